Background: an optimization exercise with open tools, aiming at small area. Do not read the settings as production practice. Only simulation tests tie the RTL to the original design; equivalence was not proved. Order is by start time. A run may have started before the one above it ended, and the first run may already hold edits. The series may have gaps, and a smaller design here may also do less where the tests do not look. The clock cells of run 12 come from the design's own scripts or RTL, not from TritonCTS. The clock input has no modelled driver; a real chip could not lean on it and would need a root buffer or a full tree.

<file path="config.mk">
export PLATFORM = sky130hd
export DESIGN_NAME = FanTimerTop
export DESIGN_NICKNAME = FanTimerTop
export VERILOG_FILES = /design/flow/design.v
export SDC_FILE = /design/flow/constraint.sdc
export NUM_CORES = 4
export LEC_CHECK = 0
export CAP_MARGIN = 20
export CORE_MARGIN = 2
export CORE_UTILIZATION = 40
export SLEW_MARGIN = 20
</file>
<file path="constraint.sdc">
create_clock -name core_clock -period 30.0 [get_ports {i_clk}]
set_input_delay 6.0000 -clock core_clock [delete_from_list [all_inputs] [get_ports {i_clk}]]
set_output_delay 6.0000 -clock core_clock [all_outputs]
set_load 0.01 [all_outputs]
</file>
<file path="design.v">
`timescale 1ns / 1ps
module ButtonController(
    input i_clk,
    input i_reset,
    input i_button,
    output o_button
    );
    parameter   PUSHED = 1'b1,
                RELEASED = 1'b0,
                TRUE = 1'b1,
                FALSE = 1'b0;
    parameter   DEBOUNCE = 100;
    reg r_prevState;
    reg [31:0] r_counter;
    reg r_button;
    assign o_button = r_button;
    always @(posedge i_clk or posedge i_reset) begin
        if (i_reset) begin
            r_prevState <= RELEASED;
            r_counter <= 0;
            r_button <= FALSE;
        end
        else begin
            if (i_button == PUSHED && r_prevState == RELEASED && r_counter < DEBOUNCE) begin
                r_counter <= r_counter + 1;
                r_button <= FALSE;
            end
            else if (i_button == PUSHED && r_prevState == RELEASED && r_counter == DEBOUNCE) begin
                r_prevState <= PUSHED;
                r_counter <= 0;
                r_button <= FALSE;
            end
            else if (i_button == RELEASED && r_prevState == PUSHED && r_counter < DEBOUNCE) begin
                r_counter <= r_counter + 1;
                r_button <= FALSE;
            end
            else if (i_button == RELEASED && r_prevState == PUSHED && r_counter == DEBOUNCE) begin
                r_prevState <= RELEASED;
                r_counter <= 0;
                r_button <= TRUE;
            end
            else begin
                r_button <= FALSE;
            end
        end
    end
endmodule
`timescale 1ns / 1ps
module ClockDivider_1Hz(
    input i_clk,
    input i_reset,
    output o_tick
    );
    reg r_clk;
    reg [31:0] r_counter;
    assign o_tick = (r_counter == 2_500 - 1) && !r_clk;
    always @(posedge i_clk or posedge i_reset) begin
        if (i_reset) begin
            r_clk <= 1'b0;
            r_counter <= 0;
        end
        else begin
            if (r_counter == 2_500 - 1) begin
                r_clk <= ~r_clk;
                r_counter <= 0;
            end
            else begin
                r_counter <= r_counter + 1;
            end
        end
    end
endmodule
`timescale 1ns / 1ps
module ClockDivider_1KHz(
    input i_clk,
    input i_reset,
    output o_tick
    );
    reg r_clk;
    reg [31:0] r_counter;
    assign o_tick = (r_counter == 50 - 1) && !r_clk;
    always @(posedge i_clk or posedge i_reset) begin
        if (i_reset) begin
            r_clk <= 1'b0;
            r_counter <= 0;
        end
        else begin
            if (r_counter == 50 - 1) begin
                r_clk <= ~r_clk;
                r_counter <= 0;
            end
            else begin
                r_counter <= r_counter + 1;
            end
        end
    end
endmodule
`timescale 1ns / 1ps
module ClockDivider_1MHz(
    input i_clk,
    input i_reset,
    output o_tick
    );
    reg r_clk;
    reg [5:0] r_counter;
    assign o_tick = (r_counter == 49) && !r_clk;
    always @(posedge i_clk or posedge i_reset) begin
        if(i_reset) begin
            r_clk <= 1'b0;
            r_counter <= 0;
        end
        else begin
            if(r_counter == 49) begin
                r_clk <= ~r_clk;
                r_counter <= 0;
            end
            else begin
                r_counter <= r_counter + 1;
            end
        end
    end
endmodule
`timescale 1ns / 1ps
module Counter_1s(
    input i_clk,
    input i_reset,
    input i_tick,
    input i_button_C,
    output [31:0] o_downCount
    );
    reg [31:0] r_downCount;
    assign o_downCount = r_downCount;
    always @(posedge i_clk or posedge i_reset) begin
        if(i_reset) r_downCount <= 0;
        else if (i_button_C)    r_downCount <= 0;
        else if (i_tick) r_downCount <= r_downCount + 1;
    end
endmodule
`timescale 1ns / 1ps
module Counter_FND(
    input i_clk,
    input i_reset,
    input i_tick,
    output [1:0] o_counter
    );
    reg [1:0] r_counter;
    assign o_counter = r_counter;
    always @(posedge i_clk or posedge i_reset) begin
        if (i_reset) begin
            r_counter <= 0;
        end
        else begin
            if (i_tick) r_counter <= r_counter + 1;
        end
    end
endmodule
`timescale 1ns / 1ps
module Counter_Fan(
    input i_clk,
    input i_reset,
    input i_tick,
    output [9:0] o_counter
    );
    reg [9:0] r_counter;
    assign o_counter = r_counter;
    always @(posedge i_clk or posedge i_reset) begin
        if(i_reset) begin
            r_counter <= 0;
        end
        else if (i_tick) begin
            if(r_counter == 999) begin
                r_counter <= 0;
            end
            else begin
                r_counter <= r_counter + 1;
            end
        end
    end
endmodule
`timescale 1ns / 1ps
module Decoder_2x4(
    input [1:0] i_digitPosition,
    output [3:0] o_Digit
    );
    reg [3:0] r_Digit;
    assign o_Digit = r_Digit;
    always @(*) begin
        case (i_digitPosition)
            2'b00 : r_Digit = 4'b1110;
            2'b01 : r_Digit = 4'b1101;
            2'b10 : r_Digit = 4'b1111;
            2'b11 : r_Digit = 4'b0111;
        endcase
    end
endmodule
`timescale 1ns / 1ps
module FSM_FAN(
    input i_clk,
    input i_reset,
    input i_button_R,
    input i_button_L,
    input i_button_D,
    output [1:0] o_fanState
    );
    parameter   S_FAN_0 = 2'b00,
                S_FAN_1 = 2'b01,
                S_FAN_2 = 2'b10,
                S_FAN_3 = 2'b11;
    reg [1:0] curState;
    reg [1:0] nextState;
    reg [1:0] r_fanState;
    assign o_fanState = r_fanState;
    always @(posedge i_clk or posedge i_reset) begin
        if(i_reset) curState <= S_FAN_0;
        else        curState <= nextState;
    end
    always @(i_button_D or i_button_R or i_button_L or curState) begin
        case (curState)
            S_FAN_0 : begin
                if(i_button_R)      nextState <= S_FAN_1;
                else                nextState <= S_FAN_0;
            end
            S_FAN_1 : begin
                if(i_button_D)      nextState <= S_FAN_0;
                else if(i_button_R) nextState <= S_FAN_2;
                else if(i_button_L) nextState <= S_FAN_0;
                else                nextState <= S_FAN_1;
            end
            S_FAN_2 : begin
                if(i_button_D)      nextState <= S_FAN_0;
                else if(i_button_R) nextState <= S_FAN_3;
                else if(i_button_L) nextState <= S_FAN_1;
                else                nextState <= S_FAN_2;
            end
            S_FAN_3 : begin
                if(i_button_D)      nextState <= S_FAN_0;
                else if(i_button_L) nextState <= S_FAN_2;
                else                nextState <= S_FAN_3;
            end
        endcase
    end
    always @(curState) begin
        case(curState)
            S_FAN_0 : r_fanState <= S_FAN_0;
            S_FAN_1 : r_fanState <= S_FAN_1;
            S_FAN_2 : r_fanState <= S_FAN_2;
            S_FAN_3 : r_fanState <= S_FAN_3;
        endcase 
    end
endmodule
`timescale 1ns / 1ps
module FSM_TIMER(
    input i_clk,
    input i_reset,
    input i_button_U,
    input i_button_C,
    input i_button_D,
    input [31:0] i_downCount,
    output [2:0] o_timerState
    );
    parameter   S_TIMER_INACTIVE    = 3'd0,    
                S_TIMER_5           = 3'd1,    
                S_TIMER_10          = 3'd2,    
                S_TIMER_15          = 3'd3,    
                S_TIMER_5_ACTIVE    = 3'd4,    
                S_TIMER_10_ACTIVE   = 3'd5,    
                S_TIMER_15_ACTIVE   = 3'd6,    
                S_TIMER_COMPLETE    = 3'd7;    
    reg [2:0] curState;
    reg [2:0] nextState;
    reg [2:0] r_timerState;
    assign o_timerState = r_timerState;
    always @(posedge i_clk or posedge i_reset) begin
        if(i_reset) curState <= S_TIMER_INACTIVE;
        else        curState <= nextState;
    end
    always @(*) begin
        case (curState)
            S_TIMER_INACTIVE : begin
                if(i_button_U)      nextState <= S_TIMER_5;
                else                nextState <= S_TIMER_INACTIVE;
            end
            S_TIMER_5 : begin
                if(i_button_U)          nextState <= S_TIMER_10;
                else if(i_button_C)     nextState <= S_TIMER_5_ACTIVE;
                else                    nextState <= S_TIMER_5;
            end
            S_TIMER_10 : begin
                if(i_button_U)          nextState <= S_TIMER_15;
                else if(i_button_C)     nextState <= S_TIMER_10_ACTIVE;
                else                    nextState <= S_TIMER_10;
            end
            S_TIMER_15 : begin
                if(i_button_U)          nextState <= S_TIMER_INACTIVE;
                else if(i_button_C)     nextState <= S_TIMER_15_ACTIVE;
                else                    nextState <= S_TIMER_15;
            end
            S_TIMER_5_ACTIVE : begin
                if(i_downCount > 4)     nextState <= S_TIMER_COMPLETE;
                else                    nextState <= S_TIMER_5_ACTIVE;
            end
            S_TIMER_10_ACTIVE : begin
                if(i_downCount > 9)    nextState <= S_TIMER_COMPLETE;
                else                    nextState <= S_TIMER_10_ACTIVE;
            end
            S_TIMER_15_ACTIVE : begin
                if(i_downCount > 14)    nextState <= S_TIMER_COMPLETE;
                else                    nextState <= S_TIMER_15_ACTIVE;
            end
            S_TIMER_COMPLETE : begin
                if(i_button_D)          nextState <= S_TIMER_INACTIVE;
                else                    nextState <= S_TIMER_COMPLETE;
            end
        endcase
    end
    always @(curState) begin
        case(curState)
            S_TIMER_INACTIVE  : r_timerState <= S_TIMER_INACTIVE;
            S_TIMER_5         : r_timerState <= S_TIMER_5;
            S_TIMER_10        : r_timerState <= S_TIMER_10;
            S_TIMER_15        : r_timerState <= S_TIMER_15;
            S_TIMER_5_ACTIVE  : r_timerState <= S_TIMER_5_ACTIVE;
            S_TIMER_10_ACTIVE : r_timerState <= S_TIMER_10_ACTIVE;
            S_TIMER_15_ACTIVE : r_timerState <= S_TIMER_15_ACTIVE;
            S_TIMER_COMPLETE  : r_timerState <= S_TIMER_COMPLETE;
        endcase
    end
endmodule
`timescale 1ns / 1ps
module ValueController(
    input [1:0] i_fanState,
    input [2:0] i_timerState,
    input [31:0] i_downCount,
    output [3:0] o_1000_value, o_100_value, o_10_value, o_1_value,
    output o_FANOnOff, o_TIMEROnOff
    );
    parameter   S_FAN_0 = 2'b00,
                S_FAN_1 = 2'b01,
                S_FAN_2 = 2'b10,
                S_FAN_3 = 2'b11;
    parameter   S_TIMER_INACTIVE    = 3'd0,    
                S_TIMER_5           = 3'd1,    
                S_TIMER_10          = 3'd2,    
                S_TIMER_15          = 3'd3,    
                S_TIMER_5_ACTIVE    = 3'd4,    
                S_TIMER_10_ACTIVE   = 3'd5,    
                S_TIMER_15_ACTIVE   = 3'd6,    
                S_TIMER_COMPLETE    = 3'd7;    
    parameter   S_FAN_OFF = 1'b0,
                S_FAN_ON  = 1'b1;
    parameter   S_TIMER_OFF = 1'b0,
                S_TIMER_ON  = 1'b1;
    reg [3:0] r_1000_value, r_100_value, r_10_value, r_1_value;
    assign o_1000_value = r_1000_value;
    assign o_100_value  = r_100_value;
    assign o_10_value   = r_10_value;
    assign o_1_value    = r_1_value;
    reg r_FANOnOff;
    assign o_FANOnOff = r_FANOnOff;
    reg r_TIMEROnOff;
    assign o_TIMEROnOff = r_TIMEROnOff;
    always @(*) begin
        r_100_value = 0;
        case(i_fanState)
            S_FAN_0 : begin
                r_1000_value = 0;
                r_FANOnOff = S_FAN_OFF;
            end
            S_FAN_1 : begin
                r_1000_value = 1;
                r_FANOnOff = S_FAN_ON;
            end
            S_FAN_2 : begin
                r_1000_value = 2;
                r_FANOnOff = S_FAN_ON;
            end
            S_FAN_3 : begin
                r_1000_value = 3;
                r_FANOnOff = S_FAN_ON;
            end
        endcase
        case(i_timerState)
            S_TIMER_INACTIVE : begin
                r_TIMEROnOff = S_TIMER_OFF;
                r_10_value = 0 / 10 % 10;
                r_1_value = 0 % 10;
            end
            S_TIMER_5 : begin
                r_TIMEROnOff = S_TIMER_OFF;
                r_10_value = 5 / 10 % 10;
                r_1_value = 5 % 10;
            end
            S_TIMER_10 : begin
                r_TIMEROnOff = S_TIMER_OFF;
                r_10_value = 10 / 10 % 10;
                r_1_value = 10 % 10;
            end
            S_TIMER_15 : begin
                r_TIMEROnOff = S_TIMER_OFF;
                r_10_value = 15 / 10 % 10;
                r_1_value = 15 % 10;
            end
            S_TIMER_5_ACTIVE : begin
                r_TIMEROnOff = S_TIMER_ON;
                r_10_value = (5 - i_downCount) / 10 % 10;
                r_1_value = (5 - i_downCount) % 10;
            end
            S_TIMER_10_ACTIVE : begin
                r_TIMEROnOff = S_TIMER_ON;
                r_10_value = (10 - i_downCount) / 10 % 10;
                r_1_value = (10 - i_downCount) % 10;
            end
            S_TIMER_15_ACTIVE : begin
                r_TIMEROnOff = S_TIMER_ON;
                r_10_value = (15 - i_downCount) / 10 % 10;
                r_1_value = (15 - i_downCount) % 10;
            end
            S_TIMER_COMPLETE : begin
                r_10_value = 0;
                r_1_value = 0;
                r_FANOnOff = S_FAN_OFF;
                r_TIMEROnOff = S_TIMER_OFF;
            end
        endcase
    end
endmodule
`timescale 1ns / 1ps
module MUX_FNDValueSel(
    input [3:0] i_1000_value, i_100_value, i_10_value, i_1_value,
    input [1:0] i_digitPosition,
    output [3:0] o_value
    );
    reg [3:0] r_value;
    assign o_value = r_value;
    always @(*) begin
        case (i_digitPosition)
            2'b00 : r_value = i_1_value;
            2'b01 : r_value = i_10_value;
            2'b10 : r_value = i_100_value;
            2'b11 : r_value = i_1000_value;
        endcase
    end
endmodule
`timescale 1ns / 1ps
module BCDToFND_Decoder(
    input [3:0] i_value,
    output [7:0] o_font
    );
    reg [7:0] r_font;
    assign o_font = r_font;
    always @(*) begin
        r_font = 8'hff;
        case (i_value)
            4'h0 : r_font = 8'hc0;
            4'h1 : r_font = 8'hf9;
            4'h2 : r_font = 8'ha4;
            4'h3 : r_font = 8'hb0;
            4'h4 : r_font = 8'h99;
            4'h5 : r_font = 8'h92;
            4'h6 : r_font = 8'h82;
            4'h7 : r_font = 8'hf8;
            4'h8 : r_font = 8'h80;
            4'h9 : r_font = 8'h98;
        endcase
    end
endmodule
`timescale 1ns / 1ps
module LightController(
    input i_FANOnOff, i_TIMEROnOff,
    input [3:0] i_1000_value,
    output [2:0] o_fanlight,
    output o_timerlight
    );
    parameter   S_FAN_OFF = 1'b0,
                S_FAN_ON  = 1'b1;
    parameter   S_TIMER_OFF = 1'b0,
                S_TIMER_ON  = 1'b1;
    reg [2:0] r_fanlight;
    assign o_fanlight = r_fanlight;
    reg r_timerlight;
    assign o_timerlight = r_timerlight;
    always @(*) begin
        case (i_FANOnOff)
            S_FAN_OFF : begin
                r_fanlight = 3'b000;
            end
            S_FAN_ON : begin
                r_fanlight = 3'b000;
                case (i_1000_value)
                    1 : r_fanlight = 3'b001;
                    2 : r_fanlight = 3'b011;
                    3 : r_fanlight = 3'b111;
                endcase
            end
        endcase
        case (i_TIMEROnOff)
            S_TIMER_OFF : begin
                r_timerlight = 1'b0;
            end
            S_TIMER_ON : begin
                r_timerlight = 1'b1;
            end
        endcase
    end
endmodule
`timescale 1ns / 1ps
module Comparator(
    input [9:0] i_counter,
    output o_fan_0, o_fan_1, o_fan_2, o_fan_3
    );
    assign o_fan_0 = (i_counter < 0)   ? 1'b1 : 1'b0;
    assign o_fan_1 = (i_counter < 222) ? 1'b1 : 1'b0;
    assign o_fan_2 = (i_counter < 444) ? 1'b1 : 1'b0;
    assign o_fan_3 = (i_counter < 666) ? 1'b1 : 1'b0;
endmodule
`timescale 1ns / 1ps
module MUX_4x1(
    input i_fan_0, i_fan_1, i_fan_2, i_fan_3,
    input i_FANOnOff,
    input [3:0] i_1000_value,
    output o_fan
    );
    parameter   S_FAN_OFF = 1'b0,
                S_FAN_ON  = 1'b1;
    reg r_fan;
    assign o_fan = r_fan;
    always @(*) begin
        r_fan = i_fan_0;
        case (i_FANOnOff)
            S_FAN_OFF : begin
                r_fan = i_fan_0;
            end
            S_FAN_ON : begin
                case(i_1000_value)
                    1 : r_fan = i_fan_1;
                    2 : r_fan = i_fan_2;
                    3 : r_fan = i_fan_3;
                endcase
            end
        endcase
    end
endmodule
`timescale 1ns / 1ps
module FanTimerTop(
    input i_clk,
    input i_reset,
    input i_button_R,
    input i_button_L,
    input i_button_D,
    input i_button_U,
    input i_button_C,
    output [3:0] o_FND_Digit,
    output [7:0] o_FND_Font,
    output [2:0] o_fanlight,
    output o_timerlight,
    output o_fan
    );
    wire w_1KHz_tick;
    ClockDivider_1KHz ClockDivider_1KHz(
        .i_clk(i_clk),
        .i_reset(i_reset),
        .o_tick(w_1KHz_tick)
    );
    wire [1:0] w_digitPosition;
    Counter_FND Counter_FND(
        .i_clk(i_clk),
        .i_reset(i_reset),
        .i_tick(w_1KHz_tick),
        .o_counter(w_digitPosition)
    );
    Decoder_2x4 Decoder_2x4(
        .i_digitPosition(w_digitPosition),
        .o_Digit(o_FND_Digit)
    );
    wire w_button_R;
    ButtonController Button_R(
        .i_clk(i_clk),
        .i_reset(i_reset),
        .i_button(i_button_R),
        .o_button(w_button_R)
    );
    wire w_button_L;
    ButtonController Button_L(
        .i_clk(i_clk),
        .i_reset(i_reset),
        .i_button(i_button_L),
        .o_button(w_button_L)
    );
    wire w_button_D;
    ButtonController Button_D(
        .i_clk(i_clk),
        .i_reset(i_reset),
        .i_button(i_button_D),
        .o_button(w_button_D)
    );
    wire w_button_U;
    ButtonController Button_U(
        .i_clk(i_clk),
        .i_reset(i_reset),
        .i_button(i_button_U),
        .o_button(w_button_U)
    );
    wire w_button_C;
    ButtonController Button_C(
        .i_clk(i_clk),
        .i_reset(i_reset),
        .i_button(i_button_C),
        .o_button(w_button_C)
    );
    wire [1:0] w_fanState;
    FSM_FAN FSM_FAN(
        .i_clk(i_clk),
        .i_reset(i_reset),
        .i_button_R(w_button_R),
        .i_button_L(w_button_L),
        .i_button_D(w_button_D),
        .o_fanState(w_fanState)
    );
    wire [31:0] w_downCount;
    wire [2:0] w_timerState;
    FSM_TIMER FSM_TIMER(
        .i_clk(i_clk),
        .i_reset(i_reset),
        .i_button_U(w_button_U),
        .i_button_C(w_button_C),
        .i_button_D(w_button_D),
        .i_downCount(w_downCount),
        .o_timerState(w_timerState)
    );
    wire w_1Hz_tick;
    ClockDivider_1Hz ClockDivider_1Hz(
        .i_clk(i_clk),
        .i_reset(i_reset),
        .o_tick(w_1Hz_tick)
    );
    Counter_1s Counter_1s(
        .i_clk(i_clk),
        .i_reset(i_reset),
        .i_tick(w_1Hz_tick),
        .i_button_C(w_button_C),
        .o_downCount(w_downCount)
    );
    wire [3:0] w_1000_value, w_100_value, w_10_value, w_1_value;
    wire w_FANOnOff, w_TIMEROnOff;
    ValueController ValueController(
        .i_fanState(w_fanState),
        .i_timerState(w_timerState),
        .i_downCount(w_downCount),
        .o_1000_value(w_1000_value), 
        .o_100_value(w_100_value), 
        .o_10_value(w_10_value), 
        .o_1_value(w_1_value),
        .o_FANOnOff(w_FANOnOff),
        .o_TIMEROnOff(w_TIMEROnOff)
    );
    wire [3:0] w_value;
    MUX_FNDValueSel MUX_FNDValueSel(
        .i_1000_value(w_1000_value), 
        .i_100_value(w_100_value), 
        .i_10_value(w_10_value), 
        .i_1_value(w_1_value),
        .i_digitPosition(w_digitPosition),
        .o_value(w_value)
    );
    BCDToFND_Decoder BCDToFND_Decoder(
        .i_value(w_value),
        .o_font(o_FND_Font)
    );
    LightController LightController(
        .i_FANOnOff(w_FANOnOff),
        .i_TIMEROnOff(w_TIMEROnOff),
        .i_1000_value(w_1000_value),
        .o_fanlight(o_fanlight),
        .o_timerlight(o_timerlight)
    );
    wire w_1MHz_tick;
    ClockDivider_1MHz ClockDivider_1MHz(
        .i_clk(i_clk),
        .i_reset(i_reset),
        .o_tick(w_1MHz_tick)
    );
    wire [9:0] w_counter;
    Counter_Fan Counter_Fan(
        .i_clk(i_clk),
        .i_reset(i_reset),
        .i_tick(w_1MHz_tick),
        .o_counter(w_counter)
    );
    wire w_fan_0, w_fan_1, w_fan_2, w_fan_3;
    Comparator Comparator(
        .i_counter(w_counter),
        .o_fan_0(w_fan_0), 
        .o_fan_1(w_fan_1), 
        .o_fan_2(w_fan_2), 
        .o_fan_3(w_fan_3)
    );
    MUX_4x1 MUX_4x1(
        .i_fan_0(w_fan_0), 
        .i_fan_1(w_fan_1), 
        .i_fan_2(w_fan_2), 
        .i_fan_3(w_fan_3),
        .i_FANOnOff(w_FANOnOff),
        .i_1000_value(w_1000_value),
        .o_fan(o_fan)
    );
endmodule
</file>
<file path="run.sh">
#!/bin/bash
# synth_recipe.tcl (not shown) runs the flow's synth.tcl, then flattens the netlist and writes it again
# the make line also repeats each setting of config.mk as NAME=value (left out here)
make -C /OpenROAD-flow-scripts/flow DESIGN_CONFIG=/design/flow/config.mk WORK_HOME=/design/flow/orfs CLKGATE_MAP_FILE= SYNTH_SCRIPT=/design/flow/synth_recipe.tcl finish
</file>
==> load_flow_metrics.sql, run 1 <==
INSERT INTO impl_metrics (metric_group, metric, value, unit) VALUES
('outcome', 'outcome', 'finished clean', ''),
('critical_path', 'crit_path_start_kind', 'flop', ''),
('layout', 'fillerInstances', '5568', ''),
('critical_path', 'reg2reg_depth', '15', ''),
('route', 'drt_pass1_iterations', '5', ''),
('placement', 'globalplace.congestion', '0.892', ''),
('critical_path', 'regToRegSetupSlack', '26.50', 'ns'),
('route', 'route.final.wire_length', '56600', 'um'),
('logic_synthesis', 'synth_area', '0.0231', 'mm2'),
('clock_tree', 'holdBufCountCts', '0', ''),
('placement', 'detailed_place_hpwl', '40400', 'um'),
('clock_tree', 'cts_root_buf', 'sky130_fd_sc_hd__clkbuf_16', ''),
('die', 'initial_util', '40.2', '%'),
('sta', 'grt_setup_unrepaired', 'false', ''),
('clock_tree', 'post_cts.resized_instances', '0', ''),
('global_routing', 'antenna_violations_before_repair', '0', ''),
('die', 'core', '0.0574', 'mm2'),
('global_routing', 'gr-total-overflow', '0', ''),
('clock_tree', 'clock_tree.buffer_depth', '3', ''),
('route', 'detail-route-antenna-nets', '0', ''),
('sta', 'tightest_pin_transition', '1.05', 'ns'),
('clock_tree', 'tritoncts', 'yes', ''),
('logic_synthesis', 'synth_sequential_area_ratio', '31.7', '%'),
('global_routing', 'global_route_wire_length_before_repair', '95600', 'um'),
('sta', 'setup_violations', '0', ''),
('sta', 'setup_total_negative_slack', '0', 'ns'),
('logic_synthesis', 'synth_edf_count', '0', ''),
('logic_synthesis', 'yosysWarningCount', '15', ''),
('clock_tree', 'cts.repair_timing.setup_buffer_count', '0', ''),
('route', 'vias_per_cell', '6.07', ''),
('die', 'floorplan.io_pins', '24', ''),
('clock_tree', 'cts.sinks', '292', ''),
('min_path', 'worst_hold_path.num_cells', '0', ''),
('sta', 'post-route-period-util', '84.7', '%'),
('clock_tree', 'clock_tree.htree_level_count', '1', ''),
('sta', 'timing.slew.headroom', '29.8', '%'),
('layout', 'layout-drive-gt1-share', '8.38', '%'),
('route', 'drtIter0Drc', '2068', ''),
('logic_synthesis', 'synthFlopType', 'sky130_fd_sc_hd__dfrtp_1', ''),
('critical_path', 'crit_path_top_delay_cell', 'sky130_fd_sc_hd__and2_1', ''),
('layout', 'final_nets', '2612', ''),
('sta', 'finClkSkew', '0.0243', 'ns'),
('logic_synthesis', 'synth_cell_types', '139', ''),
('job', 'max_cap_viol_count', '0', ''),
('layout', 'total_area_of_multi_input_combinational_cells', '0.0142', 'mm2'),
('die', 'fp-row-count', '88', ''),
('sta', 'final_max_slew_viol_count', '0', ''),
('layout', 'area_delta_synth_final', '4.75', '%'),
('critical_path', 'worst_path_largest_cell_delay', '0.88', 'ns'),
('critical_path', 'cp_data_arrival_time', '19.40', 'ns'),
('placement', 'count_of_buffers_inserted_at_the_top_level_ports', '21', ''),
('die', 'die-area', '0.0596', 'mm2'),
('clock_tree', 'clkTransAtPathRegs', '0.06', 'ns'),
('sta', 'tmin_final', '25.40', 'ns'),
('critical_path', 'required', '24.00', 'ns'),
('logic_synthesis', 'synth.ff_latch_count', '292', ''),
('route', 'route.vias.total', '20400', ''),
('route', 'post-route-drc-count', '0', ''),
('route', 'route.detailed.wl_per_inst', '16.9', 'um'),
('logic_synthesis', 'synth_cells', '2764', ''),
('logic_synthesis', 'synthesis.area_per_instance', '8.35', 'um2'),
('critical_path', 'critical_path.max_fanout', '29', ''),
('global_routing', 'grt.total_usage', '18.4', '%'),
('min_path', 'hp-class', 'reg2reg', ''),
('logic_synthesis', 'async_reset_ff_share', '100', '%'),
('sta', 'fmaxAchievable', '39.4', 'MHz'),
('layout', 'ff_latch_area', '0.00731', 'mm2'),
('global_routing', 'number_of_global_route_vias_before_repair', '19200', ''),
('global_routing', 'largest_net_degree_at_the_start_of_global_routing', '136', ''),
('die', 'die_y', '244', 'um'),
('critical_path', 'worst_setup_path_end_kind', 'output port', ''),
('clock_tree', 'worst_skew_pair_later_pin_latency', '0.57', 'ns'),
('die', 'fp.dieW', '244', 'um'),
('clock_tree', 'cts-buffers-inserted', '30', ''),
('critical_path', 'timing.setup.critical_path_class', 'reg2out', ''),
('layout', 'diodes', '0', ''),
('sta', 'finalHoldViolCount', '0', '');
==> routing by layer <==
layer  track usage (%)  share of wire (%)
met1              27.2                 49
met2              29.0                 45
met3              1.87                4.9
met4              3.96                1.6
met5                 0                  0
==> synth_stat cells, drive strengths merged (45+ instances only) <==
cell type    n  area [um2]
a21oi      127         658
a31oi       45         303
and3        45         282
buf         86         612
clkbuf     187         706
dfrtp      292        7310
inv         51         191
nand2      235         890
nand3      114         571
nand4       63         409
nor2       256         993
nor3       131         708
nor4        80         628
o211ai      46         369
o21ai      136         692
xnor2      128        1130
xor2        75         679
==> metrics by stage <==
stage / instance area, um2 / util, % / setup slack (ns) / hold slack, ns / instances
detailed placement: 23100 / 40.3 / 5.47 / 0.366 / 3301
global placement: 23100 / 40.3 / 6.26 / 0.365 / 3301
CTS: 24100 / 42.1 / 4.82 / 0.380 / 3354
finish: 24200 / 42.1 / 4.60 / 0.376 / 3354
floorplan: 23100 / - / 9.96 / 0.429 / 2765
global route: 24200 / 42.1 / 2.73 / 0.387 / 3354
==> kinds of logic (layout without fill, tap and decap cells) <==
logic type      Yosys count  in the layout  synth area share, %
xor+xnor                203            203                 7.84
fa+ha+maj                45             45                 2.36
other cells               1              2               0.0163
compound gates          764            764                 24.8
mux                      48             48                 2.22
simple gates           1081           1081                 24.4
buf+inv                 330            154                 6.75
flops                   292            292                 31.7
==> sequential cells by signal, indices dropped and copies added, names as in the netlist, 2 cells and up <==
signal	count
Button_D.r_counter	32
Counter_Fan.r_counter	10
Counter_FND.r_counter	2
ClockDivider_1KHz.r_counter	32
Counter_1s.r_downCount	32
Button_R.r_counter	32
ClockDivider_1MHz.r_counter	6
Button_L.r_counter	32
ClockDivider_1Hz.r_counter	32
FSM_FAN.curState	2
Button_C.r_counter	32
FSM_TIMER.curState	3
Button_U.r_counter	32
==> cell usage in the layout (no fill, tap or decap), types with 30 or more instances in the layout <==
| cell type | instances |
|---|---|
| sky130_fd_sc_hd__nand4_1 | 62 |
| sky130_fd_sc_hd__a31oi_1 | 43 |
| sky130_fd_sc_hd__a21oi_1 | 123 |
| sky130_fd_sc_hd__ha_1 | 37 |
| sky130_fd_sc_hd__inv_1 | 49 |
| sky130_fd_sc_hd__xor2_1 | 72 |
| sky130_fd_sc_hd__nor4_1 | 67 |
| sky130_fd_sc_hd__o211ai_1 | 43 |
| sky130_fd_sc_hd__dfrtp_1 | 292 |
| sky130_fd_sc_hd__clkbuf_16 | 30 |
| sky130_fd_sc_hd__nand3_1 | 114 |
| sky130_fd_sc_hd__o21ai_0 | 107 |
| sky130_fd_sc_hd__and3_1 | 45 |
| sky130_fd_sc_hd__nand2_1 | 232 |
| sky130_fd_sc_hd__xnor2_1 | 126 |
| sky130_fd_sc_hd__nor2_1 | 247 |
| sky130_fd_sc_hd__nor3_1 | 123 |
| sky130_fd_sc_hd__a211oi_1 | 34 |
==> final timing paths <==
kind | end | from
setup reg to reg | Counter_1s.r_downCount[29]$_DFFE_PP0P_ | ClockDivider_1Hz.r_counter[0]$_DFF_PP0_
max in group asynchronous | ClockDivider_1Hz.r_counter[4]$_DFF_PP0_ | i_reset
setup / recovery | o_FND_Font[3] | Counter_1s.r_downCount[1]$_DFFE_PP0P_
hold reg to reg | Button_U.r_counter[11]$_DFFE_PP0P_ | Button_U.r_counter[11]$_DFFE_PP0P_
min in group asynchronous | ClockDivider_1MHz.r_counter[3]$_DFF_PP0_ | i_reset
hold / removal | Button_U.r_counter[11]$_DFFE_PP0P_ | Button_U.r_counter[11]$_DFFE_PP0P_
==> critical path, delay by kind of cell, from the launching register on <==
kind	cells	cell delay, ns
adder cells (fa/ha/maj)	3	0.61
AO/OA/AOI/OAI	22	7.51
XOR/XNOR	3	0.53
AND/OR/NAND/NOR	23	7.97
multiplexers	2	0.70
flip-flops	1	0.57
buffers and inverters	3	0.86
==> area by class of cell <==
cell class              count  area share, %
repair buffers             49           1.76
clock buffers              40           3.51
flip-flops and latches    292           30.2
inverters                  52          0.839
clock inverters            13          0.761
well taps                 765           3.96
multi-input cells        2143           58.9
Power of run 1 is not shown: the default activity estimate is doubtful for this run.
==> run 2: changes to the inputs <==
==> design.v (replaced) <==
`timescale 1ns / 1ps
module ButtonController(
    input i_clk,
    input i_reset,
    input i_button,
    output o_button
    );
    reg       r_state;
    reg [6:0] r_counter;
    reg       r_button;
    assign o_button = r_button;
    wire w_active = i_button ^ r_state;
    wire w_full = r_counter[6] & r_counter[5] & r_counter[2];
    always @(posedge i_clk or posedge i_reset) begin
        if (i_reset) begin
            r_state   <= 1'b0;
            r_counter <= 7'd0;
            r_button  <= 1'b0;
        end
        else begin
            r_button <= w_active & w_full & r_state;
            if (w_active) begin
                if (w_full) begin
                    r_state   <= ~r_state;
                    r_counter <= 7'd0;
                end
                else begin
                    r_counter <= r_counter + 7'd1;
                end
            end
        end
    end
endmodule
`timescale 1ns / 1ps
module FanTimerTop(
    input i_clk,
    input i_reset,
    input i_button_R,
    input i_button_L,
    input i_button_D,
    input i_button_U,
    input i_button_C,
    output [3:0] o_FND_Digit,
    output [7:0] o_FND_Font,
    output [2:0] o_fanlight,
    output o_timerlight,
    output o_fan
    );
    wire w_R, w_L, w_D, w_U, w_C;
    ButtonController Button_R(.i_clk(i_clk), .i_reset(i_reset), .i_button(i_button_R), .o_button(w_R));
    ButtonController Button_L(.i_clk(i_clk), .i_reset(i_reset), .i_button(i_button_L), .o_button(w_L));
    ButtonController Button_D(.i_clk(i_clk), .i_reset(i_reset), .i_button(i_button_D), .o_button(w_D));
    ButtonController Button_U(.i_clk(i_clk), .i_reset(i_reset), .i_button(i_button_U), .o_button(w_U));
    ButtonController Button_C(.i_clk(i_clk), .i_reset(i_reset), .i_button(i_button_C), .o_button(w_C));
    reg [5:0] r_half;
    reg       r_phase;
    reg [5:0] r_lo;
    reg [4:0] r_hi;
    wire w_half_end = r_half[5] & r_half[4] & r_half[0];        
    wire w_tick100  = w_half_end & ~r_phase;
    wire w_lo_end   = r_lo[5] & r_lo[4] & r_lo[0];              
    wire w_hi_end   = r_hi[4] & r_hi[1] & r_hi[0];              
    wire w_lo_25    = r_lo[4] & r_lo[3] & ~r_lo[2] & ~r_lo[1] & r_lo[0];
    wire w_tick1s   = w_half_end & r_phase & w_lo_25;
    always @(posedge i_clk or posedge i_reset) begin
        if (i_reset) begin
            r_half  <= 6'd0;
            r_phase <= 1'b0;
            r_lo    <= 6'd0;
            r_hi    <= 5'd0;
        end
        else begin
            if (w_half_end) begin
                r_half  <= 6'd0;
                r_phase <= ~r_phase;
            end
            else begin
                r_half <= r_half + 6'd1;
            end
            if (w_tick100) begin
                if (w_lo_end) begin
                    r_lo <= 6'd0;
                    r_hi <= w_hi_end ? 5'd0 : r_hi + 5'd1;
                end
                else begin
                    r_lo <= r_lo + 6'd1;
                end
            end
        end
    end
    wire [1:0] w_pos = {r_lo[1] ^ r_hi[0], r_lo[0]};
    reg [1:0] r_fan;
    always @(posedge i_clk or posedge i_reset) begin
        if (i_reset) r_fan <= 2'd0;
        else if (w_D && r_fan != 2'd0) r_fan <= 2'd0;
        else if (w_R && r_fan != 2'd3) r_fan <= r_fan + 2'd1;
        else if (w_L && r_fan != 2'd0) r_fan <= r_fan - 2'd1;
    end
    reg [1:0] r_set;
    reg       r_run;
    reg [3:0] r_rem;
    wire w_active   = r_run & (r_set != 2'd0);
    wire w_complete = r_run & (r_set == 2'd0);
    wire w_zero     = (r_rem == 4'd0);
    wire [1:0] w_set_up = r_set + 2'd1;
    always @(posedge i_clk or posedge i_reset) begin
        if (i_reset) begin
            r_set <= 2'd0;
            r_run <= 1'b0;
            r_rem <= 4'd0;
        end
        else if (!r_run) begin
            if (w_U) begin
                r_set <= w_set_up;
                r_rem <= {w_set_up, w_set_up};
            end
            else if (w_C && r_set != 2'd0) begin
                r_run <= 1'b1;
            end
        end
        else if (r_set != 2'd0) begin
            if (w_zero) r_set <= 2'd0;
            else if (w_C) r_rem <= {r_set, r_set};
            else if (w_tick1s) r_rem <= r_rem - 4'd1;
        end
        else begin
            if (w_D) r_run <= 1'b0;
        end
    end
    wire w_tens = r_rem[3] & (r_rem[2] | r_rem[1]);
    wire [3:0] w_ones = w_tens ? r_rem - 4'd10 : r_rem;
    reg [3:0] w_value;
    always @(*) begin
        case (w_pos)
            2'd0: w_value = w_ones;
            2'd1: w_value = {3'd0, w_tens};
            default: w_value = {2'd0, r_fan};
        endcase
    end
    reg [7:0] r_font;
    always @(*) begin
        case (w_value)
            4'h0 : r_font = 8'hc0;
            4'h1 : r_font = 8'hf9;
            4'h2 : r_font = 8'ha4;
            4'h3 : r_font = 8'hb0;
            4'h4 : r_font = 8'h99;
            4'h5 : r_font = 8'h92;
            4'h6 : r_font = 8'h82;
            4'h7 : r_font = 8'hf8;
            4'h8 : r_font = 8'h80;
            4'h9 : r_font = 8'h98;
            default: r_font = 8'hff;
        endcase
    end
    assign o_FND_Font = r_font;
    assign o_FND_Digit = {~(w_pos == 2'd3), 1'b1, ~(w_pos == 2'd1), ~(w_pos == 2'd0)};
    wire w_fan_on = ~w_complete;
    assign o_fanlight   = w_fan_on ? {r_fan[1] & r_fan[0], r_fan[1], r_fan[1] | r_fan[0]} : 3'b000;
    assign o_timerlight = w_active;
    wire w_lt222 = (r_hi < 5'd4)  | ((r_hi == 5'd4)  & (r_lo < 6'd22));
    wire w_lt444 = (r_hi < 5'd8)  | ((r_hi == 5'd8)  & (r_lo < 6'd44));
    wire w_lt666 = (r_hi < 5'd13) | ((r_hi == 5'd13) & (r_lo < 6'd16));
    reg w_pwm;
    always @(*) begin
        case (r_fan)
            2'd0: w_pwm = 1'b0;
            2'd1: w_pwm = w_lt222;
            2'd2: w_pwm = w_lt444;
            default: w_pwm = w_lt666;
        endcase
    end
    assign o_fan = w_fan_on & w_pwm;
endmodule
--- a/config.mk
+++ b/config.mk
@@ -5,6 +5,7 @@
 export SDC_FILE = /design/flow/constraint.sdc
 export NUM_CORES = 4
 export LEC_CHECK = 0
+export ABC_AREA = 1
 export CAP_MARGIN = 20
 export CORE_MARGIN = 2
 export CORE_UTILIZATION = 40
==> run 2 against run 1 <==
Effect of this change: still clean on timing, DRC and antenna; cell area shrank 81%; area after synthesis fell by 82%; register-to-register slack better by 1.8 ns; die area down 82%; maximum frequency rose to 2.9 times the previous value; via count is 84% lower; final cell count shrank 79%; flip-flop and latch count shrank 220; routed wire length fell by 87%; core utilization grew 5.4 points; largest cell class unchanged.
==> load_flow_metrics.sql, run 2 <==
INSERT INTO impl_metrics (metric_group, metric, value, unit) VALUES
('outcome', 'outcome', 'finished clean', ''),
('clock_tree', 'worst_skew_pair_later_pin_latency', '0.34', 'ns'),
('placement', 'globalplace.congestion', '0.876', ''),
('layout', 'area_delta_synth_final', '14.5', '%'),
('logic_synthesis', 'post_synth_main_area_contributors', 'sky130_fd_sc_hd__dfrtp_1 (44%), sky130_fd_sc_hd__nand2_1 (11%), sky130_fd_sc_hd__inv_1 (8.3%)', ''),
('critical_path', 'startpoint_of_the_most_critical_register_to_register_path', 'r_set[0]$_DFFE_PP0P_', ''),
('die', 'core', '0.00982', 'mm2'),
('route', 'route.vias.total', '3240', ''),
('critical_path', 'worst_setup_path_end_kind', 'output port', ''),
('sta', 'post-route-period-util', '29.0', '%'),
('logic_synthesis', 'yosysWarningCount', '2', ''),
('logic_synthesis', 'yosys.area.top_type', 'sky130_fd_sc_hd__dfrtp_1', ''),
('critical_path', 'critical_path.max_fanout', '6', ''),
('die', 'die_y', '105', 'um'),
('logic_synthesis', 'async_reset_ff_share', '100', '%'),
('layout', 'most-common-layout-cells', 'sky130_fd_sc_hd__nand2_1 (116), sky130_fd_sc_hd__inv_1 (89), sky130_fd_sc_hd__dfrtp_1 (72)', ''),
('min_path', 'worst_hold_startpoint', 'r_lo[5]$_DFFE_PP0P_', ''),
('sta', 'grt_setup_unrepaired', 'false', ''),
('clock_tree', 'clock_tree.buffer_depth', '2', ''),
('placement', 'detailed_place_hpwl', '5480', 'um'),
('min_path', 'hold-path-endpoint', 'r_lo[5]$_DFFE_PP0P_', ''),
('logic_synthesis', 'synth_fa_ha_area_share', '6.76', '%'),
('sta', 'finalHoldViolCount', '0', ''),
('sta', 'setup_violations', '0', ''),
('die', 'die-area', '0.0110', 'mm2'),
('die', 'initial_util', '41.5', '%'),
('clock_tree', 'cts.repair_timing.setup_buffer_count', '0', ''),
('critical_path', 'regToRegSetupSlack', '28.33', 'ns'),
('sta', 'tmin_final', '8.71', 'ns'),
('sta', 'final_max_slew_viol_count', '0', ''),
('clock_tree', 'cts_root_buf', 'sky130_fd_sc_hd__clkbuf_8', ''),
('sta', 'timing.slew.headroom', '40.3', '%'),
('logic_synthesis', 'muxShareOfSynthArea', '0', '%'),
('critical_path', 'cp_data_arrival_time', '2.71', 'ns'),
('critical_path', 'reg2reg_depth', '8', ''),
('sta', 'setup_total_negative_slack', '0', 'ns'),
('die', 'fp-row-count', '36', ''),
('logic_synthesis', 'synth-simple-area-share', '27.6', '%'),
('logic_synthesis', 'area_share_of_the_leading_cell_type_in_the_synthesized_netlist', '44.2', '%'),
('clock_tree', 'holdBufCountCts', '0', ''),
('clock_tree', 'clock_tree.htree_level_count', '3', ''),
('logic_synthesis', 'yosys-top-cells-count', 'sky130_fd_sc_hd__nand2_1 (116), sky130_fd_sc_hd__inv_1 (90), sky130_fd_sc_hd__dfrtp_1 (72)', ''),
('critical_path', 'crit_path_start_kind', 'flop', ''),
('route', 'drtIter0Drc', '95', ''),
('job', 'max_cap_viol_count', '0', ''),
('critical_path', 'timing.setup.critical_path_class', 'reg2out', ''),
('die', 'fp.dieW', '105', 'um'),
('layout', 'layout-drive-gt1-share', '7.13', '%'),
('min_path', 'worst_hold_path.num_cells', '1', ''),
('logic_synthesis', 'synth_edf_count', '0', ''),
('global_routing', 'antenna_violations_before_repair', '0', ''),
('sta', 'finClkSkew', '0.0162', 'ns'),
('logic_synthesis', 'synthFlopType', 'sky130_fd_sc_hd__dfrtp_1', ''),
('die', 'floorplan.io_pins', '24', ''),
('logic_synthesis', 'synth_sequential_area_ratio', '44.2', '%'),
('route', 'drt_pass1_iterations', '4', ''),
('logic_synthesis', 'xor_xnor_cell_area_share_of_the_yosys_netlist', '2.92', '%'),
('global_routing', 'largest_net_degree_at_the_start_of_global_routing', '73', ''),
('logic_synthesis', 'synth_cell_types', '33', ''),
('logic_synthesis', 'synth_top_family_by_area', 'simple AND/OR/NAND/NOR gates', ''),
('layout', 'diodes', '0', ''),
('global_routing', 'gr-total-overflow', '0', ''),
('critical_path', 'r2r_end', 'r_set[0]$_DFFE_PP0P_', ''),
('logic_synthesis', 'synthesis.area_per_instance', '7.76', 'um2'),
('clock_tree', 'post_cts.resized_instances', '0', ''),
('sta', 'fmaxAchievable', '115', 'MHz'),
('sta', 'tightest_pin_transition', '0.895', 'ns'),
('logic_synthesis', 'synth.ff_latch_count', '72', ''),
('logic_synthesis', 'yosysMostFrequentCell', 'sky130_fd_sc_hd__nand2_1', ''),
('critical_path', 'required', '24.00', 'ns'),
('logic_synthesis', 'synth_cells', '525', ''),
('route', 'detail-route-antenna-nets', '0', ''),
('logic_synthesis', 'synth_area', '0.00407', 'mm2'),
('route', 'vias_per_cell', '4.67', ''),
('placement', 'count_of_buffers_inserted_at_the_top_level_ports', '21', ''),
('clock_tree', 'tritoncts', 'yes', ''),
('global_routing', 'number_of_global_route_vias_before_repair', '3079', ''),
('global_routing', 'grt.total_usage', '14.3', '%'),
('logic_synthesis', 'synth_compound_area_share', '9.37', '%'),
('clock_tree', 'cts-buffers-inserted', '9', ''),
('layout', 'final_nets', '585', ''),
('global_routing', 'global_route_wire_length_before_repair', '13100', 'um'),
('route', 'route.detailed.wl_per_inst', '10.4', 'um'),
('clock_tree', 'clkTransAtPathRegs', '0.09', 'ns'),
('layout', 'most_common_cell_after_layout_fill_and_taps_aside', 'sky130_fd_sc_hd__nand2_1', ''),
('route', 'post-route-drc-count', '0', ''),
('min_path', 'hp-class', 'reg2reg', ''),
('clock_tree', 'cts.sinks', '72', ''),
('route', 'route.final.wire_length', '7250', 'um');
-- run 2: changes by cell type after synthesis, sizes merged, moves of 60 or more --
| cell | before | now |
|---|---|---|
| a21oi | 127 | 29 |
| buf | 86 | 3 |
| dfrtp | 292 | 72 |
| nand4 | 63 | 3 |
| xor2 | 75 | 8 |
| nand3 | 114 | 48 |
| nor2 | 256 | 57 |
| clkbuf | 187 | 0 |
| o21ai | 136 | 37 |
| xnor2 | 128 | 3 |
| nand2 | 235 | 120 |
| nor3 | 131 | 18 |
| nor4 | 80 | 0 |
-- run 2: layer usage --
| metal | GRT usage (%) | routed length, um | vias to the layer above |
|---|---|---|---|
| met3 | 3.12 | 218 | 8 |
| met5 | 0 | 0 | - |
| li1 | - | - | 1720 |
| met4 | 4.76 | 117 | 0 |
| met2 | 24.0 | 3340 | 33 |
| met1 | 18.3 | 3570 | 1479 |
-- run 2: final cells by class --
| type | instances | area (um2) |
|---|---|---|
| multi-input cells | 358 | 1910 |
| flip-flops and latches | 72 | 1800 |
| well taps | 133 | 166 |
| clock inverters | 5 | 80.1 |
| clock buffers | 11 | 141 |
| repair buffers | 22 | 218 |
| fillers | 993 | 5160 |
| inverters | 93 | 349 |
-- run 2: through the flow --
step                      hold slack, ns  util [%]  instance area, um2  std cells  setup WS (ns)
final                              0.507      47.5                4660        694          21.29
after global routing               0.540      47.5                4660        694          21.00
after CTS                          0.509      47.5                4660        694          21.24
after detailed placement           0.488      45.2                4440        678          21.63
after global placement             0.484      45.2                4440        678          21.73
after floorplan                    0.433         -                4080        526          22.18
-- run 2: worst max path at each step --
stage / start / endpoint / slack (ns) / cells after the start
floorplan: i_reset / Button_C.r_button$_DFF_PP0_ / 22.18 / 1
global placement: r_rem[1]$_DFFE_PP0P_ / o_FND_Font[5] / 21.73 / 15
detailed placement: r_rem[1]$_DFFE_PP0P_ / o_FND_Font[6] / 21.63 / 15
CTS: r_rem[1]$_DFFE_PP0P_ / o_FND_Font[6] / 21.24 / 15
global route: r_rem[1]$_DFFE_PP0P_ / o_FND_Font[6] / 21.00 / 15
finish: r_rem[1]$_DFFE_PP0P_ / o_FND_Font[6] / 21.29 / 15
-- run 2: cell families (layout without fill, tap and decap cells) --
family,Yosys count,after routing
adder cells (fa/ha/maj),22,22
XOR/XNOR,11,11
other,1,2
buffers and inverters,96,131
AND/OR/NAND/NOR,252,252
flip-flops,72,72
AO/OA/AOI/OAI,71,71
-- run 2: worst max-delay path, cell delays in order, from the launching register on --
cell	delay (ns)
sky130_fd_sc_hd__dfrtp_1	0.40
sky130_fd_sc_hd__inv_1	0.12
sky130_fd_sc_hd__ha_1	0.24
sky130_fd_sc_hd__inv_1	0.06
sky130_fd_sc_hd__ha_1	0.20
sky130_fd_sc_hd__inv_1	0.09
sky130_fd_sc_hd__nand2_1	0.05
sky130_fd_sc_hd__nand2_1	0.06
sky130_fd_sc_hd__nand3_1	0.08
sky130_fd_sc_hd__nand2_2	0.13
sky130_fd_sc_hd__ha_1	0.16
sky130_fd_sc_hd__nor2_1	0.04
sky130_fd_sc_hd__nor2_1	0.11
sky130_fd_sc_hd__nand2_1	0.06
sky130_fd_sc_hd__nand2_1	0.05
sky130_fd_sc_hd__clkdlybuf4s50_1	0.53
Power of run 2 is not shown: the default activity estimate is doubtful for this run.
==> run 3: changes to the inputs <==
==> design.v (replaced) <==
module ButtonController(input i_clk, input i_reset, input i_button, output o_button);
    reg r_state; reg [6:0] c; reg r_button;
    assign o_button = r_button;
    wire a = i_button ^ r_state;
    wire term = ~c[0] & ~c[1] & ~c[2] & ~c[3] & c[6];
    wire fb = ~(c[6] ^ c[3]);
    wire [6:0] nx = {c[5], c[4] ^ term, c[3:0], fb};
    always @(posedge i_clk or posedge i_reset)
        if (i_reset) begin r_state <= 0; c <= 0; r_button <= 0; end
        else begin
            r_button <= a & term & r_state;
            r_state <= r_state ^ (a & term);
            if (a) c <= nx;
        end
endmodule
`timescale 1ns / 1ps
module FanTimerTop(
    input i_clk,
    input i_reset,
    input i_button_R,
    input i_button_L,
    input i_button_D,
    input i_button_U,
    input i_button_C,
    output [3:0] o_FND_Digit,
    output [7:0] o_FND_Font,
    output [2:0] o_fanlight,
    output o_timerlight,
    output o_fan
    );
    wire w_R, w_L, w_D, w_U, w_C;
    ButtonController Button_R(.i_clk(i_clk), .i_reset(i_reset), .i_button(i_button_R), .o_button(w_R));
    ButtonController Button_L(.i_clk(i_clk), .i_reset(i_reset), .i_button(i_button_L), .o_button(w_L));
    ButtonController Button_D(.i_clk(i_clk), .i_reset(i_reset), .i_button(i_button_D), .o_button(w_D));
    ButtonController Button_U(.i_clk(i_clk), .i_reset(i_reset), .i_button(i_button_U), .o_button(w_U));
    ButtonController Button_C(.i_clk(i_clk), .i_reset(i_reset), .i_button(i_button_C), .o_button(w_C));
    wire [1:0] w_pos;
    wire w_tick1s, w_lt222, w_lt444, w_lt666;
    TimeBase TimeBase(.i_clk(i_clk), .i_reset(i_reset), .o_pos(w_pos), .o_tick1s(w_tick1s),
                      .o_lt222(w_lt222), .o_lt444(w_lt444), .o_lt666(w_lt666));
    wire [1:0] w_fan;
    FanLevel FanLevel(.i_clk(i_clk), .i_reset(i_reset), .i_R(w_R), .i_L(w_L), .i_D(w_D), .o_fan(w_fan));
    wire w_active, w_complete;
    wire [3:0] w_rem;
    Timer Timer(.i_clk(i_clk), .i_reset(i_reset), .i_U(w_U), .i_C(w_C), .i_D(w_D), .i_tick(w_tick1s),
                .o_active(w_active), .o_complete(w_complete), .o_rem(w_rem));
    Display Display(.i_pos(w_pos), .i_rem(w_rem), .i_fan(w_fan), .o_digit(o_FND_Digit), .o_font(o_FND_Font));
    wire w_fan_on = ~w_complete;
    assign o_fanlight   = w_fan_on ? {w_fan[1] & w_fan[0], w_fan[1], w_fan[1] | w_fan[0]} : 3'b000;
    assign o_timerlight = w_active;
    reg w_pwm;
    always @(*) begin
        case (w_fan)
            2'd0: w_pwm = 1'b0;
            2'd1: w_pwm = w_lt222;
            2'd2: w_pwm = w_lt444;
            default: w_pwm = w_lt666;
        endcase
    end
    assign o_fan = w_fan_on & w_pwm;
endmodule
module TimeBase(
    input i_clk,
    input i_reset,
    output [1:0] o_pos,
    output o_tick1s,
    output o_lt222, o_lt444, o_lt666
    );
    reg [5:0] r_half;
    reg       r_phase;
    reg [5:0] r_lo;
    reg [4:0] r_hi;
    wire w_half_end = ~r_half[0] & r_half[2] & ~r_half[3] & r_half[5];
    wire w_half_fb  = r_half[0] ^ r_half[5];
    wire w_tick100  = w_half_end & ~r_phase;
    wire w_lo_end   = r_lo[5] & r_lo[4] & r_lo[0];              
    wire w_hi_end   = r_hi[4] & r_hi[1] & r_hi[0];              
    wire w_lo_25    = r_lo[4] & r_lo[3] & ~r_lo[2] & ~r_lo[1] & r_lo[0];
    assign o_tick1s = w_half_end & r_phase & w_lo_25;
    always @(posedge i_clk or posedge i_reset) begin
        if (i_reset) begin
            r_half  <= 6'd9;
            r_phase <= 1'b0;
            r_lo    <= 6'd0;
            r_hi    <= 5'd0;
        end
        else begin
            r_half <= {r_half[4:2], r_half[1] ^ w_half_end, r_half[0], w_half_fb};
            if (w_half_end) r_phase <= ~r_phase;
            if (w_tick100) begin
                if (w_lo_end) begin
                    r_lo <= 6'd0;
                    r_hi <= w_hi_end ? 5'd0 : r_hi + 5'd1;
                end
                else begin
                    r_lo <= r_lo + 6'd1;
                end
            end
        end
    end
    assign o_pos   = {r_lo[1] ^ r_hi[0], r_lo[0]};
    assign o_lt222 = (r_hi < 5'd4)  | ((r_hi == 5'd4)  & (r_lo < 6'd22));
    assign o_lt444 = (r_hi < 5'd8)  | ((r_hi == 5'd8)  & (r_lo < 6'd44));
    assign o_lt666 = (r_hi < 5'd13) | ((r_hi == 5'd13) & (r_lo < 6'd16));
endmodule
module FanLevel(
    input i_clk,
    input i_reset,
    input i_R, i_L, i_D,
    output [1:0] o_fan
    );
    reg [1:0] r_fan;
    assign o_fan = r_fan;
    always @(posedge i_clk or posedge i_reset) begin
        if (i_reset) r_fan <= 2'd0;
        else if (i_D && r_fan != 2'd0) r_fan <= 2'd0;
        else if (i_R && r_fan != 2'd3) r_fan <= r_fan + 2'd1;
        else if (i_L && r_fan != 2'd0) r_fan <= r_fan - 2'd1;
    end
endmodule
module Timer(
    input i_clk,
    input i_reset,
    input i_U, i_C, i_D, i_tick,
    output o_active, o_complete,
    output [3:0] o_rem
    );
    reg [1:0] r_set;
    reg       r_run;
    reg [3:0] r_rem;
    wire w_set   = r_set[1] | r_set[0];
    wire w_zero  = ~(r_rem[3] | r_rem[2] | r_rem[1] | r_rem[0]);
    wire [1:0] w_set_up = r_set + 2'd1;
    assign o_active   = r_run & w_set;
    assign o_complete = r_run & ~w_set;
    assign o_rem      = r_rem;
    always @(posedge i_clk or posedge i_reset) begin
        if (i_reset) begin
            r_set <= 2'd0;
            r_run <= 1'b0;
            r_rem <= 4'd0;
        end
        else if (!r_run) begin
            if (i_U) begin
                r_set <= w_set_up;
                r_rem <= {w_set_up, w_set_up};
            end
            else if (i_C && w_set) begin
                r_run <= 1'b1;
            end
        end
        else if (w_set) begin
            if (w_zero) r_set <= 2'd0;
            else if (i_C) r_rem <= {r_set, r_set};
            else if (i_tick) r_rem <= r_rem - 4'd1;
        end
        else begin
            if (i_D) r_run <= 1'b0;
        end
    end
endmodule
module Display(
    input [1:0] i_pos,
    input [3:0] i_rem,
    input [1:0] i_fan,
    output [3:0] o_digit,
    output [7:0] o_font
    );
    wire w_tens = i_rem[3] & (i_rem[2] | i_rem[1]);
    wire [3:0] w_ones = {i_rem[3] & ~w_tens, i_rem[2] & (i_rem[1] | ~w_tens), i_rem[1] ^ w_tens, i_rem[0]};
    wire [3:0] w_value = i_pos[1] ? {2'd0, i_fan} : (i_pos[0] ? {3'd0, w_tens} : w_ones);
    reg [7:0] r_font;
    always @(*) begin
        case (w_value)
            4'h0 : r_font = 8'hc0;
            4'h1 : r_font = 8'hf9;
            4'h2 : r_font = 8'ha4;
            4'h3 : r_font = 8'hb0;
            4'h4 : r_font = 8'h99;
            4'h5 : r_font = 8'h92;
            4'h6 : r_font = 8'h82;
            4'h7 : r_font = 8'hf8;
            4'h8 : r_font = 8'h80;
            4'h9 : r_font = 8'h98;
            default: r_font = 8'hff;
        endcase
    end
    assign o_font  = r_font;
    assign o_digit = {~(i_pos[1] & i_pos[0]), 1'b1, i_pos[1] | ~i_pos[0], i_pos[1] | i_pos[0]};
endmodule
==> run 3 against run 2 <==
Effect of this change: clock-buffer cell count unchanged; register-to-register slack improved by 0.20 ns; area after synthesis decreased by 8.6%; critical path type unchanged; routed wire length down 11%; die area decreased by 8.3%; synthesized cell count fell by 16%; highest routed layer unchanged.
==> load_flow_metrics.sql, run 3 <==
INSERT INTO impl_metrics (metric_group, metric, value, unit) VALUES
('outcome', 'outcome', 'finished clean', ''),
('route', 'route.final.wire_length', '6480', 'um'),
('logic_synthesis', 'area_share_of_the_leading_cell_type_in_the_synthesized_netlist', '47.1', '%'),
('sta', 'final_max_slew_viol_count', '0', ''),
('critical_path', 'worst_setup_path_end_kind', 'output port', ''),
('layout', 'most_common_cell_after_layout_fill_and_taps_aside', 'sky130_fd_sc_hd__nand2_1', ''),
('route', 'drt_pass1_iterations', '4', ''),
('critical_path', 'required', '24.00', 'ns'),
('global_routing', 'grt.total_usage', '14.4', '%'),
('sta', 'finClkSkew', '0.0148', 'ns'),
('logic_synthesis', 'synth_area', '0.00372', 'mm2'),
('clock_tree', 'holdBufCountCts', '0', ''),
('clock_tree', 'cts.sinks', '72', ''),
('sta', 'grt_setup_unrepaired', 'false', ''),
('sta', 'timing.slew.headroom', '41.5', '%'),
('critical_path', 'critical_path.max_fanout', '6', ''),
('placement', 'detailed_place_hpwl', '4770', 'um'),
('min_path', 'hp-class', 'reg2reg', ''),
('critical_path', 'timing.critical_path.from', 'Timer.r_rem[2]$_DFFE_PP0P_', ''),
('die', 'floorplan.io_pins', '24', ''),
('sta', 'finalHoldViolCount', '0', ''),
('die', 'initial_util', '40.7', '%'),
('logic_synthesis', 'synth_cell_types', '34', ''),
('clock_tree', 'cts-buffers-inserted', '9', ''),
('clock_tree', 'worst_skew_pair_later_pin_latency', '0.35', 'ns'),
('logic_synthesis', 'synth_sequential_area_ratio', '48.5', '%'),
('clock_tree', 'tritoncts', 'yes', ''),
('placement', 'count_of_buffers_inserted_at_the_top_level_ports', '21', ''),
('job', 'max_cap_viol_count', '0', ''),
('logic_synthesis', 'yosysMostFrequentCell', 'sky130_fd_sc_hd__nand2_1', ''),
('logic_synthesis', 'async_reset_ff_share', '100', '%'),
('sta', 'fmaxAchievable', '112', 'MHz'),
('logic_synthesis', 'synthesis.area_per_instance', '8.44', 'um2'),
('critical_path', 'r2r_end', 'Timer.r_rem[1]$_DFFE_PP0P_', ''),
('die', 'fp.dieW', '100', 'um'),
('layout', 'fillerInstances', '879', ''),
('route', 'detail-route-antenna-nets', '0', ''),
('die', 'die_y', '100', 'um'),
('die', 'core', '0.00915', 'mm2'),
('sta', 'tightest_pin_transition', '0.878', 'ns'),
('placement', 'globalplace.congestion', '0.804', ''),
('sta', 'setup_violations', '0', ''),
('critical_path', 'startpoint_of_the_most_critical_register_to_register_path', 'Timer.r_set[0]$_DFFE_PP0P_', ''),
('die', 'fp-row-count', '35', ''),
('route', 'route.detailed.wl_per_inst', '11.1', 'um'),
('logic_synthesis', 'synth_cells', '441', ''),
('die', 'die-area', '0.0101', 'mm2'),
('critical_path', 'reg2reg_depth', '8', ''),
('clock_tree', 'cts_root_buf', 'sky130_fd_sc_hd__clkbuf_8', ''),
('logic_synthesis', 'yosys-top-cells-count', 'sky130_fd_sc_hd__nand2_1 (89), sky130_fd_sc_hd__dfrtp_1 (70), sky130_fd_sc_hd__inv_1 (61)', ''),
('critical_path', 'worst_setup_path_endpoint', 'o_FND_Font[3]', ''),
('layout', 'most-common-layout-cells', 'sky130_fd_sc_hd__nand2_1 (89), sky130_fd_sc_hd__dfrtp_1 (70), sky130_fd_sc_hd__inv_1 (60)', ''),
('global_routing', 'gr-total-overflow', '0', ''),
('sta', 'post-route-period-util', '29.7', '%'),
('route', 'route.vias.total', '2757', ''),
('logic_synthesis', 'synth.ff_latch_count', '72', ''),
('route', 'vias_per_cell', '4.72', ''),
('critical_path', 'timing.setup.critical_path_class', 'reg2out', ''),
('logic_synthesis', 'post_synth_main_area_contributors', 'sky130_fd_sc_hd__dfrtp_1 (47%), sky130_fd_sc_hd__nand2_1 (9.0%), sky130_fd_sc_hd__inv_1 (6.2%)', ''),
('critical_path', 'crit_path_start_kind', 'flop', ''),
('logic_synthesis', 'synthFlopType', 'sky130_fd_sc_hd__dfrtp_1', ''),
('clock_tree', 'clock_tree.buffer_depth', '2', ''),
('global_routing', 'largest_net_degree_at_the_start_of_global_routing', '73', ''),
('route', 'post-route-drc-count', '0', ''),
('layout', 'layout-drive-gt1-share', '8.25', '%'),
('sta', 'tmin_final', '8.90', 'ns'),
('sta', 'setup_total_negative_slack', '0', 'ns'),
('logic_synthesis', 'synth_edf_count', '0', ''),
('layout', 'area_delta_synth_final', '14.7', '%'),
('layout', 'diodes', '0', ''),
('clock_tree', 'clkTransAtPathRegs', '0.08', 'ns'),
('clock_tree', 'post_cts.resized_instances', '0', ''),
('layout', 'final_nets', '491', ''),
('logic_synthesis', 'yosys.area.top_type', 'sky130_fd_sc_hd__dfrtp_1', ''),
('critical_path', 'cp_data_arrival_time', '2.90', 'ns'),
('critical_path', 'regToRegSetupSlack', '28.53', 'ns'),
('global_routing', 'antenna_violations_before_repair', '0', ''),
('global_routing', 'global_route_wire_length_before_repair', '11500', 'um'),
('logic_synthesis', 'yosysWarningCount', '6', ''),
('route', 'drtIter0Drc', '99', ''),
('clock_tree', 'clock_tree.htree_level_count', '3', ''),
('clock_tree', 'cts.repair_timing.setup_buffer_count', '0', ''),
('min_path', 'worst_hold_path.num_cells', '0', ''),
('global_routing', 'number_of_global_route_vias_before_repair', '2652', '');
run 3: cell count changes after synthesis, moves of 6 or more:
cell and change:
sky130_fd_sc_hd__nor3_1 -13, sky130_fd_sc_hd__nand3_1 -19, sky130_fd_sc_hd__nand2_1 -27, sky130_fd_sc_hd__inv_1 -29
sky130_fd_sc_hd__xor2_1 +13, sky130_fd_sc_hd__o21ai_0 +9, sky130_fd_sc_hd__nor2_1 -10, sky130_fd_sc_hd__ha_1 -6
run 3: critical path, cell delays in order, from the launching register on:
cell	delay (ns)
sky130_fd_sc_hd__dfrtp_1	0.42
sky130_fd_sc_hd__nor2_1	0.25
sky130_fd_sc_hd__nor2_1	0.11
sky130_fd_sc_hd__ha_1	0.29
sky130_fd_sc_hd__inv_1	0.06
sky130_fd_sc_hd__a22oi_4	0.22
sky130_fd_sc_hd__inv_1	0.09
sky130_fd_sc_hd__ha_1	0.28
sky130_fd_sc_hd__or2_1	0.24
sky130_fd_sc_hd__nand3_1	0.07
sky130_fd_sc_hd__nand2_1	0.05
sky130_fd_sc_hd__clkdlybuf4s50_1	0.47
run 3: worst min-delay path by stage:
stage                                       startpoint                           end  slack (ns)
after floorplan           TimeBase.r_half[4]$_DFF_PP0_  TimeBase.r_half[5]$_DFF_PP0_        0.33
after global placement    TimeBase.r_half[4]$_DFF_PP0_  TimeBase.r_half[5]$_DFF_PP0_        0.35
after detailed placement  TimeBase.r_half[4]$_DFF_PP0_  TimeBase.r_half[5]$_DFF_PP0_        0.34
after CTS                 TimeBase.r_half[4]$_DFF_PP0_  TimeBase.r_half[5]$_DFF_PP0_        0.36
after global routing      TimeBase.r_half[4]$_DFF_PP0_  TimeBase.r_half[5]$_DFF_PP0_        0.37
final                     TimeBase.r_half[4]$_DFF_PP0_  TimeBase.r_half[5]$_DFF_PP0_        0.35
run 3: final cells by class:
type / instances / area, um2 / share of cell area, %
clock inverter: 5 / 78.8 / 1.85
multi-input combinational: 298 / 1640 / 38.5
clock buffer: 11 / 141 / 3.31
sequential: 72 / 1800 / 42.3
tap: 111 / 139 / 3.25
inverter: 65 / 244 / 5.72
timing repair buffer: 22 / 218 / 5.10
run 3: per-stage QoR:
step / cells / cell area (um2) / hold slack (ns) / util (%) / setup slack (ns)
detailed placement: 568 / 4050 / 0.342 / 44.2 / 21.48
global placement: 568 / 4050 / 0.348 / 44.2 / 21.55
floorplan: 442 / 3730 / 0.331 / - / 22.08
CTS: 584 / 4270 / 0.359 / 46.6 / 21.09
finish: 584 / 4270 / 0.354 / 46.6 / 21.10
global route: 584 / 4270 / 0.368 / 46.6 / 20.90
run 3: per-layer routing:
| layer | global-route usage [%] | part of all wire (%) | vias up |
|---|---|---|---|
| met5 | 0 | 0 | - |
| met4 | 6.74 | 1.7 | 0 |
| met3 | 3.12 | 3.0 | 7 |
| met2 | 23.4 | 46 | 34 |
| met1 | 18.4 | 49 | 1261 |
| li1 | - | - | 1455 |
run 3: kinds of logic (layout without fill, tap and decap cells):
kind of cell | count (synthesis) | after routing | share of synthesized area (%)
AO/OA/AOI/OAI | 79 | 79 | 11.3
XOR/XNOR | 19 | 19 | 4.47
buffers and inverters | 72 | 103 | 7.50
other | 1 | 2 | 0.101
adder cells (fa/ha/maj) | 16 | 16 | 5.38
flip-flops | 72 | 72 | 48.5
AND/OR/NAND/NOR | 180 | 180 | 22.2
multiplexers | 2 | 2 | 0.605
Power of run 3 is not shown: the default activity estimate is doubtful for this run.
==> run 4: changes to the inputs <==
==> flow/run.sh (new file) <==
#!/bin/bash
# Own layout flow: the standard ORFS flow (standard.sh) with three changes:
#  - synthesis: the ABC area script is flow/abc_area.script (deeper area
#    optimisation) and adders are left to ABC instead of half/full-adder cells;
#    everything before ABC, and so every register, is the standard synthesis's;
#  - ports are buffered with sky130_fd_sc_hd__buf_1;
#  - clock tree synthesis inserts no dummy loads.
# Each make run's full output goes to a log file here; ORFS's own per-step logs
# are under orfs/logs.
set -euo pipefail
W=$(pwd)
OVL="$W/scripts_ovl"
mkdir -p "$OVL"
for f in "$FLOW_HOME"/scripts/*; do ln -sfn "$f" "$OVL/"; done
rm -f "$OVL/abc_area.script"
cp "$W/flow/abc_area.script" "$OVL/abc_area.script"

bash standard.sh SCRIPTS_DIR="$OVL" ABC_AREA=1 ADDER_MAP_FILE= synth > "$W/make_synth.log" 2>&1

bash standard.sh \
  BUFFER_PORTS_ARGS="-buffer_cell sky130_fd_sc_hd__buf_1" \
  CTS_ARGS="-sink_clustering_enable -repair_clock_nets -dont_use_dummy_load" \
  finish > "$W/make_layout.log" 2>&1
==> flow/abc_area.script (new file) <==
strash
&get -n
&deepsyn -T 30 -S 2
&put
dch -f
amap
topo
==> standard.sh (new file) <==
#!/bin/bash
# synth_recipe.tcl (not shown) runs the flow's synth.tcl, then flattens the netlist and writes it again
# the make line also repeats each setting of config.mk as NAME=value (left out here)
make -C /OpenROAD-flow-scripts/flow DESIGN_CONFIG=/design/flow/config.mk WORK_HOME=/design/flow/orfs CLKGATE_MAP_FILE= SYNTH_SCRIPT=/design/flow/synth_recipe.tcl "${@:-finish}"
removed: run.sh
==> run 4 against run 3 <==
Effect of this change: critical endpoint is now o_FND_Font[5]; synthesized cell count shrank 22%; clock skew grew 0.0089 ns; final cell count shrank 18%; global-route usage shrank 0.13 points; worst setup slack gained 0.18 ns; still clean; routed wire length shrank 15%; maximum frequency grew 2.1%; register-to-register slack lost 0.95 ns; area after synthesis shrank 16%; non-clock buffer count is the same.
==> load_flow_metrics.sql, run 4 <==
INSERT INTO impl_metrics (metric_group, metric, value, unit) VALUES
('global_routing', 'number_of_global_route_vias_before_repair', '2151', ''),
('die', 'fp.dieW', '92.6', 'um'),
('layout', 'most-common-layout-cells', 'sky130_fd_sc_hd__dfrtp_1 (70), sky130_fd_sc_hd__clkinv_1 (67), sky130_fd_sc_hd__nor2_1 (49)', ''),
('placement', 'count_of_buffers_inserted_at_the_top_level_ports', '21', ''),
('critical_path', 'critical_path.max_fanout', '5', ''),
('die', 'die-area', '0.00858', 'mm2'),
('critical_path', 'crit_path_top_delay_cell', 'sky130_fd_sc_hd__o22ai_1', ''),
('global_routing', 'gr-total-overflow', '0', ''),
('logic_synthesis', 'yosys-top-cells-count', 'sky130_fd_sc_hd__dfrtp_1 (70), sky130_fd_sc_hd__clkinv_1 (68), sky130_fd_sc_hd__nor2_1 (49)', ''),
('sta', 'final_max_slew_viol_count', '0', ''),
('critical_path', 'worst_path_largest_cell_delay', '0.37', 'ns'),
('clock_tree', 'holdBufCountCts', '0', ''),
('clock_tree', 'clock_tree.buffer_depth', '2', ''),
('die', 'die_y', '92.6', 'um'),
('clock_tree', 'post_cts.resized_instances', '0', ''),
('sta', 'fin_hold_ws', '0.336', 'ns'),
('die', 'initial_util', '41.1', '%'),
('global_routing', 'global_route_wire_length_before_repair', '9580', 'um'),
('placement', 'detailed_place_hpwl', '3960', 'um'),
('placement', 'place_inst', '468', ''),
('sta', 'finClkSkew', '0.0237', 'ns'),
('route', 'route.vias.total', '2380', ''),
('global_routing', 'largest_net_degree_at_the_start_of_global_routing', '73', ''),
('route', 'drtIter0Drc', '68', ''),
('logic_synthesis', 'area_share_of_the_leading_cell_type_in_the_synthesized_netlist', '55.8', '%'),
('job', 'max_cap_viol_count', '0', ''),
('logic_synthesis', 'synthFlopType', 'sky130_fd_sc_hd__dfrtp_1', ''),
('layout', 'final_area', '0.00347', 'mm2'),
('placement', 'globalplace.congestion', '0.753', ''),
('layout', 'layout-drive-gt1-share', '3.47', '%'),
('critical_path', 'timing.setup.critical_path_class', 'reg2out', ''),
('clock_tree', 'clkTransAtPathRegs', '0.06', 'ns'),
('route', 'drt_pass1_iterations', '4', ''),
('route', 'route.detailed.wl_per_inst', '11.5', 'um'),
('clock_tree', 'cts.repair_timing.setup_buffer_count', '0', ''),
('logic_synthesis', 'async_reset_ff_share', '100', '%'),
('clock_tree', 'cts.sinks', '72', ''),
('sta', 'setup_total_negative_slack', '0', 'ns'),
('sta', 'grt_setup_unrepaired', 'false', ''),
('critical_path', 'timing.critical_path.cells', 'clkinv_1 > o22ai_1 > or2_0 > a21oi_1 > a221oi_1 > clkinv_1 > nor2_1 > and2_0 > a21oi_1 > o21ai_0 > buf_1', ''),
('logic_synthesis', 'synth_sequential_area_ratio', '57.5', '%'),
('global_routing', 'antenna_violations_before_repair', '0', ''),
('critical_path', 'required', '24.00', 'ns'),
('logic_synthesis', 'post_synth_main_area_contributors', 'sky130_fd_sc_hd__dfrtp_1 (56%), sky130_fd_sc_hd__clkinv_1 (8.1%), sky130_fd_sc_hd__nor2_1 (5.9%)', ''),
('critical_path', 'crit_path_start_kind', 'flop', ''),
('outcome', 'outcome', 'finished clean', ''),
('clock_tree', 'tritoncts', 'yes', ''),
('clock_tree', 'worst_skew_pair_later_pin_latency', '0.33', 'ns'),
('logic_synthesis', 'synth_cells', '345', ''),
('logic_synthesis', 'synth_area', '0.00314', 'mm2'),
('sta', 'finalHoldViolCount', '0', ''),
('sta', 'post-route-period-util', '29.0', '%'),
('layout', 'area_delta_synth_final', '10.4', '%'),
('route', 'post-route-drc-count', '0', ''),
('critical_path', 'cp_data_arrival_time', '2.71', 'ns'),
('die', 'fp-row-count', '32', ''),
('logic_synthesis', 'synth.ff_latch_count', '72', ''),
('global_routing', 'grt.total_usage', '14.3', '%'),
('clock_tree', 'cts-buffers-inserted', '9', ''),
('logic_synthesis', 'yosysWarningCount', '6', ''),
('layout', 'diodes', '0', ''),
('layout', 'most_common_cell_after_layout_fill_and_taps_aside', 'sky130_fd_sc_hd__dfrtp_1', ''),
('route', 'vias_per_cell', '4.99', ''),
('clock_tree', 'cts_root_buf', 'sky130_fd_sc_hd__clkbuf_8', ''),
('logic_synthesis', 'yosys.area.top_type', 'sky130_fd_sc_hd__dfrtp_1', ''),
('placement', 'place_area', '0.00334', 'mm2'),
('clock_tree', 'clock_tree.htree_level_count', '3', ''),
('sta', 'timing.slew.headroom', '42.3', '%'),
('logic_synthesis', 'synthesis.area_per_instance', '9.10', 'um2'),
('sta', 'setup_violations', '0', ''),
('logic_synthesis', 'synth_cell_types', '28', ''),
('layout', 'final_nets', '384', ''),
('sta', 'tmin_final', '8.71', 'ns'),
('die', 'core', '0.00765', 'mm2'),
('logic_synthesis', 'yosysMostFrequentCell', 'sky130_fd_sc_hd__dfrtp_1', ''),
('layout', 'final_cell_count_no_fill', '477', ''),
('route', 'route.final.wire_length', '5480', 'um'),
('die', 'floorplan.io_pins', '24', ''),
('route', 'detail-route-antenna-nets', '0', ''),
('min_path', 'hp-class', 'reg2reg', ''),
('critical_path', 'worst_setup_path_end_kind', 'output port', ''),
('sta', 'fmaxAchievable', '115', 'MHz'),
('logic_synthesis', 'synth_edf_count', '0', ''),
('sta', 'tightest_pin_transition', '0.866', 'ns');
-- run 4: cell count changes after synthesis, moves of 16 or more --
cell                       previous run  this run
sky130_fd_sc_hd__nand3_1             23         3
sky130_fd_sc_hd__inv_1               61         0
sky130_fd_sc_hd__clkinv_1             0        68
sky130_fd_sc_hd__o22ai_1              0        29
sky130_fd_sc_hd__nand2_1             89        27
sky130_fd_sc_hd__xor2_1              18         0
sky130_fd_sc_hd__o21ai_0             43        19
sky130_fd_sc_hd__ha_1                16         0
-- run 4: path summary, 6_finish.rpt --
check                                        startpoint                             to  slack, ns  depth (start not counted)
min in group asynchronous                       i_reset                      async pin       5.90                          3
min reg2reg                TimeBase.r_half[4]$_DFF_PP0_   TimeBase.r_half[5]$_DFF_PP0_       0.34                          0
max                        TimeBase.r_lo[1]$_DFFE_PP0P_                  o_FND_Font[5]      21.29                         11
min                        TimeBase.r_half[4]$_DFF_PP0_   TimeBase.r_half[5]$_DFF_PP0_       0.34                          0
max in group asynchronous                       i_reset  FanLevel.r_fan[0]$_DFFE_PP0P_      23.52                          3
max reg2reg                TimeBase.r_half[0]$_DFF_PP1_   TimeBase.r_hi[3]$_DFFE_PP0P_      27.58                         11
-- run 4: area by class of cell --
class	count	area, um2
flip-flops and latches	72	1800
repair buffers	22	86.3
fillers	743	4180
inverters	68	255
multi-input cells	204	1070
clock buffers	9	124
well taps	102	128
-- run 4: routing by layer --
metal / vias up / wire (um) / global-route usage (%)
met5: - / 0 / 0
met3: 6 / 239 / 3.82
met4: 0 / 83 / 5.97
met1: 1085 / 2690 / 19.7
li1: 1243 / - / -
met2: 46 / 2460 / 21.3
-- run 4: per-stage QoR --
step	setup slack, ns	util [%]
after CTS	21.27	45.3
final	21.29	45.3
after floorplan	21.87	-
after detailed placement	21.64	43.7
after global routing	20.97	45.3
after global placement	21.81	43.7
-- run 4: logic make-up (layout without fill, tap and decap cells) --
| group | Yosys count | in the layout | synth area share, % |
|---|---|---|---|
| AND/OR/NAND/NOR | 107 | 107 | 14.8 |
| AO/OA/AOI/OAI | 95 | 95 | 19.0 |
| flip-flops | 72 | 72 | 57.5 |
| buffers and inverters | 70 | 99 | 8.61 |
| other | 1 | 2 | 0.119 |
-- run 4: worst max-delay path: cells and delay by family (launching register included) --
kind	cells	cell delay [ns]
simple gates	3	0.53
compound gates	5	1.01
buf+inv	3	0.52
flops	1	0.35
Power of run 4 is not shown: the default activity estimate is doubtful for this run.
==> run 5: changes to the inputs <==
--- a/flow/run.sh
+++ b/flow/run.sh
@@ -19,5 +19,5 @@
 
 bash standard.sh \
   BUFFER_PORTS_ARGS="-buffer_cell sky130_fd_sc_hd__buf_1" \
-  CTS_ARGS="-sink_clustering_enable -repair_clock_nets -dont_use_dummy_load" \
+  CTS_ARGS="-sink_clustering_enable -repair_clock_nets -dont_use_dummy_load -buf_list {sky130_fd_sc_hd__clkbuf_2 sky130_fd_sc_hd__clkbuf_4 sky130_fd_sc_hd__clkbuf_8} -sink_clustering_size 24" \
   finish > "$W/make_layout.log" 2>&1
==> run 5 against run 4 <==
Effect of this change: core utilization unchanged; clock skew unchanged; clock-buffer cell count unchanged; critical endpoint unchanged.
==> load_flow_metrics.sql, run 5 <==
INSERT INTO impl_metrics (metric_group, metric, value, unit) VALUES
('sta', 'tightest_pin_transition', '0.866', 'ns'),
('logic_synthesis', 'synth_fa_ha_area_share', '0', '%'),
('logic_synthesis', 'synth_top_family_by_area', 'compound AO/OA/AOI/OAI gates', ''),
('route', 'route.final.wire_length', '5480', 'um'),
('critical_path', 'required', '24.00', 'ns'),
('die', 'die_y', '92.6', 'um'),
('layout', 'diodes', '0', ''),
('logic_synthesis', 'xor_xnor_cell_area_share_of_the_yosys_netlist', '0', '%'),
('sta', 'final_max_slew_viol_count', '0', ''),
('global_routing', 'antenna_violations_before_repair', '0', ''),
('clock_tree', 'post_cts.resized_instances', '0', ''),
('route', 'drtIter0Drc', '68', ''),
('die', 'fp.dieW', '92.6', 'um'),
('logic_synthesis', 'synth_compound_area_share', '19.0', '%'),
('global_routing', 'grt.total_usage', '14.3', '%'),
('clock_tree', 'holdBufCountCts', '0', ''),
('logic_synthesis', 'synthesis.area_per_instance', '9.10', 'um2'),
('route', 'drt_pass1_iterations', '4', ''),
('critical_path', 'cp_data_arrival_time', '2.71', 'ns'),
('min_path', 'worst_hold_path.num_cells', '0', ''),
('critical_path', 'worst_path_largest_cell_delay', '0.37', 'ns'),
('sta', 'finClkSkew', '0.0237', 'ns'),
('clock_tree', 'cts.sinks', '72', ''),
('logic_synthesis', 'synth-simple-area-share', '14.8', '%'),
('logic_synthesis', 'synthFlopType', 'sky130_fd_sc_hd__dfrtp_1', ''),
('global_routing', 'largest_net_degree_at_the_start_of_global_routing', '73', ''),
('logic_synthesis', 'synth_cell_types', '28', ''),
('logic_synthesis', 'synth.ff_latch_count', '72', ''),
('critical_path', 'timing.setup.critical_path_class', 'reg2out', ''),
('critical_path', 'critical_path.max_fanout', '5', ''),
('sta', 'setup_violations', '0', ''),
('clock_tree', 'clock_tree.buffer_depth', '2', ''),
('critical_path', 'timing.critical_path.cells', 'clkinv_1 > o22ai_1 > or2_0 > a21oi_1 > a221oi_1 > clkinv_1 > nor2_1 > and2_0 > a21oi_1 > o21ai_0 > buf_1', ''),
('route', 'detail-route-antenna-nets', '0', ''),
('clock_tree', 'worst_skew_pair_later_pin_latency', '0.33', 'ns'),
('clock_tree', 'clock_tree.htree_level_count', '3', ''),
('global_routing', 'global_route_wire_length_before_repair', '9580', 'um'),
('min_path', 'hp-class', 'reg2reg', ''),
('die', 'fp-row-count', '32', ''),
('clock_tree', 'cts_root_buf', 'sky130_fd_sc_hd__clkbuf_8', ''),
('critical_path', 'reg2reg_depth', '11', ''),
('sta', 'setup_total_negative_slack', '0', 'ns'),
('route', 'route.detailed.wl_per_inst', '11.5', 'um'),
('logic_synthesis', 'synth_edf_count', '0', ''),
('placement', 'count_of_buffers_inserted_at_the_top_level_ports', '21', ''),
('route', 'route.vias.total', '2380', ''),
('logic_synthesis', 'yosys-top-cells-count', 'sky130_fd_sc_hd__dfrtp_1 (70), sky130_fd_sc_hd__clkinv_1 (68), sky130_fd_sc_hd__nor2_1 (49)', ''),
('route', 'vias_per_cell', '4.99', ''),
('layout', 'layout-drive-gt1-share', '3.47', '%'),
('sta', 'timing.slew.headroom', '42.3', '%'),
('die', 'core', '0.00765', 'mm2'),
('clock_tree', 'cts-buffers-inserted', '9', ''),
('die', 'initial_util', '41.1', '%'),
('logic_synthesis', 'synth_sequential_area_ratio', '57.5', '%'),
('sta', 'finalHoldViolCount', '0', ''),
('sta', 'grt_setup_unrepaired', 'false', ''),
('critical_path', 'crit_path_start_kind', 'flop', ''),
('logic_synthesis', 'area_share_of_the_leading_cell_type_in_the_synthesized_netlist', '55.8', '%'),
('layout', 'most_common_cell_after_layout_fill_and_taps_aside', 'sky130_fd_sc_hd__dfrtp_1', ''),
('die', 'die-area', '0.00858', 'mm2'),
('global_routing', 'gr-total-overflow', '0', ''),
('logic_synthesis', 'yosys.area.top_type', 'sky130_fd_sc_hd__dfrtp_1', ''),
('route', 'post-route-drc-count', '0', ''),
('logic_synthesis', 'muxShareOfSynthArea', '0', '%'),
('logic_synthesis', 'yosysMostFrequentCell', 'sky130_fd_sc_hd__dfrtp_1', ''),
('layout', 'final_nets', '384', ''),
('die', 'floorplan.io_pins', '24', ''),
('sta', 'fmaxAchievable', '115', 'MHz'),
('outcome', 'outcome', 'finished clean', ''),
('logic_synthesis', 'synth_cells', '345', ''),
('placement', 'globalplace.congestion', '0.753', ''),
('sta', 'tmin_final', '8.71', 'ns'),
('logic_synthesis', 'async_reset_ff_share', '100', '%'),
('critical_path', 'crit_path_top_delay_cell', 'sky130_fd_sc_hd__o22ai_1', ''),
('critical_path', 'worst_setup_path_end_kind', 'output port', ''),
('global_routing', 'number_of_global_route_vias_before_repair', '2151', ''),
('layout', 'area_delta_synth_final', '10.4', '%'),
('clock_tree', 'tritoncts', 'yes', ''),
('layout', 'most-common-layout-cells', 'sky130_fd_sc_hd__dfrtp_1 (70), sky130_fd_sc_hd__clkinv_1 (67), sky130_fd_sc_hd__nor2_1 (49)', ''),
('sta', 'post-route-period-util', '29.0', '%'),
('logic_synthesis', 'yosysWarningCount', '6', ''),
('clock_tree', 'clkTransAtPathRegs', '0.06', 'ns'),
('logic_synthesis', 'synth_area', '0.00314', 'mm2'),
('clock_tree', 'cts.repair_timing.setup_buffer_count', '0', ''),
('job', 'max_cap_viol_count', '0', ''),
('logic_synthesis', 'post_synth_main_area_contributors', 'sky130_fd_sc_hd__dfrtp_1 (56%), sky130_fd_sc_hd__clkinv_1 (8.1%), sky130_fd_sc_hd__nor2_1 (5.9%)', ''),
('placement', 'detailed_place_hpwl', '3960', 'um');
## run 5: logic make-up (layout without fill, tap and decap cells)
kind of cell	Yosys count	count (layout)
AND/OR/NAND/NOR	107	107
AO/OA/AOI/OAI	95	95
flip-flops	72	72
buffers and inverters	70	99
other	1	2
## run 5: worst paths after layout
| check | from | to | slack (ns) |
|---|---|---|---|
| worst max-delay path | TimeBase.r_lo[1]$_DFFE_PP0P_ | o_FND_Font[5] | 21.29 |
| worst min-delay path | TimeBase.r_half[4]$_DFF_PP0_ | TimeBase.r_half[5]$_DFF_PP0_ | 0.34 |
| worst max register to register | TimeBase.r_half[0]$_DFF_PP1_ | TimeBase.r_hi[3]$_DFFE_PP0P_ | 27.58 |
| worst min register to register | TimeBase.r_half[4]$_DFF_PP0_ | TimeBase.r_half[5]$_DFF_PP0_ | 0.34 |
| max in group asynchronous | i_reset | FanLevel.r_fan[0]$_DFFE_PP0P_ | 23.52 |
| min in group asynchronous | i_reset | async pin | 5.90 |
## run 5: area by class of cell
class                   instances  area, um2
clock buffers                   9        124
fillers                       743       4180
inverters                      68        255
multi-input cells             204       1070
flip-flops and latches         72       1800
well taps                     102        128
repair buffers                 22       86.3
## run 5: critical path: cells and delay by family (launching register included)
kind                   cells  cell delay [ns]
and+or+nand+nor            3             0.53
buffers and inverters      3             0.52
DFF                        1             0.35
AOI/OAI and AO/OA          5             1.01
## run 5: metrics by stage
stage	hold slack (ns)	area, um2	instances	setup slack, ns	util [%]
after global placement	0.336	3340	468	21.81	43.7
after detailed placement	0.346	3340	468	21.64	43.7
final	0.336	3470	477	21.29	45.3
after CTS	0.337	3470	477	21.27	45.3
after floorplan	0.331	3140	346	21.87	-
after global routing	0.363	3470	477	20.97	45.3
## run 5: per-layer routing
layer / global-route usage [%] / up-vias / wire length (um)
met5: 0 / - / 0
met4: 5.97 / 0 / 83
met3: 3.82 / 6 / 239
met2: 21.3 / 46 / 2460
met1: 19.7 / 1085 / 2690
li1: - / 1243 / -
Power of run 5 is not shown: the default activity estimate is doubtful for this run.
==> run 6: changes to the inputs <==
--- a/flow/run.sh
+++ b/flow/run.sh
@@ -19,5 +19,5 @@
 
 bash standard.sh \
   BUFFER_PORTS_ARGS="-buffer_cell sky130_fd_sc_hd__buf_1" \
-  CTS_ARGS="-sink_clustering_enable -repair_clock_nets -dont_use_dummy_load -buf_list {sky130_fd_sc_hd__clkbuf_2 sky130_fd_sc_hd__clkbuf_4 sky130_fd_sc_hd__clkbuf_8} -sink_clustering_size 24" \
+  CTS_ARGS="-sink_clustering_enable -repair_clock_nets -dont_use_dummy_load -buf_list sky130_fd_sc_hd__clkbuf_4 -sink_clustering_size 18" \
   finish > "$W/make_layout.log" 2>&1
==> run 6 against run 5 <==
Effect of this change: routed wire length about the same; worst setup slack worse by 0.080 ns; synthesized cell count unchanged; final cell count unchanged; core utilization down 0.74 points; area after synthesis unchanged; largest cell class unchanged.
==> load_flow_metrics.sql, run 6 <==
INSERT INTO impl_metrics (metric_group, metric, value, unit) VALUES
('outcome', 'outcome', 'finished clean', ''),
('placement', 'globalplace.congestion', '0.753', ''),
('sta', 'post-route-period-util', '29.3', '%'),
('route', 'routedLengthMet1', '2690', 'um'),
('die', 'die_y', '92.6', 'um'),
('logic_synthesis', 'synthFlopType', 'sky130_fd_sc_hd__dfrtp_1', ''),
('sta', 'tmin_final', '8.79', 'ns'),
('logic_synthesis', 'post_synth_main_area_contributors', 'sky130_fd_sc_hd__dfrtp_1 (56%), sky130_fd_sc_hd__clkinv_1 (8.1%), sky130_fd_sc_hd__nor2_1 (5.9%)', ''),
('logic_synthesis', 'synth_sequential_area_ratio', '57.5', '%'),
('layout', 'diodes', '0', ''),
('critical_path', 'critical_path.max_fanout', '5', ''),
('global_routing', 'grt.total_usage', '14.4', '%'),
('sta', 'setup_violations', '0', ''),
('critical_path', 'regToRegSetupSlack', '27.60', 'ns'),
('clock_tree', 'cts.repair_timing.setup_buffer_count', '0', ''),
('global_routing', 'largest_net_degree_at_the_start_of_global_routing', '73', ''),
('route', 'post-route-drc-count', '0', ''),
('critical_path', 'cp_num_buf_inv', '3', ''),
('logic_synthesis', 'yosys-top-cells-count', 'sky130_fd_sc_hd__dfrtp_1 (70), sky130_fd_sc_hd__clkinv_1 (68), sky130_fd_sc_hd__nor2_1 (49)', ''),
('layout', 'final_nets', '384', ''),
('clock_tree', 'cts-buffers-inserted', '9', ''),
('clock_tree', 'holdBufCountCts', '0', ''),
('route', 'route.final.wire_length', '5480', 'um'),
('clock_tree', 'post_cts.resized_instances', '0', ''),
('route', 'topRoutingLayerUsed', 'met4', ''),
('die', 'die-area', '0.00858', 'mm2'),
('sta', 'timing.slew.headroom', '42.1', '%'),
('layout', 'postLayoutCoreUtil', '44.6', '%'),
('route', 'wl_met2', '2460', 'um'),
('logic_synthesis', 'yosys.area.top_type', 'sky130_fd_sc_hd__dfrtp_1', ''),
('logic_synthesis', 'yosysWarningCount', '6', ''),
('global_routing', 'number_of_global_route_vias_before_repair', '2168', ''),
('sta', 'fmaxAchievable', '114', 'MHz'),
('clock_tree', 'clock_tree.htree_level_count', '3', ''),
('critical_path', 'required', '24.00', 'ns'),
('logic_synthesis', 'area_share_of_the_leading_cell_type_in_the_synthesized_netlist', '55.8', '%'),
('clock_tree', 'tritoncts', 'yes', ''),
('min_path', 'hold-path-endpoint', 'TimeBase.r_half[5]$_DFF_PP0_', ''),
('clock_tree', 'worst_skew_pair_later_pin_latency', '0.40', 'ns'),
('die', 'fp-row-count', '32', ''),
('layout', 'area_delta_synth_final', '8.61', '%'),
('global_routing', 'antenna_violations_before_repair', '0', ''),
('critical_path', 'timing.critical_path.max_delay_family', 'compound AO/OA/AOI/OAI gates', ''),
('placement', 'count_of_buffers_inserted_at_the_top_level_ports', '21', ''),
('route', 'route.vias.total', '2389', ''),
('sta', 'finalHoldViolCount', '0', ''),
('global_routing', 'gr-total-overflow', '0', ''),
('clock_tree', 'cts.sinks', '72', ''),
('critical_path', 'startpoint_of_the_most_critical_register_to_register_path', 'TimeBase.r_half[0]$_DFF_PP1_', ''),
('logic_synthesis', 'synth.ff_latch_count', '72', ''),
('min_path', 'worst_hold_path.num_cells', '0', ''),
('clock_tree', 'clkTransAtPathRegs', '0.10', 'ns'),
('sta', 'finClkSkew', '0.0383', 'ns'),
('logic_synthesis', 'synth_area', '0.00314', 'mm2'),
('critical_path', 'r2r_end', 'TimeBase.r_hi[3]$_DFFE_PP0P_', ''),
('critical_path', 'crit_path_top_delay_cell', 'sky130_fd_sc_hd__o22ai_1', ''),
('logic_synthesis', 'yosysMostFrequentCell', 'sky130_fd_sc_hd__dfrtp_1', ''),
('sta', 'tightest_pin_transition', '0.869', 'ns'),
('min_path', 'hp-class', 'reg2reg', ''),
('route', 'detail-route-antenna-nets', '0', ''),
('logic_synthesis', 'synth_cell_types', '28', ''),
('min_path', 'worst_hold_startpoint', 'TimeBase.r_half[4]$_DFF_PP0_', ''),
('die', 'fp.dieW', '92.6', 'um'),
('logic_synthesis', 'synth_cells', '345', ''),
('sta', 'setup_total_negative_slack', '0', 'ns'),
('die', 'initial_util', '41.1', '%'),
('layout', 'final_cell_count_no_fill', '477', ''),
('critical_path', 'timing.critical_path.cells', 'clkinv_1 > o22ai_1 > or2_0 > a21oi_1 > a221oi_1 > clkinv_1 > nor2_1 > and2_0 > a21oi_1 > o21ai_0 > buf_1', ''),
('job', 'max_cap_viol_count', '0', ''),
('placement', 'place_inst', '468', ''),
('route', 'drtIter0Drc', '64', ''),
('die', 'core', '0.00765', 'mm2'),
('layout', 'most-common-layout-cells', 'sky130_fd_sc_hd__dfrtp_1 (70), sky130_fd_sc_hd__clkinv_1 (67), sky130_fd_sc_hd__nor2_1 (49)', ''),
('logic_synthesis', 'synthesis.area_per_instance', '9.10', 'um2'),
('layout', 'layout-drive-gt1-share', '3.47', '%'),
('critical_path', 'worst_path_largest_cell_delay', '0.37', 'ns'),
('sta', 'grt_setup_unrepaired', 'false', ''),
('logic_synthesis', 'async_reset_ff_share', '100', '%'),
('critical_path', 'reg2reg_depth', '11', ''),
('global_routing', 'global_route_wire_length_before_repair', '9620', 'um'),
('route', 'met3_wirelength', '218', 'um'),
('layout', 'most_common_cell_after_layout_fill_and_taps_aside', 'sky130_fd_sc_hd__dfrtp_1', ''),
('die', 'floorplan.io_pins', '24', ''),
('placement', 'detailed_place_hpwl', '3960', 'um'),
('critical_path', 'crit_path_start_kind', 'flop', ''),
('critical_path', 'worst_setup_path_end_kind', 'output port', ''),
('route', 'drt_pass1_iterations', '4', ''),
('logic_synthesis', 'synth_edf_count', '0', ''),
('critical_path', 'cp_data_arrival_time', '2.79', 'ns'),
('sta', 'final_max_slew_viol_count', '0', ''),
('route', 'route.detailed.wl_per_inst', '11.5', 'um'),
('route', 'vias_per_cell', '5.01', ''),
('clock_tree', 'clock_tree.buffer_depth', '2', ''),
('clock_tree', 'cts_root_buf', 'sky130_fd_sc_hd__clkbuf_4', ''),
('critical_path', 'timing.setup.critical_path_class', 'reg2out', '');
## run 6: cell counts after synthesis
No cell type changed its count.
## run 6: per-layer routing
metal  up-vias  track usage [%]
met5         -                0
met2        43             21.4
met1      1086             19.7
met4         0             7.46
met3         8             3.58
li1       1252                -
## run 6: worst reg2reg max path: stages (launching register included)
cell,delay [ns]
sky130_fd_sc_hd__dfstp_2,0.37
sky130_fd_sc_hd__clkinv_1,0.05
sky130_fd_sc_hd__nand2_1,0.05
sky130_fd_sc_hd__nor3b_1,0.28
sky130_fd_sc_hd__clkinv_1,0.18
sky130_fd_sc_hd__or2_0,0.28
sky130_fd_sc_hd__nor2_1,0.23
sky130_fd_sc_hd__nand3_1,0.23
sky130_fd_sc_hd__clkinv_1,0.14
sky130_fd_sc_hd__and3_1,0.26
sky130_fd_sc_hd__o21a_1,0.17
sky130_fd_sc_hd__o22ai_1,0.09
## run 6: worst max path at each step
| stage | to | cells past startpoint | slack (ns) | startpoint |
|---|---|---|---|---|
| after floorplan | o_FND_Font[5] | 10 | 21.87 | TimeBase.r_lo[1]$_DFFE_PP0P_ |
| after global placement | o_FND_Font[5] | 11 | 21.81 | TimeBase.r_lo[1]$_DFFE_PP0P_ |
| after detailed placement | o_FND_Font[5] | 11 | 21.64 | TimeBase.r_lo[1]$_DFFE_PP0P_ |
| after CTS | o_FND_Font[5] | 11 | 21.18 | TimeBase.r_lo[1]$_DFFE_PP0P_ |
| after global routing | o_FND_Font[5] | 11 | 20.87 | TimeBase.r_lo[1]$_DFFE_PP0P_ |
| final | o_FND_Font[5] | 11 | 21.21 | TimeBase.r_lo[1]$_DFFE_PP0P_ |
## run 6: layout make-up
class	instances	area, um2
Fill cell	746	4240
Sequential cell	72	1800
Multi-Input combinational cell	204	1070
Inverter	68	255
Tap cell	102	128
Timing Repair Buffer	22	86.3
Clock buffer	9	67.6
## run 6: cell families (layout without fill, tap and decap cells)
family	Yosys count	in the layout	share of synthesized area (%)
AOI/OAI and AO/OA	95	95	19.0
buffers and inverters	70	99	8.61
other	1	2	0.119
and+or+nand+nor	107	107	14.8
DFF	72	72	57.5
## run 6: per-stage QoR
| stage | worst slack, ns | area [um2] | hold slack, ns |
|---|---|---|---|
| 2_1_floorplan | 21.87 | 3140 | 0.331 |
| 3_3_place_gp | 21.81 | 3340 | 0.336 |
| 3_5_place_dp | 21.64 | 3340 | 0.346 |
| 4_1_cts | 21.18 | 3410 | 0.336 |
| 5_1_grt | 20.87 | 3410 | 0.365 |
| 6_report | 21.21 | 3410 | 0.339 |
Power of run 6 is not shown: the default activity estimate is doubtful for this run.
==> run 7: changes to the inputs <==
--- a/flow/run.sh
+++ b/flow/run.sh
@@ -19,5 +19,5 @@
 
 bash standard.sh \
   BUFFER_PORTS_ARGS="-buffer_cell sky130_fd_sc_hd__buf_1" \
-  CTS_ARGS="-sink_clustering_enable -repair_clock_nets -dont_use_dummy_load -buf_list sky130_fd_sc_hd__clkbuf_4 -sink_clustering_size 18" \
+  CTS_ARGS="-sink_clustering_enable -repair_clock_nets -dont_use_dummy_load -buf_list sky130_fd_sc_hd__clkbuf_8 -sink_clustering_size 36" \
   finish > "$W/make_layout.log" 2>&1
==> run 7 against run 6 <==
Effect of this change: clock-buffer cell count did not move; cell area rose by 1.7%; critical endpoint unchanged; non-clock buffer count did not move; still clean; worst setup slack improved by 0.080 ns; global-route usage fell by 0.18 points.
==> load_flow_metrics.sql, run 7 <==
INSERT INTO impl_metrics (metric_group, metric, value, unit) VALUES
('sta', 'finClkSkew', '0.0237', 'ns'),
('critical_path', 'required', '24.00', 'ns'),
('critical_path', 'regToRegSetupSlack', '27.58', 'ns'),
('route', 'drt_pass1_iterations', '4', ''),
('global_routing', 'number_of_global_route_vias_before_repair', '2151', ''),
('clock_tree', 'cts_root_buf', 'sky130_fd_sc_hd__clkbuf_8', ''),
('route', 'route.final.wire_length', '5480', 'um'),
('layout', 'fillerInstances', '743', ''),
('layout', 'area_delta_synth_final', '10.4', '%'),
('clock_tree', 'worst_skew_pair_later_pin_latency', '0.33', 'ns'),
('layout', 'most-common-layout-cells', 'sky130_fd_sc_hd__dfrtp_1 (70), sky130_fd_sc_hd__clkinv_1 (67), sky130_fd_sc_hd__nor2_1 (49)', ''),
('global_routing', 'grt.busiest_layer', 'met2', ''),
('logic_synthesis', 'synth.ff_latch_count', '72', ''),
('die', 'fp-row-count', '32', ''),
('logic_synthesis', 'yosysMostFrequentCell', 'sky130_fd_sc_hd__dfrtp_1', ''),
('logic_synthesis', 'yosysWarningCount', '6', ''),
('clock_tree', 'cts.repair_timing.setup_buffer_count', '0', ''),
('sta', 'tmin_final', '8.71', 'ns'),
('die', 'die_y', '92.6', 'um'),
('logic_synthesis', 'synth_edf_count', '0', ''),
('layout', 'final_nets', '384', ''),
('layout', 'final_area', '0.00347', 'mm2'),
('clock_tree', 'cts-buffers-inserted', '9', ''),
('route', 'route.detailed.wl_per_inst', '11.5', 'um'),
('global_routing', 'antenna_violations_before_repair', '0', ''),
('min_path', 'worst_hold_path.num_cells', '0', ''),
('logic_synthesis', 'async_reset_ff_share', '100', '%'),
('clock_tree', 'clock_tree.htree_level_count', '3', ''),
('job', 'max_cap_viol_count', '0', ''),
('route', 'drtIter0Drc', '68', ''),
('clock_tree', 'post_cts.resized_instances', '0', ''),
('critical_path', 'cp_data_arrival_time', '2.71', 'ns'),
('critical_path', 'worst_path_largest_cell_delay', '0.37', 'ns'),
('clock_tree', 'holdBufCountCts', '0', ''),
('global_routing', 'largest_net_degree_at_the_start_of_global_routing', '73', ''),
('min_path', 'worst_hold_startpoint', 'TimeBase.r_half[4]$_DFF_PP0_', ''),
('logic_synthesis', 'synthFlopType', 'sky130_fd_sc_hd__dfrtp_1', ''),
('die', 'core', '0.00765', 'mm2'),
('critical_path', 'timing.critical_path.cells', 'clkinv_1 > o22ai_1 > or2_0 > a21oi_1 > a221oi_1 > clkinv_1 > nor2_1 > and2_0 > a21oi_1 > o21ai_0 > buf_1', ''),
('logic_synthesis', 'yosys-top-cells-count', 'sky130_fd_sc_hd__dfrtp_1 (70), sky130_fd_sc_hd__clkinv_1 (68), sky130_fd_sc_hd__nor2_1 (49)', ''),
('global_routing', 'gr-total-overflow', '0', ''),
('clock_tree', 'clkTransAtPathRegs', '0.06', 'ns'),
('critical_path', 'cp_num_buf_inv', '3', ''),
('critical_path', 'crit_path_top_delay_cell', 'sky130_fd_sc_hd__o22ai_1', ''),
('placement', 'count_of_buffers_inserted_at_the_top_level_ports', '21', ''),
('global_routing', 'global_route_wire_length_before_repair', '9580', 'um'),
('sta', 'fin_hold_ws', '0.336', 'ns'),
('sta', 'finalHoldViolCount', '0', ''),
('outcome', 'outcome', 'finished clean', ''),
('die', 'floorplan.io_pins', '24', ''),
('logic_synthesis', 'synth_sequential_area_ratio', '57.5', '%'),
('critical_path', 'timing.critical_path.max_delay_family', 'compound AO/OA/AOI/OAI gates', ''),
('sta', 'grt_setup_unrepaired', 'false', ''),
('clock_tree', 'clock_tree.buffer_depth', '2', ''),
('sta', 'post-route-period-util', '29.0', '%'),
('route', 'post-route-drc-count', '0', ''),
('placement', 'detailed_place_hpwl', '3960', 'um'),
('logic_synthesis', 'area_share_of_the_leading_cell_type_in_the_synthesized_netlist', '55.8', '%'),
('critical_path', 'timing.setup.critical_path_class', 'reg2out', ''),
('sta', 'timing.slew.headroom', '42.3', '%'),
('clock_tree', 'cts.sinks', '72', ''),
('global_routing', 'fraction_of_met2_tracks_used_by_global_routing', '21.3', '%'),
('critical_path', 'reg2reg_depth', '11', ''),
('die', 'die-area', '0.00858', 'mm2'),
('placement', 'place_area', '0.00334', 'mm2'),
('placement', 'globalplace.congestion', '0.753', ''),
('min_path', 'hold-path-endpoint', 'TimeBase.r_half[5]$_DFF_PP0_', ''),
('logic_synthesis', 'post_synth_main_area_contributors', 'sky130_fd_sc_hd__dfrtp_1 (56%), sky130_fd_sc_hd__clkinv_1 (8.1%), sky130_fd_sc_hd__nor2_1 (5.9%)', ''),
('global_routing', 'gr-usage-met1', '19.7', '%'),
('critical_path', 'critical_path.max_fanout', '5', ''),
('route', 'detail-route-antenna-nets', '0', ''),
('global_routing', 'grt.total_usage', '14.3', '%'),
('layout', 'most_common_cell_after_layout_fill_and_taps_aside', 'sky130_fd_sc_hd__dfrtp_1', ''),
('sta', 'tightest_pin_transition', '0.866', 'ns'),
('clock_tree', 'tritoncts', 'yes', ''),
('logic_synthesis', 'synth_cells', '345', ''),
('sta', 'setup_total_negative_slack', '0', 'ns'),
('critical_path', 'r2r_end', 'TimeBase.r_hi[3]$_DFFE_PP0P_', ''),
('critical_path', 'startpoint_of_the_most_critical_register_to_register_path', 'TimeBase.r_half[0]$_DFF_PP1_', ''),
('global_routing', 'groute.layer.met3.usage', '3.82', '%'),
('logic_synthesis', 'synthesis.area_per_instance', '9.10', 'um2'),
('sta', 'final_max_slew_viol_count', '0', ''),
('min_path', 'hp-class', 'reg2reg', ''),
('critical_path', 'worst_setup_path_end_kind', 'output port', ''),
('critical_path', 'timing.critical_path.from', 'TimeBase.r_lo[1]$_DFFE_PP0P_', ''),
('route', 'vias_per_cell', '4.99', ''),
('logic_synthesis', 'yosys.area.top_type', 'sky130_fd_sc_hd__dfrtp_1', ''),
('die', 'fp.dieW', '92.6', 'um'),
('sta', 'fmaxAchievable', '115', 'MHz'),
('die', 'initial_util', '41.1', '%'),
('layout', 'diodes', '0', ''),
('sta', 'setup_violations', '0', ''),
('logic_synthesis', 'synth_area', '0.00314', 'mm2'),
('logic_synthesis', 'synth_cell_types', '28', ''),
('route', 'route.vias.total', '2380', ''),
('layout', 'layout-drive-gt1-share', '3.47', '%'),
('critical_path', 'crit_path_start_kind', 'flop', '');
## run 7: per-layer routing
metal / share of wire, % / up-vias
met2: 45 / 46
met5: 0 / -
met1: 49 / 1085
met4: 1.5 / 0
met3: 4.4 / 6
li1: - / 1243
## run 7: kinds of logic after synthesis
logic type,synth area share (%)
flip-flops,57.5
AO/OA/AOI/OAI,19.0
AND/OR/NAND/NOR,14.8
other,0.119
buffers and inverters,8.61
## run 7: cell type report
| cell class | instances | area (um2) | area share, % |
|---|---|---|---|
| Timing Repair Buffer | 22 | 86.3 | 2.49 |
| Sequential cell | 72 | 1800 | 52.0 |
| Inverter | 68 | 255 | 7.36 |
| Clock buffer | 9 | 124 | 3.57 |
| Multi-Input combinational cell | 204 | 1070 | 30.9 |
| Tap cell | 102 | 128 | 3.68 |
## run 7: worst max path at each step
stage                    endpoint  slack [ns]  depth (start not counted)
floorplan           o_FND_Font[5]       21.87                         10
global placement    o_FND_Font[5]       21.81                         11
detailed placement  o_FND_Font[5]       21.64                         11
CTS                 o_FND_Font[5]       21.27                         11
global route        o_FND_Font[5]       20.97                         11
finish              o_FND_Font[5]       21.29                         11
## run 7: stage by stage
stage                     util [%]  std cells  worst slack [ns]
after floorplan                  -        346             21.87
after global routing          45.3        477             20.97
after global placement        43.7        468             21.81
after CTS                     45.3        477             21.27
after detailed placement      43.7        468             21.64
final                         45.3        477             21.29
Power of run 7 is not shown: the default activity estimate is doubtful for this run.
==> run 8: changes to the inputs <==
--- a/design.v
+++ b/design.v
@@ -9,7 +9,7 @@
         if (i_reset) begin r_state <= 0; c <= 0; r_button <= 0; end
         else begin
             r_button <= a & term & r_state;
-            r_state <= r_state ^ (a & term);
+            if (a & term) r_state <= ~r_state;
             if (a) c <= nx;
         end
 endmodule
--- a/flow/run.sh
+++ b/flow/run.sh
@@ -4,7 +4,7 @@
 #    optimisation) and adders are left to ABC instead of half/full-adder cells;
 #    everything before ABC, and so every register, is the standard synthesis's;
 #  - ports are buffered with sky130_fd_sc_hd__buf_1;
-#  - clock tree synthesis inserts no dummy loads.
+#  - clock tree synthesis uses clkbuf_4 buffers and inserts no dummy loads.
 # Each make run's full output goes to a log file here; ORFS's own per-step logs
 # are under orfs/logs.
 set -euo pipefail
@@ -19,5 +19,5 @@
 
 bash standard.sh \
   BUFFER_PORTS_ARGS="-buffer_cell sky130_fd_sc_hd__buf_1" \
-  CTS_ARGS="-sink_clustering_enable -repair_clock_nets -dont_use_dummy_load -buf_list sky130_fd_sc_hd__clkbuf_8 -sink_clustering_size 36" \
+  CTS_ARGS="-sink_clustering_enable -repair_clock_nets -dont_use_dummy_load -buf_list sky130_fd_sc_hd__clkbuf_4 -sink_clustering_size 18" \
   finish > "$W/make_layout.log" 2>&1
==> run 8 against run 7 <==
Effect of this change: register-to-register slack got worse by 0.27 ns; clock skew rose by 0.0046 ns; synthesized cell count fell by 2.0%; worst setup slack improved by 0.039 ns; critical path type unchanged.
==> load_flow_metrics.sql, run 8 <==
INSERT INTO impl_metrics (metric_group, metric, value, unit) VALUES
('outcome', 'outcome', 'finished clean', ''),
('clock_tree', 'cts.repair_timing.setup_buffer_count', '0', ''),
('placement', 'globalplace.congestion', '0.798', ''),
('critical_path', 'crit_path_top_delay_cell', 'sky130_fd_sc_hd__dfrtp_1', ''),
('clock_tree', 'tritoncts', 'yes', ''),
('layout', 'total_area_of_multi_input_combinational_cells', '0.00107', 'mm2'),
('die', 'core', '0.00765', 'mm2'),
('critical_path', 'timing.critical_path.max_delay_family', 'compound AO/OA/AOI/OAI gates', ''),
('critical_path', 'timing.setup.critical_path_class', 'reg2out', ''),
('logic_synthesis', 'synth.ff_latch_count', '72', ''),
('logic_synthesis', 'synth_area', '0.00312', 'mm2'),
('die', 'die_y', '92.3', 'um'),
('global_routing', 'number_of_global_route_vias_before_repair', '2123', ''),
('placement', 'place_inst', '461', ''),
('clock_tree', 'post_cts.resized_instances', '0', ''),
('clock_tree', 'cts.sinks', '72', ''),
('logic_synthesis', 'synth_sequential_area_ratio', '57.9', '%'),
('layout', 'fillerInstances', '747', ''),
('route', 'post-route-drc-count', '0', ''),
('sta', 'final_max_slew_viol_count', '0', ''),
('critical_path', 'regToRegSetupSlack', '27.31', 'ns'),
('die', 'floorplan.io_pins', '24', ''),
('die', 'fp.dieW', '92.3', 'um'),
('layout', 'layout-drive-gt1-share', '3.53', '%'),
('layout', 'diodes', '0', ''),
('layout', 'most_common_cell_after_layout_fill_and_taps_aside', 'sky130_fd_sc_hd__dfrtp_1', ''),
('route', 'drtIter0Drc', '93', ''),
('logic_synthesis', 'yosysMostFrequentCell', 'sky130_fd_sc_hd__dfrtp_1', ''),
('logic_synthesis', 'synthFlopType', 'sky130_fd_sc_hd__dfrtp_1', ''),
('clock_tree', 'holdBufCountCts', '0', ''),
('logic_synthesis', 'async_reset_ff_share', '100', '%'),
('critical_path', 'startpoint_of_the_most_critical_register_to_register_path', 'TimeBase.r_half[5]$_DFF_PP0_', ''),
('critical_path', 'timing.critical_path.cells', 'clkinv_1 > o22ai_1 > clkinv_1 > nand2_1 > or3_1 > a32oi_1 > nor2b_1 > o21ai_0 > clkinv_1 > nor2_1 > buf_1', ''),
('global_routing', 'global_route_wire_length_before_repair', '9400', 'um'),
('logic_synthesis', 'synth_cell_types', '30', ''),
('critical_path', 'worst_setup_path_end_kind', 'output port', ''),
('layout', 'area_delta_synth_final', '8.67', '%'),
('critical_path', 'cp_data_arrival_time', '2.68', 'ns'),
('layout', 'most-common-layout-cells', 'sky130_fd_sc_hd__dfrtp_1 (70), sky130_fd_sc_hd__clkinv_1 (62), sky130_fd_sc_hd__nor2_1 (50)', ''),
('critical_path', 'critical_path.max_fanout', '4', ''),
('job', 'max_cap_viol_count', '0', ''),
('die', 'die-area', '0.00852', 'mm2'),
('clock_tree', 'clock_tree.buffer_depth', '2', ''),
('route', 'route.vias.total', '2303', ''),
('clock_tree', 'cts-buffers-inserted', '9', ''),
('clock_tree', 'worst_skew_pair_later_pin_latency', '0.40', 'ns'),
('route', 'route.detailed.wl_per_inst', '11.6', 'um'),
('sta', 'grt_setup_unrepaired', 'false', ''),
('critical_path', 'crit_path_start_kind', 'flop', ''),
('global_routing', 'gr-total-overflow', '0', ''),
('global_routing', 'largest_net_degree_at_the_start_of_global_routing', '73', ''),
('placement', 'detailed_place_hpwl', '3960', 'um'),
('critical_path', 'cp_common_cell', 'sky130_fd_sc_hd__clkinv_1', ''),
('clock_tree', 'clkTransAtPathRegs', '0.10', 'ns'),
('critical_path', 'reg2reg_depth', '10', ''),
('placement', 'count_of_buffers_inserted_at_the_top_level_ports', '21', ''),
('layout', 'ff_latch_area', '0.00180', 'mm2'),
('sta', 'post-route-period-util', '28.9', '%'),
('logic_synthesis', 'post_synth_main_area_contributors', 'sky130_fd_sc_hd__dfrtp_1 (56%), sky130_fd_sc_hd__clkinv_1 (7.6%), sky130_fd_sc_hd__nor2_1 (6.0%)', ''),
('route', 'route.final.wire_length', '5460', 'um'),
('critical_path', 'cp_num_buf_inv', '4', ''),
('logic_synthesis', 'area_share_of_the_leading_cell_type_in_the_synthesized_netlist', '56.2', '%'),
('logic_synthesis', 'yosys.area.top_type', 'sky130_fd_sc_hd__dfrtp_1', ''),
('sta', 'tightest_pin_transition', '0.861', 'ns'),
('logic_synthesis', 'synthesis.area_per_instance', '9.22', 'um2'),
('clock_tree', 'clock_tree.htree_level_count', '3', ''),
('clock_tree', 'cts_root_buf', 'sky130_fd_sc_hd__clkbuf_4', ''),
('die', 'initial_util', '40.8', '%'),
('critical_path', 'worst_path_largest_cell_delay', '0.41', 'ns'),
('layout', 'final_nets', '377', ''),
('logic_synthesis', 'synth_cells', '338', ''),
('critical_path', 'r2r_end', 'TimeBase.r_hi[3]$_DFFE_PP0P_', ''),
('global_routing', 'grt.total_usage', '14.2', '%'),
('logic_synthesis', 'yosys-top-cells-count', 'sky130_fd_sc_hd__dfrtp_1 (70), sky130_fd_sc_hd__clkinv_1 (63), sky130_fd_sc_hd__nor2_1 (50)', ''),
('min_path', 'hp-class', 'reg2reg', ''),
('min_path', 'worst_hold_path.num_cells', '0', ''),
('sta', 'fmaxAchievable', '115', 'MHz'),
('route', 'drt_pass1_iterations', '4', ''),
('sta', 'finClkSkew', '0.0283', 'ns'),
('min_path', 'hold-path-endpoint', 'TimeBase.r_half[5]$_DFF_PP0_', ''),
('sta', 'finalHoldViolCount', '0', ''),
('logic_synthesis', 'yosysWarningCount', '6', ''),
('sta', 'tmin_final', '8.68', 'ns'),
('placement', 'placement.setup.worst_slack', '21.79', 'ns'),
('sta', 'timing.slew.headroom', '42.6', '%'),
('layout', 'postLayoutCoreUtil', '44.3', '%'),
('sta', 'setup_violations', '0', ''),
('logic_synthesis', 'synth_edf_count', '0', ''),
('route', 'vias_per_cell', '4.90', ''),
('die', 'fp-row-count', '32', ''),
('min_path', 'worst_hold_startpoint', 'TimeBase.r_half[4]$_DFF_PP0_', ''),
('global_routing', 'antenna_violations_before_repair', '0', ''),
('critical_path', 'required', '24.00', 'ns'),
('sta', 'final.setup.worst_slack', '21.32', 'ns'),
('route', 'detail-route-antenna-nets', '0', ''),
('layout', 'final_cell_count_no_fill', '470', ''),
('sta', 'setup_total_negative_slack', '0', 'ns');
## run 8: changes by cell type after synthesis, sizes merged, moves of 2 or more
cell,previous run,this run
a21oi,20,23
a221oi,2,0
clkinv,68,63
nand2,27,23
nor2b,1,4
o21ai,19,16
o31ai,0,2
## run 8: worst register-to-register path, stage by stage, from the launching register on
cell	delay [ns]
sky130_fd_sc_hd__dfrtp_1	0.35
sky130_fd_sc_hd__clkinv_1	0.08
sky130_fd_sc_hd__nor4b_1	0.63
sky130_fd_sc_hd__clkinv_1	0.18
sky130_fd_sc_hd__or2_0	0.28
sky130_fd_sc_hd__nor2_1	0.24
sky130_fd_sc_hd__nand3_1	0.17
sky130_fd_sc_hd__nor2_1	0.23
sky130_fd_sc_hd__nand2_1	0.13
sky130_fd_sc_hd__a21oi_1	0.19
sky130_fd_sc_hd__o22ai_1	0.10
## run 8: worst max-delay path by stage
stage	start	endpoint	slack (ns)	cells after the start
2_1_floorplan	TimeBase.r_lo[1]$_DFFE_PP0P_	o_FND_Font[1]	21.95	11
3_3_place_gp	TimeBase.r_lo[1]$_DFFE_PP0P_	o_FND_Font[1]	21.94	11
3_5_place_dp	TimeBase.r_lo[1]$_DFFE_PP0P_	o_FND_Font[1]	21.79	11
4_1_cts	TimeBase.r_hi[0]$_DFFE_PP0P_	o_FND_Font[1]	21.33	11
5_1_grt	TimeBase.r_hi[0]$_DFFE_PP0P_	o_FND_Font[1]	21.04	11
6_report	TimeBase.r_hi[0]$_DFFE_PP0P_	o_FND_Font[1]	21.32	11
## run 8: cells by family after synthesis
kind of cell | count (synthesis) | synth area share [%]
and+or+nand+nor | 107 | 15.2
AOI/OAI and AO/OA | 93 | 18.7
DFF | 72 | 57.9
buffers and inverters | 65 | 8.07
other | 1 | 0.120
## run 8: through the flow
stage | cell area, um2 | hold WS [ns]
after CTS | 3390 | 0.376
after detailed placement | 3320 | 0.356
after global placement | 3320 | 0.342
after global routing | 3390 | 0.384
final | 3390 | 0.366
after floorplan | 3120 | 0.331
## run 8: cell type report
cell class / instances / share of cell area (%)
Clock buffer: 9 / 1.99
Tap cell: 102 / 3.77
Sequential cell: 72 / 53.2
Inverter: 63 / 6.98
Timing Repair Buffer: 22 / 2.55
Multi-Input combinational cell: 202 / 31.5
## run 8: layer usage
layer / routed length, um / part of all wire [%] / GRT usage, %
met1: 2680 / 49 / 17.7
met4: 102 / 1.9 / 4.85
met2: 2450 / 45 / 22.5
met5: 0 / 0 / 0
met3: 226 / 4.1 / 5.53
Power of run 8 is not shown: the default activity estimate is doubtful for this run.
==> run 9: changes to the inputs <==
--- a/design.v
+++ b/design.v
@@ -126,37 +126,32 @@
     output [3:0] o_rem
     );
     reg [1:0] r_set;
-    reg       r_run;
     reg [3:0] r_rem;
-    wire w_set   = r_set[1] | r_set[0];
-    wire w_zero  = ~(r_rem[3] | r_rem[2] | r_rem[1] | r_rem[0]);
-    wire [1:0] w_set_up = r_set + 2'd1;
-    assign o_active   = r_run & w_set;
-    assign o_complete = r_run & ~w_set;
-    assign o_rem      = r_rem;
+    wire w_active = r_set[1] | r_set[0];
+    wire w_zero   = ~(r_rem[3] | r_rem[2] | r_rem[1] | r_rem[0]);
+    wire w_complete = ~w_active & r_rem[0] & ~r_rem[2];
+    wire [1:0] w_next = r_rem[3:2] + 2'd1;
+    assign o_active   = w_active;
+    assign o_complete = w_complete;
+    assign o_rem      = {r_rem[3:1], r_rem[0] & ~w_complete};
     always @(posedge i_clk or posedge i_reset) begin
         if (i_reset) begin
             r_set <= 2'd0;
-            r_run <= 1'b0;
             r_rem <= 4'd0;
         end
-        else if (!r_run) begin
-            if (i_U) begin
-                r_set <= w_set_up;
-                r_rem <= {w_set_up, w_set_up};
+        else if (w_active) begin
+            if (w_zero) begin
+                r_set <= 2'd0;
+                r_rem <= 4'd1;
             end
-            else if (i_C && w_set) begin
-                r_run <= 1'b1;
-            end
-        end
-        else if (w_set) begin
-            if (w_zero) r_set <= 2'd0;
             else if (i_C) r_rem <= {r_set, r_set};
             else if (i_tick) r_rem <= r_rem - 4'd1;
         end
-        else begin
-            if (i_D) r_run <= 1'b0;
+        else if (w_complete) begin
+            if (i_D) r_rem <= 4'd0;
         end
+        else if (i_U) r_rem <= {w_next, w_next};
+        else if (i_C) r_set <= r_rem[3:2];
     end
 endmodule
 module Display(
==> run 9 against run 8 <==
Effect of this change: worst setup slack gained 0.43 ns; clock skew grew 0.0041 ns; area after synthesis shrank 1.4%; core utilization grew 1.3 points.
==> load_flow_metrics.sql, run 9 <==
INSERT INTO impl_metrics (metric_group, metric, value, unit) VALUES
('route', 'vias_per_cell', '5.05', ''),
('critical_path', 'timing.critical_path.cells', 'clkinv_1 > o22ai_1 > nor2_1 > clkinv_1 > nor2_1 > a22oi_1 > clkinv_1 > nor2_1 > nand2_1 > nor2_1 > buf_1', ''),
('placement', 'count_of_buffers_inserted_at_the_top_level_ports', '21', ''),
('layout', 'layout-drive-gt1-share', '3.58', '%'),
('global_routing', 'largest_net_degree_at_the_start_of_global_routing', '72', ''),
('placement', 'detailed_place_hpwl', '3810', 'um'),
('min_path', 'worst_hold_startpoint', 'TimeBase.r_half[4]$_DFF_PP0_', ''),
('logic_synthesis', 'area_share_of_the_leading_cell_type_in_the_synthesized_netlist', '56.2', '%'),
('clock_tree', 'post_cts.resized_instances', '0', ''),
('logic_synthesis', 'synth_area', '0.00307', 'mm2'),
('logic_synthesis', 'yosys.area.top_type', 'sky130_fd_sc_hd__dfrtp_1', ''),
('critical_path', 'startpoint_of_the_most_critical_register_to_register_path', 'TimeBase.r_half[5]$_DFF_PP0_', ''),
('global_routing', 'number_of_global_route_vias_before_repair', '2149', ''),
('logic_synthesis', 'yosysWarningCount', '6', ''),
('sta', 'setup_violations', '0', ''),
('logic_synthesis', 'synth_cells', '333', ''),
('critical_path', 'timing.critical_path.from', 'TimeBase.r_lo[1]$_DFFE_PP0P_', ''),
('clock_tree', 'cts-buffers-inserted', '9', ''),
('clock_tree', 'cts.sinks', '71', ''),
('sta', 'grt_setup_unrepaired', 'false', ''),
('clock_tree', 'clock_tree.buffer_depth', '2', ''),
('critical_path', 'cp_common_cell', 'sky130_fd_sc_hd__nor2_1', ''),
('critical_path', 'timing.critical_path.max_delay_family', 'compound AO/OA/AOI/OAI gates', ''),
('logic_synthesis', 'post_synth_main_area_contributors', 'sky130_fd_sc_hd__dfrtp_1 (56%), sky130_fd_sc_hd__clkinv_1 (7.4%), sky130_fd_sc_hd__o22ai_1 (6.3%)', ''),
('sta', 'setup_total_negative_slack', '0', 'ns'),
('critical_path', 'timing.setup.critical_path_class', 'reg2out', ''),
('die', 'fp-row-count', '31', ''),
('logic_synthesis', 'yosysMostFrequentCell', 'sky130_fd_sc_hd__dfrtp_1', ''),
('logic_synthesis', 'synth_edf_count', '0', ''),
('clock_tree', 'holdBufCountCts', '0', ''),
('layout', 'area_delta_synth_final', '8.67', '%'),
('critical_path', 'worst_setup_path_end_kind', 'output port', ''),
('logic_synthesis', 'synthFlopType', 'sky130_fd_sc_hd__dfrtp_1', ''),
('critical_path', 'cp_data_arrival_time', '2.25', 'ns'),
('placement', 'globalplace.congestion', '0.818', ''),
('route', 'drt_pass1_iterations', '4', ''),
('sta', 'finalHoldViolCount', '0', ''),
('global_routing', 'antenna_violations_before_repair', '0', ''),
('global_routing', 'gr-total-overflow', '0', ''),
('critical_path', 'crit_path_start_kind', 'flop', ''),
('route', 'detail-route-antenna-nets', '0', ''),
('layout', 'diodes', '0', ''),
('clock_tree', 'cts_root_buf', 'sky130_fd_sc_hd__clkbuf_4', ''),
('logic_synthesis', 'synth.ff_latch_count', '71', ''),
('die', 'die-area', '0.00840', 'mm2'),
('route', 'post-route-drc-count', '0', ''),
('critical_path', 'crit_path_top_delay_cell', 'sky130_fd_sc_hd__dfrtp_1', ''),
('sta', 'post-route-period-util', '27.5', '%'),
('route', 'drtIter0Drc', '75', ''),
('critical_path', 'critical_path.max_fanout', '5', ''),
('clock_tree', 'cts.repair_timing.setup_buffer_count', '0', ''),
('layout', 'most_common_cell_after_layout_fill_and_taps_aside', 'sky130_fd_sc_hd__dfrtp_1', ''),
('logic_synthesis', 'yosys-top-cells-count', 'sky130_fd_sc_hd__dfrtp_1 (69), sky130_fd_sc_hd__clkinv_1 (61), sky130_fd_sc_hd__nor2_1 (45)', ''),
('layout', 'most-common-layout-cells', 'sky130_fd_sc_hd__dfrtp_1 (69), sky130_fd_sc_hd__clkinv_1 (60), sky130_fd_sc_hd__nor2_1 (45)', ''),
('route', 'route.final.wire_length', '5300', 'um'),
('logic_synthesis', 'synth_sequential_area_ratio', '57.9', '%'),
('clock_tree', 'tritoncts', 'yes', ''),
('die', 'initial_util', '41.9', '%'),
('die', 'die_y', '91.7', 'um'),
('min_path', 'hp-class', 'reg2reg', ''),
('logic_synthesis', 'async_reset_ff_share', '100', '%'),
('die', 'core', '0.00733', 'mm2'),
('sta', 'tightest_pin_transition', '0.857', 'ns'),
('critical_path', 'required', '24.00', 'ns'),
('global_routing', 'grt.total_usage', '14.1', '%'),
('sta', 'timing.slew.headroom', '42.8', '%'),
('clock_tree', 'clkTransAtPathRegs', '0.09', 'ns'),
('sta', 'tmin_final', '8.25', 'ns'),
('sta', 'final_max_slew_viol_count', '0', ''),
('sta', 'finClkSkew', '0.0325', 'ns'),
('clock_tree', 'clock_tree.htree_level_count', '3', ''),
('critical_path', 'cp_num_buf_inv', '4', ''),
('outcome', 'outcome', 'finished clean', ''),
('sta', 'fmaxAchievable', '121', 'MHz'),
('die', 'fp.dieW', '91.7', 'um'),
('route', 'route.detailed.wl_per_inst', '11.5', 'um'),
('die', 'floorplan.io_pins', '24', ''),
('route', 'route.vias.total', '2333', ''),
('global_routing', 'global_route_wire_length_before_repair', '9430', 'um'),
('logic_synthesis', 'synth_cell_types', '29', ''),
('layout', 'final_nets', '372', ''),
('critical_path', 'worst_path_largest_cell_delay', '0.35', 'ns'),
('clock_tree', 'worst_skew_pair_later_pin_latency', '0.40', 'ns'),
('job', 'max_cap_viol_count', '0', ''),
('logic_synthesis', 'synthesis.area_per_instance', '9.23', 'um2');
==> run 9: path summary, 6_finish.rpt <==
path | to | slack [ns] | cells after the start
max in group asynchronous | Button_D.r_button$_DFF_PP0_ | 23.59 | 3
hold / removal | TimeBase.r_half[5]$_DFF_PP0_ | 0.34 | 0
setup reg to reg | TimeBase.r_hi[4]$_DFFE_PP0P_ | 27.11 | 12
setup / recovery | o_FND_Font[0] | 21.75 | 11
min in group asynchronous | Button_C.c[4]$_DFFE_PP0P_ | 5.83 | 3
hold reg to reg | TimeBase.r_half[5]$_DFF_PP0_ | 0.34 | 0
==> run 9: cell families after synthesis <==
family          after synthesis  synth area share [%]
flops                        71                  57.9
buf+inv                      63                  7.94
other cells                   1                 0.122
compound gates              106                  21.3
simple gates                 92                  12.7
==> run 9: metrics by stage <==
stage	std cells	cell area, um2	worst slack [ns]	hold slack (ns)	utilization [%]
3_3_place_gp	453	3270	22.21	0.336	44.6
2_1_floorplan	334	3080	22.35	0.331	-
3_5_place_dp	453	3270	22.14	0.338	44.6
6_report	462	3340	21.75	0.339	45.6
4_1_cts	462	3340	21.71	0.349	45.6
5_1_grt	462	3340	21.39	0.347	45.6
==> run 9: worst reg2reg max path: stages (launching register included) <==
cell	delay, ns
sky130_fd_sc_hd__dfrtp_1	0.34
sky130_fd_sc_hd__clkinv_1	0.09
sky130_fd_sc_hd__nor4b_1	0.48
sky130_fd_sc_hd__clkinv_1	0.21
sky130_fd_sc_hd__nor2_1	0.20
sky130_fd_sc_hd__nand2_1	0.14
sky130_fd_sc_hd__nor3_1	0.42
sky130_fd_sc_hd__clkinv_1	0.20
sky130_fd_sc_hd__nor2_1	0.21
sky130_fd_sc_hd__nand2_1	0.15
sky130_fd_sc_hd__nor3_1	0.26
sky130_fd_sc_hd__nor2_1	0.06
sky130_fd_sc_hd__nor2_1	0.08
==> run 9: cell type report <==
class	instances	area, um2
clock buffers	9	67.6
fillers	707	3990
inverters	61	229
multi-input cells	200	1050
flip-flops and latches	71	1780
well taps	99	124
repair buffers	22	86.3
==> run 9: routing by layer <==
layer	track usage [%]	vias to the layer above	wire length [um]
met1	19.1	1067	2710
met4	7.32	0	71
met2	21.1	38	2300
met3	3.29	7	219
met5	0	-	0
li1	-	1221	-
Power of run 9 is not shown: the default activity estimate is doubtful for this run.
==> run 10: changes to the inputs <==
--- a/design.v
+++ b/design.v
@@ -1,17 +1,30 @@
-module ButtonController(input i_clk, input i_reset, input i_button, output o_button);
-    reg r_state; reg [6:0] c; reg r_button;
-    assign o_button = r_button;
-    wire a = i_button ^ r_state;
-    wire term = ~c[0] & ~c[1] & ~c[2] & ~c[3] & c[6];
-    wire fb = ~(c[6] ^ c[3]);
-    wire [6:0] nx = {c[5], c[4] ^ term, c[3:0], fb};
-    always @(posedge i_clk or posedge i_reset)
-        if (i_reset) begin r_state <= 0; c <= 0; r_button <= 0; end
+`timescale 1ns / 1ps
+module ButtonController(
+    input i_clk,
+    input i_reset,
+    input i_button,
+    output o_button
+    );
+    reg       r_state;
+    reg [6:0] c;
+    wire w_active = i_button ^ r_state;
+    wire w_term   = ~c[0] & c[1] & c[2] & c[3] & c[4] & ~c[6];
+    wire w_pulse  = ~c[0] & ~c[1] & c[2] & c[3] & c[4] & c[5];
+    wire w_jump   = w_term & ~r_state;
+    wire w_fb     = (c[0] ^ c[6]);
+    wire [6:0] w_step = {c[5], c[4], c[3], c[2], (c[1] ^ w_jump), c[0], w_fb};
+    assign o_button = w_pulse;
+    always @(posedge i_clk or posedge i_reset) begin
+        if (i_reset) begin
+            r_state <= 1'b0;
+            c       <= 7'd120;
+        end
         else begin
-            r_button <= a & term & r_state;
-            if (a & term) r_state <= ~r_state;
-            if (a) c <= nx;
+            if (w_active & w_term) r_state <= ~r_state;
+            if (w_pulse) c <= w_active ? 7'd113 : 7'd120;
+            else if (w_active) c <= w_step;
         end
+    end
 endmodule
 `timescale 1ns / 1ps
 module FanTimerTop(
==> run 10 against run 9 <==
Effect of this change: still clean; maximum frequency decreased by 6.9%; clock-buffer cell count did not move; clock skew shrank 0.0064 ns; die area decreased by 1.7%; worst hold slack better by 0.024 ns; worst setup slack got worse by 0.61 ns; register-to-register slack got worse by 0.49 ns; flip-flop and latch count down 5; sequential share of layout area shrank 2.1 points; routed wire length rose by 4.1%; via count rose by 2.4%; critical path depth down 2; critical endpoint is now o_FND_Font[5]; largest cell class unchanged.
==> load_flow_metrics.sql, run 10 <==
INSERT INTO impl_metrics (metric_group, metric, value, unit) VALUES
('clock_tree', 'holdBufCountCts', '0', ''),
('sta', 'setup_violations', '0', ''),
('clock_tree', 'clock_tree.htree_level_count', '3', ''),
('job', 'max_cap_viol_count', '0', ''),
('route', 'drtIter0Drc', '125', ''),
('critical_path', 'critical_path.max_fanout', '5', ''),
('die', 'initial_util', '41.4', '%'),
('sta', 'setup_total_negative_slack', '0', 'ns'),
('die', 'die_y', '90.9', 'um'),
('layout', 'total_area_of_multi_input_combinational_cells', '0.00111', 'mm2'),
('min_path', 'worst_hold_startpoint', 'TimeBase.r_half[4]$_DFF_PP0_', ''),
('logic_synthesis', 'synth_cell_types', '26', ''),
('die', 'fp-row-count', '31', ''),
('logic_synthesis', 'yosys-top-cells-count', 'sky130_fd_sc_hd__nor2_1 (58), sky130_fd_sc_hd__clkinv_1 (57), sky130_fd_sc_hd__dfrtp_1 (44)', ''),
('logic_synthesis', 'yosysWarningCount', '6', ''),
('route', 'post-route-drc-count', '0', ''),
('sta', 'finClkSkew', '0.0260', 'ns'),
('clock_tree', 'worst_skew_pair_later_pin_latency', '0.40', 'ns'),
('route', 'route.detailed.wl_per_inst', '11.7', 'um'),
('logic_synthesis', 'post_synth_main_area_contributors', 'sky130_fd_sc_hd__dfrtp_1 (36%), sky130_fd_sc_hd__dfstp_2 (19%), sky130_fd_sc_hd__nor2_1 (7.2%)', ''),
('placement', 'count_of_buffers_inserted_at_the_top_level_ports', '21', ''),
('logic_synthesis', 'synth_area', '0.00302', 'mm2'),
('logic_synthesis', 'area_share_of_the_leading_cell_type_in_the_synthesized_netlist', '36.5', '%'),
('placement', 'detailed_place_hpwl', '4040', 'um'),
('critical_path', 'crit_path_start_kind', 'flop', ''),
('global_routing', 'grt.total_usage', '14.8', '%'),
('layout', 'diodes', '0', ''),
('critical_path', 'cp_data_arrival_time', '2.86', 'ns'),
('clock_tree', 'clock_tree.buffer_depth', '2', ''),
('logic_synthesis', 'async_reset_ff_share', '100', '%'),
('logic_synthesis', 'synth_edf_count', '0', ''),
('placement', 'place_area', '0.00322', 'mm2'),
('critical_path', 'r2r_end', 'TimeBase.r_hi[4]$_DFFE_PP0P_', ''),
('sta', 'timing.slew.headroom', '45.9', '%'),
('route', 'route.vias.total', '2389', ''),
('critical_path', 'worst_setup_path_end_kind', 'output port', ''),
('logic_synthesis', 'synth_cells', '345', ''),
('layout', 'fillerInstances', '754', ''),
('die', 'core', '0.00729', 'mm2'),
('sta', 'finalHoldViolCount', '0', ''),
('critical_path', 'startpoint_of_the_most_critical_register_to_register_path', 'TimeBase.r_half[5]$_DFF_PP0_', ''),
('sta', 'fmaxAchievable', '113', 'MHz'),
('global_routing', 'antenna_violations_before_repair', '0', ''),
('clock_tree', 'cts_root_buf', 'sky130_fd_sc_hd__clkbuf_4', ''),
('placement', 'globalplace.congestion', '0.845', ''),
('clock_tree', 'cts.repair_timing.setup_buffer_count', '0', ''),
('logic_synthesis', 'yosysMostFrequentCell', 'sky130_fd_sc_hd__nor2_1', ''),
('global_routing', 'largest_net_degree_at_the_start_of_global_routing', '67', ''),
('sta', 'tmin_final', '8.86', 'ns'),
('critical_path', 'regToRegSetupSlack', '26.62', 'ns'),
('min_path', 'hold-path-endpoint', 'TimeBase.r_half[5]$_DFF_PP0_', ''),
('layout', 'most_common_cell_after_layout_fill_and_taps_aside', 'sky130_fd_sc_hd__nor2_1', ''),
('die', 'die-area', '0.00826', 'mm2'),
('sta', 'grt_setup_unrepaired', 'false', ''),
('layout', 'ff_latch_area', '0.00168', 'mm2'),
('route', 'detail-route-antenna-nets', '0', ''),
('critical_path', 'worst_path_largest_cell_delay', '0.51', 'ns'),
('route', 'vias_per_cell', '5.04', ''),
('die', 'fp.dieW', '90.9', 'um'),
('logic_synthesis', 'synth.ff_latch_count', '66', ''),
('layout', 'postLayoutCoreUtil', '45.0', '%'),
('logic_synthesis', 'yosys.area.top_type', 'sky130_fd_sc_hd__dfrtp_1', ''),
('layout', 'final_nets', '384', ''),
('critical_path', 'timing.critical_path.cells', 'nor2_1 > clkinv_1 > nor3_1 > nor2_1 > a222oi_1 > clkinv_1 > o21ai_0 > clkinv_1 > buf_1', ''),
('global_routing', 'number_of_global_route_vias_before_repair', '2250', ''),
('critical_path', 'cp_common_cell', 'sky130_fd_sc_hd__clkinv_1', ''),
('clock_tree', 'tritoncts', 'yes', ''),
('layout', 'layout-drive-gt1-share', '8.80', '%'),
('clock_tree', 'clkTransAtPathRegs', '0.11', 'ns'),
('min_path', 'hp-class', 'reg2reg', ''),
('layout', 'final_area', '0.00328', 'mm2'),
('global_routing', 'global_route_wire_length_before_repair', '9900', 'um'),
('critical_path', 'timing.setup.critical_path_class', 'reg2out', ''),
('layout', 'most-common-layout-cells', 'sky130_fd_sc_hd__nor2_1 (58), sky130_fd_sc_hd__clkinv_1 (56), sky130_fd_sc_hd__dfrtp_1 (44)', ''),
('critical_path', 'reg2reg_depth', '13', ''),
('sta', 'post-route-period-util', '29.5', '%'),
('route', 'route.final.wire_length', '5520', 'um'),
('critical_path', 'crit_path_top_delay_cell', 'sky130_fd_sc_hd__a222oi_1', ''),
('clock_tree', 'cts-buffers-inserted', '9', ''),
('clock_tree', 'post_cts.resized_instances', '0', ''),
('logic_synthesis', 'synthFlopType', 'sky130_fd_sc_hd__dfrtp_1', ''),
('critical_path', 'required', '24.00', 'ns'),
('min_path', 'worst_hold_path.num_cells', '0', ''),
('sta', 'final_max_slew_viol_count', '0', ''),
('clock_tree', 'cts.sinks', '66', ''),
('logic_synthesis', 'synthesis.area_per_instance', '8.75', 'um2'),
('layout', 'area_delta_synth_final', '8.83', '%'),
('global_routing', 'gr-total-overflow', '0', ''),
('route', 'drt_pass1_iterations', '4', ''),
('die', 'floorplan.io_pins', '24', ''),
('sta', 'tightest_pin_transition', '0.811', 'ns'),
('outcome', 'outcome', 'finished clean', ''),
('logic_synthesis', 'synth_sequential_area_ratio', '55.6', '%');
run 10: how the worst max path moves through the flow:
stage,start,to,slack [ns],cells after the start
6_report,Timer.r_set[0]$_DFFE_PP0P_,o_FND_Font[5],21.14,9
3_5_place_dp,Timer.r_set[0]$_DFFE_PP0P_,o_FND_Font[5],21.60,9
3_3_place_gp,Timer.r_set[0]$_DFFE_PP0P_,o_FND_Font[5],21.78,9
4_1_cts,Timer.r_set[0]$_DFFE_PP0P_,o_FND_Font[5],21.13,9
2_1_floorplan,Timer.r_set[0]$_DFFE_PP0P_,o_FND_Font[3],21.91,8
5_1_grt,Timer.r_set[0]$_DFFE_PP0P_,o_FND_Font[5],20.69,9
run 10: cell families (layout without fill, tap and decap cells):
logic type / count (synthesis) / count (layout) / share of synthesized area (%)
flip-flops: 66 / 66 / 55.6
AO/OA/AOI/OAI: 96 / 96 / 19.8
AND/OR/NAND/NOR: 123 / 123 / 16.9
buffers and inverters: 59 / 88 / 7.59
other: 1 / 2 / 0.124
run 10: per-layer routing:
layer  wire, um  part of all wire (%)  vias up  track usage (%)
met2       2400                    43       42             22.7
met1       2790                    50     1093             19.7
met5          0                     0        -                0
met4        129                   2.3        0             6.94
li1           -                     -     1239                -
met3        204                   3.7       15             3.84
run 10: area by class of cell:
type | count | share of cell area (%)
multi-input cells | 221 | 33.9
flip-flops and latches | 66 | 51.1
well taps | 99 | 3.77
clock buffers | 9 | 2.06
inverters | 57 | 6.51
repair buffers | 22 | 2.63
run 10: critical path, delay by kind of cell (launching register included):
family,cells,cell delay [ns]
AO/OA/AOI/OAI,2,0.80
AND/OR/NAND/NOR,3,0.71
buffers and inverters,4,0.56
flip-flops,1,0.40
run 10: per-stage QoR:
| stage | setup WS [ns] | hold WS (ns) | std cells |
|---|---|---|---|
| final | 21.14 | 0.363 | 474 |
| after global routing | 20.69 | 0.383 | 474 |
| after CTS | 21.13 | 0.364 | 474 |
| after detailed placement | 21.60 | 0.338 | 465 |
| after global placement | 21.78 | 0.333 | 465 |
| after floorplan | 21.91 | 0.331 | 346 |
Power of run 10 is not shown: the default activity estimate is doubtful for this run.
==> run 11: changes to the inputs <==
--- a/design.v
+++ b/design.v
@@ -83,8 +83,8 @@
     reg       r_phase;
     reg [5:0] r_lo;
     reg [4:0] r_hi;
-    wire w_half_end = ~r_half[0] & r_half[2] & ~r_half[3] & r_half[5];
-    wire w_half_fb  = r_half[0] ^ r_half[5];
+    wire w_half_end = ~r_half[0] & r_half[1] & ~r_half[3] & r_half[4];
+    wire w_half_fb  = (r_half[4] ^ r_half[5]);
     wire w_tick100  = w_half_end & ~r_phase;
     wire w_lo_end   = r_lo[5] & r_lo[4] & r_lo[0];              
     wire w_hi_end   = r_hi[4] & r_hi[1] & r_hi[0];              
@@ -92,13 +92,13 @@
     assign o_tick1s = w_half_end & r_phase & w_lo_25;
     always @(posedge i_clk or posedge i_reset) begin
         if (i_reset) begin
-            r_half  <= 6'd9;
+            r_half  <= 6'd44;
             r_phase <= 1'b0;
             r_lo    <= 6'd0;
             r_hi    <= 5'd0;
         end
         else begin
-            r_half <= {r_half[4:2], r_half[1] ^ w_half_end, r_half[0], w_half_fb};
+            r_half <= {r_half[4], r_half[3], r_half[2] ^ w_half_end, r_half[1], r_half[0], w_half_fb};
             if (w_half_end) r_phase <= ~r_phase;
             if (w_tick100) begin
                 if (w_lo_end) begin
==> run 11 against run 10 <==
Effect of this change: still clean on timing, DRC and antenna; non-clock buffer count did not move; worst setup slack gained 0.30 ns; flip-flop and latch count stayed put; critical path depth up 2; global-route usage rose by 0.71 points; critical endpoint is now o_FND_Font[0]; largest cell class unchanged; highest routed layer unchanged.
==> load_flow_metrics.sql, run 11 <==
INSERT INTO impl_metrics (metric_group, metric, value, unit) VALUES
('outcome', 'outcome', 'finished clean', ''),
('critical_path', 'r2r_end', 'Timer.r_rem[1]$_DFFE_PP0P_', ''),
('route', 'post-route-drc-count', '0', ''),
('min_path', 'hp-class', 'reg2reg', ''),
('sta', 'tmin_final', '8.57', 'ns'),
('logic_synthesis', 'synth_edf_count', '0', ''),
('critical_path', 'reg2reg_depth', '11', ''),
('min_path', 'worst_hold_path.num_cells', '0', ''),
('critical_path', 'required', '24.00', 'ns'),
('sta', 'finalHoldViolCount', '0', ''),
('global_routing', 'global_route_wire_length_before_repair', '10300', 'um'),
('logic_synthesis', 'yosysWarningCount', '6', ''),
('logic_synthesis', 'yosysMostFrequentCell', 'sky130_fd_sc_hd__clkinv_1', ''),
('die', 'die-area', '0.00823', 'mm2'),
('logic_synthesis', 'synth.ff_latch_count', '66', ''),
('logic_synthesis', 'synthFlopType', 'sky130_fd_sc_hd__dfrtp_1', ''),
('die', 'die_y', '90.7', 'um'),
('global_routing', 'groute.layer.met3.usage', '3.17', '%'),
('min_path', 'hold-path-endpoint', 'TimeBase.r_half[1]$_DFF_PP0_', ''),
('sta', 'grt_setup_unrepaired', 'false', ''),
('global_routing', 'grt.busiest_layer', 'met2', ''),
('logic_synthesis', 'synth_sequential_area_ratio', '55.9', '%'),
('clock_tree', 'cts_root_buf', 'sky130_fd_sc_hd__clkbuf_4', ''),
('critical_path', 'regToRegSetupSlack', '27.23', 'ns'),
('global_routing', 'grt.total_usage', '15.5', '%'),
('layout', 'area_delta_synth_final', '8.86', '%'),
('die', 'initial_util', '41.5', '%'),
('sta', 'tightest_pin_transition', '0.815', 'ns'),
('layout', 'final_nets', '385', ''),
('global_routing', 'fraction_of_met2_tracks_used_by_global_routing', '25.2', '%'),
('job', 'max_cap_viol_count', '0', ''),
('global_routing', 'largest_net_degree_at_the_start_of_global_routing', '67', ''),
('layout', 'ff_latch_area', '0.00168', 'mm2'),
('layout', 'most-common-layout-cells', 'sky130_fd_sc_hd__clkinv_1 (59), sky130_fd_sc_hd__nor2_1 (59), sky130_fd_sc_hd__dfrtp_1 (43)', ''),
('clock_tree', 'clock_tree.htree_level_count', '3', ''),
('clock_tree', 'clock_tree.buffer_depth', '2', ''),
('critical_path', 'startpoint_of_the_most_critical_register_to_register_path', 'Button_C.c[5]$_DFFE_PP1P_', ''),
('global_routing', 'gr-usage-met1', '19.3', '%'),
('layout', 'diodes', '0', ''),
('sta', 'finClkSkew', '0.0293', 'ns'),
('logic_synthesis', 'yosys-top-cells-count', 'sky130_fd_sc_hd__clkinv_1 (60), sky130_fd_sc_hd__nor2_1 (59), sky130_fd_sc_hd__dfrtp_1 (43)', ''),
('global_routing', 'number_of_global_route_vias_before_repair', '2311', ''),
('sta', 'setup_violations', '0', ''),
('route', 'route.detailed.wl_per_inst', '12.5', 'um'),
('clock_tree', 'cts.repair_timing.setup_buffer_count', '0', ''),
('logic_synthesis', 'post_synth_main_area_contributors', 'sky130_fd_sc_hd__dfrtp_1 (36%), sky130_fd_sc_hd__dfstp_2 (20%), sky130_fd_sc_hd__clkinv_1 (7.5%)', ''),
('critical_path', 'worst_setup_path_end_kind', 'output port', ''),
('sta', 'post-route-period-util', '28.6', '%'),
('clock_tree', 'worst_skew_pair_later_pin_latency', '0.40', 'ns'),
('critical_path', 'critical_path.max_fanout', '6', ''),
('route', 'route.final.wire_length', '5930', 'um'),
('route', 'drt_pass1_iterations', '5', ''),
('critical_path', 'crit_path_start_kind', 'flop', ''),
('logic_synthesis', 'yosys.area.top_type', 'sky130_fd_sc_hd__dfrtp_1', ''),
('die', 'fp.dieW', '90.7', 'um'),
('critical_path', 'cp_data_arrival_time', '2.57', 'ns'),
('logic_synthesis', 'area_share_of_the_leading_cell_type_in_the_synthesized_netlist', '35.8', '%'),
('logic_synthesis', 'synth_area', '0.00301', 'mm2'),
('die', 'fp-row-count', '31', ''),
('clock_tree', 'cts-buffers-inserted', '9', ''),
('clock_tree', 'tritoncts', 'yes', ''),
('sta', 'fmaxAchievable', '117', 'MHz'),
('layout', 'fillerInstances', '734', ''),
('critical_path', 'timing.setup.critical_path_class', 'reg2out', ''),
('route', 'vias_per_cell', '5.15', ''),
('sta', 'final_max_slew_viol_count', '0', ''),
('layout', 'layout-drive-gt1-share', '9.04', '%'),
('route', 'drtIter0Drc', '96', ''),
('logic_synthesis', 'synthesis.area_per_instance', '8.69', 'um2'),
('placement', 'count_of_buffers_inserted_at_the_top_level_ports', '21', ''),
('min_path', 'worst_hold_startpoint', 'TimeBase.r_half[0]$_DFF_PP0_', ''),
('global_routing', 'gr-total-overflow', '0', ''),
('logic_synthesis', 'async_reset_ff_share', '100', '%'),
('placement', 'detailed_place_hpwl', '4330', 'um'),
('route', 'detail-route-antenna-nets', '0', ''),
('route', 'route.vias.total', '2447', ''),
('clock_tree', 'post_cts.resized_instances', '0', ''),
('die', 'core', '0.00725', 'mm2'),
('logic_synthesis', 'synth_cells', '346', ''),
('sta', 'timing.slew.headroom', '45.6', '%'),
('placement', 'globalplace.congestion', '0.849', ''),
('clock_tree', 'clkTransAtPathRegs', '0.10', 'ns'),
('clock_tree', 'holdBufCountCts', '0', ''),
('sta', 'setup_total_negative_slack', '0', 'ns'),
('clock_tree', 'cts.sinks', '66', ''),
('layout', 'total_area_of_multi_input_combinational_cells', '0.00109', 'mm2'),
('die', 'floorplan.io_pins', '24', ''),
('logic_synthesis', 'synth_cell_types', '29', ''),
('global_routing', 'antenna_violations_before_repair', '0', '');
==> run 11: cell types whose count changed in the layout (fill, tap and decap cells not counted), moves of 3 or more <==
cell,change
sky130_fd_sc_hd__nor2b_1,+3
sky130_fd_sc_hd__o22a_1,-8
sky130_fd_sc_hd__o21ai_0,-9
sky130_fd_sc_hd__nor3_1,+8
sky130_fd_sc_hd__clkinv_1,+3
sky130_fd_sc_hd__nand2_1,-9
sky130_fd_sc_hd__o32ai_1,-4
sky130_fd_sc_hd__o22ai_1,+11
==> run 11: area by class of cell <==
| class | count | share of cell area (%) |
|---|---|---|
| flip-flops and latches | 66 | 51.3 |
| multi-input cells | 219 | 33.3 |
| inverters | 60 | 6.88 |
| well taps | 99 | 3.78 |
| repair buffers | 22 | 2.64 |
| clock buffers | 9 | 2.06 |
==> run 11: metal layers <==
metal | share of wire [%] | vias up
li1 | - | 1239
met1 | 47 | 1156
met2 | 47 | 39
met3 | 3.2 | 13
met4 | 2.6 | 0
met5 | 0 | -
==> run 11: worst max-delay path by stage <==
stage	start	endpoint	slack (ns)	cells past startpoint
after floorplan	Timer.r_set[0]$_DFFE_PP0P_	o_FND_Font[0]	22.00	9
after global placement	Timer.r_rem[0]$_DFFE_PP0P_	o_FND_Font[0]	21.94	11
after detailed placement	Timer.r_rem[0]$_DFFE_PP0P_	o_FND_Font[0]	21.83	11
after CTS	Timer.r_rem[0]$_DFFE_PP0P_	o_FND_Font[0]	21.41	11
after global routing	Timer.r_rem[0]$_DFFE_PP0P_	o_FND_Font[0]	21.06	11
final	Timer.r_rem[0]$_DFFE_PP0P_	o_FND_Font[0]	21.43	11
==> run 11: kinds of logic after synthesis <==
family | share of synthesized area, %
AND/OR/NAND/NOR | 17.9
AO/OA/AOI/OAI | 18.1
flip-flops | 55.9
buffers and inverters | 7.99
other | 0.125
==> run 11: metrics by stage <==
step / hold slack, ns / worst slack (ns) / instance area [um2] / util, % / cells
finish: 0.385 / 21.43 / 3270 / 45.1 / 475
global route: 0.404 / 21.06 / 3270 / 45.1 / 475
CTS: 0.390 / 21.41 / 3270 / 45.1 / 475
detailed placement: 0.365 / 21.83 / 3210 / 44.2 / 466
global placement: 0.361 / 21.94 / 3210 / 44.2 / 466
floorplan: 0.354 / 22.00 / 3010 / - / 347
==> run 11: worst max-delay path, cell delays in order, from the launching register on <==
cell and delay, ns:
sky130_fd_sc_hd__dfrtp_1 0.42, sky130_fd_sc_hd__clkinv_1 0.17, sky130_fd_sc_hd__nor2_1 0.19, sky130_fd_sc_hd__clkinv_1 0.10, sky130_fd_sc_hd__nor2_1 0.29, sky130_fd_sc_hd__nor2_1 0.10, sky130_fd_sc_hd__a221oi_1 0.37, sky130_fd_sc_hd__o21ai_0 0.18
sky130_fd_sc_hd__nand2_1 0.09, sky130_fd_sc_hd__nor2_1 0.05, sky130_fd_sc_hd__o21a_1 0.10, sky130_fd_sc_hd__buf_1 0.12
Power of run 11 is not shown: the default activity estimate is doubtful for this run.
==> run 12: changes to the inputs <==
--- a/flow/run.sh
+++ b/flow/run.sh
@@ -4,7 +4,8 @@
 #    optimisation) and adders are left to ABC instead of half/full-adder cells;
 #    everything before ABC, and so every register, is the standard synthesis's;
 #  - ports are buffered with sky130_fd_sc_hd__buf_1;
-#  - clock tree synthesis uses clkbuf_4 buffers and inserts no dummy loads.
+#  - the clock tree is built by flow/manual_cts.tcl: four clkbuf_8, one per
+#    quadrant of the flip-flops.
 # Each make run's full output goes to a log file here; ORFS's own per-step logs
 # are under orfs/logs.
 set -euo pipefail
@@ -19,5 +20,5 @@
 
 bash standard.sh \
   BUFFER_PORTS_ARGS="-buffer_cell sky130_fd_sc_hd__buf_1" \
-  CTS_ARGS="-sink_clustering_enable -repair_clock_nets -dont_use_dummy_load -buf_list sky130_fd_sc_hd__clkbuf_4 -sink_clustering_size 18" \
+  PRE_CTS_TCL="$W/flow/manual_cts.tcl" \
   finish > "$W/make_layout.log" 2>&1
==> flow/manual_cts.tcl (new file) <==
# PRE_CTS_TCL hook: builds the clock tree by hand. The flip-flops are split by
# position into four quadrants of equal size, each driven by one clkbuf_8
# placed at the quadrant's centre and fed from the clock port's net (the port
# thus drives four cell pins). clock_tree_synthesis is then replaced by a
# command that only marks the clock as propagated; the rest of the CTS step
# (legalisation, timing repair) runs as usual.
set mcts_block [ord::get_db_block]
set mcts_master [[ord::get_db] findMaster sky130_fd_sc_hd__clkbuf_8]
set mcts_net [$mcts_block findNet i_clk]
set mcts_sinks {}
foreach it [$mcts_net getITerms] {
  set bb [[$it getInst] getBBox]
  lappend mcts_sinks [list $it [expr {([$bb xMin] + [$bb xMax]) / 2}] [expr {([$bb yMin] + [$bb yMax]) / 2}]]
}
proc mcts_split {items idx} {
  set s [lsort -integer -index $idx $items]
  set h [expr {[llength $s] / 2}]
  return [list [lrange $s 0 [expr {$h - 1}]] [lrange $s $h end]]
}
set mcts_groups {}
foreach g [mcts_split $mcts_sinks 1] {
  foreach h [mcts_split $g 2] { lappend mcts_groups $h }
}
set k 0
foreach g $mcts_groups {
  set sx 0
  set sy 0
  foreach s $g {
    incr sx [lindex $s 1]
    incr sy [lindex $s 2]
  }
  set n [llength $g]
  set net [odb::dbNet_create $mcts_block "clknet_manual_$k"]
  $net setSigType CLOCK
  set buf [odb::dbInst_create $mcts_block $mcts_master "clkbuf_manual_$k"]
  $buf setLocation [expr {$sx / $n}] [expr {$sy / $n}]
  $buf setPlacementStatus PLACED
  foreach s $g {
    set it [lindex $s 0]
    $it disconnect
    $it connect $net
  }
  [$buf findITerm A] connect $mcts_net
  [$buf findITerm X] connect $net
  puts "manual CTS: clkbuf_manual_$k drives $n flip-flops"
  incr k
}
global_connect
rename clock_tree_synthesis mcts_unused_clock_tree_synthesis
proc clock_tree_synthesis {args} {
  puts "clock_tree_synthesis replaced: clock tree built by manual_cts.tcl"
  set_propagated_clock [all_clocks]
}
==> run 12 against run 11 <==
Effect of this change: still clean; worst setup slack improved by 0.22 ns; clock skew is 0.020 ns lower; maximum frequency increased by 2.7%.
==> load_flow_metrics.sql, run 12 <==
INSERT INTO impl_metrics (metric_group, metric, value, unit) VALUES
('sta', 'timing.slew.headroom', '46.3', '%'),
('critical_path', 'regToRegSetupSlack', '27.22', 'ns'),
('layout', 'most-common-layout-cells', 'sky130_fd_sc_hd__clkinv_1 (59), sky130_fd_sc_hd__nor2_1 (59), sky130_fd_sc_hd__dfrtp_1 (43)', ''),
('layout', 'final_nets', '380', ''),
('global_routing', 'grt.total_usage', '14.1', '%'),
('logic_synthesis', 'yosysWarningCount', '6', ''),
('clock_tree', 'holdBufCountCts', '0', ''),
('critical_path', 'worst_setup_path_endpoint', 'o_FND_Font[0]', ''),
('clock_tree', 'post_cts.resized_instances', '0', ''),
('route', 'detail-route-antenna-nets', '0', ''),
('clock_tree', 'cts.repair_timing.setup_buffer_count', '0', ''),
('logic_synthesis', 'synth_sequential_area_ratio', '55.9', '%'),
('min_path', 'hp-class', 'reg2reg', ''),
('sta', 'setup_violations', '0', ''),
('logic_synthesis', 'async_reset_ff_share', '100', '%'),
('logic_synthesis', 'synth.ff_latch_count', '66', ''),
('die', 'fp.dieW', '90.7', 'um'),
('global_routing', 'antenna_violations_before_repair', '0', ''),
('logic_synthesis', 'synthesis.area_per_instance', '8.69', 'um2'),
('critical_path', 'timing.critical_path.from', 'Timer.r_rem[0]$_DFFE_PP0P_', ''),
('route', 'route.vias.total', '2389', ''),
('sta', 'finClkSkew', '0.00971', 'ns'),
('critical_path', 'reg2reg_depth', '11', ''),
('sta', 'post-route-period-util', '27.8', '%'),
('critical_path', 'worst_setup_path_end_kind', 'output port', ''),
('sta', 'tmin_final', '8.34', 'ns'),
('logic_synthesis', 'yosys.area.top_type', 'sky130_fd_sc_hd__dfrtp_1', ''),
('sta', 'setup_total_negative_slack', '0', 'ns'),
('critical_path', 'critical_path.max_fanout', '6', ''),
('route', 'vias_per_cell', '5.08', ''),
('die', 'die_y', '90.7', 'um'),
('placement', 'count_of_buffers_inserted_at_the_top_level_ports', '21', ''),
('route', 'route.detailed.wl_per_inst', '12.3', 'um'),
('logic_synthesis', 'post_synth_main_area_contributors', 'sky130_fd_sc_hd__dfrtp_1 (36%), sky130_fd_sc_hd__dfstp_2 (20%), sky130_fd_sc_hd__clkinv_1 (7.5%)', ''),
('route', 'drt_pass1_iterations', '4', ''),
('job', 'max_cap_viol_count', '0', ''),
('layout', 'layout-drive-gt1-share', '7.82', '%'),
('logic_synthesis', 'area_share_of_the_leading_cell_type_in_the_synthesized_netlist', '35.8', '%'),
('layout', 'fillerInstances', '734', ''),
('clock_tree', 'clkTransAtPathRegs', '0.10', 'ns'),
('die', 'fp-row-count', '31', ''),
('critical_path', 'required', '24.00', 'ns'),
('placement', 'globalplace.congestion', '0.849', ''),
('layout', 'diodes', '0', ''),
('die', 'core', '0.00725', 'mm2'),
('route', 'post-route-drc-count', '0', ''),
('route', 'route.final.wire_length', '5800', 'um'),
('placement', 'detailed_place_hpwl', '4330', 'um'),
('sta', 'finalHoldViolCount', '0', ''),
('die', 'die-area', '0.00823', 'mm2'),
('logic_synthesis', 'synth_area', '0.00301', 'mm2'),
('global_routing', 'global_route_wire_length_before_repair', '10200', 'um'),
('die', 'initial_util', '41.5', '%'),
('route', 'drtIter0Drc', '90', ''),
('logic_synthesis', 'synth_cell_types', '29', ''),
('outcome', 'outcome', 'finished clean', ''),
('critical_path', 'crit_path_start_kind', 'flop', ''),
('logic_synthesis', 'yosysMostFrequentCell', 'sky130_fd_sc_hd__clkinv_1', ''),
('logic_synthesis', 'synthFlopType', 'sky130_fd_sc_hd__dfrtp_1', ''),
('clock_tree', 'worst_skew_pair_later_pin_latency', '0.16', 'ns'),
('global_routing', 'largest_net_degree_at_the_start_of_global_routing', '67', ''),
('sta', 'final_max_slew_viol_count', '0', ''),
('global_routing', 'number_of_global_route_vias_before_repair', '2278', ''),
('sta', 'tightest_pin_transition', '0.805', 'ns'),
('logic_synthesis', 'synth_cells', '346', ''),
('die', 'floorplan.io_pins', '24', ''),
('layout', 'area_delta_synth_final', '8.45', '%'),
('critical_path', 'cp_data_arrival_time', '2.34', 'ns'),
('logic_synthesis', 'synth_edf_count', '0', ''),
('critical_path', 'timing.setup.critical_path_class', 'reg2out', ''),
('critical_path', 'r2r_end', 'Timer.r_rem[1]$_DFFE_PP0P_', ''),
('global_routing', 'gr-total-overflow', '0', ''),
('critical_path', 'startpoint_of_the_most_critical_register_to_register_path', 'Button_C.c[5]$_DFFE_PP1P_', ''),
('sta', 'fmaxAchievable', '120', 'MHz'),
('logic_synthesis', 'yosys-top-cells-count', 'sky130_fd_sc_hd__clkinv_1 (60), sky130_fd_sc_hd__nor2_1 (59), sky130_fd_sc_hd__dfrtp_1 (43)', ''),
('sta', 'grt_setup_unrepaired', 'false', '');
run 12: layout make-up:
cell class	instances	area [um2]	area share (%)
flip-flops and latches	66	1680	51.5
repair buffers	22	86.3	2.65
inverters	60	225	6.91
plain buffers	4	55.1	1.69
multi-input cells	219	1090	33.4
well taps	99	124	3.80
run 12: stage by stage:
step | hold WS (ns) | setup WS, ns | std cells | utilization (%) | area, um2
global route | 0.410 | 21.30 | 470 | 45.0 | 3260
detailed placement | 0.365 | 21.83 | 466 | 44.2 | 3210
finish | 0.393 | 21.66 | 470 | 45.0 | 3260
global placement | 0.361 | 21.94 | 466 | 44.2 | 3210
floorplan | 0.354 | 22.00 | 347 | - | 3010
CTS | 0.393 | 21.66 | 470 | 45.0 | 3260
run 12: metal layers:
layer | global-route usage [%] | part of all wire, %
met1 | 18.8 | 47
met2 | 25.7 | 49
met3 | 1.34 | 3.0
met4 | 1.67 | 1.1
met5 | 0 | 0
run 12: worst min path at each step:
stage	startpoint	end	slack (ns)	cells past startpoint
3_3_place_gp	TimeBase.r_half[1]$_DFF_PP0_	TimeBase.r_half[2]$_DFF_PP1_	0.36	0
5_1_grt	TimeBase.r_half[1]$_DFF_PP0_	TimeBase.r_half[2]$_DFF_PP1_	0.41	0
3_5_place_dp	TimeBase.r_half[0]$_DFF_PP0_	TimeBase.r_half[1]$_DFF_PP0_	0.37	0
4_1_cts	TimeBase.r_half[1]$_DFF_PP0_	TimeBase.r_half[2]$_DFF_PP1_	0.39	0
2_1_floorplan	TimeBase.r_half[1]$_DFF_PP0_	TimeBase.r_half[2]$_DFF_PP1_	0.35	0
6_report	TimeBase.r_half[1]$_DFF_PP0_	TimeBase.r_half[2]$_DFF_PP1_	0.39	0
run 12: critical path, stage by stage, from the launching register on:
cell,delay [ns]
sky130_fd_sc_hd__dfrtp_1,0.42
sky130_fd_sc_hd__clkinv_1,0.17
sky130_fd_sc_hd__nor2_1,0.19
sky130_fd_sc_hd__clkinv_1,0.10
sky130_fd_sc_hd__nor2_1,0.29
sky130_fd_sc_hd__nor2_1,0.10
sky130_fd_sc_hd__a221oi_1,0.37
sky130_fd_sc_hd__o21ai_0,0.18
sky130_fd_sc_hd__nand2_1,0.09
sky130_fd_sc_hd__nor2_1,0.05
sky130_fd_sc_hd__o21a_1,0.10
sky130_fd_sc_hd__buf_1,0.12
run 12: kinds of logic after synthesis:
kind of cell / synth area share [%]
flip-flops: 55.9
AO/OA/AOI/OAI: 18.1
AND/OR/NAND/NOR: 17.9
buffers and inverters: 7.99
other: 0.125
Power of run 12 is not shown: the default activity estimate is doubtful for this run.

## afterwards: timing with drivers on the ports
No port has a modelled driver above. Below, the same layouts with a new extraction and two added sets of constraints. Step 1 (the two cells are an assumption about what drives the block):
set clk [get_ports {i_clk}]
set_driving_cell -lib_cell sky130_fd_sc_hd__clkbuf_16 $clk
set_driving_cell -lib_cell sky130_fd_sc_hd__buf_2 [delete_from_list [all_inputs] $clk]
Step 2, shift: input delay + t, output delay - t, t = (earliest + latest rising clock arrival at the registers) / 2. This alone moves slack from input paths to output paths. Slacks: ideal / step 1 / step 2; pairs: ideal / step 1.
run	t, ns	setup slack, ns	pins driven straight from the clock port
run 1	0.618	4.603 / 4.544 / 5.162	1
run 2	0.367	21.288 / 21.257 / 21.624	1
run 3	0.371	21.104 / 21.074 / 21.445	1
run 4	0.352	21.285 / 21.251 / 21.603	1
run 5	0.352	21.285 / 21.251 / 21.603	1
run 6	0.414	21.205 / 21.175 / 21.589	1
run 7	0.352	21.285 / 21.251 / 21.603	1
run 8	0.417	21.325 / 21.294 / 21.712	1
run 9	0.410	21.752 / 21.724 / 22.134	1
run 10	0.418	21.138 / 21.110 / 21.528	1
run 11	0.418	21.434 / 21.402 / 21.820	1
run 12	0.213	21.655 / 21.598 / 21.811	4
After both steps every run listed still meets setup and hold.
